This design comes from an exercise in tuning for small area on the open sky130 flow, not from production work.
Only simulation tests tie the RTL to the original design; equivalence was not proved.
Runs are listed by start time; runs that overlapped did not see each other's results, and the first one shown may already differ from the original design.
Not every run is shown, and edits may drop behaviour that the tests do not exercise.

[design/flow/run.sh]
#!/bin/bash
# synth_recipe.tcl (not shown) runs the flow's synth.tcl, then flattens the netlist and writes it again
# the make line also repeats each setting of config.mk as NAME=value (left out here)
make -C /OpenROAD-flow-scripts/flow DESIGN_CONFIG=/design/flow/config.mk WORK_HOME=/design/flow/orfs CLKGATE_MAP_FILE= SYNTH_SCRIPT=/design/flow/synth_recipe.tcl finish
[design/flow/config.mk]
export PLATFORM = sky130hd
export DESIGN_NAME = svpwm_top
export DESIGN_NICKNAME = svpwm_top
export VERILOG_FILES = /design/flow/design.v
export SDC_FILE = /design/flow/constraint.sdc
export NUM_CORES = 4
export LEC_CHECK = 0
export CAP_MARGIN = 40
export CORE_MARGIN = 2
export CORE_UTILIZATION = 45
export SLEW_MARGIN = 20
export SYNTH_HIERARCHICAL = 1
export SYNTH_MEMORY_MAX_BITS = 65536
[design/flow/constraint.sdc]
create_clock -name core_clock -period 25.0 [get_ports {clk}]
set_input_delay 5.0000 -clock core_clock [delete_from_list [all_inputs] [get_ports {clk}]]
set_output_delay 5.0000 -clock core_clock [all_outputs]
set_load 0.01 [all_outputs]
[design/flow/design.v]
module sine_wave (
    input  wire               clk,
    input  wire               rst_n,
    input  wire [31:0]        phase_step,
    input  wire signed [15:0] amplitude,
    output reg  [2:0]         sectors,
    output reg  [15:0]        t1,
    output reg  [15:0]        t2,
    output reg  signed [15:0] va,
    output reg  signed [15:0] vb,
    output reg  signed [15:0] vc
);
    reg  [31:0] phase_acc;
    reg  [2:0]  sector_cur;      
    reg  [2:0]  sectors_temp;
    wire [31:0] acc_next;
    wire [10:0] ka = phase_acc[31:21];
    wire [10:0] kb, kc;
    wire [15:0] ra, rb, rc;
    reg [15:0] x1v, y1v, x2v, y2v;
    wire sw_1;
    wire sw_2;
    wire sw_3;
    wire sw_4;
    wire sw_5;
    wire sw_6;
    wire sw_7;
    wire sw_8;
    wire sw_9;
    wire sw_10;
    wire sw_11;
    wire sw_12;
    wire sw_13;
    wire sw_14;
    wire sw_15;
    wire sw_16;
    wire sw_17;
    wire sw_18;
    wire sw_19;
    wire sw_20;
    wire sw_21;
    wire sw_22;
    wire sw_23;
    wire sw_24;
    wire sw_25;
    wire sw_26;
    wire sw_27;
    wire sw_28;
    wire sw_29;
    wire sw_30;
    wire sw_31;
    wire sw_32;
    wire sw_33;
    wire sw_34;
    wire sw_35;
    wire sw_36;
    wire sw_37;
    wire sw_38;
    wire sw_39;
    wire sw_40;
    wire sw_41;
    wire sw_42;
    wire sw_43;
    wire sw_44;
    wire sw_45;
    wire sw_46;
    wire sw_47;
    wire sw_48;
    wire sw_49;
    wire sw_50;
    wire sw_51;
    wire sw_52;
    wire sw_53;
    wire sw_54;
    wire sw_55;
    wire sw_56;
    wire sw_57;
    wire sw_58;
    wire sw_59;
    wire sw_60;
    wire sw_61;
    wire sw_62;
    wire sw_63;
    wire sw_64;
    wire sw_65;
    wire sw_66;
    wire sw_67;
    wire sw_68;
    wire sw_69;
    wire sw_70;
    wire sw_71;
    wire sw_72;
    wire sw_73;
    wire sw_74;
    wire sw_75;
    wire sw_76;
    wire sw_77;
    wire sw_78;
    wire sw_79;
    wire sw_80;
    wire sw_81;
    wire sw_82;
    wire sw_83;
    wire sw_84;
    wire sw_85;
    wire sw_86;
    wire sw_87;
    wire sw_88;
    wire sw_89;
    wire sw_90;
    wire sw_91;
    wire sw_92;
    wire sw_93;
    wire sw_94;
    wire sw_95;
    wire sw_96;
    wire sw_97;
    wire sw_98;
    wire sw_99;
    wire sw_100;
    wire sw_101;
    wire sw_102;
    wire sw_103;
    wire sw_104;
    wire sw_105;
    wire sw_106;
    wire sw_107;
    wire sw_108;
    wire sw_109;
    wire sw_110;
    wire sw_111;
    wire sw_112;
    wire sw_113;
    wire sw_114;
    wire sw_115;
    wire sw_116;
    wire sw_117;
    wire sw_118;
    wire [16:0] sw_119;
    wire sw_120;
    wire sw_121;
    wire [16:0] sw_122;
    wire sw_123;
    wire sw_124;
    wire [16:0] sw_125;
    wire sw_126;
    wire sw_127;
    wire [16:0] sw_128;
    wire sw_129;
    wire sw_130;
    wire [16:0] sw_131;
    wire sw_132;
    wire sw_133;
    wire [16:0] sw_134;
    wire sw_135;
    wire sw_136;
    wire [16:0] sw_137;
    wire sw_138;
    wire sw_139;
    wire [16:0] sw_140;
    wire sw_141;
    wire sw_142;
    wire sw_143;
    wire sw_144;
    wire sw_145;
    wire sw_146;
    wire sw_147;
    wire sw_148;
    wire sw_149;
    wire sw_150;
    wire sw_151;
    wire sw_152;
    wire sw_153;
    wire sw_154;
    wire sw_155;
    wire sw_156;
    wire sw_157;
    wire sw_158;
    wire sw_159;
    wire sw_160;
    wire sw_161;
    wire sw_162;
    wire sw_163;
    wire sw_164;
    wire sw_165;
    wire sw_166;
    wire sw_167;
    wire sw_168;
    wire sw_169;
    wire sw_170;
    wire sw_171;
    wire sw_172;
    wire sw_173;
    wire sw_174;
    wire sw_175;
    wire sw_176;
    wire sw_177;
    wire sw_178;
    wire sw_179;
    wire sw_180;
    wire sw_181;
    wire sw_182;
    wire sw_183;
    wire sw_184;
    wire sw_185;
    wire sw_186;
    wire sw_187;
    wire sw_188;
    wire sw_189;
    wire sw_190;
    wire sw_191;
    wire sw_192;
    wire sw_193;
    wire sw_194;
    wire sw_195;
    wire sw_196;
    wire sw_197;
    wire sw_198;
    wire sw_199;
    wire sw_200;
    wire sw_201;
    wire sw_202;
    wire sw_203;
    wire sw_204;
    wire sw_205;
    wire sw_206;
    wire sw_207;
    wire sw_208;
    wire sw_209;
    wire sw_210;
    wire sw_211;
    wire sw_212;
    wire sw_213;
    wire sw_214;
    wire sw_215;
    wire sw_216;
    wire sw_217;
    wire sw_218;
    wire sw_219;
    wire sw_220;
    wire sw_221;
    wire sw_222;
    wire sw_223;
    wire sw_224;
    wire sw_225;
    wire sw_226;
    wire sw_227;
    wire sw_228;
    wire sw_229;
    wire sw_230;
    wire sw_231;
    wire sw_232;
    wire sw_233;
    wire sw_234;
    wire sw_235;
    wire sw_236;
    wire sw_237;
    wire sw_238;
    wire sw_239;
    wire sw_240;
    wire sw_241;
    wire sw_242;
    wire sw_243;
    wire sw_244;
    wire sw_245;
    wire sw_246;
    wire sw_247;
    wire sw_248;
    wire sw_249;
    wire sw_250;
    wire sw_251;
    wire sw_252;
    wire sw_253;
    wire sw_254;
    wire sw_255;
    wire sw_256;
    wire sw_257;
    wire sw_258;
    wire sw_259;
    wire sw_260;
    wire sw_261;
    wire sw_262;
    wire sw_263;
    wire sw_264;
    wire sw_265;
    wire sw_266;
    wire sw_267;
    wire sw_268;
    wire sw_269;
    wire sw_270;
    wire sw_271;
    wire sw_272;
    wire sw_273;
    wire sw_274;
    wire sw_275;
    wire sw_276;
    wire sw_277;
    wire sw_278;
    wire sw_279;
    wire sw_280;
    wire sw_281;
    wire sw_282;
    wire sw_283;
    wire sw_284;
    wire sw_285;
    wire sw_286;
    wire sw_287;
    wire sw_288;
    wire sw_289;
    wire sw_290;
    wire sw_291;
    wire sw_292;
    wire sw_293;
    wire sw_294;
    wire sw_295;
    wire sw_296;
    wire sw_297;
    wire sw_298;
    wire sw_299;
    wire sw_300;
    wire sw_301;
    wire sw_302;
    wire sw_303;
    wire sw_304;
    wire sw_305;
    wire sw_306;
    wire sw_307;
    wire sw_308;
    wire sw_309;
    wire sw_310;
    wire sw_311;
    wire sw_312;
    wire sw_313;
    wire sw_314;
    wire sw_315;
    wire sw_316;
    wire sw_317;
    wire sw_318;
    wire sw_319;
    wire sw_320;
    wire sw_321;
    wire sw_322;
    wire sw_323;
    wire sw_324;
    wire sw_325;
    wire sw_326;
    wire sw_327;
    wire sw_328;
    wire sw_329;
    wire sw_330;
    wire sw_331;
    wire sw_332;
    wire sw_333;
    wire sw_334;
    wire sw_335;
    wire sw_336;
    wire sw_337;
    wire sw_338;
    wire sw_339;
    wire sw_340;
    wire sw_341;
    wire sw_342;
    wire sw_343;
    wire sw_344;
    wire sw_345;
    wire sw_346;
    wire sw_347;
    wire sw_348;
    wire sw_349;
    wire sw_350;
    wire sw_351;
    wire sw_352;
    wire sw_353;
    wire sw_354;
    wire sw_355;
    wire sw_356;
    wire sw_357;
    wire sw_358;
    wire sw_359;
    wire sw_360;
    wire sw_361;
    wire sw_362;
    wire sw_363;
    wire sw_364;
    wire sw_365;
    wire [30:0] sw_366;
    wire sw_367;
    wire [16:0] sw_368;
    wire sw_369;
    wire sw_370;
    wire [16:0] sw_371;
    wire sw_372;
    wire sw_373;
    wire [16:0] sw_374;
    wire sw_375;
    wire sw_376;
    wire [16:0] sw_377;
    wire sw_378;
    wire sw_379;
    wire [16:0] sw_380;
    wire sw_381;
    wire sw_382;
    wire [16:0] sw_383;
    wire sw_384;
    wire sw_385;
    wire [16:0] sw_386;
    wire sw_387;
    wire sw_388;
    wire [16:0] sw_389;
    wire sw_390;
    wire sw_391;
    wire sw_392;
    wire sw_393;
    wire sw_394;
    wire sw_395;
    wire sw_396;
    wire sw_397;
    wire sw_398;
    wire sw_399;
    wire sw_400;
    wire sw_401;
    wire sw_402;
    wire sw_403;
    wire sw_404;
    wire sw_405;
    wire sw_406;
    wire sw_407;
    wire sw_408;
    wire sw_409;
    wire sw_410;
    wire sw_411;
    wire sw_412;
    wire sw_413;
    wire sw_414;
    wire sw_415;
    wire sw_416;
    wire sw_417;
    wire sw_418;
    wire sw_419;
    wire sw_420;
    wire sw_421;
    wire sw_422;
    wire sw_423;
    wire sw_424;
    wire sw_425;
    wire sw_426;
    wire sw_427;
    wire sw_428;
    wire sw_429;
    wire sw_430;
    wire sw_431;
    wire sw_432;
    wire sw_433;
    wire sw_434;
    wire sw_435;
    wire sw_436;
    wire sw_437;
    wire sw_438;
    wire sw_439;
    wire sw_440;
    wire sw_441;
    wire sw_442;
    wire sw_443;
    wire sw_444;
    wire sw_445;
    wire sw_446;
    wire sw_447;
    wire sw_448;
    wire sw_449;
    wire sw_450;
    wire sw_451;
    wire sw_452;
    wire sw_453;
    wire sw_454;
    wire sw_455;
    wire sw_456;
    wire sw_457;
    wire sw_458;
    wire sw_459;
    wire sw_460;
    wire sw_461;
    wire sw_462;
    wire sw_463;
    wire sw_464;
    wire sw_465;
    wire sw_466;
    wire sw_467;
    wire sw_468;
    wire sw_469;
    wire sw_470;
    wire sw_471;
    wire sw_472;
    wire sw_473;
    wire sw_474;
    wire sw_475;
    wire sw_476;
    wire sw_477;
    wire sw_478;
    wire sw_479;
    wire sw_480;
    wire sw_481;
    wire sw_482;
    wire sw_483;
    wire sw_484;
    wire sw_485;
    wire sw_486;
    wire sw_487;
    wire sw_488;
    wire sw_489;
    wire sw_490;
    wire sw_491;
    wire sw_492;
    wire sw_493;
    wire sw_494;
    wire sw_495;
    wire sw_496;
    wire sw_497;
    wire sw_498;
    wire sw_499;
    wire sw_500;
    wire sw_501;
    wire sw_502;
    wire sw_503;
    wire sw_504;
    wire sw_505;
    wire sw_506;
    wire sw_507;
    wire sw_508;
    wire sw_509;
    wire sw_510;
    wire sw_511;
    wire sw_512;
    wire sw_513;
    wire sw_514;
    wire sw_515;
    wire sw_516;
    wire sw_517;
    wire sw_518;
    wire sw_519;
    wire sw_520;
    wire sw_521;
    wire sw_522;
    wire sw_523;
    wire sw_524;
    wire sw_525;
    wire sw_526;
    wire sw_527;
    wire sw_528;
    wire sw_529;
    wire sw_530;
    wire sw_531;
    wire sw_532;
    wire sw_533;
    wire sw_534;
    wire sw_535;
    wire sw_536;
    wire sw_537;
    wire sw_538;
    wire sw_539;
    wire sw_540;
    wire sw_541;
    wire sw_542;
    wire sw_543;
    wire sw_544;
    wire sw_545;
    wire sw_546;
    wire sw_547;
    wire sw_548;
    wire sw_549;
    wire sw_550;
    wire sw_551;
    wire sw_552;
    wire sw_553;
    wire sw_554;
    wire sw_555;
    wire sw_556;
    wire sw_557;
    wire sw_558;
    wire sw_559;
    wire sw_560;
    wire sw_561;
    wire sw_562;
    wire sw_563;
    wire sw_564;
    wire sw_565;
    wire sw_566;
    wire sw_567;
    wire sw_568;
    wire sw_569;
    wire sw_570;
    wire sw_571;
    wire sw_572;
    wire sw_573;
    wire sw_574;
    wire sw_575;
    wire sw_576;
    wire sw_577;
    wire sw_578;
    wire sw_579;
    wire sw_580;
    wire sw_581;
    wire sw_582;
    wire sw_583;
    wire sw_584;
    wire sw_585;
    wire sw_586;
    wire sw_587;
    wire sw_588;
    wire sw_589;
    wire sw_590;
    wire sw_591;
    wire sw_592;
    wire sw_593;
    wire sw_594;
    wire sw_595;
    wire sw_596;
    wire sw_597;
    wire sw_598;
    wire sw_599;
    wire sw_600;
    wire sw_601;
    wire sw_602;
    wire sw_603;
    wire sw_604;
    wire sw_605;
    wire sw_606;
    wire sw_607;
    wire sw_608;
    wire sw_609;
    wire sw_610;
    wire sw_611;
    wire sw_612;
    wire sw_613;
    wire sw_614;
    wire [30:0] sw_615;
    wire sw_616;
    wire [16:0] sw_617;
    wire sw_618;
    wire sw_619;
    wire [16:0] sw_620;
    wire sw_621;
    wire sw_622;
    wire [16:0] sw_623;
    wire sw_624;
    wire sw_625;
    wire [16:0] sw_626;
    wire sw_627;
    wire sw_628;
    wire [16:0] sw_629;
    wire sw_630;
    wire sw_631;
    wire [16:0] sw_632;
    wire sw_633;
    wire sw_634;
    wire [16:0] sw_635;
    wire sw_636;
    wire sw_637;
    wire [16:0] sw_638;
    wire sw_639;
    wire sw_640;
    wire sw_641;
    wire sw_642;
    wire sw_643;
    wire sw_644;
    wire sw_645;
    wire sw_646;
    wire sw_647;
    wire sw_648;
    wire sw_649;
    wire sw_650;
    wire sw_651;
    wire sw_652;
    wire sw_653;
    wire sw_654;
    wire sw_655;
    wire sw_656;
    wire sw_657;
    wire sw_658;
    wire sw_659;
    wire sw_660;
    wire sw_661;
    wire sw_662;
    wire sw_663;
    wire sw_664;
    wire sw_665;
    wire sw_666;
    wire sw_667;
    wire sw_668;
    wire sw_669;
    wire sw_670;
    wire sw_671;
    wire sw_672;
    wire sw_673;
    wire sw_674;
    wire sw_675;
    wire sw_676;
    wire sw_677;
    wire sw_678;
    wire sw_679;
    wire sw_680;
    wire sw_681;
    wire sw_682;
    wire sw_683;
    wire sw_684;
    wire sw_685;
    wire sw_686;
    wire sw_687;
    wire sw_688;
    wire sw_689;
    wire sw_690;
    wire sw_691;
    wire sw_692;
    wire sw_693;
    wire sw_694;
    wire sw_695;
    wire sw_696;
    wire sw_697;
    wire sw_698;
    wire sw_699;
    wire sw_700;
    wire sw_701;
    wire sw_702;
    wire sw_703;
    wire sw_704;
    wire sw_705;
    wire sw_706;
    wire sw_707;
    wire sw_708;
    wire sw_709;
    wire sw_710;
    wire sw_711;
    wire sw_712;
    wire sw_713;
    wire sw_714;
    wire sw_715;
    wire sw_716;
    wire sw_717;
    wire sw_718;
    wire sw_719;
    wire sw_720;
    wire sw_721;
    wire sw_722;
    wire sw_723;
    wire sw_724;
    wire sw_725;
    wire sw_726;
    wire sw_727;
    wire sw_728;
    wire sw_729;
    wire sw_730;
    wire sw_731;
    wire sw_732;
    wire sw_733;
    wire sw_734;
    wire sw_735;
    wire sw_736;
    wire sw_737;
    wire sw_738;
    wire sw_739;
    wire sw_740;
    wire sw_741;
    wire sw_742;
    wire sw_743;
    wire sw_744;
    wire sw_745;
    wire sw_746;
    wire sw_747;
    wire sw_748;
    wire sw_749;
    wire sw_750;
    wire sw_751;
    wire sw_752;
    wire sw_753;
    wire sw_754;
    wire sw_755;
    wire sw_756;
    wire sw_757;
    wire sw_758;
    wire sw_759;
    wire sw_760;
    wire sw_761;
    wire sw_762;
    wire sw_763;
    wire sw_764;
    wire sw_765;
    wire sw_766;
    wire sw_767;
    wire sw_768;
    wire sw_769;
    wire sw_770;
    wire sw_771;
    wire sw_772;
    wire sw_773;
    wire sw_774;
    wire sw_775;
    wire sw_776;
    wire sw_777;
    wire sw_778;
    wire sw_779;
    wire sw_780;
    wire sw_781;
    wire sw_782;
    wire sw_783;
    wire sw_784;
    wire sw_785;
    wire sw_786;
    wire sw_787;
    wire sw_788;
    wire sw_789;
    wire sw_790;
    wire sw_791;
    wire sw_792;
    wire sw_793;
    wire sw_794;
    wire sw_795;
    wire sw_796;
    wire sw_797;
    wire sw_798;
    wire sw_799;
    wire sw_800;
    wire sw_801;
    wire sw_802;
    wire sw_803;
    wire sw_804;
    wire sw_805;
    wire sw_806;
    wire sw_807;
    wire sw_808;
    wire sw_809;
    wire sw_810;
    wire sw_811;
    wire sw_812;
    wire sw_813;
    wire sw_814;
    wire sw_815;
    wire sw_816;
    wire sw_817;
    wire sw_818;
    wire sw_819;
    wire sw_820;
    wire sw_821;
    wire sw_822;
    wire sw_823;
    wire sw_824;
    wire sw_825;
    wire sw_826;
    wire sw_827;
    wire sw_828;
    wire sw_829;
    wire sw_830;
    wire sw_831;
    wire sw_832;
    wire sw_833;
    wire sw_834;
    wire sw_835;
    wire sw_836;
    wire sw_837;
    wire sw_838;
    wire sw_839;
    wire sw_840;
    wire sw_841;
    wire sw_842;
    wire sw_843;
    wire sw_844;
    wire sw_845;
    wire sw_846;
    wire sw_847;
    wire sw_848;
    wire sw_849;
    wire sw_850;
    wire sw_851;
    wire sw_852;
    wire sw_853;
    wire sw_854;
    wire sw_855;
    wire sw_856;
    wire sw_857;
    wire sw_858;
    wire sw_859;
    wire sw_860;
    wire sw_861;
    wire sw_862;
    wire sw_863;
    wire [30:0] sw_864;
    wire [15:0] sw_865;
    wire [15:0] sw_866;
    wire sw_867;
    wire sw_868;
    wire sw_869;
    wire sw_870;
    wire sw_871;
    wire sw_872;
    wire sw_873;
    wire sw_874;
    wire sw_875;
    wire sw_876;
    wire sw_877;
    wire sw_878;
    wire sw_879;
    wire sw_880;
    wire sw_881;
    wire sw_882;
    wire sw_883;
    wire sw_884;
    wire sw_885;
    wire sw_886;
    wire sw_887;
    wire sw_888;
    wire sw_889;
    wire sw_890;
    wire sw_891;
    wire sw_892;
    wire sw_893;
    wire sw_894;
    wire sw_895;
    wire sw_896;
    wire sw_897;
    wire sw_898;
    wire sw_899;
    wire sw_900;
    wire sw_901;
    wire sw_902;
    wire sw_903;
    wire sw_904;
    wire sw_905;
    wire sw_906;
    wire sw_907;
    wire sw_908;
    wire sw_909;
    wire sw_910;
    wire sw_911;
    wire sw_912;
    wire sw_913;
    wire sw_914;
    wire sw_915;
    wire sw_916;
    wire sw_917;
    wire sw_918;
    wire sw_919;
    wire sw_920;
    wire sw_921;
    wire sw_922;
    wire sw_923;
    wire sw_924;
    wire sw_925;
    wire sw_926;
    wire sw_927;
    wire sw_928;
    ha_cell u_sw_1 (phase_acc[0], phase_step[0], sw_1, sw_2);
    fa_cell u_sw_3 (phase_acc[1], phase_step[1], sw_2, sw_3, sw_4);
    fa_cell u_sw_5 (phase_acc[2], phase_step[2], sw_4, sw_5, sw_6);
    fa_cell u_sw_7 (phase_acc[3], phase_step[3], sw_6, sw_7, sw_8);
    fa_cell u_sw_9 (phase_acc[4], phase_step[4], sw_8, sw_9, sw_10);
    fa_cell u_sw_11 (phase_acc[5], phase_step[5], sw_10, sw_11, sw_12);
    fa_cell u_sw_13 (phase_acc[6], phase_step[6], sw_12, sw_13, sw_14);
    fa_cell u_sw_15 (phase_acc[7], phase_step[7], sw_14, sw_15, sw_16);
    fa_cell u_sw_17 (phase_acc[8], phase_step[8], sw_16, sw_17, sw_18);
    fa_cell u_sw_19 (phase_acc[9], phase_step[9], sw_18, sw_19, sw_20);
    fa_cell u_sw_21 (phase_acc[10], phase_step[10], sw_20, sw_21, sw_22);
    fa_cell u_sw_23 (phase_acc[11], phase_step[11], sw_22, sw_23, sw_24);
    fa_cell u_sw_25 (phase_acc[12], phase_step[12], sw_24, sw_25, sw_26);
    fa_cell u_sw_27 (phase_acc[13], phase_step[13], sw_26, sw_27, sw_28);
    fa_cell u_sw_29 (phase_acc[14], phase_step[14], sw_28, sw_29, sw_30);
    fa_cell u_sw_31 (phase_acc[15], phase_step[15], sw_30, sw_31, sw_32);
    fa_cell u_sw_33 (phase_acc[16], phase_step[16], sw_32, sw_33, sw_34);
    fa_cell u_sw_35 (phase_acc[17], phase_step[17], sw_34, sw_35, sw_36);
    fa_cell u_sw_37 (phase_acc[18], phase_step[18], sw_36, sw_37, sw_38);
    fa_cell u_sw_39 (phase_acc[19], phase_step[19], sw_38, sw_39, sw_40);
    fa_cell u_sw_41 (phase_acc[20], phase_step[20], sw_40, sw_41, sw_42);
    fa_cell u_sw_43 (phase_acc[21], phase_step[21], sw_42, sw_43, sw_44);
    fa_cell u_sw_45 (phase_acc[22], phase_step[22], sw_44, sw_45, sw_46);
    fa_cell u_sw_47 (phase_acc[23], phase_step[23], sw_46, sw_47, sw_48);
    fa_cell u_sw_49 (phase_acc[24], phase_step[24], sw_48, sw_49, sw_50);
    fa_cell u_sw_51 (phase_acc[25], phase_step[25], sw_50, sw_51, sw_52);
    fa_cell u_sw_53 (phase_acc[26], phase_step[26], sw_52, sw_53, sw_54);
    fa_cell u_sw_55 (phase_acc[27], phase_step[27], sw_54, sw_55, sw_56);
    fa_cell u_sw_57 (phase_acc[28], phase_step[28], sw_56, sw_57, sw_58);
    fa_cell u_sw_59 (phase_acc[29], phase_step[29], sw_58, sw_59, sw_60);
    fa_cell u_sw_61 (phase_acc[30], phase_step[30], sw_60, sw_61, sw_62);
    assign sw_63 = phase_acc[31] ^ phase_step[31] ^ sw_62;
    assign sw_64 = ~phase_acc[21];
    ha_cell u_sw_65 (phase_acc[22], phase_acc[21], sw_65, sw_66);
    assign sw_67 = ~(phase_acc[23] ^ sw_66);
    assign sw_68 = phase_acc[23] | sw_66;
    ha_cell u_sw_69 (phase_acc[24], sw_68, sw_69, sw_70);
    assign sw_71 = ~(phase_acc[25] ^ sw_70);
    assign sw_72 = phase_acc[25] | sw_70;
    ha_cell u_sw_73 (phase_acc[26], sw_72, sw_73, sw_74);
    assign sw_75 = ~(phase_acc[27] ^ sw_74);
    assign sw_76 = phase_acc[27] | sw_74;
    ha_cell u_sw_77 (phase_acc[28], sw_76, sw_77, sw_78);
    assign sw_79 = ~(phase_acc[29] ^ sw_78);
    assign sw_80 = phase_acc[29] | sw_78;
    ha_cell u_sw_81 (phase_acc[30], sw_80, sw_81, sw_82);
    assign sw_83 = ~(phase_acc[31] ^ sw_82);
    assign sw_84 = ~phase_acc[22];
    ha_cell u_sw_85 (phase_acc[23], phase_acc[22], sw_85, sw_86);
    assign sw_87 = ~(phase_acc[24] ^ sw_86);
    assign sw_88 = phase_acc[24] | sw_86;
    ha_cell u_sw_89 (phase_acc[25], sw_88, sw_89, sw_90);
    assign sw_91 = ~(phase_acc[26] ^ sw_90);
    assign sw_92 = phase_acc[26] | sw_90;
    ha_cell u_sw_93 (phase_acc[27], sw_92, sw_93, sw_94);
    assign sw_95 = ~(phase_acc[28] ^ sw_94);
    assign sw_96 = phase_acc[28] | sw_94;
    ha_cell u_sw_97 (phase_acc[29], sw_96, sw_97, sw_98);
    assign sw_99 = ~(phase_acc[30] ^ sw_98);
    assign sw_100 = phase_acc[30] | sw_98;
    assign sw_101 = phase_acc[31] ^ sw_100;
    assign sw_102 = amplitude[0];
    assign sw_103 = amplitude[1] & ~amplitude[0];
    assign sw_104 = amplitude[2] ^ amplitude[1];
    assign sw_105 = (amplitude[3] & ~amplitude[2] & ~amplitude[1]) | (~amplitude[3] & amplitude[2] & amplitude[1]);
    assign sw_106 = amplitude[4] ^ amplitude[3];
    assign sw_107 = (amplitude[5] & ~amplitude[4] & ~amplitude[3]) | (~amplitude[5] & amplitude[4] & amplitude[3]);
    assign sw_108 = amplitude[6] ^ amplitude[5];
    assign sw_109 = (amplitude[7] & ~amplitude[6] & ~amplitude[5]) | (~amplitude[7] & amplitude[6] & amplitude[5]);
    assign sw_110 = amplitude[8] ^ amplitude[7];
    assign sw_111 = (amplitude[9] & ~amplitude[8] & ~amplitude[7]) | (~amplitude[9] & amplitude[8] & amplitude[7]);
    assign sw_112 = amplitude[10] ^ amplitude[9];
    assign sw_113 = (amplitude[11] & ~amplitude[10] & ~amplitude[9]) | (~amplitude[11] & amplitude[10] & amplitude[9]);
    assign sw_114 = amplitude[12] ^ amplitude[11];
    assign sw_115 = (amplitude[13] & ~amplitude[12] & ~amplitude[11]) | (~amplitude[13] & amplitude[12] & amplitude[11]);
    assign sw_116 = amplitude[14] ^ amplitude[13];
    assign sw_117 = (amplitude[15] & ~amplitude[14] & ~amplitude[13]) | (~amplitude[15] & amplitude[14] & amplitude[13]);
    assign sw_118 = amplitude[1] ^ s_a;
    booth_row #(17) u_sw_119 ({17{sw_102}}, {17{sw_103}}, {17{sw_118}}, {mm_a[15], mm_a}, {mm_a, 1'b0}, sw_119);
    assign sw_120 = ~sw_119[16];
    assign sw_121 = amplitude[3] ^ s_a;
    booth_row #(17) u_sw_122 ({17{sw_104}}, {17{sw_105}}, {17{sw_121}}, {mm_a[15], mm_a}, {mm_a, 1'b0}, sw_122);
    assign sw_123 = ~sw_122[16];
    assign sw_124 = amplitude[5] ^ s_a;
    booth_row #(17) u_sw_125 ({17{sw_106}}, {17{sw_107}}, {17{sw_124}}, {mm_a[15], mm_a}, {mm_a, 1'b0}, sw_125);
    assign sw_126 = ~sw_125[16];
    assign sw_127 = amplitude[7] ^ s_a;
    booth_row #(17) u_sw_128 ({17{sw_108}}, {17{sw_109}}, {17{sw_127}}, {mm_a[15], mm_a}, {mm_a, 1'b0}, sw_128);
    assign sw_129 = ~sw_128[16];
    assign sw_130 = amplitude[9] ^ s_a;
    booth_row #(17) u_sw_131 ({17{sw_110}}, {17{sw_111}}, {17{sw_130}}, {mm_a[15], mm_a}, {mm_a, 1'b0}, sw_131);
    assign sw_132 = ~sw_131[16];
    assign sw_133 = amplitude[11] ^ s_a;
    booth_row #(17) u_sw_134 ({17{sw_112}}, {17{sw_113}}, {17{sw_133}}, {mm_a[15], mm_a}, {mm_a, 1'b0}, sw_134);
    assign sw_135 = ~sw_134[16];
    assign sw_136 = amplitude[13] ^ s_a;
    booth_row #(17) u_sw_137 ({17{sw_114}}, {17{sw_115}}, {17{sw_136}}, {mm_a[15], mm_a}, {mm_a, 1'b0}, sw_137);
    assign sw_138 = ~sw_137[16];
    assign sw_139 = amplitude[15] ^ s_a;
    booth_row #(17) u_sw_140 ({17{sw_116}}, {17{sw_117}}, {17{sw_139}}, {mm_a[15], mm_a}, {mm_a, 1'b0}, sw_140);
    assign sw_141 = ~sw_140[16];
    fa_cell u_sw_142 (sw_121, sw_119[2], sw_122[0], sw_142, sw_143);
    fa_cell u_sw_144 (sw_119[3], sw_122[1], sw_143, sw_144, sw_145);
    fa_cell u_sw_146 (sw_124, sw_119[4], sw_122[2], sw_146, sw_147);
    fa_cell u_sw_148 (sw_125[0], sw_146, sw_145, sw_148, sw_149);
    fa_cell u_sw_150 (sw_119[5], sw_122[3], sw_125[1], sw_150, sw_151);
    fa_cell u_sw_152 (sw_147, sw_150, sw_149, sw_152, sw_153);
    fa_cell u_sw_154 (sw_127, sw_119[6], sw_122[4], sw_154, sw_155);
    fa_cell u_sw_156 (sw_125[2], sw_128[0], sw_151, sw_156, sw_157);
    fa_cell u_sw_158 (sw_154, sw_156, sw_153, sw_158, sw_159);
    fa_cell u_sw_160 (sw_119[7], sw_122[5], sw_125[3], sw_160, sw_161);
    fa_cell u_sw_162 (sw_128[1], sw_155, sw_160, sw_162, sw_163);
    fa_cell u_sw_164 (sw_157, sw_162, sw_159, sw_164, sw_165);
    fa_cell u_sw_166 (sw_130, sw_119[8], sw_122[6], sw_166, sw_167);
    fa_cell u_sw_168 (sw_125[4], sw_128[2], sw_131[0], sw_168, sw_169);
    fa_cell u_sw_170 (sw_161, sw_166, sw_168, sw_170, sw_171);
    fa_cell u_sw_172 (sw_163, sw_170, sw_165, sw_172, sw_173);
    fa_cell u_sw_174 (sw_119[9], sw_122[7], sw_125[5], sw_174, sw_175);
    fa_cell u_sw_176 (sw_128[3], sw_131[1], sw_167, sw_176, sw_177);
    fa_cell u_sw_178 (sw_169, sw_174, sw_171, sw_178, sw_179);
    fa_cell u_sw_180 (sw_176, sw_178, sw_173, sw_180, sw_181);
    fa_cell u_sw_182 (sw_133, sw_119[10], sw_122[8], sw_182, sw_183);
    fa_cell u_sw_184 (sw_125[6], sw_128[4], sw_131[2], sw_184, sw_185);
    fa_cell u_sw_186 (sw_134[0], sw_175, sw_182, sw_186, sw_187);
    fa_cell u_sw_188 (sw_184, sw_177, sw_186, sw_188, sw_189);
    fa_cell u_sw_190 (sw_179, sw_188, sw_181, sw_190, sw_191);
    fa_cell u_sw_192 (sw_119[11], sw_122[9], sw_125[7], sw_192, sw_193);
    fa_cell u_sw_194 (sw_128[5], sw_131[3], sw_134[1], sw_194, sw_195);
    fa_cell u_sw_196 (sw_183, sw_185, sw_192, sw_196, sw_197);
    fa_cell u_sw_198 (sw_194, sw_187, sw_196, sw_198, sw_199);
    fa_cell u_sw_200 (sw_189, sw_198, sw_191, sw_200, sw_201);
    fa_cell u_sw_202 (sw_136, sw_119[12], sw_122[10], sw_202, sw_203);
    fa_cell u_sw_204 (sw_125[8], sw_128[6], sw_131[4], sw_204, sw_205);
    fa_cell u_sw_206 (sw_134[2], sw_137[0], sw_193, sw_206, sw_207);
    fa_cell u_sw_208 (sw_195, sw_202, sw_204, sw_208, sw_209);
    fa_cell u_sw_210 (sw_197, sw_206, sw_208, sw_210, sw_211);
    fa_cell u_sw_212 (sw_199, sw_210, sw_201, sw_212, sw_213);
    fa_cell u_sw_214 (sw_119[13], sw_122[11], sw_125[9], sw_214, sw_215);
    fa_cell u_sw_216 (sw_128[7], sw_131[5], sw_134[3], sw_216, sw_217);
    fa_cell u_sw_218 (sw_137[1], sw_203, sw_205, sw_218, sw_219);
    fa_cell u_sw_220 (sw_214, sw_216, sw_207, sw_220, sw_221);
    fa_cell u_sw_222 (sw_209, sw_218, sw_220, sw_222, sw_223);
    fa_cell u_sw_224 (sw_211, sw_222, sw_213, sw_224, sw_225);
    fa_cell u_sw_226 (sw_139, sw_119[14], sw_122[12], sw_226, sw_227);
    fa_cell u_sw_228 (sw_125[10], sw_128[8], sw_131[6], sw_228, sw_229);
    fa_cell u_sw_230 (sw_134[4], sw_137[2], sw_140[0], sw_230, sw_231);
    fa_cell u_sw_232 (sw_215, sw_217, sw_226, sw_232, sw_233);
    fa_cell u_sw_234 (sw_228, sw_230, sw_219, sw_234, sw_235);
    fa_cell u_sw_236 (sw_232, sw_221, sw_234, sw_236, sw_237);
    fa_cell u_sw_238 (sw_223, sw_236, sw_225, sw_238, sw_239);
    fa_cell u_sw_240 (sw_119[15], sw_122[13], sw_125[11], sw_240, sw_241);
    fa_cell u_sw_242 (sw_128[9], sw_131[7], sw_134[5], sw_242, sw_243);
    fa_cell u_sw_244 (sw_137[3], sw_140[1], sw_227, sw_244, sw_245);
    fa_cell u_sw_246 (sw_229, sw_231, sw_240, sw_246, sw_247);
    fa_cell u_sw_248 (sw_242, sw_233, sw_244, sw_248, sw_249);
    fa_cell u_sw_250 (sw_246, sw_235, sw_248, sw_250, sw_251);
    fa_cell u_sw_252 (sw_237, sw_250, sw_239, sw_252, sw_253);
    assign sw_254 = ~(sw_122[14] ^ sw_125[12]);
    assign sw_255 = sw_122[14] | sw_125[12];
    fa_cell u_sw_256 (sw_128[10], sw_131[8], sw_134[6], sw_256, sw_257);
    fa_cell u_sw_258 (sw_137[4], sw_140[2], sw_120, sw_258, sw_259);
    fa_cell u_sw_260 (sw_241, sw_243, sw_254, sw_260, sw_261);
    fa_cell u_sw_262 (sw_256, sw_258, sw_245, sw_262, sw_263);
    fa_cell u_sw_264 (sw_247, sw_260, sw_249, sw_264, sw_265);
    fa_cell u_sw_266 (sw_262, sw_251, sw_264, sw_266, sw_267);
    assign sw_268 = ~(sw_122[15] ^ sw_125[13]);
    assign sw_269 = sw_122[15] | sw_125[13];
    fa_cell u_sw_270 (sw_128[11], sw_131[9], sw_134[7], sw_270, sw_271);
    fa_cell u_sw_272 (sw_137[5], sw_140[3], sw_255, sw_272, sw_273);
    fa_cell u_sw_274 (sw_257, sw_268, sw_270, sw_274, sw_275);
    fa_cell u_sw_276 (sw_259, sw_272, sw_261, sw_276, sw_277);
    fa_cell u_sw_278 (sw_274, sw_263, sw_276, sw_278, sw_279);
    fa_cell u_sw_280 (sw_265, sw_278, sw_267, sw_280, sw_281);
    fa_cell u_sw_282 (sw_125[14], sw_128[12], sw_131[10], sw_282, sw_283);
    fa_cell u_sw_284 (sw_134[8], sw_137[6], sw_140[4], sw_284, sw_285);
    fa_cell u_sw_286 (sw_123, sw_269, sw_271, sw_286, sw_287);
    fa_cell u_sw_288 (sw_282, sw_284, sw_273, sw_288, sw_289);
    fa_cell u_sw_290 (sw_275, sw_286, sw_288, sw_290, sw_291);
    fa_cell u_sw_292 (sw_277, sw_290, sw_279, sw_292, sw_293);
    assign sw_294 = ~(sw_125[15] ^ sw_128[13]);
    assign sw_295 = sw_125[15] | sw_128[13];
    fa_cell u_sw_296 (sw_131[11], sw_134[9], sw_137[7], sw_296, sw_297);
    fa_cell u_sw_298 (sw_140[5], sw_283, sw_285, sw_298, sw_299);
    fa_cell u_sw_300 (sw_294, sw_296, sw_287, sw_300, sw_301);
    fa_cell u_sw_302 (sw_298, sw_289, sw_300, sw_302, sw_303);
    fa_cell u_sw_304 (sw_291, sw_302, sw_293, sw_304, sw_305);
    fa_cell u_sw_306 (sw_128[14], sw_131[12], sw_134[10], sw_306, sw_307);
    fa_cell u_sw_308 (sw_137[8], sw_140[6], sw_126, sw_308, sw_309);
    fa_cell u_sw_310 (sw_295, sw_297, sw_306, sw_310, sw_311);
    fa_cell u_sw_312 (sw_308, sw_299, sw_310, sw_312, sw_313);
    fa_cell u_sw_314 (sw_301, sw_312, sw_303, sw_314, sw_315);
    assign sw_316 = ~(sw_128[15] ^ sw_131[13]);
    assign sw_317 = sw_128[15] | sw_131[13];
    fa_cell u_sw_318 (sw_134[11], sw_137[9], sw_140[7], sw_318, sw_319);
    fa_cell u_sw_320 (sw_307, sw_316, sw_318, sw_320, sw_321);
    fa_cell u_sw_322 (sw_309, sw_311, sw_320, sw_322, sw_323);
    fa_cell u_sw_324 (sw_313, sw_322, sw_315, sw_324, sw_325);
    fa_cell u_sw_326 (sw_131[14], sw_134[12], sw_137[10], sw_326, sw_327);
    fa_cell u_sw_328 (sw_140[8], sw_129, sw_317, sw_328, sw_329);
    fa_cell u_sw_330 (sw_319, sw_326, sw_328, sw_330, sw_331);
    fa_cell u_sw_332 (sw_321, sw_330, sw_323, sw_332, sw_333);
    assign sw_334 = ~(sw_131[15] ^ sw_134[13]);
    assign sw_335 = sw_131[15] | sw_134[13];
    fa_cell u_sw_336 (sw_137[11], sw_140[9], sw_327, sw_336, sw_337);
    fa_cell u_sw_338 (sw_334, sw_329, sw_336, sw_338, sw_339);
    fa_cell u_sw_340 (sw_331, sw_338, sw_333, sw_340, sw_341);
    fa_cell u_sw_342 (sw_134[14], sw_137[12], sw_140[10], sw_342, sw_343);
    fa_cell u_sw_344 (sw_132, sw_335, sw_342, sw_344, sw_345);
    fa_cell u_sw_346 (sw_337, sw_344, sw_339, sw_346, sw_347);
    assign sw_348 = ~(sw_134[15] ^ sw_137[13]);
    assign sw_349 = sw_134[15] | sw_137[13];
    fa_cell u_sw_350 (sw_140[11], sw_343, sw_348, sw_350, sw_351);
    fa_cell u_sw_352 (sw_345, sw_350, sw_347, sw_352, sw_353);
    fa_cell u_sw_354 (sw_137[14], sw_140[12], sw_135, sw_354, sw_355);
    fa_cell u_sw_356 (sw_349, sw_354, sw_351, sw_356, sw_357);
    assign sw_358 = ~(sw_137[15] ^ sw_140[13]);
    assign sw_359 = sw_137[15] | sw_140[13];
    fa_cell u_sw_360 (sw_358, sw_355, sw_357, sw_360, sw_361);
    fa_cell u_sw_362 (sw_140[14], sw_138, sw_359, sw_362, sw_363);
    assign sw_364 = ~(sw_140[15] ^ sw_363);
    assign sw_365 = sw_140[15] | sw_363;
    assign sw_366 = {sw_141, sw_364, sw_361, sw_360, sw_353, sw_352, sw_341, sw_340, sw_325, sw_324, sw_305, sw_304, sw_281, sw_280, sw_253, sw_252, sw_238, sw_224, sw_212, sw_200, sw_190, sw_180, sw_172, sw_164, sw_158, sw_152, sw_148, sw_144, sw_142, sw_119[1], sw_119[0]} + {sw_365, 1'b0, sw_362, 1'b0, sw_356, 1'b0, sw_346, 1'b0, sw_332, 1'b0, sw_314, 1'b0, sw_292, 1'b0, sw_266, 1'b0, 1'b0, 1'b0, 1'b0, 1'b0, 1'b0, 1'b0, 1'b0, 1'b0, 1'b0, 1'b0, 1'b0, 1'b0, 1'b0, 1'b0, sw_118};
    assign sw_367 = amplitude[1] ^ s_b;
    booth_row #(17) u_sw_368 ({17{sw_102}}, {17{sw_103}}, {17{sw_367}}, {mm_b[15], mm_b}, {mm_b, 1'b0}, sw_368);
    assign sw_369 = ~sw_368[16];
    assign sw_370 = amplitude[3] ^ s_b;
    booth_row #(17) u_sw_371 ({17{sw_104}}, {17{sw_105}}, {17{sw_370}}, {mm_b[15], mm_b}, {mm_b, 1'b0}, sw_371);
    assign sw_372 = ~sw_371[16];
    assign sw_373 = amplitude[5] ^ s_b;
    booth_row #(17) u_sw_374 ({17{sw_106}}, {17{sw_107}}, {17{sw_373}}, {mm_b[15], mm_b}, {mm_b, 1'b0}, sw_374);
    assign sw_375 = ~sw_374[16];
    assign sw_376 = amplitude[7] ^ s_b;
    booth_row #(17) u_sw_377 ({17{sw_108}}, {17{sw_109}}, {17{sw_376}}, {mm_b[15], mm_b}, {mm_b, 1'b0}, sw_377);
    assign sw_378 = ~sw_377[16];
    assign sw_379 = amplitude[9] ^ s_b;
    booth_row #(17) u_sw_380 ({17{sw_110}}, {17{sw_111}}, {17{sw_379}}, {mm_b[15], mm_b}, {mm_b, 1'b0}, sw_380);
    assign sw_381 = ~sw_380[16];
    assign sw_382 = amplitude[11] ^ s_b;
    booth_row #(17) u_sw_383 ({17{sw_112}}, {17{sw_113}}, {17{sw_382}}, {mm_b[15], mm_b}, {mm_b, 1'b0}, sw_383);
    assign sw_384 = ~sw_383[16];
    assign sw_385 = amplitude[13] ^ s_b;
    booth_row #(17) u_sw_386 ({17{sw_114}}, {17{sw_115}}, {17{sw_385}}, {mm_b[15], mm_b}, {mm_b, 1'b0}, sw_386);
    assign sw_387 = ~sw_386[16];
    assign sw_388 = amplitude[15] ^ s_b;
    booth_row #(17) u_sw_389 ({17{sw_116}}, {17{sw_117}}, {17{sw_388}}, {mm_b[15], mm_b}, {mm_b, 1'b0}, sw_389);
    assign sw_390 = ~sw_389[16];
    fa_cell u_sw_391 (sw_370, sw_368[2], sw_371[0], sw_391, sw_392);
    fa_cell u_sw_393 (sw_368[3], sw_371[1], sw_392, sw_393, sw_394);
    fa_cell u_sw_395 (sw_373, sw_368[4], sw_371[2], sw_395, sw_396);
    fa_cell u_sw_397 (sw_374[0], sw_395, sw_394, sw_397, sw_398);
    fa_cell u_sw_399 (sw_368[5], sw_371[3], sw_374[1], sw_399, sw_400);
    fa_cell u_sw_401 (sw_396, sw_399, sw_398, sw_401, sw_402);
    fa_cell u_sw_403 (sw_376, sw_368[6], sw_371[4], sw_403, sw_404);
    fa_cell u_sw_405 (sw_374[2], sw_377[0], sw_400, sw_405, sw_406);
    fa_cell u_sw_407 (sw_403, sw_405, sw_402, sw_407, sw_408);
    fa_cell u_sw_409 (sw_368[7], sw_371[5], sw_374[3], sw_409, sw_410);
    fa_cell u_sw_411 (sw_377[1], sw_404, sw_409, sw_411, sw_412);
    fa_cell u_sw_413 (sw_406, sw_411, sw_408, sw_413, sw_414);
    fa_cell u_sw_415 (sw_379, sw_368[8], sw_371[6], sw_415, sw_416);
    fa_cell u_sw_417 (sw_374[4], sw_377[2], sw_380[0], sw_417, sw_418);
    fa_cell u_sw_419 (sw_410, sw_415, sw_417, sw_419, sw_420);
    fa_cell u_sw_421 (sw_412, sw_419, sw_414, sw_421, sw_422);
    fa_cell u_sw_423 (sw_368[9], sw_371[7], sw_374[5], sw_423, sw_424);
    fa_cell u_sw_425 (sw_377[3], sw_380[1], sw_416, sw_425, sw_426);
    fa_cell u_sw_427 (sw_418, sw_423, sw_420, sw_427, sw_428);
    fa_cell u_sw_429 (sw_425, sw_427, sw_422, sw_429, sw_430);
    fa_cell u_sw_431 (sw_382, sw_368[10], sw_371[8], sw_431, sw_432);
    fa_cell u_sw_433 (sw_374[6], sw_377[4], sw_380[2], sw_433, sw_434);
    fa_cell u_sw_435 (sw_383[0], sw_424, sw_431, sw_435, sw_436);
    fa_cell u_sw_437 (sw_433, sw_426, sw_435, sw_437, sw_438);
    fa_cell u_sw_439 (sw_428, sw_437, sw_430, sw_439, sw_440);
    fa_cell u_sw_441 (sw_368[11], sw_371[9], sw_374[7], sw_441, sw_442);
    fa_cell u_sw_443 (sw_377[5], sw_380[3], sw_383[1], sw_443, sw_444);
    fa_cell u_sw_445 (sw_432, sw_434, sw_441, sw_445, sw_446);
    fa_cell u_sw_447 (sw_443, sw_436, sw_445, sw_447, sw_448);
    fa_cell u_sw_449 (sw_438, sw_447, sw_440, sw_449, sw_450);
    fa_cell u_sw_451 (sw_385, sw_368[12], sw_371[10], sw_451, sw_452);
    fa_cell u_sw_453 (sw_374[8], sw_377[6], sw_380[4], sw_453, sw_454);
    fa_cell u_sw_455 (sw_383[2], sw_386[0], sw_442, sw_455, sw_456);
    fa_cell u_sw_457 (sw_444, sw_451, sw_453, sw_457, sw_458);
    fa_cell u_sw_459 (sw_446, sw_455, sw_457, sw_459, sw_460);
    fa_cell u_sw_461 (sw_448, sw_459, sw_450, sw_461, sw_462);
    fa_cell u_sw_463 (sw_368[13], sw_371[11], sw_374[9], sw_463, sw_464);
    fa_cell u_sw_465 (sw_377[7], sw_380[5], sw_383[3], sw_465, sw_466);
    fa_cell u_sw_467 (sw_386[1], sw_452, sw_454, sw_467, sw_468);
    fa_cell u_sw_469 (sw_463, sw_465, sw_456, sw_469, sw_470);
    fa_cell u_sw_471 (sw_458, sw_467, sw_469, sw_471, sw_472);
    fa_cell u_sw_473 (sw_460, sw_471, sw_462, sw_473, sw_474);
    fa_cell u_sw_475 (sw_388, sw_368[14], sw_371[12], sw_475, sw_476);
    fa_cell u_sw_477 (sw_374[10], sw_377[8], sw_380[6], sw_477, sw_478);
    fa_cell u_sw_479 (sw_383[4], sw_386[2], sw_389[0], sw_479, sw_480);
    fa_cell u_sw_481 (sw_464, sw_466, sw_475, sw_481, sw_482);
    fa_cell u_sw_483 (sw_477, sw_479, sw_468, sw_483, sw_484);
    fa_cell u_sw_485 (sw_481, sw_470, sw_483, sw_485, sw_486);
    fa_cell u_sw_487 (sw_472, sw_485, sw_474, sw_487, sw_488);
    fa_cell u_sw_489 (sw_368[15], sw_371[13], sw_374[11], sw_489, sw_490);
    fa_cell u_sw_491 (sw_377[9], sw_380[7], sw_383[5], sw_491, sw_492);
    fa_cell u_sw_493 (sw_386[3], sw_389[1], sw_476, sw_493, sw_494);
    fa_cell u_sw_495 (sw_478, sw_480, sw_489, sw_495, sw_496);
    fa_cell u_sw_497 (sw_491, sw_482, sw_493, sw_497, sw_498);
    fa_cell u_sw_499 (sw_495, sw_484, sw_497, sw_499, sw_500);
    fa_cell u_sw_501 (sw_486, sw_499, sw_488, sw_501, sw_502);
    assign sw_503 = ~(sw_371[14] ^ sw_374[12]);
    assign sw_504 = sw_371[14] | sw_374[12];
    fa_cell u_sw_505 (sw_377[10], sw_380[8], sw_383[6], sw_505, sw_506);
    fa_cell u_sw_507 (sw_386[4], sw_389[2], sw_369, sw_507, sw_508);
    fa_cell u_sw_509 (sw_490, sw_492, sw_503, sw_509, sw_510);
    fa_cell u_sw_511 (sw_505, sw_507, sw_494, sw_511, sw_512);
    fa_cell u_sw_513 (sw_496, sw_509, sw_498, sw_513, sw_514);
    fa_cell u_sw_515 (sw_511, sw_500, sw_513, sw_515, sw_516);
    assign sw_517 = ~(sw_371[15] ^ sw_374[13]);
    assign sw_518 = sw_371[15] | sw_374[13];
    fa_cell u_sw_519 (sw_377[11], sw_380[9], sw_383[7], sw_519, sw_520);
    fa_cell u_sw_521 (sw_386[5], sw_389[3], sw_504, sw_521, sw_522);
    fa_cell u_sw_523 (sw_506, sw_517, sw_519, sw_523, sw_524);
    fa_cell u_sw_525 (sw_508, sw_521, sw_510, sw_525, sw_526);
    fa_cell u_sw_527 (sw_523, sw_512, sw_525, sw_527, sw_528);
    fa_cell u_sw_529 (sw_514, sw_527, sw_516, sw_529, sw_530);
    fa_cell u_sw_531 (sw_374[14], sw_377[12], sw_380[10], sw_531, sw_532);
    fa_cell u_sw_533 (sw_383[8], sw_386[6], sw_389[4], sw_533, sw_534);
    fa_cell u_sw_535 (sw_372, sw_518, sw_520, sw_535, sw_536);
    fa_cell u_sw_537 (sw_531, sw_533, sw_522, sw_537, sw_538);
    fa_cell u_sw_539 (sw_524, sw_535, sw_537, sw_539, sw_540);
    fa_cell u_sw_541 (sw_526, sw_539, sw_528, sw_541, sw_542);
    assign sw_543 = ~(sw_374[15] ^ sw_377[13]);
    assign sw_544 = sw_374[15] | sw_377[13];
    fa_cell u_sw_545 (sw_380[11], sw_383[9], sw_386[7], sw_545, sw_546);
    fa_cell u_sw_547 (sw_389[5], sw_532, sw_534, sw_547, sw_548);
    fa_cell u_sw_549 (sw_543, sw_545, sw_536, sw_549, sw_550);
    fa_cell u_sw_551 (sw_547, sw_538, sw_549, sw_551, sw_552);
    fa_cell u_sw_553 (sw_540, sw_551, sw_542, sw_553, sw_554);
    fa_cell u_sw_555 (sw_377[14], sw_380[12], sw_383[10], sw_555, sw_556);
    fa_cell u_sw_557 (sw_386[8], sw_389[6], sw_375, sw_557, sw_558);
    fa_cell u_sw_559 (sw_544, sw_546, sw_555, sw_559, sw_560);
    fa_cell u_sw_561 (sw_557, sw_548, sw_559, sw_561, sw_562);
    fa_cell u_sw_563 (sw_550, sw_561, sw_552, sw_563, sw_564);
    assign sw_565 = ~(sw_377[15] ^ sw_380[13]);
    assign sw_566 = sw_377[15] | sw_380[13];
    fa_cell u_sw_567 (sw_383[11], sw_386[9], sw_389[7], sw_567, sw_568);
    fa_cell u_sw_569 (sw_556, sw_565, sw_567, sw_569, sw_570);
    fa_cell u_sw_571 (sw_558, sw_560, sw_569, sw_571, sw_572);
    fa_cell u_sw_573 (sw_562, sw_571, sw_564, sw_573, sw_574);
    fa_cell u_sw_575 (sw_380[14], sw_383[12], sw_386[10], sw_575, sw_576);
    fa_cell u_sw_577 (sw_389[8], sw_378, sw_566, sw_577, sw_578);
    fa_cell u_sw_579 (sw_568, sw_575, sw_577, sw_579, sw_580);
    fa_cell u_sw_581 (sw_570, sw_579, sw_572, sw_581, sw_582);
    assign sw_583 = ~(sw_380[15] ^ sw_383[13]);
    assign sw_584 = sw_380[15] | sw_383[13];
    fa_cell u_sw_585 (sw_386[11], sw_389[9], sw_576, sw_585, sw_586);
    fa_cell u_sw_587 (sw_583, sw_578, sw_585, sw_587, sw_588);
    fa_cell u_sw_589 (sw_580, sw_587, sw_582, sw_589, sw_590);
    fa_cell u_sw_591 (sw_383[14], sw_386[12], sw_389[10], sw_591, sw_592);
    fa_cell u_sw_593 (sw_381, sw_584, sw_591, sw_593, sw_594);
    fa_cell u_sw_595 (sw_586, sw_593, sw_588, sw_595, sw_596);
    assign sw_597 = ~(sw_383[15] ^ sw_386[13]);
    assign sw_598 = sw_383[15] | sw_386[13];
    fa_cell u_sw_599 (sw_389[11], sw_592, sw_597, sw_599, sw_600);
    fa_cell u_sw_601 (sw_594, sw_599, sw_596, sw_601, sw_602);
    fa_cell u_sw_603 (sw_386[14], sw_389[12], sw_384, sw_603, sw_604);
    fa_cell u_sw_605 (sw_598, sw_603, sw_600, sw_605, sw_606);
    assign sw_607 = ~(sw_386[15] ^ sw_389[13]);
    assign sw_608 = sw_386[15] | sw_389[13];
    fa_cell u_sw_609 (sw_607, sw_604, sw_606, sw_609, sw_610);
    fa_cell u_sw_611 (sw_389[14], sw_387, sw_608, sw_611, sw_612);
    assign sw_613 = ~(sw_389[15] ^ sw_612);
    assign sw_614 = sw_389[15] | sw_612;
    assign sw_615 = {sw_390, sw_613, sw_610, sw_609, sw_602, sw_601, sw_590, sw_589, sw_574, sw_573, sw_554, sw_553, sw_530, sw_529, sw_502, sw_501, sw_487, sw_473, sw_461, sw_449, sw_439, sw_429, sw_421, sw_413, sw_407, sw_401, sw_397, sw_393, sw_391, sw_368[1], sw_368[0]} + {sw_614, 1'b0, sw_611, 1'b0, sw_605, 1'b0, sw_595, 1'b0, sw_581, 1'b0, sw_563, 1'b0, sw_541, 1'b0, sw_515, 1'b0, 1'b0, 1'b0, 1'b0, 1'b0, 1'b0, 1'b0, 1'b0, 1'b0, 1'b0, 1'b0, 1'b0, 1'b0, 1'b0, 1'b0, sw_367};
    assign sw_616 = amplitude[1] ^ s_c;
    booth_row #(17) u_sw_617 ({17{sw_102}}, {17{sw_103}}, {17{sw_616}}, {mm_c[15], mm_c}, {mm_c, 1'b0}, sw_617);
    assign sw_618 = ~sw_617[16];
    assign sw_619 = amplitude[3] ^ s_c;
    booth_row #(17) u_sw_620 ({17{sw_104}}, {17{sw_105}}, {17{sw_619}}, {mm_c[15], mm_c}, {mm_c, 1'b0}, sw_620);
    assign sw_621 = ~sw_620[16];
    assign sw_622 = amplitude[5] ^ s_c;
    booth_row #(17) u_sw_623 ({17{sw_106}}, {17{sw_107}}, {17{sw_622}}, {mm_c[15], mm_c}, {mm_c, 1'b0}, sw_623);
    assign sw_624 = ~sw_623[16];
    assign sw_625 = amplitude[7] ^ s_c;
    booth_row #(17) u_sw_626 ({17{sw_108}}, {17{sw_109}}, {17{sw_625}}, {mm_c[15], mm_c}, {mm_c, 1'b0}, sw_626);
    assign sw_627 = ~sw_626[16];
    assign sw_628 = amplitude[9] ^ s_c;
    booth_row #(17) u_sw_629 ({17{sw_110}}, {17{sw_111}}, {17{sw_628}}, {mm_c[15], mm_c}, {mm_c, 1'b0}, sw_629);
    assign sw_630 = ~sw_629[16];
    assign sw_631 = amplitude[11] ^ s_c;
    booth_row #(17) u_sw_632 ({17{sw_112}}, {17{sw_113}}, {17{sw_631}}, {mm_c[15], mm_c}, {mm_c, 1'b0}, sw_632);
    assign sw_633 = ~sw_632[16];
    assign sw_634 = amplitude[13] ^ s_c;
    booth_row #(17) u_sw_635 ({17{sw_114}}, {17{sw_115}}, {17{sw_634}}, {mm_c[15], mm_c}, {mm_c, 1'b0}, sw_635);
    assign sw_636 = ~sw_635[16];
    assign sw_637 = amplitude[15] ^ s_c;
    booth_row #(17) u_sw_638 ({17{sw_116}}, {17{sw_117}}, {17{sw_637}}, {mm_c[15], mm_c}, {mm_c, 1'b0}, sw_638);
    assign sw_639 = ~sw_638[16];
    fa_cell u_sw_640 (sw_619, sw_617[2], sw_620[0], sw_640, sw_641);
    fa_cell u_sw_642 (sw_617[3], sw_620[1], sw_641, sw_642, sw_643);
    fa_cell u_sw_644 (sw_622, sw_617[4], sw_620[2], sw_644, sw_645);
    fa_cell u_sw_646 (sw_623[0], sw_644, sw_643, sw_646, sw_647);
    fa_cell u_sw_648 (sw_617[5], sw_620[3], sw_623[1], sw_648, sw_649);
    fa_cell u_sw_650 (sw_645, sw_648, sw_647, sw_650, sw_651);
    fa_cell u_sw_652 (sw_625, sw_617[6], sw_620[4], sw_652, sw_653);
    fa_cell u_sw_654 (sw_623[2], sw_626[0], sw_649, sw_654, sw_655);
    fa_cell u_sw_656 (sw_652, sw_654, sw_651, sw_656, sw_657);
    fa_cell u_sw_658 (sw_617[7], sw_620[5], sw_623[3], sw_658, sw_659);
    fa_cell u_sw_660 (sw_626[1], sw_653, sw_658, sw_660, sw_661);
    fa_cell u_sw_662 (sw_655, sw_660, sw_657, sw_662, sw_663);
    fa_cell u_sw_664 (sw_628, sw_617[8], sw_620[6], sw_664, sw_665);
    fa_cell u_sw_666 (sw_623[4], sw_626[2], sw_629[0], sw_666, sw_667);
    fa_cell u_sw_668 (sw_659, sw_664, sw_666, sw_668, sw_669);
    fa_cell u_sw_670 (sw_661, sw_668, sw_663, sw_670, sw_671);
    fa_cell u_sw_672 (sw_617[9], sw_620[7], sw_623[5], sw_672, sw_673);
    fa_cell u_sw_674 (sw_626[3], sw_629[1], sw_665, sw_674, sw_675);
    fa_cell u_sw_676 (sw_667, sw_672, sw_669, sw_676, sw_677);
    fa_cell u_sw_678 (sw_674, sw_676, sw_671, sw_678, sw_679);
    fa_cell u_sw_680 (sw_631, sw_617[10], sw_620[8], sw_680, sw_681);
    fa_cell u_sw_682 (sw_623[6], sw_626[4], sw_629[2], sw_682, sw_683);
    fa_cell u_sw_684 (sw_632[0], sw_673, sw_680, sw_684, sw_685);
    fa_cell u_sw_686 (sw_682, sw_675, sw_684, sw_686, sw_687);
    fa_cell u_sw_688 (sw_677, sw_686, sw_679, sw_688, sw_689);
    fa_cell u_sw_690 (sw_617[11], sw_620[9], sw_623[7], sw_690, sw_691);
    fa_cell u_sw_692 (sw_626[5], sw_629[3], sw_632[1], sw_692, sw_693);
    fa_cell u_sw_694 (sw_681, sw_683, sw_690, sw_694, sw_695);
    fa_cell u_sw_696 (sw_692, sw_685, sw_694, sw_696, sw_697);
    fa_cell u_sw_698 (sw_687, sw_696, sw_689, sw_698, sw_699);
    fa_cell u_sw_700 (sw_634, sw_617[12], sw_620[10], sw_700, sw_701);
    fa_cell u_sw_702 (sw_623[8], sw_626[6], sw_629[4], sw_702, sw_703);
    fa_cell u_sw_704 (sw_632[2], sw_635[0], sw_691, sw_704, sw_705);
    fa_cell u_sw_706 (sw_693, sw_700, sw_702, sw_706, sw_707);
    fa_cell u_sw_708 (sw_695, sw_704, sw_706, sw_708, sw_709);
    fa_cell u_sw_710 (sw_697, sw_708, sw_699, sw_710, sw_711);
    fa_cell u_sw_712 (sw_617[13], sw_620[11], sw_623[9], sw_712, sw_713);
    fa_cell u_sw_714 (sw_626[7], sw_629[5], sw_632[3], sw_714, sw_715);
    fa_cell u_sw_716 (sw_635[1], sw_701, sw_703, sw_716, sw_717);
    fa_cell u_sw_718 (sw_712, sw_714, sw_705, sw_718, sw_719);
    fa_cell u_sw_720 (sw_707, sw_716, sw_718, sw_720, sw_721);
    fa_cell u_sw_722 (sw_709, sw_720, sw_711, sw_722, sw_723);
    fa_cell u_sw_724 (sw_637, sw_617[14], sw_620[12], sw_724, sw_725);
    fa_cell u_sw_726 (sw_623[10], sw_626[8], sw_629[6], sw_726, sw_727);
    fa_cell u_sw_728 (sw_632[4], sw_635[2], sw_638[0], sw_728, sw_729);
    fa_cell u_sw_730 (sw_713, sw_715, sw_724, sw_730, sw_731);
    fa_cell u_sw_732 (sw_726, sw_728, sw_717, sw_732, sw_733);
    fa_cell u_sw_734 (sw_730, sw_719, sw_732, sw_734, sw_735);
    fa_cell u_sw_736 (sw_721, sw_734, sw_723, sw_736, sw_737);
    fa_cell u_sw_738 (sw_617[15], sw_620[13], sw_623[11], sw_738, sw_739);
    fa_cell u_sw_740 (sw_626[9], sw_629[7], sw_632[5], sw_740, sw_741);
    fa_cell u_sw_742 (sw_635[3], sw_638[1], sw_725, sw_742, sw_743);
    fa_cell u_sw_744 (sw_727, sw_729, sw_738, sw_744, sw_745);
    fa_cell u_sw_746 (sw_740, sw_731, sw_742, sw_746, sw_747);
    fa_cell u_sw_748 (sw_744, sw_733, sw_746, sw_748, sw_749);
    fa_cell u_sw_750 (sw_735, sw_748, sw_737, sw_750, sw_751);
    assign sw_752 = ~(sw_620[14] ^ sw_623[12]);
    assign sw_753 = sw_620[14] | sw_623[12];
    fa_cell u_sw_754 (sw_626[10], sw_629[8], sw_632[6], sw_754, sw_755);
    fa_cell u_sw_756 (sw_635[4], sw_638[2], sw_618, sw_756, sw_757);
    fa_cell u_sw_758 (sw_739, sw_741, sw_752, sw_758, sw_759);
    fa_cell u_sw_760 (sw_754, sw_756, sw_743, sw_760, sw_761);
    fa_cell u_sw_762 (sw_745, sw_758, sw_747, sw_762, sw_763);
    fa_cell u_sw_764 (sw_760, sw_749, sw_762, sw_764, sw_765);
    assign sw_766 = ~(sw_620[15] ^ sw_623[13]);
    assign sw_767 = sw_620[15] | sw_623[13];
    fa_cell u_sw_768 (sw_626[11], sw_629[9], sw_632[7], sw_768, sw_769);
    fa_cell u_sw_770 (sw_635[5], sw_638[3], sw_753, sw_770, sw_771);
    fa_cell u_sw_772 (sw_755, sw_766, sw_768, sw_772, sw_773);
    fa_cell u_sw_774 (sw_757, sw_770, sw_759, sw_774, sw_775);
    fa_cell u_sw_776 (sw_772, sw_761, sw_774, sw_776, sw_777);
    fa_cell u_sw_778 (sw_763, sw_776, sw_765, sw_778, sw_779);
    fa_cell u_sw_780 (sw_623[14], sw_626[12], sw_629[10], sw_780, sw_781);
    fa_cell u_sw_782 (sw_632[8], sw_635[6], sw_638[4], sw_782, sw_783);
    fa_cell u_sw_784 (sw_621, sw_767, sw_769, sw_784, sw_785);
    fa_cell u_sw_786 (sw_780, sw_782, sw_771, sw_786, sw_787);
    fa_cell u_sw_788 (sw_773, sw_784, sw_786, sw_788, sw_789);
    fa_cell u_sw_790 (sw_775, sw_788, sw_777, sw_790, sw_791);
    assign sw_792 = ~(sw_623[15] ^ sw_626[13]);
    assign sw_793 = sw_623[15] | sw_626[13];
    fa_cell u_sw_794 (sw_629[11], sw_632[9], sw_635[7], sw_794, sw_795);
    fa_cell u_sw_796 (sw_638[5], sw_781, sw_783, sw_796, sw_797);
    fa_cell u_sw_798 (sw_792, sw_794, sw_785, sw_798, sw_799);
    fa_cell u_sw_800 (sw_796, sw_787, sw_798, sw_800, sw_801);
    fa_cell u_sw_802 (sw_789, sw_800, sw_791, sw_802, sw_803);
    fa_cell u_sw_804 (sw_626[14], sw_629[12], sw_632[10], sw_804, sw_805);
    fa_cell u_sw_806 (sw_635[8], sw_638[6], sw_624, sw_806, sw_807);
    fa_cell u_sw_808 (sw_793, sw_795, sw_804, sw_808, sw_809);
    fa_cell u_sw_810 (sw_806, sw_797, sw_808, sw_810, sw_811);
    fa_cell u_sw_812 (sw_799, sw_810, sw_801, sw_812, sw_813);
    assign sw_814 = ~(sw_626[15] ^ sw_629[13]);
    assign sw_815 = sw_626[15] | sw_629[13];
    fa_cell u_sw_816 (sw_632[11], sw_635[9], sw_638[7], sw_816, sw_817);
    fa_cell u_sw_818 (sw_805, sw_814, sw_816, sw_818, sw_819);
    fa_cell u_sw_820 (sw_807, sw_809, sw_818, sw_820, sw_821);
    fa_cell u_sw_822 (sw_811, sw_820, sw_813, sw_822, sw_823);
    fa_cell u_sw_824 (sw_629[14], sw_632[12], sw_635[10], sw_824, sw_825);
    fa_cell u_sw_826 (sw_638[8], sw_627, sw_815, sw_826, sw_827);
    fa_cell u_sw_828 (sw_817, sw_824, sw_826, sw_828, sw_829);
    fa_cell u_sw_830 (sw_819, sw_828, sw_821, sw_830, sw_831);
    assign sw_832 = ~(sw_629[15] ^ sw_632[13]);
    assign sw_833 = sw_629[15] | sw_632[13];
    fa_cell u_sw_834 (sw_635[11], sw_638[9], sw_825, sw_834, sw_835);
    fa_cell u_sw_836 (sw_832, sw_827, sw_834, sw_836, sw_837);
    fa_cell u_sw_838 (sw_829, sw_836, sw_831, sw_838, sw_839);
    fa_cell u_sw_840 (sw_632[14], sw_635[12], sw_638[10], sw_840, sw_841);
    fa_cell u_sw_842 (sw_630, sw_833, sw_840, sw_842, sw_843);
    fa_cell u_sw_844 (sw_835, sw_842, sw_837, sw_844, sw_845);
    assign sw_846 = ~(sw_632[15] ^ sw_635[13]);
    assign sw_847 = sw_632[15] | sw_635[13];
    fa_cell u_sw_848 (sw_638[11], sw_841, sw_846, sw_848, sw_849);
    fa_cell u_sw_850 (sw_843, sw_848, sw_845, sw_850, sw_851);
    fa_cell u_sw_852 (sw_635[14], sw_638[12], sw_633, sw_852, sw_853);
    fa_cell u_sw_854 (sw_847, sw_852, sw_849, sw_854, sw_855);
    assign sw_856 = ~(sw_635[15] ^ sw_638[13]);
    assign sw_857 = sw_635[15] | sw_638[13];
    fa_cell u_sw_858 (sw_856, sw_853, sw_855, sw_858, sw_859);
    fa_cell u_sw_860 (sw_638[14], sw_636, sw_857, sw_860, sw_861);
    assign sw_862 = ~(sw_638[15] ^ sw_861);
    assign sw_863 = sw_638[15] | sw_861;
    assign sw_864 = {sw_639, sw_862, sw_859, sw_858, sw_851, sw_850, sw_839, sw_838, sw_823, sw_822, sw_803, sw_802, sw_779, sw_778, sw_751, sw_750, sw_736, sw_722, sw_710, sw_698, sw_688, sw_678, sw_670, sw_662, sw_656, sw_650, sw_646, sw_642, sw_640, sw_617[1], sw_617[0]} + {sw_863, 1'b0, sw_860, 1'b0, sw_854, 1'b0, sw_844, 1'b0, sw_830, 1'b0, sw_812, 1'b0, sw_790, 1'b0, sw_764, 1'b0, 1'b0, 1'b0, 1'b0, 1'b0, 1'b0, 1'b0, 1'b0, 1'b0, 1'b0, 1'b0, 1'b0, 1'b0, 1'b0, 1'b0, sw_616};
    assign sw_865 = ~y1v;
    assign sw_866 = ~y2v;
    assign sw_867 = ~(x1v[0] ^ sw_865[0]);
    assign sw_868 = x1v[0] | sw_865[0];
    fa_cell u_sw_869 (x1v[1], sw_865[1], sw_868, sw_869, sw_870);
    fa_cell u_sw_871 (x1v[2], sw_865[2], sw_870, sw_871, sw_872);
    fa_cell u_sw_873 (x1v[3], sw_865[3], sw_872, sw_873, sw_874);
    fa_cell u_sw_875 (x1v[4], sw_865[4], sw_874, sw_875, sw_876);
    fa_cell u_sw_877 (x1v[5], sw_865[5], sw_876, sw_877, sw_878);
    fa_cell u_sw_879 (x1v[6], sw_865[6], sw_878, sw_879, sw_880);
    fa_cell u_sw_881 (x1v[7], sw_865[7], sw_880, sw_881, sw_882);
    fa_cell u_sw_883 (x1v[8], sw_865[8], sw_882, sw_883, sw_884);
    fa_cell u_sw_885 (x1v[9], sw_865[9], sw_884, sw_885, sw_886);
    fa_cell u_sw_887 (x1v[10], sw_865[10], sw_886, sw_887, sw_888);
    fa_cell u_sw_889 (x1v[11], sw_865[11], sw_888, sw_889, sw_890);
    fa_cell u_sw_891 (x1v[12], sw_865[12], sw_890, sw_891, sw_892);
    fa_cell u_sw_893 (x1v[13], sw_865[13], sw_892, sw_893, sw_894);
    fa_cell u_sw_895 (x1v[14], sw_865[14], sw_894, sw_895, sw_896);
    assign sw_897 = x1v[15] ^ sw_865[15] ^ sw_896;
    assign sw_898 = ~(x2v[0] ^ sw_866[0]);
    assign sw_899 = x2v[0] | sw_866[0];
    fa_cell u_sw_900 (x2v[1], sw_866[1], sw_899, sw_900, sw_901);
    fa_cell u_sw_902 (x2v[2], sw_866[2], sw_901, sw_902, sw_903);
    fa_cell u_sw_904 (x2v[3], sw_866[3], sw_903, sw_904, sw_905);
    fa_cell u_sw_906 (x2v[4], sw_866[4], sw_905, sw_906, sw_907);
    fa_cell u_sw_908 (x2v[5], sw_866[5], sw_907, sw_908, sw_909);
    fa_cell u_sw_910 (x2v[6], sw_866[6], sw_909, sw_910, sw_911);
    fa_cell u_sw_912 (x2v[7], sw_866[7], sw_911, sw_912, sw_913);
    fa_cell u_sw_914 (x2v[8], sw_866[8], sw_913, sw_914, sw_915);
    fa_cell u_sw_916 (x2v[9], sw_866[9], sw_915, sw_916, sw_917);
    fa_cell u_sw_918 (x2v[10], sw_866[10], sw_917, sw_918, sw_919);
    fa_cell u_sw_920 (x2v[11], sw_866[11], sw_919, sw_920, sw_921);
    fa_cell u_sw_922 (x2v[12], sw_866[12], sw_921, sw_922, sw_923);
    fa_cell u_sw_924 (x2v[13], sw_866[13], sw_923, sw_924, sw_925);
    fa_cell u_sw_926 (x2v[14], sw_866[14], sw_925, sw_926, sw_927);
    assign sw_928 = x2v[15] ^ sw_866[15] ^ sw_927;
    assign acc_next = {sw_63, sw_61, sw_59, sw_57, sw_55, sw_53, sw_51, sw_49, sw_47, sw_45, sw_43, sw_41, sw_39, sw_37, sw_35, sw_33, sw_31, sw_29, sw_27, sw_25, sw_23, sw_21, sw_19, sw_17, sw_15, sw_13, sw_11, sw_9, sw_7, sw_5, sw_3, sw_1};
    assign kb = {sw_83, sw_81, sw_79, sw_77, sw_75, sw_73, sw_71, sw_69, sw_67, sw_65, sw_64};
    assign kc = {sw_101, sw_99, sw_97, sw_95, sw_93, sw_91, sw_89, sw_87, sw_85, sw_84, phase_acc[21]};
    wire [8:0] j_a = ka[8:0] ^ {9{ka[9]}};
    wire [8:0] j_b = kb[8:0] ^ {9{kb[9]}};
    wire [8:0] j_c = kc[8:0] ^ {9{kc[9]}};
    wire s_a = ka[9] ^ ka[10];
    wire s_b = kb[9] ^ kb[10];
    wire s_c = kc[9] ^ kc[10];
    wire e_a = (ka == 11'd682) | (ka == 11'd1365);
    wire e_b = (kb == 11'd682) | (kb == 11'd1365);
    wire e_c = (kc == 11'd682) | (kc == 11'd1365);
    wire [9:0] u = ka[9:0];
    wire g0  = (u == 10'd0) | (u >= 10'd853);
    wire g1  = (u != 10'd0) & (u < 10'd171);
    wire g2  = (u >= 10'd171) & (u < 10'd342);
    wire g3  = (u >= 10'd342) & (u < 10'd512);
    wire g4  = (u >= 10'd512) & (u < 10'd683);
    wire g5  = (u >= 10'd683) & (u < 10'd853);
    wire [8:0] i0 = (g0 | g1) ? j_a : (g4 | g5) ? j_b : j_c;
    wire [8:0] i1 = (g2 | g5) ? j_a : (g0 | g3) ? j_b : j_c;
    wire [8:0] i2 = (g3 | g4) ? j_a : (g1 | g2) ? j_b : j_c;
    wire [7:0] x0 = i0[7:0];
    wire [7:0] x1 = i1[7:0];
    wire [7:0] x2 = ~i2[7:0];
    reg [14:0] r0;
    always @(*) begin
        case (x0)
            8'd0: r0 = 15'd32767;
            8'd1: r0 = 15'd32767;
            8'd2: r0 = 15'd32766;
            8'd3: r0 = 15'd32766;
            8'd4: r0 = 15'd32765;
            8'd5: r0 = 15'd32763;
            8'd6: r0 = 15'd32761;
            8'd7: r0 = 15'd32759;
            8'd8: r0 = 15'd32757;
            8'd9: r0 = 15'd32754;
            8'd10: r0 = 15'd32752;
            8'd11: r0 = 15'd32748;
            8'd12: r0 = 15'd32745;
            8'd13: r0 = 15'd32741;
            8'd14: r0 = 15'd32737;
            8'd15: r0 = 15'd32732;
            8'd16: r0 = 15'd32727;
            8'd17: r0 = 15'd32722;
            8'd18: r0 = 15'd32717;
            8'd19: r0 = 15'd32711;
            8'd20: r0 = 15'd32705;
            8'd21: r0 = 15'd32699;
            8'd22: r0 = 15'd32692;
            8'd23: r0 = 15'd32685;
            8'd24: r0 = 15'd32678;
            8'd25: r0 = 15'd32670;
            8'd26: r0 = 15'd32663;
            8'd27: r0 = 15'd32654;
            8'd28: r0 = 15'd32646;
            8'd29: r0 = 15'd32637;
            8'd30: r0 = 15'd32628;
            8'd31: r0 = 15'd32619;
            8'd32: r0 = 15'd32609;
            8'd33: r0 = 15'd32599;
            8'd34: r0 = 15'd32589;
            8'd35: r0 = 15'd32578;
            8'd36: r0 = 15'd32567;
            8'd37: r0 = 15'd32556;
            8'd38: r0 = 15'd32544;
            8'd39: r0 = 15'd32532;
            8'd40: r0 = 15'd32520;
            8'd41: r0 = 15'd32508;
            8'd42: r0 = 15'd32495;
            8'd43: r0 = 15'd32482;
            8'd44: r0 = 15'd32468;
            8'd45: r0 = 15'd32455;
            8'd46: r0 = 15'd32441;
            8'd47: r0 = 15'd32426;
            8'd48: r0 = 15'd32412;
            8'd49: r0 = 15'd32397;
            8'd50: r0 = 15'd32381;
            8'd51: r0 = 15'd32366;
            8'd52: r0 = 15'd32350;
            8'd53: r0 = 15'd32334;
            8'd54: r0 = 15'd32317;
            8'd55: r0 = 15'd32301;
            8'd56: r0 = 15'd32284;
            8'd57: r0 = 15'd32266;
            8'd58: r0 = 15'd32249;
            8'd59: r0 = 15'd32231;
            8'd60: r0 = 15'd32212;
            8'd61: r0 = 15'd32194;
            8'd62: r0 = 15'd32175;
            8'd63: r0 = 15'd32156;
            8'd64: r0 = 15'd32136;
            8'd65: r0 = 15'd32116;
            8'd66: r0 = 15'd32096;
            8'd67: r0 = 15'd32076;
            8'd68: r0 = 15'd32055;
            8'd69: r0 = 15'd32034;
            8'd70: r0 = 15'd32013;
            8'd71: r0 = 15'd31991;
            8'd72: r0 = 15'd31969;
            8'd73: r0 = 15'd31947;
            8'd74: r0 = 15'd31925;
            8'd75: r0 = 15'd31902;
            8'd76: r0 = 15'd31879;
            8'd77: r0 = 15'd31855;
            8'd78: r0 = 15'd31831;
            8'd79: r0 = 15'd31807;
            8'd80: r0 = 15'd31783;
            8'd81: r0 = 15'd31758;
            8'd82: r0 = 15'd31734;
            8'd83: r0 = 15'd31708;
            8'd84: r0 = 15'd31683;
            8'd85: r0 = 15'd31657;
            8'd86: r0 = 15'd31631;
            8'd87: r0 = 15'd31604;
            8'd88: r0 = 15'd31578;
            8'd89: r0 = 15'd31551;
            8'd90: r0 = 15'd31523;
            8'd91: r0 = 15'd31496;
            8'd92: r0 = 15'd31468;
            8'd93: r0 = 15'd31440;
            8'd94: r0 = 15'd31411;
            8'd95: r0 = 15'd31382;
            8'd96: r0 = 15'd31353;
            8'd97: r0 = 15'd31324;
            8'd98: r0 = 15'd31294;
            8'd99: r0 = 15'd31264;
            8'd100: r0 = 15'd31234;
            8'd101: r0 = 15'd31203;
            8'd102: r0 = 15'd31173;
            8'd103: r0 = 15'd31141;
            8'd104: r0 = 15'd31110;
            8'd105: r0 = 15'd31078;
            8'd106: r0 = 15'd31046;
            8'd107: r0 = 15'd31014;
            8'd108: r0 = 15'd30981;
            8'd109: r0 = 15'd30948;
            8'd110: r0 = 15'd30915;
            8'd111: r0 = 15'd30882;
            8'd112: r0 = 15'd30848;
            8'd113: r0 = 15'd30814;
            8'd114: r0 = 15'd30779;
            8'd115: r0 = 15'd30745;
            8'd116: r0 = 15'd30710;
            8'd117: r0 = 15'd30675;
            8'd118: r0 = 15'd30639;
            8'd119: r0 = 15'd30603;
            8'd120: r0 = 15'd30567;
            8'd121: r0 = 15'd30531;
            8'd122: r0 = 15'd30494;
            8'd123: r0 = 15'd30457;
            8'd124: r0 = 15'd30420;
            8'd125: r0 = 15'd30382;
            8'd126: r0 = 15'd30344;
            8'd127: r0 = 15'd30306;
            8'd128: r0 = 15'd30268;
            8'd129: r0 = 15'd30229;
            8'd130: r0 = 15'd30190;
            8'd131: r0 = 15'd30151;
            8'd132: r0 = 15'd30111;
            8'd133: r0 = 15'd30072;
            8'd134: r0 = 15'd30032;
            8'd135: r0 = 15'd29991;
            8'd136: r0 = 15'd29950;
            8'd137: r0 = 15'd29910;
            8'd138: r0 = 15'd29868;
            8'd139: r0 = 15'd29827;
            8'd140: r0 = 15'd29785;
            8'd141: r0 = 15'd29743;
            8'd142: r0 = 15'd29701;
            8'd143: r0 = 15'd29658;
            8'd144: r0 = 15'd29615;
            8'd145: r0 = 15'd29572;
            8'd146: r0 = 15'd29528;
            8'd147: r0 = 15'd29485;
            8'd148: r0 = 15'd29440;
            8'd149: r0 = 15'd29396;
            8'd150: r0 = 15'd29352;
            8'd151: r0 = 15'd29307;
            8'd152: r0 = 15'd29262;
            8'd153: r0 = 15'd29216;
            8'd154: r0 = 15'd29170;
            8'd155: r0 = 15'd29124;
            8'd156: r0 = 15'd29078;
            8'd157: r0 = 15'd29032;
            8'd158: r0 = 15'd28985;
            8'd159: r0 = 15'd28938;
            8'd160: r0 = 15'd28890;
            8'd161: r0 = 15'd28843;
            8'd162: r0 = 15'd28795;
            8'd163: r0 = 15'd28747;
            8'd164: r0 = 15'd28698;
            8'd165: r0 = 15'd28650;
            8'd166: r0 = 15'd28601;
            8'd167: r0 = 15'd28552;
            8'd168: r0 = 15'd28502;
            8'd169: r0 = 15'd28452;
            8'd170: r0 = 15'd28402;
            default: r0 = 15'd0;
        endcase
    end
    reg [14:0] r1;
    always @(*) begin
        case (x1)
            8'd0: r1 = 15'd23152;
            8'd1: r1 = 15'd23081;
            8'd2: r1 = 15'd23009;
            8'd3: r1 = 15'd22937;
            8'd4: r1 = 15'd22865;
            8'd5: r1 = 15'd22793;
            8'd6: r1 = 15'd22721;
            8'd7: r1 = 15'd22648;
            8'd8: r1 = 15'd22575;
            8'd9: r1 = 15'd22502;
            8'd10: r1 = 15'd22429;
            8'd11: r1 = 15'd22356;
            8'd12: r1 = 15'd22282;
            8'd13: r1 = 15'd22208;
            8'd14: r1 = 15'd22134;
            8'd15: r1 = 15'd22060;
            8'd16: r1 = 15'd21985;
            8'd17: r1 = 15'd21910;
            8'd18: r1 = 15'd21836;
            8'd19: r1 = 15'd21760;
            8'd20: r1 = 15'd21685;
            8'd21: r1 = 15'd21610;
            8'd22: r1 = 15'd21534;
            8'd23: r1 = 15'd21458;
            8'd24: r1 = 15'd21382;
            8'd25: r1 = 15'd21305;
            8'd26: r1 = 15'd21229;
            8'd27: r1 = 15'd21152;
            8'd28: r1 = 15'd21075;
            8'd29: r1 = 15'd20998;
            8'd30: r1 = 15'd20921;
            8'd31: r1 = 15'd20843;
            8'd32: r1 = 15'd20765;
            8'd33: r1 = 15'd20687;
            8'd34: r1 = 15'd20609;
            8'd35: r1 = 15'd20531;
            8'd36: r1 = 15'd20452;
            8'd37: r1 = 15'd20374;
            8'd38: r1 = 15'd20295;
            8'd39: r1 = 15'd20216;
            8'd40: r1 = 15'd20136;
            8'd41: r1 = 15'd20057;
            8'd42: r1 = 15'd19977;
            8'd43: r1 = 15'd19897;
            8'd44: r1 = 15'd19817;
            8'd45: r1 = 15'd19737;
            8'd46: r1 = 15'd19657;
            8'd47: r1 = 15'd19576;
            8'd48: r1 = 15'd19495;
            8'd49: r1 = 15'd19414;
            8'd50: r1 = 15'd19333;
            8'd51: r1 = 15'd19252;
            8'd52: r1 = 15'd19170;
            8'd53: r1 = 15'd19089;
            8'd54: r1 = 15'd19007;
            8'd55: r1 = 15'd18925;
            8'd56: r1 = 15'd18842;
            8'd57: r1 = 15'd18760;
            8'd58: r1 = 15'd18677;
            8'd59: r1 = 15'd18595;
            8'd60: r1 = 15'd18512;
            8'd61: r1 = 15'd18429;
            8'd62: r1 = 15'd18345;
            8'd63: r1 = 15'd18262;
            8'd64: r1 = 15'd18178;
            8'd65: r1 = 15'd18094;
            8'd66: r1 = 15'd18010;
            8'd67: r1 = 15'd17926;
            8'd68: r1 = 15'd17842;
            8'd69: r1 = 15'd17757;
            8'd70: r1 = 15'd17673;
            8'd71: r1 = 15'd17588;
            8'd72: r1 = 15'd17503;
            8'd73: r1 = 15'd17418;
            8'd74: r1 = 15'd17333;
            8'd75: r1 = 15'd17247;
            8'd76: r1 = 15'd17161;
            8'd77: r1 = 15'd17076;
            8'd78: r1 = 15'd16990;
            8'd79: r1 = 15'd16904;
            8'd80: r1 = 15'd16817;
            8'd81: r1 = 15'd16731;
            8'd82: r1 = 15'd16644;
            8'd83: r1 = 15'd16557;
            8'd84: r1 = 15'd16471;
            8'd85: r1 = 15'd16384;
            8'd86: r1 = 15'd0;
            8'd87: r1 = 15'd0;
            8'd88: r1 = 15'd0;
            8'd89: r1 = 15'd0;
            8'd90: r1 = 15'd0;
            8'd91: r1 = 15'd0;
            8'd92: r1 = 15'd0;
            8'd93: r1 = 15'd0;
            8'd94: r1 = 15'd0;
            8'd95: r1 = 15'd0;
            8'd96: r1 = 15'd0;
            8'd97: r1 = 15'd0;
            8'd98: r1 = 15'd0;
            8'd99: r1 = 15'd0;
            8'd100: r1 = 15'd0;
            8'd101: r1 = 15'd0;
            8'd102: r1 = 15'd0;
            8'd103: r1 = 15'd0;
            8'd104: r1 = 15'd0;
            8'd105: r1 = 15'd0;
            8'd106: r1 = 15'd0;
            8'd107: r1 = 15'd0;
            8'd108: r1 = 15'd0;
            8'd109: r1 = 15'd0;
            8'd110: r1 = 15'd0;
            8'd111: r1 = 15'd0;
            8'd112: r1 = 15'd0;
            8'd113: r1 = 15'd0;
            8'd114: r1 = 15'd0;
            8'd115: r1 = 15'd0;
            8'd116: r1 = 15'd0;
            8'd117: r1 = 15'd0;
            8'd118: r1 = 15'd0;
            8'd119: r1 = 15'd0;
            8'd120: r1 = 15'd0;
            8'd121: r1 = 15'd0;
            8'd122: r1 = 15'd0;
            8'd123: r1 = 15'd0;
            8'd124: r1 = 15'd0;
            8'd125: r1 = 15'd0;
            8'd126: r1 = 15'd0;
            8'd127: r1 = 15'd0;
            8'd128: r1 = 15'd0;
            8'd129: r1 = 15'd0;
            8'd130: r1 = 15'd0;
            8'd131: r1 = 15'd0;
            8'd132: r1 = 15'd0;
            8'd133: r1 = 15'd0;
            8'd134: r1 = 15'd0;
            8'd135: r1 = 15'd0;
            8'd136: r1 = 15'd0;
            8'd137: r1 = 15'd0;
            8'd138: r1 = 15'd0;
            8'd139: r1 = 15'd0;
            8'd140: r1 = 15'd0;
            8'd141: r1 = 15'd0;
            8'd142: r1 = 15'd0;
            8'd143: r1 = 15'd0;
            8'd144: r1 = 15'd0;
            8'd145: r1 = 15'd0;
            8'd146: r1 = 15'd0;
            8'd147: r1 = 15'd0;
            8'd148: r1 = 15'd0;
            8'd149: r1 = 15'd0;
            8'd150: r1 = 15'd0;
            8'd151: r1 = 15'd0;
            8'd152: r1 = 15'd0;
            8'd153: r1 = 15'd0;
            8'd154: r1 = 15'd0;
            8'd155: r1 = 15'd0;
            8'd156: r1 = 15'd0;
            8'd157: r1 = 15'd0;
            8'd158: r1 = 15'd0;
            8'd159: r1 = 15'd0;
            8'd160: r1 = 15'd0;
            8'd161: r1 = 15'd0;
            8'd162: r1 = 15'd0;
            8'd163: r1 = 15'd0;
            8'd164: r1 = 15'd0;
            8'd165: r1 = 15'd0;
            8'd166: r1 = 15'd0;
            8'd167: r1 = 15'd0;
            8'd168: r1 = 15'd0;
            8'd169: r1 = 15'd0;
            8'd170: r1 = 15'd28402;
            8'd171: r1 = 15'd28352;
            8'd172: r1 = 15'd28301;
            8'd173: r1 = 15'd28250;
            8'd174: r1 = 15'd28199;
            8'd175: r1 = 15'd28148;
            8'd176: r1 = 15'd28096;
            8'd177: r1 = 15'd28044;
            8'd178: r1 = 15'd27992;
            8'd179: r1 = 15'd27940;
            8'd180: r1 = 15'd27887;
            8'd181: r1 = 15'd27834;
            8'd182: r1 = 15'd27781;
            8'd183: r1 = 15'd27727;
            8'd184: r1 = 15'd27674;
            8'd185: r1 = 15'd27620;
            8'd186: r1 = 15'd27565;
            8'd187: r1 = 15'd27511;
            8'd188: r1 = 15'd27456;
            8'd189: r1 = 15'd27401;
            8'd190: r1 = 15'd27346;
            8'd191: r1 = 15'd27290;
            8'd192: r1 = 15'd27234;
            8'd193: r1 = 15'd27178;
            8'd194: r1 = 15'd27122;
            8'd195: r1 = 15'd27065;
            8'd196: r1 = 15'd27008;
            8'd197: r1 = 15'd26951;
            8'd198: r1 = 15'd26894;
            8'd199: r1 = 15'd26836;
            8'd200: r1 = 15'd26778;
            8'd201: r1 = 15'd26720;
            8'd202: r1 = 15'd26662;
            8'd203: r1 = 15'd26603;
            8'd204: r1 = 15'd26545;
            8'd205: r1 = 15'd26485;
            8'd206: r1 = 15'd26426;
            8'd207: r1 = 15'd26366;
            8'd208: r1 = 15'd26307;
            8'd209: r1 = 15'd26246;
            8'd210: r1 = 15'd26186;
            8'd211: r1 = 15'd26125;
            8'd212: r1 = 15'd26065;
            8'd213: r1 = 15'd26003;
            8'd214: r1 = 15'd25942;
            8'd215: r1 = 15'd25881;
            8'd216: r1 = 15'd25819;
            8'd217: r1 = 15'd25757;
            8'd218: r1 = 15'd25694;
            8'd219: r1 = 15'd25632;
            8'd220: r1 = 15'd25569;
            8'd221: r1 = 15'd25506;
            8'd222: r1 = 15'd25443;
            8'd223: r1 = 15'd25379;
            8'd224: r1 = 15'd25315;
            8'd225: r1 = 15'd25251;
            8'd226: r1 = 15'd25187;
            8'd227: r1 = 15'd25123;
            8'd228: r1 = 15'd25058;
            8'd229: r1 = 15'd24993;
            8'd230: r1 = 15'd24928;
            8'd231: r1 = 15'd24862;
            8'd232: r1 = 15'd24797;
            8'd233: r1 = 15'd24731;
            8'd234: r1 = 15'd24665;
            8'd235: r1 = 15'd24598;
            8'd236: r1 = 15'd24532;
            8'd237: r1 = 15'd24465;
            8'd238: r1 = 15'd24398;
            8'd239: r1 = 15'd24330;
            8'd240: r1 = 15'd24263;
            8'd241: r1 = 15'd24195;
            8'd242: r1 = 15'd24127;
            8'd243: r1 = 15'd24059;
            8'd244: r1 = 15'd23991;
            8'd245: r1 = 15'd23922;
            8'd246: r1 = 15'd23853;
            8'd247: r1 = 15'd23784;
            8'd248: r1 = 15'd23715;
            8'd249: r1 = 15'd23645;
            8'd250: r1 = 15'd23575;
            8'd251: r1 = 15'd23505;
            8'd252: r1 = 15'd23435;
            8'd253: r1 = 15'd23365;
            8'd254: r1 = 15'd23294;
            8'd255: r1 = 15'd23223;
            default: r1 = 15'd0;
        endcase
    end
    reg [14:0] r2;
    always @(*) begin
        case (x2)
            8'd0: r2 = 15'd50;
            8'd1: r2 = 15'd151;
            8'd2: r2 = 15'd252;
            8'd3: r2 = 15'd352;
            8'd4: r2 = 15'd453;
            8'd5: r2 = 15'd553;
            8'd6: r2 = 15'd654;
            8'd7: r2 = 15'd755;
            8'd8: r2 = 15'd855;
            8'd9: r2 = 15'd956;
            8'd10: r2 = 15'd1056;
            8'd11: r2 = 15'd1157;
            8'd12: r2 = 15'd1258;
            8'd13: r2 = 15'd1358;
            8'd14: r2 = 15'd1459;
            8'd15: r2 = 15'd1559;
            8'd16: r2 = 15'd1660;
            8'd17: r2 = 15'd1760;
            8'd18: r2 = 15'd1861;
            8'd19: r2 = 15'd1961;
            8'd20: r2 = 15'd2061;
            8'd21: r2 = 15'd2162;
            8'd22: r2 = 15'd2262;
            8'd23: r2 = 15'd2363;
            8'd24: r2 = 15'd2463;
            8'd25: r2 = 15'd2563;
            8'd26: r2 = 15'd2664;
            8'd27: r2 = 15'd2764;
            8'd28: r2 = 15'd2864;
            8'd29: r2 = 15'd2964;
            8'd30: r2 = 15'd3065;
            8'd31: r2 = 15'd3165;
            8'd32: r2 = 15'd3265;
            8'd33: r2 = 15'd3365;
            8'd34: r2 = 15'd3465;
            8'd35: r2 = 15'd3565;
            8'd36: r2 = 15'd3665;
            8'd37: r2 = 15'd3765;
            8'd38: r2 = 15'd3865;
            8'd39: r2 = 15'd3965;
            8'd40: r2 = 15'd4065;
            8'd41: r2 = 15'd4165;
            8'd42: r2 = 15'd4264;
            8'd43: r2 = 15'd4364;
            8'd44: r2 = 15'd4464;
            8'd45: r2 = 15'd4564;
            8'd46: r2 = 15'd4663;
            8'd47: r2 = 15'd4763;
            8'd48: r2 = 15'd4862;
            8'd49: r2 = 15'd4962;
            8'd50: r2 = 15'd5061;
            8'd51: r2 = 15'd5161;
            8'd52: r2 = 15'd5260;
            8'd53: r2 = 15'd5359;
            8'd54: r2 = 15'd5459;
            8'd55: r2 = 15'd5558;
            8'd56: r2 = 15'd5657;
            8'd57: r2 = 15'd5756;
            8'd58: r2 = 15'd5855;
            8'd59: r2 = 15'd5954;
            8'd60: r2 = 15'd6053;
            8'd61: r2 = 15'd6152;
            8'd62: r2 = 15'd6251;
            8'd63: r2 = 15'd6349;
            8'd64: r2 = 15'd6448;
            8'd65: r2 = 15'd6547;
            8'd66: r2 = 15'd6645;
            8'd67: r2 = 15'd6744;
            8'd68: r2 = 15'd6842;
            8'd69: r2 = 15'd6941;
            8'd70: r2 = 15'd7039;
            8'd71: r2 = 15'd7137;
            8'd72: r2 = 15'd7235;
            8'd73: r2 = 15'd7333;
            8'd74: r2 = 15'd7431;
            8'd75: r2 = 15'd7529;
            8'd76: r2 = 15'd7627;
            8'd77: r2 = 15'd7725;
            8'd78: r2 = 15'd7823;
            8'd79: r2 = 15'd7921;
            8'd80: r2 = 15'd8018;
            8'd81: r2 = 15'd8116;
            8'd82: r2 = 15'd8213;
            8'd83: r2 = 15'd8311;
            8'd84: r2 = 15'd8408;
            8'd85: r2 = 15'd8505;
            8'd86: r2 = 15'd8602;
            8'd87: r2 = 15'd8699;
            8'd88: r2 = 15'd8796;
            8'd89: r2 = 15'd8893;
            8'd90: r2 = 15'd8990;
            8'd91: r2 = 15'd9087;
            8'd92: r2 = 15'd9183;
            8'd93: r2 = 15'd9280;
            8'd94: r2 = 15'd9376;
            8'd95: r2 = 15'd9473;
            8'd96: r2 = 15'd9569;
            8'd97: r2 = 15'd9665;
            8'd98: r2 = 15'd9761;
            8'd99: r2 = 15'd9857;
            8'd100: r2 = 15'd9953;
            8'd101: r2 = 15'd10049;
            8'd102: r2 = 15'd10145;
            8'd103: r2 = 15'd10240;
            8'd104: r2 = 15'd10336;
            8'd105: r2 = 15'd10431;
            8'd106: r2 = 15'd10527;
            8'd107: r2 = 15'd10622;
            8'd108: r2 = 15'd10717;
            8'd109: r2 = 15'd10812;
            8'd110: r2 = 15'd10907;
            8'd111: r2 = 15'd11002;
            8'd112: r2 = 15'd11097;
            8'd113: r2 = 15'd11191;
            8'd114: r2 = 15'd11286;
            8'd115: r2 = 15'd11380;
            8'd116: r2 = 15'd11474;
            8'd117: r2 = 15'd11569;
            8'd118: r2 = 15'd11663;
            8'd119: r2 = 15'd11757;
            8'd120: r2 = 15'd11851;
            8'd121: r2 = 15'd11944;
            8'd122: r2 = 15'd12038;
            8'd123: r2 = 15'd12132;
            8'd124: r2 = 15'd12225;
            8'd125: r2 = 15'd12318;
            8'd126: r2 = 15'd12411;
            8'd127: r2 = 15'd12505;
            8'd128: r2 = 15'd12597;
            8'd129: r2 = 15'd12690;
            8'd130: r2 = 15'd12783;
            8'd131: r2 = 15'd12876;
            8'd132: r2 = 15'd12968;
            8'd133: r2 = 15'd13060;
            8'd134: r2 = 15'd13153;
            8'd135: r2 = 15'd13245;
            8'd136: r2 = 15'd13337;
            8'd137: r2 = 15'd13429;
            8'd138: r2 = 15'd13520;
            8'd139: r2 = 15'd13612;
            8'd140: r2 = 15'd13703;
            8'd141: r2 = 15'd13795;
            8'd142: r2 = 15'd13886;
            8'd143: r2 = 15'd13977;
            8'd144: r2 = 15'd14068;
            8'd145: r2 = 15'd14159;
            8'd146: r2 = 15'd14249;
            8'd147: r2 = 15'd14340;
            8'd148: r2 = 15'd14430;
            8'd149: r2 = 15'd14521;
            8'd150: r2 = 15'd14611;
            8'd151: r2 = 15'd14701;
            8'd152: r2 = 15'd14791;
            8'd153: r2 = 15'd14880;
            8'd154: r2 = 15'd14970;
            8'd155: r2 = 15'd15059;
            8'd156: r2 = 15'd15149;
            8'd157: r2 = 15'd15238;
            8'd158: r2 = 15'd15327;
            8'd159: r2 = 15'd15416;
            8'd160: r2 = 15'd15504;
            8'd161: r2 = 15'd15593;
            8'd162: r2 = 15'd15681;
            8'd163: r2 = 15'd15770;
            8'd164: r2 = 15'd15858;
            8'd165: r2 = 15'd15946;
            8'd166: r2 = 15'd16034;
            8'd167: r2 = 15'd16121;
            8'd168: r2 = 15'd16209;
            8'd169: r2 = 15'd16296;
            8'd170: r2 = 15'd16384;
            default: r2 = 15'd0;
        endcase
    end
    wire [14:0] q_a = (g0 | g1) ? r0 : (g2 | g5) ? r1 : r2;
    wire [14:0] q_b = (g4 | g5) ? r0 : (g0 | g3) ? r1 : r2;
    wire [14:0] q_c = (g2 | g3) ? r0 : (g1 | g4) ? r1 : r2;
    wire [14:0] m_a = e_a ? 15'd16383 : q_a;
    wire [14:0] m_b = e_b ? 15'd16383 : q_b;
    wire [14:0] m_c = e_c ? 15'd16383 : q_c;
    wire [15:0] mm_a = {1'b0, m_a};
    wire [15:0] mm_b = {1'b0, m_b};
    wire [15:0] mm_c = {1'b0, m_c};
    assign ra = {sw_366[30], sw_366[29], sw_366[28], sw_366[27], sw_366[26], sw_366[25], sw_366[24], sw_366[23], sw_366[22], sw_366[21], sw_366[20], sw_366[19], sw_366[18], sw_366[17], sw_366[16], sw_366[15]};
    assign rb = {sw_615[30], sw_615[29], sw_615[28], sw_615[27], sw_615[26], sw_615[25], sw_615[24], sw_615[23], sw_615[22], sw_615[21], sw_615[20], sw_615[19], sw_615[18], sw_615[17], sw_615[16], sw_615[15]};
    assign rc = {sw_864[30], sw_864[29], sw_864[28], sw_864[27], sw_864[26], sw_864[25], sw_864[24], sw_864[23], sw_864[22], sw_864[21], sw_864[20], sw_864[19], sw_864[18], sw_864[17], sw_864[16], sw_864[15]};
    wire [2:0] sector_next = (ka < 11'd344)  ? 3'd1 :
                             (ka < 11'd684)  ? 3'd2 :
                             (ka < 11'd1024) ? 3'd3 :
                             (ka < 11'd1364) ? 3'd4 :
                             (ka < 11'd1704) ? 3'd5 : 3'd6;
    always @(*) begin
        case (sector_cur)
            3'd1:    begin x1v = va; y1v = vb; x2v = vb; y2v = vc; end
            3'd2:    begin x1v = va; y1v = vc; x2v = vb; y2v = va; end
            3'd3:    begin x1v = vb; y1v = vc; x2v = vc; y2v = va; end
            3'd4:    begin x1v = vb; y1v = va; x2v = vc; y2v = vb; end
            3'd5:    begin x1v = vc; y1v = va; x2v = va; y2v = vb; end
            default: begin x1v = vc; y1v = vb; x2v = va; y2v = vc; end
        endcase
    end
    wire [15:0] d1 = {sw_897, sw_895, sw_893, sw_891, sw_889, sw_887, sw_885, sw_883, sw_881, sw_879, sw_877, sw_875, sw_873, sw_871, sw_869, sw_867};
    wire [15:0] d2 = {sw_928, sw_926, sw_924, sw_922, sw_920, sw_918, sw_916, sw_914, sw_912, sw_910, sw_908, sw_906, sw_904, sw_902, sw_900, sw_898};
    always @(posedge clk or negedge rst_n) begin
        if (!rst_n) begin
            phase_acc    <= 32'd0;
            va           <= 16'sd0;
            vb           <= 16'sd0;
            vc           <= 16'sd0;
            sector_cur   <= 3'd1;
            sectors_temp <= 3'd1;
            sectors      <= 3'd1;
            t1           <= 16'd0;
            t2           <= 16'd0;
        end else begin
            phase_acc    <= acc_next;
            va           <= ra;
            vb           <= rb;
            vc           <= rc;
            sector_cur   <= sector_next;
            sectors_temp <= sector_cur;
            sectors      <= sectors_temp;
            t1           <= d1[15] ? 16'd0 : {1'b0, d1[14:0]};
            t2           <= d2[15] ? 16'd0 : {1'b0, d2[14:0]};
        end
    end
endmodule
module sv_out (
    input  wire               clk,
    input  wire               rst_n,
    input  wire [15:0]        t1_in,       
    input  wire [15:0]        t2_in,
    input  wire [2:0]         sector_in,
    input  wire signed [15:0] t_period_cnt,
    output reg                pwm_a,
    output reg                pwm_b,
    output reg                pwm_c
);
    reg  [15:0] cnt;
    reg  [14:0] t1_latched;      
    reg  [14:0] t2_latched;
    reg  [2:0]  sector_latched;
    reg  [1:0]  seg;             
    wire [15:0] t1_ext = {1'b0, t1_latched};
    wire [15:0] t2_ext = {1'b0, t2_latched};
    wire so_1;
    wire so_2;
    wire so_3;
    wire so_4;
    wire so_5;
    wire so_6;
    wire so_7;
    wire so_8;
    wire so_9;
    wire so_10;
    wire so_11;
    wire so_12;
    wire so_13;
    wire so_14;
    wire so_15;
    wire so_16;
    wire [16:0] so_17;
    wire so_18;
    wire [16:0] so_19;
    wire so_20;
    wire [16:0] so_21;
    wire so_22;
    wire [16:0] so_23;
    wire so_24;
    wire [16:0] so_25;
    wire so_26;
    wire [16:0] so_27;
    wire so_28;
    wire [16:0] so_29;
    wire so_30;
    wire [16:0] so_31;
    wire so_32;
    wire so_33;
    wire so_34;
    wire so_35;
    wire so_36;
    wire so_37;
    wire so_38;
    wire so_39;
    wire so_40;
    wire so_41;
    wire so_42;
    wire so_43;
    wire so_44;
    wire so_45;
    wire so_46;
    wire so_47;
    wire so_48;
    wire so_49;
    wire so_50;
    wire so_51;
    wire so_52;
    wire so_53;
    wire so_54;
    wire so_55;
    wire so_56;
    wire so_57;
    wire so_58;
    wire so_59;
    wire so_60;
    wire so_61;
    wire so_62;
    wire so_63;
    wire so_64;
    wire so_65;
    wire so_66;
    wire so_67;
    wire so_68;
    wire so_69;
    wire so_70;
    wire so_71;
    wire so_72;
    wire so_73;
    wire so_74;
    wire so_75;
    wire so_76;
    wire so_77;
    wire so_78;
    wire so_79;
    wire so_80;
    wire so_81;
    wire so_82;
    wire so_83;
    wire so_84;
    wire so_85;
    wire so_86;
    wire so_87;
    wire so_88;
    wire so_89;
    wire so_90;
    wire so_91;
    wire so_92;
    wire so_93;
    wire so_94;
    wire so_95;
    wire so_96;
    wire so_97;
    wire so_98;
    wire so_99;
    wire so_100;
    wire so_101;
    wire so_102;
    wire so_103;
    wire so_104;
    wire so_105;
    wire so_106;
    wire so_107;
    wire so_108;
    wire so_109;
    wire so_110;
    wire so_111;
    wire so_112;
    wire so_113;
    wire so_114;
    wire so_115;
    wire so_116;
    wire so_117;
    wire so_118;
    wire so_119;
    wire so_120;
    wire so_121;
    wire so_122;
    wire so_123;
    wire so_124;
    wire so_125;
    wire so_126;
    wire so_127;
    wire so_128;
    wire so_129;
    wire so_130;
    wire so_131;
    wire so_132;
    wire so_133;
    wire so_134;
    wire so_135;
    wire so_136;
    wire so_137;
    wire so_138;
    wire so_139;
    wire so_140;
    wire so_141;
    wire so_142;
    wire so_143;
    wire so_144;
    wire so_145;
    wire so_146;
    wire so_147;
    wire so_148;
    wire so_149;
    wire so_150;
    wire so_151;
    wire so_152;
    wire so_153;
    wire so_154;
    wire so_155;
    wire so_156;
    wire so_157;
    wire so_158;
    wire so_159;
    wire so_160;
    wire so_161;
    wire so_162;
    wire so_163;
    wire so_164;
    wire so_165;
    wire so_166;
    wire so_167;
    wire so_168;
    wire so_169;
    wire so_170;
    wire so_171;
    wire so_172;
    wire so_173;
    wire so_174;
    wire so_175;
    wire so_176;
    wire so_177;
    wire so_178;
    wire so_179;
    wire so_180;
    wire so_181;
    wire so_182;
    wire so_183;
    wire so_184;
    wire so_185;
    wire so_186;
    wire so_187;
    wire so_188;
    wire so_189;
    wire so_190;
    wire so_191;
    wire so_192;
    wire so_193;
    wire so_194;
    wire so_195;
    wire so_196;
    wire so_197;
    wire so_198;
    wire so_199;
    wire so_200;
    wire so_201;
    wire so_202;
    wire so_203;
    wire so_204;
    wire so_205;
    wire so_206;
    wire so_207;
    wire so_208;
    wire so_209;
    wire so_210;
    wire so_211;
    wire so_212;
    wire so_213;
    wire so_214;
    wire so_215;
    wire so_216;
    wire so_217;
    wire so_218;
    wire so_219;
    wire so_220;
    wire so_221;
    wire so_222;
    wire so_223;
    wire so_224;
    wire so_225;
    wire so_226;
    wire so_227;
    wire so_228;
    wire so_229;
    wire so_230;
    wire so_231;
    wire so_232;
    wire so_233;
    wire so_234;
    wire so_235;
    wire so_236;
    wire so_237;
    wire so_238;
    wire so_239;
    wire so_240;
    wire so_241;
    wire so_242;
    wire so_243;
    wire so_244;
    wire so_245;
    wire so_246;
    wire so_247;
    wire so_248;
    wire so_249;
    wire so_250;
    wire so_251;
    wire so_252;
    wire so_253;
    wire so_254;
    wire so_255;
    wire so_256;
    wire [30:0] so_257;
    wire [16:0] so_258;
    wire so_259;
    wire [16:0] so_260;
    wire so_261;
    wire [16:0] so_262;
    wire so_263;
    wire [16:0] so_264;
    wire so_265;
    wire [16:0] so_266;
    wire so_267;
    wire [16:0] so_268;
    wire so_269;
    wire [16:0] so_270;
    wire so_271;
    wire [16:0] so_272;
    wire so_273;
    wire so_274;
    wire so_275;
    wire so_276;
    wire so_277;
    wire so_278;
    wire so_279;
    wire so_280;
    wire so_281;
    wire so_282;
    wire so_283;
    wire so_284;
    wire so_285;
    wire so_286;
    wire so_287;
    wire so_288;
    wire so_289;
    wire so_290;
    wire so_291;
    wire so_292;
    wire so_293;
    wire so_294;
    wire so_295;
    wire so_296;
    wire so_297;
    wire so_298;
    wire so_299;
    wire so_300;
    wire so_301;
    wire so_302;
    wire so_303;
    wire so_304;
    wire so_305;
    wire so_306;
    wire so_307;
    wire so_308;
    wire so_309;
    wire so_310;
    wire so_311;
    wire so_312;
    wire so_313;
    wire so_314;
    wire so_315;
    wire so_316;
    wire so_317;
    wire so_318;
    wire so_319;
    wire so_320;
    wire so_321;
    wire so_322;
    wire so_323;
    wire so_324;
    wire so_325;
    wire so_326;
    wire so_327;
    wire so_328;
    wire so_329;
    wire so_330;
    wire so_331;
    wire so_332;
    wire so_333;
    wire so_334;
    wire so_335;
    wire so_336;
    wire so_337;
    wire so_338;
    wire so_339;
    wire so_340;
    wire so_341;
    wire so_342;
    wire so_343;
    wire so_344;
    wire so_345;
    wire so_346;
    wire so_347;
    wire so_348;
    wire so_349;
    wire so_350;
    wire so_351;
    wire so_352;
    wire so_353;
    wire so_354;
    wire so_355;
    wire so_356;
    wire so_357;
    wire so_358;
    wire so_359;
    wire so_360;
    wire so_361;
    wire so_362;
    wire so_363;
    wire so_364;
    wire so_365;
    wire so_366;
    wire so_367;
    wire so_368;
    wire so_369;
    wire so_370;
    wire so_371;
    wire so_372;
    wire so_373;
    wire so_374;
    wire so_375;
    wire so_376;
    wire so_377;
    wire so_378;
    wire so_379;
    wire so_380;
    wire so_381;
    wire so_382;
    wire so_383;
    wire so_384;
    wire so_385;
    wire so_386;
    wire so_387;
    wire so_388;
    wire so_389;
    wire so_390;
    wire so_391;
    wire so_392;
    wire so_393;
    wire so_394;
    wire so_395;
    wire so_396;
    wire so_397;
    wire so_398;
    wire so_399;
    wire so_400;
    wire so_401;
    wire so_402;
    wire so_403;
    wire so_404;
    wire so_405;
    wire so_406;
    wire so_407;
    wire so_408;
    wire so_409;
    wire so_410;
    wire so_411;
    wire so_412;
    wire so_413;
    wire so_414;
    wire so_415;
    wire so_416;
    wire so_417;
    wire so_418;
    wire so_419;
    wire so_420;
    wire so_421;
    wire so_422;
    wire so_423;
    wire so_424;
    wire so_425;
    wire so_426;
    wire so_427;
    wire so_428;
    wire so_429;
    wire so_430;
    wire so_431;
    wire so_432;
    wire so_433;
    wire so_434;
    wire so_435;
    wire so_436;
    wire so_437;
    wire so_438;
    wire so_439;
    wire so_440;
    wire so_441;
    wire so_442;
    wire so_443;
    wire so_444;
    wire so_445;
    wire so_446;
    wire so_447;
    wire so_448;
    wire so_449;
    wire so_450;
    wire so_451;
    wire so_452;
    wire so_453;
    wire so_454;
    wire so_455;
    wire so_456;
    wire so_457;
    wire so_458;
    wire so_459;
    wire so_460;
    wire so_461;
    wire so_462;
    wire so_463;
    wire so_464;
    wire so_465;
    wire so_466;
    wire so_467;
    wire so_468;
    wire so_469;
    wire so_470;
    wire so_471;
    wire so_472;
    wire so_473;
    wire so_474;
    wire so_475;
    wire so_476;
    wire so_477;
    wire so_478;
    wire so_479;
    wire so_480;
    wire so_481;
    wire so_482;
    wire so_483;
    wire so_484;
    wire so_485;
    wire so_486;
    wire so_487;
    wire so_488;
    wire so_489;
    wire so_490;
    wire so_491;
    wire so_492;
    wire so_493;
    wire so_494;
    wire so_495;
    wire so_496;
    wire so_497;
    wire [30:0] so_498;
    assign so_1 = t_period_cnt[0];
    assign so_2 = t_period_cnt[1] & ~t_period_cnt[0];
    assign so_3 = t_period_cnt[2] ^ t_period_cnt[1];
    assign so_4 = (t_period_cnt[3] & ~t_period_cnt[2] & ~t_period_cnt[1]) | (~t_period_cnt[3] & t_period_cnt[2] & t_period_cnt[1]);
    assign so_5 = t_period_cnt[4] ^ t_period_cnt[3];
    assign so_6 = (t_period_cnt[5] & ~t_period_cnt[4] & ~t_period_cnt[3]) | (~t_period_cnt[5] & t_period_cnt[4] & t_period_cnt[3]);
    assign so_7 = t_period_cnt[6] ^ t_period_cnt[5];
    assign so_8 = (t_period_cnt[7] & ~t_period_cnt[6] & ~t_period_cnt[5]) | (~t_period_cnt[7] & t_period_cnt[6] & t_period_cnt[5]);
    assign so_9 = t_period_cnt[8] ^ t_period_cnt[7];
    assign so_10 = (t_period_cnt[9] & ~t_period_cnt[8] & ~t_period_cnt[7]) | (~t_period_cnt[9] & t_period_cnt[8] & t_period_cnt[7]);
    assign so_11 = t_period_cnt[10] ^ t_period_cnt[9];
    assign so_12 = (t_period_cnt[11] & ~t_period_cnt[10] & ~t_period_cnt[9]) | (~t_period_cnt[11] & t_period_cnt[10] & t_period_cnt[9]);
    assign so_13 = t_period_cnt[12] ^ t_period_cnt[11];
    assign so_14 = (t_period_cnt[13] & ~t_period_cnt[12] & ~t_period_cnt[11]) | (~t_period_cnt[13] & t_period_cnt[12] & t_period_cnt[11]);
    assign so_15 = t_period_cnt[14] ^ t_period_cnt[13];
    assign so_16 = (t_period_cnt[15] & ~t_period_cnt[14] & ~t_period_cnt[13]) | (~t_period_cnt[15] & t_period_cnt[14] & t_period_cnt[13]);
    booth_row #(17) u_so_17 ({17{so_1}}, {17{so_2}}, {17{t_period_cnt[1]}}, {t1_ext[15], t1_ext}, {t1_ext, 1'b0}, so_17);
    assign so_18 = ~so_17[16];
    booth_row #(17) u_so_19 ({17{so_3}}, {17{so_4}}, {17{t_period_cnt[3]}}, {t1_ext[15], t1_ext}, {t1_ext, 1'b0}, so_19);
    assign so_20 = ~so_19[16];
    booth_row #(17) u_so_21 ({17{so_5}}, {17{so_6}}, {17{t_period_cnt[5]}}, {t1_ext[15], t1_ext}, {t1_ext, 1'b0}, so_21);
    assign so_22 = ~so_21[16];
    booth_row #(17) u_so_23 ({17{so_7}}, {17{so_8}}, {17{t_period_cnt[7]}}, {t1_ext[15], t1_ext}, {t1_ext, 1'b0}, so_23);
    assign so_24 = ~so_23[16];
    booth_row #(17) u_so_25 ({17{so_9}}, {17{so_10}}, {17{t_period_cnt[9]}}, {t1_ext[15], t1_ext}, {t1_ext, 1'b0}, so_25);
    assign so_26 = ~so_25[16];
    booth_row #(17) u_so_27 ({17{so_11}}, {17{so_12}}, {17{t_period_cnt[11]}}, {t1_ext[15], t1_ext}, {t1_ext, 1'b0}, so_27);
    assign so_28 = ~so_27[16];
    booth_row #(17) u_so_29 ({17{so_13}}, {17{so_14}}, {17{t_period_cnt[13]}}, {t1_ext[15], t1_ext}, {t1_ext, 1'b0}, so_29);
    assign so_30 = ~so_29[16];
    booth_row #(17) u_so_31 ({17{so_15}}, {17{so_16}}, {17{t_period_cnt[15]}}, {t1_ext[15], t1_ext}, {t1_ext, 1'b0}, so_31);
    assign so_32 = ~so_31[16];
    fa_cell u_so_33 (t_period_cnt[3], so_17[2], so_19[0], so_33, so_34);
    fa_cell u_so_35 (so_17[3], so_19[1], so_34, so_35, so_36);
    fa_cell u_so_37 (t_period_cnt[5], so_17[4], so_19[2], so_37, so_38);
    fa_cell u_so_39 (so_21[0], so_37, so_36, so_39, so_40);
    fa_cell u_so_41 (so_17[5], so_19[3], so_21[1], so_41, so_42);
    fa_cell u_so_43 (so_38, so_41, so_40, so_43, so_44);
    fa_cell u_so_45 (t_period_cnt[7], so_17[6], so_19[4], so_45, so_46);
    fa_cell u_so_47 (so_21[2], so_23[0], so_42, so_47, so_48);
    fa_cell u_so_49 (so_45, so_47, so_44, so_49, so_50);
    fa_cell u_so_51 (so_17[7], so_19[5], so_21[3], so_51, so_52);
    fa_cell u_so_53 (so_23[1], so_46, so_51, so_53, so_54);
    fa_cell u_so_55 (so_48, so_53, so_50, so_55, so_56);
    fa_cell u_so_57 (t_period_cnt[9], so_17[8], so_19[6], so_57, so_58);
    fa_cell u_so_59 (so_21[4], so_23[2], so_25[0], so_59, so_60);
    fa_cell u_so_61 (so_52, so_57, so_59, so_61, so_62);
    fa_cell u_so_63 (so_54, so_61, so_56, so_63, so_64);
    fa_cell u_so_65 (so_17[9], so_19[7], so_21[5], so_65, so_66);
    fa_cell u_so_67 (so_23[3], so_25[1], so_58, so_67, so_68);
    fa_cell u_so_69 (so_60, so_65, so_62, so_69, so_70);
    fa_cell u_so_71 (so_67, so_69, so_64, so_71, so_72);
    fa_cell u_so_73 (t_period_cnt[11], so_17[10], so_19[8], so_73, so_74);
    fa_cell u_so_75 (so_21[6], so_23[4], so_25[2], so_75, so_76);
    fa_cell u_so_77 (so_27[0], so_66, so_73, so_77, so_78);
    fa_cell u_so_79 (so_75, so_68, so_77, so_79, so_80);
    fa_cell u_so_81 (so_70, so_79, so_72, so_81, so_82);
    fa_cell u_so_83 (so_17[11], so_19[9], so_21[7], so_83, so_84);
    fa_cell u_so_85 (so_23[5], so_25[3], so_27[1], so_85, so_86);
    fa_cell u_so_87 (so_74, so_76, so_83, so_87, so_88);
    fa_cell u_so_89 (so_85, so_78, so_87, so_89, so_90);
    fa_cell u_so_91 (so_80, so_89, so_82, so_91, so_92);
    fa_cell u_so_93 (t_period_cnt[13], so_17[12], so_19[10], so_93, so_94);
    fa_cell u_so_95 (so_21[8], so_23[6], so_25[4], so_95, so_96);
    fa_cell u_so_97 (so_27[2], so_29[0], so_84, so_97, so_98);
    fa_cell u_so_99 (so_86, so_93, so_95, so_99, so_100);
    fa_cell u_so_101 (so_88, so_97, so_99, so_101, so_102);
    fa_cell u_so_103 (so_90, so_101, so_92, so_103, so_104);
    fa_cell u_so_105 (so_17[13], so_19[11], so_21[9], so_105, so_106);
    fa_cell u_so_107 (so_23[7], so_25[5], so_27[3], so_107, so_108);
    fa_cell u_so_109 (so_29[1], so_94, so_96, so_109, so_110);
    fa_cell u_so_111 (so_105, so_107, so_98, so_111, so_112);
    fa_cell u_so_113 (so_100, so_109, so_111, so_113, so_114);
    fa_cell u_so_115 (so_102, so_113, so_104, so_115, so_116);
    fa_cell u_so_117 (t_period_cnt[15], so_17[14], so_19[12], so_117, so_118);
    fa_cell u_so_119 (so_21[10], so_23[8], so_25[6], so_119, so_120);
    fa_cell u_so_121 (so_27[4], so_29[2], so_31[0], so_121, so_122);
    fa_cell u_so_123 (so_106, so_108, so_117, so_123, so_124);
    fa_cell u_so_125 (so_119, so_121, so_110, so_125, so_126);
    fa_cell u_so_127 (so_123, so_112, so_125, so_127, so_128);
    fa_cell u_so_129 (so_114, so_127, so_116, so_129, so_130);
    fa_cell u_so_131 (so_17[15], so_19[13], so_21[11], so_131, so_132);
    fa_cell u_so_133 (so_23[9], so_25[7], so_27[5], so_133, so_134);
    fa_cell u_so_135 (so_29[3], so_31[1], so_118, so_135, so_136);
    fa_cell u_so_137 (so_120, so_122, so_131, so_137, so_138);
    fa_cell u_so_139 (so_133, so_124, so_135, so_139, so_140);
    fa_cell u_so_141 (so_137, so_126, so_139, so_141, so_142);
    fa_cell u_so_143 (so_128, so_141, so_130, so_143, so_144);
    assign so_145 = ~(so_19[14] ^ so_21[12]);
    assign so_146 = so_19[14] | so_21[12];
    fa_cell u_so_147 (so_23[10], so_25[8], so_27[6], so_147, so_148);
    fa_cell u_so_149 (so_29[4], so_31[2], so_18, so_149, so_150);
    fa_cell u_so_151 (so_132, so_134, so_145, so_151, so_152);
    fa_cell u_so_153 (so_147, so_149, so_136, so_153, so_154);
    fa_cell u_so_155 (so_138, so_151, so_140, so_155, so_156);
    fa_cell u_so_157 (so_153, so_142, so_155, so_157, so_158);
    assign so_159 = ~(so_19[15] ^ so_21[13]);
    assign so_160 = so_19[15] | so_21[13];
    fa_cell u_so_161 (so_23[11], so_25[9], so_27[7], so_161, so_162);
    fa_cell u_so_163 (so_29[5], so_31[3], so_146, so_163, so_164);
    fa_cell u_so_165 (so_148, so_159, so_161, so_165, so_166);
    fa_cell u_so_167 (so_150, so_163, so_152, so_167, so_168);
    fa_cell u_so_169 (so_165, so_154, so_167, so_169, so_170);
    fa_cell u_so_171 (so_156, so_169, so_158, so_171, so_172);
    fa_cell u_so_173 (so_21[14], so_23[12], so_25[10], so_173, so_174);
    fa_cell u_so_175 (so_27[8], so_29[6], so_31[4], so_175, so_176);
    fa_cell u_so_177 (so_20, so_160, so_162, so_177, so_178);
    fa_cell u_so_179 (so_173, so_175, so_164, so_179, so_180);
    fa_cell u_so_181 (so_166, so_177, so_179, so_181, so_182);
    fa_cell u_so_183 (so_168, so_181, so_170, so_183, so_184);
    assign so_185 = ~(so_21[15] ^ so_23[13]);
    assign so_186 = so_21[15] | so_23[13];
    fa_cell u_so_187 (so_25[11], so_27[9], so_29[7], so_187, so_188);
    fa_cell u_so_189 (so_31[5], so_174, so_176, so_189, so_190);
    fa_cell u_so_191 (so_185, so_187, so_178, so_191, so_192);
    fa_cell u_so_193 (so_189, so_180, so_191, so_193, so_194);
    fa_cell u_so_195 (so_182, so_193, so_184, so_195, so_196);
    fa_cell u_so_197 (so_23[14], so_25[12], so_27[10], so_197, so_198);
    fa_cell u_so_199 (so_29[8], so_31[6], so_22, so_199, so_200);
    fa_cell u_so_201 (so_186, so_188, so_197, so_201, so_202);
    fa_cell u_so_203 (so_199, so_190, so_201, so_203, so_204);
    fa_cell u_so_205 (so_192, so_203, so_194, so_205, so_206);
    assign so_207 = ~(so_23[15] ^ so_25[13]);
    assign so_208 = so_23[15] | so_25[13];
    fa_cell u_so_209 (so_27[11], so_29[9], so_31[7], so_209, so_210);
    fa_cell u_so_211 (so_198, so_207, so_209, so_211, so_212);
    fa_cell u_so_213 (so_200, so_202, so_211, so_213, so_214);
    fa_cell u_so_215 (so_204, so_213, so_206, so_215, so_216);
    fa_cell u_so_217 (so_25[14], so_27[12], so_29[10], so_217, so_218);
    fa_cell u_so_219 (so_31[8], so_24, so_208, so_219, so_220);
    fa_cell u_so_221 (so_210, so_217, so_219, so_221, so_222);
    fa_cell u_so_223 (so_212, so_221, so_214, so_223, so_224);
    assign so_225 = ~(so_25[15] ^ so_27[13]);
    assign so_226 = so_25[15] | so_27[13];
    fa_cell u_so_227 (so_29[11], so_31[9], so_218, so_227, so_228);
    fa_cell u_so_229 (so_225, so_220, so_227, so_229, so_230);
    fa_cell u_so_231 (so_222, so_229, so_224, so_231, so_232);
    fa_cell u_so_233 (so_27[14], so_29[12], so_31[10], so_233, so_234);
    fa_cell u_so_235 (so_26, so_226, so_233, so_235, so_236);
    fa_cell u_so_237 (so_228, so_235, so_230, so_237, so_238);
    assign so_239 = ~(so_27[15] ^ so_29[13]);
    assign so_240 = so_27[15] | so_29[13];
    fa_cell u_so_241 (so_31[11], so_234, so_239, so_241, so_242);
    fa_cell u_so_243 (so_236, so_241, so_238, so_243, so_244);
    fa_cell u_so_245 (so_29[14], so_31[12], so_28, so_245, so_246);
    fa_cell u_so_247 (so_240, so_245, so_242, so_247, so_248);
    assign so_249 = ~(so_29[15] ^ so_31[13]);
    assign so_250 = so_29[15] | so_31[13];
    fa_cell u_so_251 (so_249, so_246, so_248, so_251, so_252);
    fa_cell u_so_253 (so_31[14], so_30, so_250, so_253, so_254);
    assign so_255 = ~(so_31[15] ^ so_254);
    assign so_256 = so_31[15] | so_254;
    assign so_257 = {so_32, so_255, so_252, so_251, so_244, so_243, so_232, so_231, so_216, so_215, so_196, so_195, so_172, so_171, so_144, so_143, so_129, so_115, so_103, so_91, so_81, so_71, so_63, so_55, so_49, so_43, so_39, so_35, so_33, so_17[1], so_17[0]} + {so_256, 1'b0, so_253, 1'b0, so_247, 1'b0, so_237, 1'b0, so_223, 1'b0, so_205, 1'b0, so_183, 1'b0, so_157, 1'b0, 1'b0, 1'b0, 1'b0, 1'b0, 1'b0, 1'b0, 1'b0, 1'b0, 1'b0, 1'b0, 1'b0, 1'b0, 1'b0, 1'b0, t_period_cnt[1]};
    booth_row #(17) u_so_258 ({17{so_1}}, {17{so_2}}, {17{t_period_cnt[1]}}, {t2_ext[15], t2_ext}, {t2_ext, 1'b0}, so_258);
    assign so_259 = ~so_258[16];
    booth_row #(17) u_so_260 ({17{so_3}}, {17{so_4}}, {17{t_period_cnt[3]}}, {t2_ext[15], t2_ext}, {t2_ext, 1'b0}, so_260);
    assign so_261 = ~so_260[16];
    booth_row #(17) u_so_262 ({17{so_5}}, {17{so_6}}, {17{t_period_cnt[5]}}, {t2_ext[15], t2_ext}, {t2_ext, 1'b0}, so_262);
    assign so_263 = ~so_262[16];
    booth_row #(17) u_so_264 ({17{so_7}}, {17{so_8}}, {17{t_period_cnt[7]}}, {t2_ext[15], t2_ext}, {t2_ext, 1'b0}, so_264);
    assign so_265 = ~so_264[16];
    booth_row #(17) u_so_266 ({17{so_9}}, {17{so_10}}, {17{t_period_cnt[9]}}, {t2_ext[15], t2_ext}, {t2_ext, 1'b0}, so_266);
    assign so_267 = ~so_266[16];
    booth_row #(17) u_so_268 ({17{so_11}}, {17{so_12}}, {17{t_period_cnt[11]}}, {t2_ext[15], t2_ext}, {t2_ext, 1'b0}, so_268);
    assign so_269 = ~so_268[16];
    booth_row #(17) u_so_270 ({17{so_13}}, {17{so_14}}, {17{t_period_cnt[13]}}, {t2_ext[15], t2_ext}, {t2_ext, 1'b0}, so_270);
    assign so_271 = ~so_270[16];
    booth_row #(17) u_so_272 ({17{so_15}}, {17{so_16}}, {17{t_period_cnt[15]}}, {t2_ext[15], t2_ext}, {t2_ext, 1'b0}, so_272);
    assign so_273 = ~so_272[16];
    fa_cell u_so_274 (t_period_cnt[3], so_258[2], so_260[0], so_274, so_275);
    fa_cell u_so_276 (so_258[3], so_260[1], so_275, so_276, so_277);
    fa_cell u_so_278 (t_period_cnt[5], so_258[4], so_260[2], so_278, so_279);
    fa_cell u_so_280 (so_262[0], so_278, so_277, so_280, so_281);
    fa_cell u_so_282 (so_258[5], so_260[3], so_262[1], so_282, so_283);
    fa_cell u_so_284 (so_279, so_282, so_281, so_284, so_285);
    fa_cell u_so_286 (t_period_cnt[7], so_258[6], so_260[4], so_286, so_287);
    fa_cell u_so_288 (so_262[2], so_264[0], so_283, so_288, so_289);
    fa_cell u_so_290 (so_286, so_288, so_285, so_290, so_291);
    fa_cell u_so_292 (so_258[7], so_260[5], so_262[3], so_292, so_293);
    fa_cell u_so_294 (so_264[1], so_287, so_292, so_294, so_295);
    fa_cell u_so_296 (so_289, so_294, so_291, so_296, so_297);
    fa_cell u_so_298 (t_period_cnt[9], so_258[8], so_260[6], so_298, so_299);
    fa_cell u_so_300 (so_262[4], so_264[2], so_266[0], so_300, so_301);
    fa_cell u_so_302 (so_293, so_298, so_300, so_302, so_303);
    fa_cell u_so_304 (so_295, so_302, so_297, so_304, so_305);
    fa_cell u_so_306 (so_258[9], so_260[7], so_262[5], so_306, so_307);
    fa_cell u_so_308 (so_264[3], so_266[1], so_299, so_308, so_309);
    fa_cell u_so_310 (so_301, so_306, so_303, so_310, so_311);
    fa_cell u_so_312 (so_308, so_310, so_305, so_312, so_313);
    fa_cell u_so_314 (t_period_cnt[11], so_258[10], so_260[8], so_314, so_315);
    fa_cell u_so_316 (so_262[6], so_264[4], so_266[2], so_316, so_317);
    fa_cell u_so_318 (so_268[0], so_307, so_314, so_318, so_319);
    fa_cell u_so_320 (so_316, so_309, so_318, so_320, so_321);
    fa_cell u_so_322 (so_311, so_320, so_313, so_322, so_323);
    fa_cell u_so_324 (so_258[11], so_260[9], so_262[7], so_324, so_325);
    fa_cell u_so_326 (so_264[5], so_266[3], so_268[1], so_326, so_327);
    fa_cell u_so_328 (so_315, so_317, so_324, so_328, so_329);
    fa_cell u_so_330 (so_326, so_319, so_328, so_330, so_331);
    fa_cell u_so_332 (so_321, so_330, so_323, so_332, so_333);
    fa_cell u_so_334 (t_period_cnt[13], so_258[12], so_260[10], so_334, so_335);
    fa_cell u_so_336 (so_262[8], so_264[6], so_266[4], so_336, so_337);
    fa_cell u_so_338 (so_268[2], so_270[0], so_325, so_338, so_339);
    fa_cell u_so_340 (so_327, so_334, so_336, so_340, so_341);
    fa_cell u_so_342 (so_329, so_338, so_340, so_342, so_343);
    fa_cell u_so_344 (so_331, so_342, so_333, so_344, so_345);
    fa_cell u_so_346 (so_258[13], so_260[11], so_262[9], so_346, so_347);
    fa_cell u_so_348 (so_264[7], so_266[5], so_268[3], so_348, so_349);
    fa_cell u_so_350 (so_270[1], so_335, so_337, so_350, so_351);
    fa_cell u_so_352 (so_346, so_348, so_339, so_352, so_353);
    fa_cell u_so_354 (so_341, so_350, so_352, so_354, so_355);
    fa_cell u_so_356 (so_343, so_354, so_345, so_356, so_357);
    fa_cell u_so_358 (t_period_cnt[15], so_258[14], so_260[12], so_358, so_359);
    fa_cell u_so_360 (so_262[10], so_264[8], so_266[6], so_360, so_361);
    fa_cell u_so_362 (so_268[4], so_270[2], so_272[0], so_362, so_363);
    fa_cell u_so_364 (so_347, so_349, so_358, so_364, so_365);
    fa_cell u_so_366 (so_360, so_362, so_351, so_366, so_367);
    fa_cell u_so_368 (so_364, so_353, so_366, so_368, so_369);
    fa_cell u_so_370 (so_355, so_368, so_357, so_370, so_371);
    fa_cell u_so_372 (so_258[15], so_260[13], so_262[11], so_372, so_373);
    fa_cell u_so_374 (so_264[9], so_266[7], so_268[5], so_374, so_375);
    fa_cell u_so_376 (so_270[3], so_272[1], so_359, so_376, so_377);
    fa_cell u_so_378 (so_361, so_363, so_372, so_378, so_379);
    fa_cell u_so_380 (so_374, so_365, so_376, so_380, so_381);
    fa_cell u_so_382 (so_378, so_367, so_380, so_382, so_383);
    fa_cell u_so_384 (so_369, so_382, so_371, so_384, so_385);
    assign so_386 = ~(so_260[14] ^ so_262[12]);
    assign so_387 = so_260[14] | so_262[12];
    fa_cell u_so_388 (so_264[10], so_266[8], so_268[6], so_388, so_389);
    fa_cell u_so_390 (so_270[4], so_272[2], so_259, so_390, so_391);
    fa_cell u_so_392 (so_373, so_375, so_386, so_392, so_393);
    fa_cell u_so_394 (so_388, so_390, so_377, so_394, so_395);
    fa_cell u_so_396 (so_379, so_392, so_381, so_396, so_397);
    fa_cell u_so_398 (so_394, so_383, so_396, so_398, so_399);
    assign so_400 = ~(so_260[15] ^ so_262[13]);
    assign so_401 = so_260[15] | so_262[13];
    fa_cell u_so_402 (so_264[11], so_266[9], so_268[7], so_402, so_403);
    fa_cell u_so_404 (so_270[5], so_272[3], so_387, so_404, so_405);
    fa_cell u_so_406 (so_389, so_400, so_402, so_406, so_407);
    fa_cell u_so_408 (so_391, so_404, so_393, so_408, so_409);
    fa_cell u_so_410 (so_406, so_395, so_408, so_410, so_411);
    fa_cell u_so_412 (so_397, so_410, so_399, so_412, so_413);
    fa_cell u_so_414 (so_262[14], so_264[12], so_266[10], so_414, so_415);
    fa_cell u_so_416 (so_268[8], so_270[6], so_272[4], so_416, so_417);
    fa_cell u_so_418 (so_261, so_401, so_403, so_418, so_419);
    fa_cell u_so_420 (so_414, so_416, so_405, so_420, so_421);
    fa_cell u_so_422 (so_407, so_418, so_420, so_422, so_423);
    fa_cell u_so_424 (so_409, so_422, so_411, so_424, so_425);
    assign so_426 = ~(so_262[15] ^ so_264[13]);
    assign so_427 = so_262[15] | so_264[13];
    fa_cell u_so_428 (so_266[11], so_268[9], so_270[7], so_428, so_429);
    fa_cell u_so_430 (so_272[5], so_415, so_417, so_430, so_431);
    fa_cell u_so_432 (so_426, so_428, so_419, so_432, so_433);
    fa_cell u_so_434 (so_430, so_421, so_432, so_434, so_435);
    fa_cell u_so_436 (so_423, so_434, so_425, so_436, so_437);
    fa_cell u_so_438 (so_264[14], so_266[12], so_268[10], so_438, so_439);
    fa_cell u_so_440 (so_270[8], so_272[6], so_263, so_440, so_441);
    fa_cell u_so_442 (so_427, so_429, so_438, so_442, so_443);
    fa_cell u_so_444 (so_440, so_431, so_442, so_444, so_445);
    fa_cell u_so_446 (so_433, so_444, so_435, so_446, so_447);
    assign so_448 = ~(so_264[15] ^ so_266[13]);
    assign so_449 = so_264[15] | so_266[13];
    fa_cell u_so_450 (so_268[11], so_270[9], so_272[7], so_450, so_451);
    fa_cell u_so_452 (so_439, so_448, so_450, so_452, so_453);
    fa_cell u_so_454 (so_441, so_443, so_452, so_454, so_455);
    fa_cell u_so_456 (so_445, so_454, so_447, so_456, so_457);
    fa_cell u_so_458 (so_266[14], so_268[12], so_270[10], so_458, so_459);
    fa_cell u_so_460 (so_272[8], so_265, so_449, so_460, so_461);
    fa_cell u_so_462 (so_451, so_458, so_460, so_462, so_463);
    fa_cell u_so_464 (so_453, so_462, so_455, so_464, so_465);
    assign so_466 = ~(so_266[15] ^ so_268[13]);
    assign so_467 = so_266[15] | so_268[13];
    fa_cell u_so_468 (so_270[11], so_272[9], so_459, so_468, so_469);
    fa_cell u_so_470 (so_466, so_461, so_468, so_470, so_471);
    fa_cell u_so_472 (so_463, so_470, so_465, so_472, so_473);
    fa_cell u_so_474 (so_268[14], so_270[12], so_272[10], so_474, so_475);
    fa_cell u_so_476 (so_267, so_467, so_474, so_476, so_477);
    fa_cell u_so_478 (so_469, so_476, so_471, so_478, so_479);
    assign so_480 = ~(so_268[15] ^ so_270[13]);
    assign so_481 = so_268[15] | so_270[13];
    fa_cell u_so_482 (so_272[11], so_475, so_480, so_482, so_483);
    fa_cell u_so_484 (so_477, so_482, so_479, so_484, so_485);
    fa_cell u_so_486 (so_270[14], so_272[12], so_269, so_486, so_487);
    fa_cell u_so_488 (so_481, so_486, so_483, so_488, so_489);
    assign so_490 = ~(so_270[15] ^ so_272[13]);
    assign so_491 = so_270[15] | so_272[13];
    fa_cell u_so_492 (so_490, so_487, so_489, so_492, so_493);
    fa_cell u_so_494 (so_272[14], so_271, so_491, so_494, so_495);
    assign so_496 = ~(so_272[15] ^ so_495);
    assign so_497 = so_272[15] | so_495;
    assign so_498 = {so_273, so_496, so_493, so_492, so_485, so_484, so_473, so_472, so_457, so_456, so_437, so_436, so_413, so_412, so_385, so_384, so_370, so_356, so_344, so_332, so_322, so_312, so_304, so_296, so_290, so_284, so_280, so_276, so_274, so_258[1], so_258[0]} + {so_497, 1'b0, so_494, 1'b0, so_488, 1'b0, so_478, 1'b0, so_464, 1'b0, so_446, 1'b0, so_424, 1'b0, so_398, 1'b0, 1'b0, 1'b0, 1'b0, 1'b0, 1'b0, 1'b0, 1'b0, 1'b0, 1'b0, 1'b0, 1'b0, 1'b0, 1'b0, 1'b0, t_period_cnt[1]};
    wire signed [15:0] t1_cnt = so_257[30:15];
    wire signed [15:0] t2_cnt = so_498[30:15];
    wire signed [15:0] t_sum = t1_cnt + t2_cnt;
    wire signed [15:0] t_zero_period = (t_sum > t_period_cnt) ? 16'sd0 : (t_period_cnt - t_sum);
    wire [15:0] h1 = t1_cnt >> 1;
    wire [15:0] h2 = t2_cnt >> 1;
    wire [15:0] s12 = h1 + h2;
    wire [15:0] s122 = s12 + h2;
    wire [15:0] s1122 = s122 + h1;
    wire [15:0] ta = t_zero_period >> 2;
    wire [15:0] z3 = ta + (t_zero_period >> 1);
    wire [15:0] tb = ta + h1;
    wire [15:0] tc = ta + s12;
    wire [15:0] td = z3 + s12;
    wire [15:0] te = z3 + s122;
    wire [15:0] tf = z3 + s1122;
    wire [1:0] seg_next = (cnt < ta) ? 2'd0 : (cnt < tb) ? 2'd1 : (cnt < tc) ? 2'd2 :
                          (cnt < td) ? 2'd3 : (cnt < te) ? 2'd2 : (cnt < tf) ? 2'd1 : 2'd0;
    reg [2:0] pat_t1, pat_t2;
    always @(*) begin
        case (sector_latched)
            3'd1: begin pat_t1 = 3'b100; pat_t2 = 3'b110; end
            3'd2: begin pat_t1 = 3'b110; pat_t2 = 3'b010; end
            3'd3: begin pat_t1 = 3'b010; pat_t2 = 3'b011; end
            3'd4: begin pat_t1 = 3'b011; pat_t2 = 3'b001; end
            3'd5: begin pat_t1 = 3'b001; pat_t2 = 3'b101; end
            3'd6: begin pat_t1 = 3'b101; pat_t2 = 3'b100; end
            default: begin pat_t1 = 3'b000; pat_t2 = 3'b000; end
        endcase
    end
    always @(posedge clk or negedge rst_n) begin
        if (!rst_n) begin
            cnt <= 16'd0;
            t1_latched <= 15'd0;
            t2_latched <= 15'd0;
            sector_latched <= 3'd1;
            seg <= 2'd0;
            {pwm_a, pwm_b, pwm_c} <= 3'b000;
        end else begin
            cnt <= (cnt >= t_period_cnt) ? 16'd0 : cnt + 16'd1;
            if (cnt == 16'd0) begin
                t1_latched <= t1_in[14:0];
                t2_latched <= t2_in[14:0];
                sector_latched <= sector_in;
            end
            seg <= seg_next;
            case (seg)
                2'd0: {pwm_a, pwm_b, pwm_c} <= 3'b000;
                2'd1: {pwm_a, pwm_b, pwm_c} <= pat_t1;
                2'd2: {pwm_a, pwm_b, pwm_c} <= pat_t2;
                default: {pwm_a, pwm_b, pwm_c} <= 3'b111;
            endcase
        end
    end
endmodule
module svpwm_top (
    input  wire               clk,
    input  wire               rst_n,
    input  wire [31:0]        phase_step,
    input  wire signed [15:0] amplitude,
    input  wire signed [15:0] t_period_cnt,
    output wire [2:0]         sectors,
    output wire [15:0]        t1,
    output wire [15:0]        t2,
    output wire signed [15:0] va,
    output wire signed [15:0] vb,
    output wire signed [15:0] vc,
    output wire               pwm_a,
    output wire               pwm_b,
    output wire               pwm_c
);
    sine_wave u_sine (
        .clk        (clk),
        .rst_n      (rst_n),
        .phase_step (phase_step),
        .amplitude  (amplitude),
        .sectors    (sectors),
        .t1         (t1),
        .t2         (t2),
        .va         (va),
        .vb         (vb),
        .vc         (vc)
    );
    sv_out u_pwm (
        .clk          (clk),
        .rst_n        (rst_n),
        .t1_in        (t1),
        .t2_in        (t2),
        .sector_in    (sectors),
        .t_period_cnt (t_period_cnt),
        .pwm_a        (pwm_a),
        .pwm_b        (pwm_b),
        .pwm_c        (pwm_c)
    );
endmodule
module fa_cell (input wire a, input wire b, input wire c, output wire s, output wire co);
    assign s  = a ^ b ^ c;
    assign co = ~((~a & ~b) | (~a & ~c) | (~b & ~c));
endmodule
module ha_cell (input wire a, input wire b, output wire s, output wire co);
    assign s  = a ^ b;
    assign co = a & b;
endmodule
module fa_row #(parameter W = 1) (
    input  wire [W-1:0] a,
    input  wire [W-1:0] b,
    input  wire [W-1:0] c,
    output wire [W-1:0] s,
    output wire [W-1:0] co
);
    assign s  = a ^ b ^ c;
    assign co = ~((~a & ~b) | (~a & ~c) | (~b & ~c));
endmodule
module booth_row #(parameter W = 1) (
    input  wire [W-1:0] one,
    input  wire [W-1:0] two,
    input  wire [W-1:0] neg,
    input  wire [W-1:0] a1,
    input  wire [W-1:0] a2,
    output wire [W-1:0] p
);
    assign p = ((one & a1) | (two & a2)) ^ neg;
endmodule
module ha_row #(parameter W = 1) (
    input  wire [W-1:0] a,
    input  wire [W-1:0] b,
    output wire [W-1:0] s,
    output wire [W-1:0] co
);
    assign s  = a ^ b;
    assign co = a & b;
endmodule
==> summary.txt, run 1 <==
setup violators final 0; post-route minimum period 22.91 ns; Finished Core Util 50.81%; smallest setup slack after layout 2.092 ns; CTS tree yes; Synth async-reset ratio 100.0%; Req. time, crit path 25.37 ns; number of vias in the routed layout 50500; biggest cell delay along the critical path 0.68 ns; height of the chip 357.7 um; most common cell after layout, fill and taps aside xnor2_1; signed area change from the synthesized netlist to the final layout 11.85%; maximum fanout along the worst path 28; Max H-tree Level 4; Worst Hold Margin 0.3599 ns; CTS root buffer clkbuf_16; global-route total usage across every layer 30.71%; sum of buffers and inverters on the critical path 6; I/O pin count 152; area taken by multi-input logic gates 50920 um^2; Sinks on Clock Net 173; hold-fix buffer count after cts 0; initial cell density of the core 45.42%; type of the tightest min-delay check reg2reg; count of flip-flops with a built-in enable after synthesis 0; Iter 0 DRT Violations 5234; post-synthesis area per instance 9.346 um^2; critical path class in2reg; Total Die Area 128000 um^2; placed wire-length estimate after detailed placement 147700 um; total gr overflow 0; number of antenna violations at the first check in global routing 2; area of the core region 124000 um^2; area taken by flip-flops and latches 4334 um^2; number of filler instances in the final layout 11600; detailed-route wire length per cell 24.96 um; fraction of layout instances using a drive strength above 1 18.63%; clock slew seen by the registers of the worst setup and hold paths 0.07 ns; part of the Yosys area used for sequential elements 7.697%; Slew HR 41.32%; final count of hold timing violations 0; pins over their slew limit 0; Max Cap Viol 0; category of the worst setup path launch point input pin; number of global-route vias before repair 50430; yosys warns 8; post-placement worst setup slack 1.744 ns; RSZ-0062 raised after global routing false; family with the most delay on the worst path adder cells; Inserted Clock Buffers 17; synthesized flop and latch total 173; wire length of the first global-routing pass 308700 um; data arrival time of the critical path 23.28 ns; I/O Buffers 149; last weighted congestion value of the routability-driven placer 0.9849; ys flop type dfrtp_1; clock latency on the worst-skew pair 0.49 ns; cell area after technology mapping 56310 um^2; number of cell rows 129; critical path endpoint category register; Setup TNS 0 ns; number of buffers on the longest clock path 2; slew of the pin with the lowest slew margin 0.8802 ns; largest clock skew in the final design 0.01956 ns; Max Fclk 43.65 MHz; Pre-antenna DRT Iters 10; Die Wd 357.7 um; nets@finish 7429; setup repair bufs after CTS 0; number of vias per cell 6.297; run status timing/DRC/antenna clean; ANT cells 0; ANT nets after route 0; post-synthesis cell count 6025; DRC violation count after routing 0; detailed-route wire length 200200 um; fin crit share 91.63%; pin count of the biggest net entering global routing 79; Resized Gates After CTS 0; cell repeated most along the worst path fa_1; highest-count cells in the layout ignoring fill and taps 856 x xnor2_1, 680 x a22oi_2, 597 x fa_1, 395 x ha_1, 387 x nand2_1; distinct cell type count after synthesis 116; Crit-path slowest cell clkdlybuf4s50_1
==> per-stage QoR <==
stage	std cells	area (um^2)
after detailed placement	7978	62230
final	8020	62980
after floorplan	6185	56910
after global routing	8020	62980
after CTS	8010	62840
after global placement	7943	61760
==> Yosys stat by module (local to each module, per instance), excerpt <==
module / flops+latches / cells inside / copies in the design / cell area [um^2]
sine_wave: 119 / 2603 / 1 / 18100
ha_cell: 0 / 1 / 10 / 12.51
fa_cell: 0 / 1 / 578 / 20.02
sv_out: 54 / 1474 / 1 / 12050
==> final timing paths <==
path | startpoint | endpoint | slack (ns) | cells past startpoint
max | t_period_cnt[2] | u_pwm.seg[0] | 2.09 | 68
min | u_sine.sectors_temp[0] | u_sine.sectors[0] | 0.36 | 0
max reg2reg | u_pwm.t1_latched[2] | u_pwm.seg[0] | 7.15 | 65
min reg2reg | u_sine.sectors_temp[0] | u_sine.sectors[0] | 0.36 | 0
max in group asynchronous | rst_n | u_sine.sectors[0] | 19.18 | 4
min in group asynchronous | rst_n | u_sine.phase_acc[1] | 4.39 | 1
==> worst register-to-register path: cells and delay by family, from the launching register on <==
family / cells / cell delay, ns
compound gates: 24 / 5.37
xor+xnor: 7 / 1.59
fa+ha+maj: 22 / 8.30
buf+inv: 6 / 1.17
flops: 1 / 0.35
simple gates: 6 / 0.94
==> final cells by class <==
cell class                 instances  share of cell area (%)
inverter                         374                   2.233
multi-input combinational       5396                   80.85
clock buffer                      17                  0.6755
sequential                       173                   6.882
clock inverter                    15                  0.2881
timing repair buffer             408                   5.815
tap                             1637                   3.252
==> registers in the layout, summed over array words and instances, names as in the netlist, 2 cells and up <==
register and cells:
u_pwm.sector_latched 3, u_pwm.t1_latched 15, u_sine.sectors_temp 3, u_sine.t1 15, u_sine.va 16, u_pwm.seg 2, u_sine.vc 16, u_sine.phase_acc 32
u_sine.t2 15, u_sine.sectors 3, u_pwm.t2_latched 15, u_sine.sector_cur 3, u_sine.vb 16, u_pwm.cnt 16
==> synthesized netlist by cell type, drive strengths merged, types with 9 or more instances <==
library cell | instances | share of area, %
xnor2 | 863 | 13
a22oi | 750 | 16
fa | 597 | 21
ha | 396 | 8.8
nand2 | 388 | 2.6
inv | 373 | 2.5
a21oi | 301 | 2.7
nor2 | 295 | 2.0
o21ai | 253 | 2.3
dfrtp | 169 | 7.5
xor2 | 136 | 2.2
clkbuf | 124 | 0.83
buf | 118 | 1.1
a21o | 109 | 1.5
a31oi | 104 | 1.2
nand3 | 92 | 0.83
nor3 | 88 | 0.82
o211ai | 75 | 1.0
a211oi | 66 | 0.89
and2 | 57 | 0.64
nand4 | 47 | 0.53
nand2b | 38 | 0.42
mux2 | 37 | 0.74
o21bai | 37 | 0.49
o31ai | 36 | 0.52
nor4 | 31 | 0.39
o22ai | 31 | 0.36
a221oi | 30 | 0.49
o221ai | 24 | 0.37
and3 | 23 | 0.26
nor2b | 21 | 0.23
a2111oi | 20 | 0.32
mux2i | 20 | 0.36
a311oi | 19 | 0.33
o21a | 19 | 0.26
o311ai | 19 | 0.34
or3 | 17 | 0.20
o2111ai | 16 | 0.25
a21boi | 14 | 0.19
a211o | 11 | 0.17
nand3b | 10 | 0.13
o32ai | 10 | 0.17
a41oi | 9 | 0.14
or2 | 9 | 0.10
==> layer usage <==
layer  GRT usage (%)  share of wire, %
met5               0            0.0065
met4           11.82               3.8
met3           3.221               6.2
met2           51.27                48
met1           40.90                42
==> logic make-up (layout without fill, tap and decap cells) <==
logic type | Yosys count | in the layout | share of synthesized area [%]
compound gates | 2044 | 2044 | 31.56
mux | 57 | 57 | 1.095
fa+ha+maj | 994 | 994 | 30.04
simple gates | 1138 | 1138 | 9.459
flops | 173 | 173 | 7.697
other cells | 2 | 162 | 0.01334
buf+inv | 616 | 814 | 4.471
xor+xnor | 1001 | 1001 | 15.66
Power of run 1 is left out: the tool's default activity adds up to more than one toggle a clock period on the data nets, which glitch-free logic cannot reach.
==> run 2: changes to the inputs <==
--- a/design/flow/design.v
+++ b/design/flow/design.v
@@ -2704,6 +2704,53 @@
     wire so_496;
     wire so_497;
     wire [30:0] so_498;
+    wire so_499;
+    wire so_500;
+    wire so_501;
+    wire so_502;
+    wire so_503;
+    wire so_504;
+    wire so_505;
+    wire so_506;
+    wire so_507;
+    wire so_508;
+    wire so_509;
+    wire so_510;
+    wire so_511;
+    wire so_512;
+    wire so_513;
+    wire so_514;
+    wire so_515;
+    wire so_516;
+    wire so_517;
+    wire so_518;
+    wire so_519;
+    wire so_520;
+    wire so_521;
+    wire so_522;
+    wire so_523;
+    wire so_524;
+    wire so_525;
+    wire so_526;
+    wire so_527;
+    wire so_528;
+    wire so_529;
+    wire so_530;
+    wire so_531;
+    wire so_532;
+    wire so_533;
+    wire so_534;
+    wire so_535;
+    wire so_536;
+    wire so_537;
+    wire so_538;
+    wire so_539;
+    wire so_540;
+    wire so_541;
+    wire so_542;
+    wire so_543;
+    wire so_544;
+    wire so_545;
     assign so_1 = t_period_cnt[0];
     assign so_2 = t_period_cnt[1] & ~t_period_cnt[0];
     assign so_3 = t_period_cnt[2] ^ t_period_cnt[1];
@@ -2994,6 +3041,39 @@
     assign so_496 = ~(so_272[15] ^ so_495);
     assign so_497 = so_272[15] | so_495;
     assign so_498 = {so_273, so_496, so_493, so_492, so_485, so_484, so_473, so_472, so_457, so_456, so_437, so_436, so_413, so_412, so_385, so_384, so_370, so_356, so_344, so_332, so_322, so_312, so_304, so_296, so_290, so_284, so_280, so_276, so_274, so_258[1], so_258[0]} + {so_497, 1'b0, so_494, 1'b0, so_488, 1'b0, so_478, 1'b0, so_464, 1'b0, so_446, 1'b0, so_424, 1'b0, so_398, 1'b0, 1'b0, 1'b0, 1'b0, 1'b0, 1'b0, 1'b0, 1'b0, 1'b0, 1'b0, 1'b0, 1'b0, 1'b0, 1'b0, 1'b0, t_period_cnt[1]};
+    assign so_499 = ~cnt[0];
+    ha_cell u_so_500 (cnt[1], cnt[0], so_500, so_501);
+    ha_cell u_so_502 (cnt[2], so_501, so_502, so_503);
+    ha_cell u_so_504 (cnt[3], so_503, so_504, so_505);
+    ha_cell u_so_506 (cnt[4], so_505, so_506, so_507);
+    ha_cell u_so_508 (cnt[5], so_507, so_508, so_509);
+    ha_cell u_so_510 (cnt[6], so_509, so_510, so_511);
+    ha_cell u_so_512 (cnt[7], so_511, so_512, so_513);
+    ha_cell u_so_514 (cnt[8], so_513, so_514, so_515);
+    ha_cell u_so_516 (cnt[9], so_515, so_516, so_517);
+    ha_cell u_so_518 (cnt[10], so_517, so_518, so_519);
+    ha_cell u_so_520 (cnt[11], so_519, so_520, so_521);
+    ha_cell u_so_522 (cnt[12], so_521, so_522, so_523);
+    ha_cell u_so_524 (cnt[13], so_523, so_524, so_525);
+    ha_cell u_so_526 (cnt[14], so_525, so_526, so_527);
+    assign so_528 = cnt[15] ^ so_527;
+    assign so_529 = ~cnt[0] & t_period_cnt[0];
+    assign so_530 = ~((cnt[1] & ~t_period_cnt[1]) | (cnt[1] & ~so_529) | (~t_period_cnt[1] & ~so_529));
+    assign so_531 = ~((cnt[2] & ~t_period_cnt[2]) | (cnt[2] & ~so_530) | (~t_period_cnt[2] & ~so_530));
+    assign so_532 = ~((cnt[3] & ~t_period_cnt[3]) | (cnt[3] & ~so_531) | (~t_period_cnt[3] & ~so_531));
+    assign so_533 = ~((cnt[4] & ~t_period_cnt[4]) | (cnt[4] & ~so_532) | (~t_period_cnt[4] & ~so_532));
+    assign so_534 = ~((cnt[5] & ~t_period_cnt[5]) | (cnt[5] & ~so_533) | (~t_period_cnt[5] & ~so_533));
+    assign so_535 = ~((cnt[6] & ~t_period_cnt[6]) | (cnt[6] & ~so_534) | (~t_period_cnt[6] & ~so_534));
+    assign so_536 = ~((cnt[7] & ~t_period_cnt[7]) | (cnt[7] & ~so_535) | (~t_period_cnt[7] & ~so_535));
+    assign so_537 = ~((cnt[8] & ~t_period_cnt[8]) | (cnt[8] & ~so_536) | (~t_period_cnt[8] & ~so_536));
+    assign so_538 = ~((cnt[9] & ~t_period_cnt[9]) | (cnt[9] & ~so_537) | (~t_period_cnt[9] & ~so_537));
+    assign so_539 = ~((cnt[10] & ~t_period_cnt[10]) | (cnt[10] & ~so_538) | (~t_period_cnt[10] & ~so_538));
+    assign so_540 = ~((cnt[11] & ~t_period_cnt[11]) | (cnt[11] & ~so_539) | (~t_period_cnt[11] & ~so_539));
+    assign so_541 = ~((cnt[12] & ~t_period_cnt[12]) | (cnt[12] & ~so_540) | (~t_period_cnt[12] & ~so_540));
+    assign so_542 = ~((cnt[13] & ~t_period_cnt[13]) | (cnt[13] & ~so_541) | (~t_period_cnt[13] & ~so_541));
+    assign so_543 = ~((cnt[14] & ~t_period_cnt[14]) | (cnt[14] & ~so_542) | (~t_period_cnt[14] & ~so_542));
+    assign so_544 = ~((cnt[15] & ~t_period_cnt[15]) | (cnt[15] & ~so_543) | (~t_period_cnt[15] & ~so_543));
+    assign so_545 = ~so_544;
     wire signed [15:0] t1_cnt = so_257[30:15];
     wire signed [15:0] t2_cnt = so_498[30:15];
     wire signed [15:0] t_sum = t1_cnt + t2_cnt;
@@ -3002,7 +3082,7 @@
     wire [15:0] h2 = t2_cnt >> 1;
     wire [15:0] s12 = h1 + h2;
     wire [15:0] s122 = s12 + h2;
-    wire [15:0] s1122 = s122 + h1;
+    wire [15:0] s1122 = {s12[14:0], 1'b0};    
     wire [15:0] ta = t_zero_period >> 2;
     wire [15:0] z3 = ta + (t_zero_period >> 1);
     wire [15:0] tb = ta + h1;
@@ -3033,7 +3113,7 @@
             seg <= 2'd0;
             {pwm_a, pwm_b, pwm_c} <= 3'b000;
         end else begin
-            cnt <= (cnt >= t_period_cnt) ? 16'd0 : cnt + 16'd1;
+            cnt <= so_545 ? 16'd0 : {so_528, so_526, so_524, so_522, so_520, so_518, so_516, so_514, so_512, so_510, so_508, so_506, so_504, so_502, so_500, so_499};
             if (cnt == 16'd0) begin
                 t1_latched <= t1_in[14:0];
                 t2_latched <= t2_in[14:0];
==> design/flow/flow/run.sh (new file) <==
#!/bin/bash
# Layout flow: the standard flow, with one extra step after the floorplan
# that maps every logic cell to the smallest drive strength of its function
# (synthesis picks larger ones than the relaxed clock needs). The placement,
# clock-tree and routing steps that follow size up again wherever timing,
# slew or capacitance need it. Each step's full output goes to its own log.
set -euo pipefail
bash standard.sh synth > synth.log 2>&1
bash standard.sh floorplan > floorplan.log 2>&1
R=orfs/results/${FLOW_PLATFORM}/svpwm_top/base
openroad -no_init -exit -threads ${NUM_CORES:-4} flow/downsize.tcl > downsize.log 2>&1
bash standard.sh finish > finish.log 2>&1
==> design/flow/flow/downsize.tcl (new file) <==
# Swap each logic cell of the floorplan to the drive-strength variant of
# smallest area with the same function and pins. Flip-flops keep their type
# (only the drive strength changes); buffers, clock cells, tie, tap and fill
# cells are left alone.
set results "orfs/results/$::env(FLOW_PLATFORM)/svpwm_top/base"
read_db $results/2_floorplan.odb
set db [ord::get_db]
set block [ord::get_db_block]
set swapped 0
set saved 0
foreach inst [$block getInsts] {
  set master [$inst getMaster]
  set name [$master getName]
  if {![regexp {^(sky130_fd_sc_hd__[a-z0-9]+)_([0-9]+)$} $name -> base size]} { continue }
  if {[regexp {buf|clk|conb|tap|fill|decap|diode|dly} $base]} { continue }
  set best $master
  set best_area [expr {[$master getWidth] * [$master getHeight]}]
  foreach s {0 1 2} {
    if {$s >= $size} { break }
    set m [$db findMaster "${base}_$s"]
    if {$m == "NULL"} { continue }
    set a [expr {[$m getWidth] * [$m getHeight]}]
    if {$a < $best_area} { set best $m; set best_area $a }
  }
  if {$best != $master} {
    set saved [expr {$saved + [$master getWidth] * [$master getHeight] - $best_area}]
    $inst swapMaster $best
    incr swapped
  }
}
puts "downsize: swapped $swapped instances, saved [expr {$saved / 1e6}] um^2"
write_db $results/2_floorplan.odb
==> design/flow/standard.sh (new file) <==
#!/bin/bash
# synth_recipe.tcl (not shown) runs the flow's synth.tcl, then flattens the netlist and writes it again
# the make line also repeats each setting of config.mk as NAME=value (left out here)
make -C /OpenROAD-flow-scripts/flow DESIGN_CONFIG=/design/flow/config.mk WORK_HOME=/design/flow/orfs CLKGATE_MAP_FILE= SYNTH_SCRIPT=/design/flow/synth_recipe.tcl "${@:-finish}"
--- a/design/flow/config.mk
+++ b/design/flow/config.mk
@@ -7,7 +7,7 @@
 export LEC_CHECK = 0
 export CAP_MARGIN = 40
 export CORE_MARGIN = 2
-export CORE_UTILIZATION = 45
+export CORE_UTILIZATION = 60
 export SLEW_MARGIN = 20
 export SYNTH_HIERARCHICAL = 1
 export SYNTH_MEMORY_MAX_BITS = 65536
removed: design/flow/run.sh
==> run 2 against run 1 <==
Still clean on timing, DRC and antenna. Non-clock buffer count shrank 18. First-iteration DRC count grew 38%. Register-to-register slack lost 1.4 ns. Flip-flop and latch count is the same. Maximum frequency shrank 3.5%. Cell count shrank 4.2%. Sequential share of layout area grew 0.50 points. Cell area shrank 6.7%. Count of clock-buffer cells in the layout is the same. Critical endpoint unchanged.
==> summary.txt, run 2 <==
run status timing/DRC/antenna clean; Max Fclk 42.13 MHz (-3.5%); final count of hold timing violations 0 (unchanged); fin crit share 94.95% (+3.3 points); CTS tree yes; hold-fix buffer count after cts 0 (unchanged); Commonest cells post-synth 820 x xnor2_1, 681 x a22oi_2, 599 x fa_1; Max H-tree Level 4 (unchanged); number of buffers on the longest clock path 2 (unchanged); category of the worst setup path launch point input pin; part of the Yosys area used for sequential elements 7.608% (-0.089 points); post-synthesis area per instance 9.339 um^2 (about the same); Pre-antenna DRT Iters 7 (-3); Inserted Clock Buffers 17 (unchanged); nets@finish 7442 (+0.17%); Total Die Area 97430 um^2 (-24%); Synth async-reset ratio 100.0% (unchanged); slew of the pin with the lowest slew margin 0.9636 ns (+0.08332 ns); Critical R2R Capture u_pwm.seg[0]; Critical path origin t_period_cnt[2]; yosys warns 8 (unchanged); crit path to u_pwm.seg[0]; type of the tightest min-delay check reg2reg; Die Wd 312.1 um (-13%); wire length of the first global-routing pass 306800 um (-0.62%); cell area after technology mapping 56970 um^2 (+1.2%); number of filler instances in the final layout 8344 (-28%); Crit-path slowest cell clkdlybuf4s50_1; Sinks on Clock Net 173 (unchanged); number of global-route vias before repair 51850 (+2.8%); synthesized flop and latch total 173 (unchanged); data arrival time of the critical path 24.16 ns (+0.88 ns); area of the core region 94590 um^2 (-24%); I/O Buffers 149 (unchanged); biggest cell delay along the critical path 0.56 ns (-0.12 ns); Finished Core Util 62.10% (+11 points); detailed-route wire length 198900 um (-0.61%); largest clock skew in the final design 0.01692 ns (-0.002637 ns); R2R Setup Slk 5.73 ns (-1.42 ns); total gr overflow 0 (unchanged); most flop-heavy register u_sine.phase_acc; fraction of layout instances using a drive strength above 1 7.077% (-12 points); global-route total usage across every layer 39.71% (+9.0 points); distinct cell type count after synthesis 128 (+10%); Slew HR 35.71% (-5.6 points); critical path endpoint category register; number of antenna violations at the first check in global routing 0 (-2); number of vias in the routed layout 52750 (+4.5%); post-route minimum period 23.74 ns (+0.8283 ns); share of Yosys cell area claimed by the top area cell type 21.05% (-0.18 points); top cells by area in the synthesized netlist fa_1 21%, a22oi_2 15%, xnor2_1 13%; number of vias per cell 6.869 (+9.1%); highest-count cells in the layout ignoring fill and taps 819 x xnor2_1, 761 x a22oi_1, 599 x fa_1, 373 x ha_1, 351 x nand2_1; ANT cells 0 (unchanged); Iter 0 DRT Violations 7234 (+38%); last weighted congestion value of the routability-driven placer 0.9928 (+0.80%); pin count of the biggest net entering global routing 68 (-14%); maximum fanout along the worst path 18 (-36%); Setup TNS 0 ns (unchanged); Req. time, crit path 25.43 ns (+0.06 ns); signed area change from the synthesized netlist to the final layout 3.099%; I/O pin count 152 (unchanged); clock latency on the worst-skew pair 0.51 ns (+0.02 ns); initial cell density of the core 60.23% (+15 points); most common cell after layout, fill and taps aside xnor2_1; Max Cap Viol 0 (unchanged); critical path class in2reg; most numerous cell in the Yosys netlist xnor2_1; pins over their slew limit 0 (unchanged); CTS root buffer clkbuf_16; post-synthesis cell count 6100 (+1.2%); cell repeated most along the worst path fa_1; setup violators final 0 (unchanged); clock slew seen by the registers of the worst setup and hold paths 0.08 ns (about the same); cell taking the most area after synthesis fa_1; detailed-route wire length per cell 25.90 um (+3.8%); r2r startpoint u_pwm.t1_latched[1]; RSZ-0062 raised after global routing false; ANT nets after route 0 (unchanged); count of flip-flops with a built-in enable after synthesis 0 (unchanged); startpoint of the lowest-slack hold path u_sine.sectors_temp[2]; ys flop type dfrtp_1; path depth of the worst reg2reg path 71 (+9.2%); height of the chip 312.1 um (-13%); Resized Gates After CTS 0 (unchanged); placed wire-length estimate after detailed placement 142200 um (-3.7%); number of cell rows 113 (-12%); flip-flop count of the largest register, all copies and words added 32 (unchanged); setup repair bufs after CTS 0 (unchanged); DRC violation count after routing 0 (unchanged)
==> run 2: cell count changes after synthesis, moves of 28 or more <==
cell | before | now
a21o_1 | 108 | 57
xnor2_1 | 863 | 820
a31oi_1 | 103 | 62
nand2_1 | 387 | 350
a21oi_1 | 294 | 324
and3_1 | 23 | 51
inv_1 | 369 | 341
==> run 2: cell families (layout without fill, tap and decap cells) <==
kind of cell	Yosys count	count (layout)	share of synthesized area [%]
other cells	2	162	0.01318
mux	56	56	1.074
xor+xnor	953	953	14.88
fa+ha+maj	978	978	29.36
flops	173	173	7.608
compound gates	2093	2093	31.95
buf+inv	620	775	4.441
simple gates	1225	1225	10.68
==> run 2: Yosys stat by module (local to each module, per instance), excerpt <==
| module | flops+latches | cell area (um^2) | cells inside | times used |
|---|---|---|---|---|
| ha_cell | 0 | 12.51 | 1 | 24 |
| sine_wave | 119 | 18980 | 2713 | 1 |
| fa_cell | 0 | 20.02 | 1 | 578 |
| sv_out | 54 | 11650 | 1425 | 1 |
==> run 2: layout make-up <==
class | instances | area (um^2) | share of cell area, %
clock buffer | 17 | 425.4 | 0.7243
clock inverter | 15 | 222.7 | 0.3792
inverter | 353 | 1325 | 2.256
multi-input combinational | 5467 | 47450 | 80.79
sequential | 173 | 4334 | 7.379
tap | 1265 | 1583 | 2.695
timing repair buffer | 390 | 3392 | 5.775
==> run 2: how the worst min path moves through the flow <==
stage          depth (start not counted)                end
2_1_floorplan                          0  u_sine.sectors[1]
3_3_place_gp                           0  u_sine.sectors[1]
3_5_place_dp                           0  u_sine.sectors[2]
4_1_cts                                0  u_sine.sectors[1]
5_1_grt                                0  u_sine.sectors[2]
6_report                               0  u_sine.sectors[2]
==> run 2: worst max-delay path, delay by kind of cell <==
kind / cells / cell delay (ns)
XOR/XNOR: 7 / 1.26
buffers and inverters: 5 / 1.18
adder cells (fa/ha/maj): 21 / 8.48
multiplexers: 1 / 0.14
AO/OA/AOI/OAI: 29 / 5.91
AND/OR/NAND/NOR: 10 / 2.11
==> run 2: stage by stage <==
step                      hold slack (ns)  instance area (um^2)  cells  worst slack [ns]
after detailed placement           0.3373                 57940   7639            0.7837
final                              0.3520                 58740   7680             1.263
after global placement             0.3317                 57700   7618             1.016
after global routing               0.3614                 58740   7680           0.04549
after floorplan                    0.3312                 57570   6260            0.4658
after CTS                          0.3521                 58590   7671             1.126
==> run 2: metal layers <==
layer,vias to the layer above,GRT usage (%),wire (um)
met3,711,6.470,18470
met1,25770,51.62,77480
met4,0,20.65,11100
met2,3358,63.92,91880
li1,22910,-,-
met5,-,0,0
Power of run 2 is left out for the same reason.
==> run 3: changes to the inputs <==
==> design/flow/run.sh (new file) <==
#!/bin/bash
# synth_recipe.tcl (not shown) runs the flow's synth.tcl, then flattens the netlist and writes it again
# the make line also repeats each setting of config.mk as NAME=value (left out here)
make -C /OpenROAD-flow-scripts/flow DESIGN_CONFIG=/design/flow/config.mk WORK_HOME=/design/flow/orfs CLKGATE_MAP_FILE= SYNTH_SCRIPT=/design/flow/synth_recipe.tcl finish
removed: design/flow/flow/run.sh
removed: design/flow/flow/downsize.tcl
removed: design/flow/standard.sh
==> run 3 against run 2 <==
Still clean on timing, DRC and antenna. Maximum frequency down 0.44%. Sequential share of layout area down 0.50 points. Clock skew up 0.0032 ns. Non-clock buffer count up 10. Count of clock-buffer cells in the layout unchanged. Synthesized area unchanged. Global-route usage up 0.77 points. Utilization up 4.5 points. Cell area up 7.3%. Die area unchanged. Critical endpoint unchanged.
==> summary.txt, run 3 <==
run status timing/DRC/antenna clean; signed area change from the synthesized netlist to the final layout 10.58%; Max H-tree Level 4 (unchanged); Max Fclk 41.94 MHz (-0.44%); nets@finish 7452 (+0.13%); flip-flop count of the largest register, all copies and words added 32 (unchanged); setup repair bufs after CTS 0 (unchanged); cell area after technology mapping 56970 um^2 (unchanged); cell repeated most along the worst path fa_1; Worst path depth 71 (-2.7%); synthesized flop and latch total 173 (unchanged); distinct cell type count after synthesis 128 (unchanged); detailed-route wire length 201300 um (+1.2%); clock latency on the worst-skew pair 0.48 ns (-0.03 ns); detailed-route wire length per cell 26.18 um (+1.1%); ANT cells 0 (unchanged); count of flip-flops with a built-in enable after synthesis 0 (unchanged); number of antenna violations at the first check in global routing 2 (+2); yosys warns 8 (unchanged); XOR/XNOR Fraction of Synth Area 14.88% (unchanged); number of vias per cell 6.870 (about the same); largest clock skew in the final design 0.02014 ns (+0.003215 ns); fraction of layout instances using a drive strength above 1 18.94% (+12 points); Critical R2R Capture u_pwm.seg[0]; Slew HR 39.68% (+4.0 points); pins over their slew limit 0 (unchanged); Iter 0 DRT Violations 6105 (-16%); share of Yosys cell area claimed by the top area cell type 21.05% (unchanged); maximum fanout along the worst path 18 (unchanged); number of vias in the routed layout 52830 (+0.14%); number of cell rows 113 (unchanged); area of the core region 94590 um^2 (unchanged); clock slew seen by the registers of the worst setup and hold paths 0.09 ns (about the same); Req. time, crit path 25.40 ns (-0.03 ns); simple-gate area share of the yosys netlist 10.68% (unchanged); ys flop type dfrtp_1; setup violators final 0 (unchanged); Total Die Area 97430 um^2 (unchanged); combinational family with the most area after synthesis compound AO/OA/AOI/OAI gates; category of the worst setup path launch point input pin; most common cell after layout, fill and taps aside xnor2_1; mux share of post-synthesis cell area 1.074% (unchanged); part of the Yosys area used for sequential elements 7.608% (unchanged); type of the tightest min-delay check reg2reg; R2R Setup Slk 5.99 ns (+0.26 ns); r2r startpoint u_pwm.t1_latched[2]; I/O pin count 152 (unchanged); Die Wd 312.1 um (unchanged); Critical path origin t_period_cnt[1]; ANT nets after route 0 (unchanged); sum of buffers and inverters on the critical path 6 (+1); Crit-path slowest cell fa_1; Setup TNS 0 ns (unchanged); total gr overflow 0 (unchanged); family with the most delay on the worst path adder cells; initial cell density of the core 60.23% (unchanged); DRC violation count after routing 0 (unchanged); RSZ-0062 raised after global routing false; fin crit share 95.36% (+0.42 points); adder-cell area share of the yosys netlist 29.36% (unchanged); startpoint of the lowest-slack hold path u_sine.sectors_temp[2]; Max Cap Viol 0 (unchanged); final count of hold timing violations 0 (unchanged); Sinks on Clock Net 173 (unchanged); Inserted Clock Buffers 17 (unchanged); slew of the pin with the lowest slew margin 0.9034 ns (-0.06019 ns); most numerous cell in the Yosys netlist xnor2_1; critical path endpoint category register; filler-free cell count of the finished design 7690 (+0.13%); pin count of the biggest net entering global routing 91 (+34%); highest-count cells in the layout ignoring fill and taps 813 x xnor2_1, 681 x a22oi_2, 599 x fa_1, 373 x ha_1, 349 x nand2_1; smallest setup slack after layout 1.159 ns (-0.1047 ns); number of global-route vias before repair 52420 (+1.1%); critical path class in2reg; biggest cell delay along the critical path 0.53 ns (-0.03 ns); cell taking the most area after synthesis fa_1; CTS tree yes; global-route total usage across every layer 40.48% (+0.77 points); post-route minimum period 23.84 ns (+0.1047 ns); Synth Area in Compound Gates 31.95% (unchanged); wire length of the first global-routing pass 312400 um (+1.8%); number of buffers on the longest clock path 2 (unchanged); post-synthesis area per instance 9.339 um^2 (unchanged); placed wire-length estimate after detailed placement 146000 um (+2.6%); height of the chip 312.1 um (unchanged); post-synthesis cell count 6100 (unchanged); crit path to u_pwm.seg[0]; Synth async-reset ratio 100.0% (unchanged); post-placement worst setup slack 0.6596 ns (-0.1241 ns); CTS root buffer clkbuf_16; data arrival time of the critical path 24.24 ns (+0.08 ns); last weighted congestion value of the routability-driven placer 0.9953 (+0.25%); I/O Buffers 149 (unchanged); path depth of the worst reg2reg path 70 (-1.4%); count of placed standard cells including taps 7641 (+0.026%); Pre-antenna DRT Iters 8 (+1); Commonest cells post-synth 820 x xnor2_1, 681 x a22oi_2, 599 x fa_1; most flop-heavy register u_sine.phase_acc; top cells by area in the synthesized netlist fa_1 21%, a22oi_2 15%, xnor2_1 13%
[run 3: changes by cell type in the layout (fill, tap and decap cells not counted), moves of 6 or more]
cell,delta
a22oi_2,+681
nor4_1,-7
a22oi_1,-681
nor2_1,-6
a21oi_2,+10
a21oi_1,-12
buf_8,+9
nor3_1,-6
o21ai_4,+7
xnor2_1,-6
xor2_4,+8
[run 3: cells by family after synthesis]
kind of cell	count (synthesis)
XOR/XNOR	953
other	2
buffers and inverters	620
adder cells (fa/ha/maj)	978
AO/OA/AOI/OAI	2093
AND/OR/NAND/NOR	1225
multiplexers	56
flip-flops	173
[run 3: how the worst min path moves through the flow]
stage	slack, ns	depth (start not counted)	to
global placement	0.33	0	u_sine.sectors[2]
global route	0.37	0	u_sine.sectors[0]
finish	0.36	0	u_sine.sectors[2]
CTS	0.36	0	u_sine.sectors[2]
floorplan	0.33	0	u_sine.sectors[1]
detailed placement	0.34	0	u_sine.sectors[2]
[run 3: per-layer routing]
layer | track usage [%] | wire length, um | vias to the layer above
met2 | 65.65 | 93620 | 3089
met5 | 0 | 11 | -
met3 | 5.839 | 17150 | 692
met1 | 52.96 | 79160 | 26090
met4 | 20.39 | 11370 | 2
li1 | - | - | 22950
[run 3: layout make-up]
cell class	count	area (um^2)
Timing Repair Buffer	400	3646
Clock inverter	15	168.9
Multi-Input combinational cell	5467	51510
Clock buffer	17	425.4
Fill cell	7753	31590
Sequential cell	173	4334
Inverter	353	1325
Tap cell	1265	1583
[run 3: what timing repair did]
action	in CTS	in global routing
resized for setup	0	4
setup endpoints to repair	0	2
hold buffers	0	0
[run 3: through the flow]
step	hold WS, ns	util (%)	area [um^2]
2_1_floorplan	0.3312	-	57570
3_3_place_gp	0.3340	65.31	61780
3_5_place_dp	0.3370	65.67	62120
4_1_cts	0.3580	66.30	62710
5_1_grt	0.3654	66.60	63000
6_report	0.3577	66.60	63000
[run 3: Yosys stat by module (local to each module, per instance), excerpt]
module     cells  flops+latches
sine_wave   2713            119
ha_cell        1              0
sv_out      1425             54
fa_cell        1              0
Power of run 3 is left out for the same reason.
==> run 4: too many edits to list; what changed since run 3 <==
design/flow/design.v: 3208 -> 3288 lines; modules unchanged: 6
  sine_wave: edited, 2190 -> 2238 lines, shown in part
  sv_out: edited, 941 -> 973 lines, not shown
==> module sine_wave, changes in run 4, first 88 of 1234 lines <==
@@ -136,35 +136,35 @@
     wire sw_116;
     wire sw_117;
     wire sw_118;
-    wire [16:0] sw_119;
+    wire [14:0] sw_119;
     wire sw_120;
     wire sw_121;
-    wire [16:0] sw_122;
-    wire sw_123;
+    wire sw_122;
+    wire [14:0] sw_123;
     wire sw_124;
-    wire [16:0] sw_125;
+    wire sw_125;
     wire sw_126;
-    wire sw_127;
-    wire [16:0] sw_128;
+    wire [14:0] sw_127;
+    wire sw_128;
     wire sw_129;
     wire sw_130;
-    wire [16:0] sw_131;
+    wire [14:0] sw_131;
     wire sw_132;
     wire sw_133;
-    wire [16:0] sw_134;
-    wire sw_135;
+    wire sw_134;
+    wire [14:0] sw_135;
     wire sw_136;
-    wire [16:0] sw_137;
+    wire sw_137;
     wire sw_138;
-    wire sw_139;
-    wire [16:0] sw_140;
+    wire [14:0] sw_139;
+    wire sw_140;
     wire sw_141;
     wire sw_142;
-    wire sw_143;
+    wire [14:0] sw_143;
     wire sw_144;
     wire sw_145;
     wire sw_146;
-    wire sw_147;
+    wire [14:0] sw_147;
     wire sw_148;
     wire sw_149;
     wire sw_150;
@@ -383,45 +383,45 @@
     wire sw_363;
     wire sw_364;
     wire sw_365;
-    wire [30:0] sw_366;
+    wire sw_366;
     wire sw_367;
-    wire [16:0] sw_368;
+    wire sw_368;
     wire sw_369;
     wire sw_370;
-    wire [16:0] sw_371;
+    wire sw_371;
     wire sw_372;
     wire sw_373;
-    wire [16:0] sw_374;
+    wire [30:0] sw_374;
     wire sw_375;
-    wire sw_376;
-    wire [16:0] sw_377;
+    wire [14:0] sw_376;
+    wire sw_377;
     wire sw_378;
     wire sw_379;
-    wire [16:0] sw_380;
+    wire [14:0] sw_380;
     wire sw_381;
     wire sw_382;
-    wire [16:0] sw_383;
-    wire sw_384;
+    wire sw_383;
+    wire [14:0] sw_384;
     wire sw_385;
-    wire [16:0] sw_386;
+    wire sw_386;
     wire sw_387;
-    wire sw_388;
-    wire [16:0] sw_389;
removed: design/flow/run.sh
==> design/flow/flow/run.sh (new file) <==
#!/bin/bash
# Layout flow: the standard flow, with one extra step after the floorplan
# that maps every logic cell to the smallest drive strength of its function
# (synthesis picks larger ones than the relaxed clock needs). The placement,
# clock-tree and routing steps that follow size up again wherever timing,
# slew or capacitance need it. Each step's full output goes to its own log.
set -euo pipefail
bash standard.sh synth > synth.log 2>&1
bash standard.sh floorplan > floorplan.log 2>&1
R=orfs/results/${FLOW_PLATFORM}/svpwm_top/base
DOWNSIZE_MARGIN=2.0 openroad -no_init -exit -threads ${NUM_CORES:-4} flow/downsize.tcl > downsize.log 2>&1
bash standard.sh finish > finish.log 2>&1
==> design/flow/flow/downsize.tcl (new file) <==
# Swap each logic cell of the floorplan to the drive-strength variant of
# smallest area with the same function and pins. Flip-flops keep their type
# (only the drive strength changes); buffers, clock cells, tie, tap and fill
# cells are left alone. Then size up again wherever the (wire-less) timing
# has less than the margin below, so that the later steps start with slack.
set results "orfs/results/$::env(FLOW_PLATFORM)/svpwm_top/base"
read_liberty $::env(FLOW_HOME)/platforms/$::env(FLOW_PLATFORM)/lib/sky130_fd_sc_hd__tt_025C_1v80.lib
read_db $results/2_floorplan.odb
read_sdc $results/2_floorplan.sdc
source $::env(FLOW_HOME)/platforms/$::env(FLOW_PLATFORM)/setRC.tcl
set db [ord::get_db]
set block [ord::get_db_block]
set swapped 0
set saved 0
foreach inst [$block getInsts] {
  set master [$inst getMaster]
  set name [$master getName]
  if {![regexp {^(sky130_fd_sc_hd__[a-z0-9]+)_([0-9]+)$} $name -> base size]} { continue }
  if {[regexp {buf|clk|conb|tap|fill|decap|diode|dly} $base]} { continue }
  set best $master
  set best_area [expr {[$master getWidth] * [$master getHeight]}]
  foreach s {0 1 2} {
    if {$s >= $size} { break }
    set m [$db findMaster "${base}_$s"]
    if {$m == "NULL"} { continue }
    set a [expr {[$m getWidth] * [$m getHeight]}]
    if {$a < $best_area} { set best $m; set best_area $a }
  }
  if {$best != $master} {
    set saved [expr {$saved + [$master getWidth] * [$master getHeight] - $best_area}]
    $inst swapMaster $best
    incr swapped
  }
}
puts "downsize: swapped $swapped instances, saved [expr {$saved / 1e6}] um^2"
report_worst_slack -max
repair_timing -setup -setup_margin $::env(DOWNSIZE_MARGIN) -sequence "sizeup,swap" -skip_last_gasp
report_worst_slack -max
write_db $results/2_floorplan.odb
==> design/flow/standard.sh (new file) <==
#!/bin/bash
# synth_recipe.tcl (not shown) runs the flow's synth.tcl, then flattens the netlist and writes it again
# the make line also repeats each setting of config.mk as NAME=value (left out here)
make -C /OpenROAD-flow-scripts/flow DESIGN_CONFIG=/design/flow/config.mk WORK_HOME=/design/flow/orfs CLKGATE_MAP_FILE= SYNTH_SCRIPT=/design/flow/synth_recipe.tcl "${@:-finish}"
==> run 4 against run 3 <==
Still clean on timing, DRC and antenna. Utilization down 4.5 points. Via count is 4.4% lower. Global-route usage shrank 1.0 points. Flip-flop and latch count is the same. Synthesized area fell by 2.4%. Critical endpoint unchanged. Largest cell class unchanged.
==> summary.txt, run 4 <==
run status timing/DRC/antenna clean; area taken by multi-input logic gates 46200 um^2 (-10%); Iter 0 DRT Violations 6694 (+9.6%); Inserted Clock Buffers 17 (unchanged); most numerous cell in the Yosys netlist xnor2_1; I/O pin count 152 (unchanged); global-route total usage across every layer 39.46% (-1.0 points); fraction of layout instances using a drive strength above 1 6.723% (-12 points); setup repair bufs after CTS 0 (unchanged); largest clock skew in the final design 0.02133 ns (+0.001194 ns); post-synthesis cell count 5940 (-2.6%); detailed-route wire length per cell 25.92 um (-0.97%); number of global-route vias before repair 49020 (-6.5%); placed wire-length estimate after detailed placement 136500 um (-6.5%); Max H-tree Level 4 (unchanged); last weighted congestion value of the routability-driven placer 1.026 (+3.0%); CTS root buffer clkbuf_16; Commonest cells post-synth 794 x xnor2_1, 602 x fa_1, 600 x a22oi_2; most flop-heavy register u_sine.phase_acc; fin crit share 93.86% (-1.5 points); area of the core region 91800 um^2 (-2.9%); flip-flop count of the largest register, all copies and words added 32 (unchanged); Max Fclk 42.62 MHz (+1.6%); slew of the pin with the lowest slew margin 0.9566 ns (+0.05326 ns); setup violators final 0 (unchanged); Pre-antenna DRT Iters 9 (+1); number of vias per cell 6.864 (about the same); pins over their slew limit 0 (unchanged); number of filler instances in the final layout 8164 (+5.3%); highest-count cells in the layout ignoring fill and taps 795 x xnor2_1, 671 x a22oi_1, 602 x fa_1, 389 x ha_1, 351 x nand2_1; synthesized flop and latch total 173 (unchanged); ys flop type dfrtp_1; count of flip-flops with a built-in enable after synthesis 0 (unchanged); clock slew seen by the registers of the worst setup and hold paths 0.07 ns (-0.02 ns); final count of hold timing violations 0 (unchanged); CTS tree yes; startpoint of the lowest-slack hold path u_sine.sectors_temp[0]; Slew HR 36.03% (-3.7 points); top cells by area in the synthesized netlist fa_1 22%, a22oi_2 14%, xnor2_1 13%; part of the Yosys area used for sequential elements 7.797% (+0.19 points); cell area after technology mapping 55580 um^2 (-2.4%); Total Die Area 95090 um^2 (-2.4%); initial cell density of the core 60.55% (+0.32 points); type of the tightest min-delay check reg2reg; ANT nets after route 0 (unchanged); total gr overflow 0 (unchanged); pin count of the biggest net entering global routing 76 (-16%); data arrival time of the critical path 23.83 ns (-0.41 ns); Setup TNS 0 ns (unchanged); most common cell after layout, fill and taps aside xnor2_1; clock latency on the worst-skew pair 0.48 ns (about the same); biggest cell delay along the critical path 0.68 ns (+0.15 ns); number of buffers on the longest clock path 2 (unchanged); RSZ-0062 raised after global routing false; number of cell rows 111 (-1.8%); critical path class in2reg; detailed-route wire length 190700 um (-5.3%); DRC violation count after routing 0 (unchanged); post-synthesis area per instance 9.358 um^2 (+0.20%); Die Wd 308.4 um (-1.2%); r2r startpoint u_pwm.t1_latched[2]; Max Cap Viol 0 (unchanged); Sinks on Clock Net 173 (unchanged); number of vias in the routed layout 50500 (-4.4%); wire length of the first global-routing pass 294600 um (-5.7%); distinct cell type count after synthesis 123 (-3.9%); Req. time, crit path 25.37 ns (-0.03 ns); Critical path origin t_period_cnt[0]; category of the worst setup path launch point input pin; yosys warns 8 (unchanged); height of the chip 308.4 um (-1.2%); I/O Buffers 149 (unchanged); critical path endpoint category register; Crit-path slowest cell o31ai_1; cell repeated most along the worst path fa_1; signed area change from the synthesized netlist to the final layout 2.616%; post-route minimum period 23.47 ns (-0.3760 ns); number of antenna violations at the first check in global routing 5 (+3); cell taking the most area after synthesis fa_1; Synth async-reset ratio 100.0% (unchanged); share of Yosys cell area claimed by the top area cell type 21.68% (+0.63 points); area taken by flip-flops and latches 4334 um^2 (unchanged); maximum fanout along the worst path 33 (+15); nets@finish 7158 (-3.9%)
[run 4: changes by cell type in the layout (fill, tap and decap cells not counted), sizes merged, moves of 18 or more]
cell / delta
inv: -30
buf: -41
xnor2: -31
nor2: -34
nand2b: -20
a22oi: -90
nand3: +30
a21o: +24
nor4: -18
conb: -120
mux2i: +18
[run 4: worst paths after layout]
kind / endpoint / slack [ns] / cells past startpoint
worst min register to register: u_sine.sectors[0] / 0.36 / 0
min in group asynchronous: u_sine.phase_acc[0] / 4.42 / 1
worst max-delay path: u_pwm.seg[0] / 1.53 / 66
worst max register to register: u_pwm.seg[0] / 6.07 / 64
max in group asynchronous: u_pwm.t2_latched[3] / 19.18 / 4
worst min-delay path: u_sine.sectors[0] / 0.36 / 0
[run 4: worst max-delay path, delay by kind of cell]
family | cells | cell delay, ns
AOI/OAI and AO/OA | 25 | 5.74
xor gates and xnor gates | 8 | 2.05
adders and majority gates | 20 | 7.89
buffers and inverters | 5 | 1.74
and+or+nand+nor | 8 | 1.37
[run 4: logic make-up after synthesis]
| kind of cell | after synthesis | synth area share [%] |
|---|---|---|
| AOI/OAI and AO/OA | 2028 | 31.17 |
| xor gates and xnor gates | 914 | 14.56 |
| buffers and inverters | 586 | 4.340 |
| and+or+nand+nor | 1165 | 10.09 |
| other | 2 | 0.01351 |
| adders and majority gates | 998 | 30.57 |
| muxes | 74 | 1.452 |
| DFF | 173 | 7.797 |
[run 4: metal layers]
metal  vias to the layer above  share of wire (%)  track usage (%)
met5                         -              0.024                0
met4                         8                5.6            20.54
met3                       595                9.4            6.425
met2                      3077                 45            62.31
met1                     24680                 40            52.17
li1                      22130                  -                -
[run 4: layout make-up]
type                       count  area share (%)
multi-input combinational   5221           81.00
sequential                   173           7.599
timing repair buffer         360           5.471
tap                         1243           2.727
inverter                     327           2.159
clock buffer                  17          0.7458
clock inverter                15          0.2918
antenna                        1        0.004387
[run 4: timing repair]
action / CTS / global route
hold buffers: 0 / 0
gates resized for setup: 0 / 4
setup endpoints to repair: 0 / 2
[run 4: modules after synthesis (local to each module, per instance), a selection]
module	flops+latches	times used
sine_wave	119	1
sv_out	54	1
fa_cell	0	578
ha_cell	0	24
[run 4: through the flow]
stage	hold slack, ns	util, %	cell area, um^2	setup WS, ns	instances
3_3_place_gp	0.3338	61.15	56140	0.9474	7298
2_1_floorplan	0.3312	-	55730	1.130	5980
6_report	0.3560	62.13	57040	1.535	7357
4_1_cts	0.3570	61.96	56880	1.395	7343
5_1_grt	0.3638	62.13	57040	0.1189	7357
3_5_place_dp	0.3404	61.31	56290	1.005	7311
Power of run 4 is left out for the same reason.

[afterwards: timing with drivers on the ports]
In the flow no input, the clock included, has a driving cell. The finished layouts below were timed again as built, in two steps.
Step 1, drivers: a clkbuf_16 drives clk and a buf_2 each remaining input, both assumed.
Step 2 times the ports against the registers' clock, not the clock port: input delays grow and output delays shrink by t, the midpoint of the rising clock arrivals with the driver on.
Three values: no drivers, after step 1, after step 2; two values: the first two.
| run | t, ns | setup slack, ns | worst hold slack (ns) | worst setup path after step 2 | worst slew at a driven data input, ns |
|---|---|---|---|---|---|
| run 1 | 0.547 | 2.092 / 2.128 / 1.581 | 0.360 / 0.360 / 0.360 | input to register | 0.08 |
| run 2 | 0.557 | 1.263 / 1.299 / 0.742 | 0.352 / 0.352 / 0.352 | input to register | 0.05 |
| run 3 | 0.538 | 1.159 / 1.200 / 0.662 | 0.358 / 0.358 / 0.358 | input to register | 0.05 |
| run 4 | 0.537 | 1.535 / 1.563 / 1.026 | 0.356 / 0.356 / 0.356 | input to register | 0.09 |
After both steps every run listed still meets setup and hold. The setup slack of run 2, which loses most, moves by +0.036 ns with the drivers and by -0.521 ns with both steps.
